Background: an optimization exercise with open tools, aiming at small area. Do not read the settings as production practice. At most, simulation tests tie the RTL to the original design; equivalence was not proved. Order is by start time. A run may have started before the one above it ended, and the first run may already hold edits. Not every run is shown, and edits may drop behaviour that the tests do not exercise. No functional check of the RTL was part of runs 5 and 9.

--- flow/config.mk ---
export PLATFORM = sky130hd
export DESIGN_NAME = fifo
export DESIGN_NICKNAME = fifo
export VERILOG_FILES = /design/flow/design.v
export SDC_FILE = /design/flow/constraint.sdc
export NUM_CORES = 4
export LEC_CHECK = 0
export CAP_MARGIN = 20
export CORE_MARGIN = 2
export CORE_UTILIZATION = 40
export PLACE_DENSITY = 0.6
export SLEW_MARGIN = 20
--- flow/constraint.sdc ---
create_clock -name core_clock -period 5.0 [get_ports {clk}]
set_input_delay 1.0000 -clock core_clock [delete_from_list [all_inputs] [get_ports {clk}]]
set_output_delay 1.0000 -clock core_clock [all_outputs]
set_load 0.01 [all_outputs]
--- flow/design.v ---
module invert (input wire i, output wire o);
   assign o = !i;
endmodule
module and2 (input wire i0, i1, output wire o);
  assign o = i0 & i1;
endmodule
module or2 (input wire i0, i1, output wire o);
  assign o = i0 | i1;
endmodule
module xor2 (input wire i0, i1, output wire o);
  assign o = i0 ^ i1;
endmodule
module and3 (input wire i0, i1, i2, output wire o);
   wire t;
   and2 and2_0 (i0, i1, t);
   and2 and2_1 (i2, t, o);
endmodule
module or3 (input wire i0, i1, i2, output wire o);
   wire t;
   or2 or2_0 (i0, i1, t);
   or2 or2_1 (i2, t, o);
endmodule
module xor3 (input wire i0, i1, i2, output wire o);
   wire t;
   xor2 xor2_0 (i0, i1, t);
   xor2 xor2_1 (i2, t, o);
endmodule
module and5(input wire i0, i1, i2, i3, i4, output wire o);
  wire t1;
  and3 a1(i0,i1,i2,t1);
  and3 a2(i3,i4,t1,o);
endmodule
module or5(input wire i0, i1, i2, i3, i4, output wire o);
  wire t1;
  or3 o1(i0,i1,i2,t1);
  or3 o2(i3,i4,t1,o);
endmodule
module mux2 (input wire i0, i1, j, output wire o);
  assign o = (j==0)?i0:i1;
endmodule
module mux4 (input wire [0:3] i, input wire j1, j0, output wire o);
  wire  t0, t1;
  mux2 mux2_0 (i[0], i[1], j0, t0);
  mux2 mux2_1 (i[2], i[3], j0, t1);
  mux2 mux2_2 (t0, t1, j1, o);
endmodule
module mux8 (input wire [0:7] i, input wire j2, j1, j0, output wire o);
  wire  t0, t1;
  mux4 mux4_0 (i[0:3], j1, j0, t0);
  mux4 mux4_1 (i[4:7], j1, j0, t1);
  mux2 mux2_0 (t0, t1, j2, o);
endmodule
module mux16 (input wire [0:15] i, input wire j3, j2, j1, j0, output wire o);
  wire  t0, t1;
  mux8 mux8_0 (i[0:7], j2, j1, j0, t0);
  mux8 mux8_1 (i[8:15], j2, j1, j0, t1);
  mux2 mux2_0 (t0, t1, j3, o);
endmodule
module demux2 (input wire i, j, output wire o0, o1);
  assign o0 = (j==0)?i:1'b0;
  assign o1 = (j==1)?i:1'b0;
endmodule
module demux4 (input wire i, input wire j1, j0, output wire [0:3] o);
  wire  t0, t1;
  demux2 demux2_0 (i, j1, t0, t1);
  demux2 demux2_1 (t0, j0, o[0], o[1]);
  demux2 demux2_2 (t1, j0, o[2], o[3]);
endmodule
module demux8 (input wire i, j2, j1, j0, output wire [0:7] o);
  wire  t0, t1;
  demux2 demux2_0 (i, j2, t0, t1);
  demux4 demux4_0 (t0, j1, j0, o[0:3]);
  demux4 demux4_1 (t1, j1, j0, o[4:7]);
endmodule
module demux16 (input wire i, j3, j2, j1, j0, output wire [0:15] o);
  wire  t0, t1;
  demux2 demux2_0 (i, j3, t0, t1);
  demux8 demux4_0 (t0, j2, j1, j0, o[0:7]);
  demux8 demux4_1 (t1, j2, j1, j0, o[8:15]);
endmodule
module df (input wire clk, in, output wire out);
  reg df_out;
  always@(posedge clk) df_out <= in;
  assign out = df_out;
endmodule
module dfr (input wire clk, reset, in, output wire out);
  wire reset_, df_in;
  invert invert_0 (reset, reset_);
  and2 and2_0 (in, reset_, df_in);
  df df_0 (clk, df_in, out);
endmodule
module dfr16 (input wire clk,reset, input wire [15:0] in, output wire [15:0] out);
  dfr d0(clk,reset, in[0], out[0]);
  dfr d1(clk,reset, in[1], out[1]);
  dfr d2(clk,reset, in[2], out[2]);
  dfr d3(clk,reset, in[3], out[3]);
  dfr d4(clk,reset, in[4], out[4]);
  dfr d5(clk,reset, in[5], out[5]);
  dfr d6(clk,reset, in[6], out[6]);
  dfr d7(clk,reset, in[7], out[7]);
  dfr d8(clk,reset, in[8], out[8]);
  dfr d9(clk,reset, in[9], out[9]);
  dfr d10(clk,reset, in[10], out[10]);
  dfr d11(clk,reset, in[11], out[11]);
  dfr d12(clk,reset, in[12], out[12]);
  dfr d13(clk,reset, in[13], out[13]);
  dfr d14(clk,reset, in[14], out[14]);
  dfr d15(clk,reset, in[15], out[15]);
endmodule
module dfrl (input wire clk, reset, load, in, output wire out);
  wire _in;
  mux2 mux2_0(out, in, load, _in);
  dfr dfr_1(clk, reset, _in, out);
endmodule
module ha(input wire i0, i1, output wire sum, cout);
  xor2 _i0(i0, i1, sum);
  and2 _i1(i0, i1, cout);
endmodule
module fa (input wire i0, i1, cin, output wire sum, cout);
   wire t0, t1, t2;
   xor3 _i0 (i0, i1, cin, sum);
   and2 _i1 (i0, i1, t0);
   and2 _i2 (i1, cin, t1);
   and2 _i3 (cin, i0, t2);
   or3 _i4 (t0, t1, t2, cout);
endmodule
module addsub (input wire addsub, i0, i1, cin, output wire sumdiff, cout);
  wire t;
  fa _i0 (i0, t, cin, sumdiff, cout);
  xor2 _i1 (i1, addsub, t);
endmodule
module bin_counter(input wire clk, reset, in, output wire[3:0] out);
    wire[3:0] t0,t1;
    dfrl d0(clk,reset,in,t0[0],out[0]);
    dfrl d1(clk,reset,in,t0[1],out[1]);
    dfrl d2(clk,reset,in,t0[2],out[2]);
    dfrl d3(clk,reset,in,t0[3],out[3]);
    ha h0(out[0],in,t0[0],t1[0]);
    ha h1(out[1],t1[0],t0[1],t1[1]);
    ha h2(out[2],t1[1],t0[2],t1[2]);
    ha h3(out[3],t1[2],t0[3],t1[3]);
endmodule
module reg_file_slice (input wire clk, reset, wr, rd, input wire [3:0] rd_addr, wr_addr, input wire d_in, output wire d_out);
	wire [0:15] t1,t2;
	wire t3;
	demux16 dm1(wr, wr_addr[3], wr_addr[2], wr_addr[1], wr_addr[0], t1);
	dfrl d0 (clk,reset,t1[0] ,d_in,t2[0]);
	dfrl d1 (clk,reset,t1[1] ,d_in,t2[1]);
	dfrl d2 (clk,reset,t1[2] ,d_in,t2[2]);
	dfrl d3 (clk,reset,t1[3] ,d_in,t2[3]);
	dfrl d4 (clk,reset,t1[4] ,d_in,t2[4]);
	dfrl d5 (clk,reset,t1[5] ,d_in,t2[5]);
	dfrl d6 (clk,reset,t1[6] ,d_in,t2[6]);
	dfrl d7 (clk,reset,t1[7] ,d_in,t2[7]);
	dfrl d8 (clk,reset,t1[8] ,d_in,t2[8]);
	dfrl d9 (clk,reset,t1[9] ,d_in,t2[9]);
	dfrl d10(clk,reset,t1[10],d_in,t2[10]);
	dfrl d11(clk,reset,t1[11],d_in,t2[11]);
	dfrl d12(clk,reset,t1[12],d_in,t2[12]);
	dfrl d13(clk,reset,t1[13],d_in,t2[13]);
	dfrl d14(clk,reset,t1[14],d_in,t2[14]);
    dfrl d15(clk,reset,t1[15],d_in,t2[15]);
	mux16 m1(t2, rd_addr[3], rd_addr[2], rd_addr[1], rd_addr[0], t3);
	and2 a1(t3, rd, d_out);
endmodule
module full_empty(input wire[3:0] front,rear, output wire full, empty);
	wire [3:0] t,out;
	wire t1,t2;
	addsub as1(1, front[0], rear[0], 1, out[0], t[0]);
	addsub as2(1, front[1], rear[1], t[0], out[1], t[1]);
	addsub as3(1, front[2], rear[2], t[1], out[2], t[2]);
	addsub as4(1, front[3], rear[3], t[2], out[3], t[3]);
	invert i1(t[3],t1);
	and5 a1(out[0],out[1],out[2],out[3],1'b1,full);
	or5 o1(out[0],out[1],out[2],out[3],t1,t2);
	invert i2(t2,empty);
endmodule
module memory(input wire clk, reset, wr, rd, input wire[3:0] wr_addr, rd_addr, input wire[15:0] d_in, output wire[15:0] d_out);
	reg_file_slice r0 (clk,reset,wr,rd,rd_addr,wr_addr,d_in[0], d_out[0]);
	reg_file_slice r1 (clk,reset,wr,rd,rd_addr,wr_addr,d_in[1], d_out[1]);
	reg_file_slice r2 (clk,reset,wr,rd,rd_addr,wr_addr,d_in[2], d_out[2]);
	reg_file_slice r3 (clk,reset,wr,rd,rd_addr,wr_addr,d_in[3], d_out[3]);
	reg_file_slice r4 (clk,reset,wr,rd,rd_addr,wr_addr,d_in[4], d_out[4]);
	reg_file_slice r5 (clk,reset,wr,rd,rd_addr,wr_addr,d_in[5], d_out[5]);
	reg_file_slice r6 (clk,reset,wr,rd,rd_addr,wr_addr,d_in[6], d_out[6]);
	reg_file_slice r7 (clk,reset,wr,rd,rd_addr,wr_addr,d_in[7], d_out[7]);
	reg_file_slice r8 (clk,reset,wr,rd,rd_addr,wr_addr,d_in[8], d_out[8]);
	reg_file_slice r9 (clk,reset,wr,rd,rd_addr,wr_addr,d_in[9], d_out[9]);
	reg_file_slice r10(clk,reset,wr,rd,rd_addr,wr_addr,d_in[10],d_out[10]);
	reg_file_slice r11(clk,reset,wr,rd,rd_addr,wr_addr,d_in[11],d_out[11]);
	reg_file_slice r12(clk,reset,wr,rd,rd_addr,wr_addr,d_in[12],d_out[12]);
	reg_file_slice r13(clk,reset,wr,rd,rd_addr,wr_addr,d_in[13],d_out[13]);
	reg_file_slice r14(clk,reset,wr,rd,rd_addr,wr_addr,d_in[14],d_out[14]);
	reg_file_slice r15(clk,reset,wr,rd,rd_addr,wr_addr,d_in[15],d_out[15]);
endmodule
module fifo(input wire clk,reset,wr,rd, input wire[15:0] d_in, output wire full,empty, output wire[15:0] d_out);
	wire[3:0] front,rear;
	wire[15:0] t;
	wire front_inc,rear_inc,full_,empty_;
	full_empty f0(front,rear,full,empty);
	invert i0(full,full_);
	invert i1(empty,empty_);
	and2 a1(wr,full_,front_inc);
	bin_counter bc0(clk,reset,front_inc,front);
	and2 a2(rd,empty_,rear_inc);
	bin_counter bc1(clk,reset,rear_inc,rear);
	memory m0(clk, reset, front_inc, rear_inc, front, rear, d_in, t);
	dfr16 d0(clk, reset, t, d_out);
endmodule
--- flow/run.sh ---
#!/bin/bash
# synth_recipe.tcl (not shown) runs the flow's synth.tcl, then flattens the netlist and writes it again
# the make line also repeats each setting of config.mk as NAME=value (left out here)
make -C /OpenROAD-flow-scripts/flow DESIGN_CONFIG=/design/flow/config.mk WORK_HOME=/design/flow/orfs CLKGATE_MAP_FILE= SYNTH_SCRIPT=/design/flow/synth_recipe.tcl finish
==> impl_metrics.toml, run 1 <==
[run_status]
status = "no timing/DRC/antenna violations"

[floorplanning]
num_rows = 64
dieArea_um2 = 32000
die_h_um = 179
initial_core_util = 0.403
core-area_um2 = 30300
die_x_um = 179
io_pins = 38

[synthesis]
yosys_warnings = 6
synthesis.instances = 1399
async_reset_ff_frac = 0
synth-edff-count = 0
yosys_most_used_dff = "dfxtp_1"
syn_area_um2 = 12200
syn_avg_cell_area_um2 = 8.74
synth-seq-cells = 280
ys_types = 35
seq_area_frac_synth = 0.458

[critical_path]
worstSetupPathType = "flop to primary output"
crit_top_cell = "fa_1"
critPathLaunchType = "flop"
crit_slowest_cell = "dfxtp_4"
r2r_setup_slack_ns = 1.31
max_stage_delay_ns = 0.57
crit_required_ns = 4.00
crit_chain = "ha_1, inv_1, fa_1, fa_1, inv_1, fa_1, nand4bb_1, inv_2, clkdlybuf4s50_1"
reg2regPathDepth = 11
end_kind = "primary output"
critPathArrivalTime_ns = 3.47
timing.rr.start = "bc1.d0.dfr_1.df_0.df_out$_DFF_P_"
cp_max_fo = 16
r2r-end = "m0.r7.d2.dfr_1.df_0.df_out$_DFF_P_"

[routing]
drt_iter0_markers = 923
viasPerCell = 5.41
num_vias = 9475
drtPass1Iterations = 5
route.detailed.drc = 0
wl_mm = 33.4
wl_per_cell_um = 19.1
antenna_left = 0

[layout]
n_fill_cell = 2875
n_antenna_cell = 0
drive_gt1_frac = 0.106
area_growth_pct = 9.05
fin_util = 0.440
fin_nets = 1361

[sta]
slew_violations = 0
clock_skew_ns = 0.0227
period_minus_slack_ns = 4.47
tightestPinTransition_ns = 1.04
period_share = 0.893
setup_violations = 0
fin_setup_tns_ns = 0
slew_headroom = 0.305
rsz0062_at_grt = "no"
fmax_mhz = 224
finalHoldViolations = 0

[cts]
postCtsSetupRepairBufs = 0
clockRootBuffer = "clkbuf_16"
htree_levels = 1
clock_latency_ns = 0.56
cts_resized = 0
cts_buffer_depth = 3
cts_tree = "done"
clk_pin_slew_worst_paths_ns = 0.06
clkSinkCount = 280
numCtsBuffers = 30
ctsHoldBuffers = 0

[global_route]
grt_busiest_layer = "met2"
grt_max_degree = 139
grt_usage = 0.211
grtUsageMet3 = 0.0318
antenna_found_initial = 0
grt_pass1_vias = 9048
gr-total-overflow = 0
grt_pass1_wl_mm = 52.2
grt_use_met1 = 0.301
met2_usage = 0.336

[placed_design]
io_buffer_count = 37
post-dp-hpwl_mm = 18.9
gp_congestion = 0.763

[min_path]
hold_path_class = "flop to flop"
min_to = "m0.r9.d10.dfr_1.df_0.df_out$_DFF_P_"
holdPathStages = 2
hp-start = "m0.r9.d10.dfr_1.df_0.df_out$_DFF_P_"

[job]
cap_violations = 0
Yosys cell counts, drive strengths merged, types with 9 or more instances:
| master | number | share of area |
|---|---|---|
| a21oi | 260 | 0.11 |
| buf | 93 | 0.049 |
| clkbuf | 51 | 0.016 |
| dfxtp | 280 | 0.46 |
| inv | 9 | 0.0028 |
| mux2i | 32 | 0.026 |
| mux4 | 64 | 0.12 |
| nand2 | 520 | 0.16 |
| nand3 | 20 | 0.0082 |
| nor3 | 11 | 0.014 |
| o22ai | 16 | 0.0082 |
critical path: cells and delay by family (launching register included):
| family | cells | cell delay, ns |
|---|---|---|
| buffers and inverters | 4 | 0.73 |
| AND/OR/NAND/NOR | 1 | 0.24 |
| flip-flops | 1 | 0.57 |
| adder cells (fa/ha/maj) | 4 | 1.36 |
final cells by class:
class                      count  area, um^2  share of cell area
sequential                   280        5610               0.421
timing repair buffer          44         427              0.0320
multi-input combinational    966        5790               0.434
clock buffer                  45         887              0.0665
inverter                       9        33.8             0.00253
tap                          396         495              0.0371
clock inverter                11        93.8             0.00703
metrics by stage:
step                setup slack [ns]  hold WS (ns)  instances  area, um^2
finish                         0.534         0.452       1751       13300
global route                   0.407         0.467       1751       13300
floorplan                       1.11         0.433       1399       12200
global placement                1.10         0.439       1695       12400
detailed placement              1.10         0.444       1695       12400
CTS                            0.507         0.453       1751       13300
logic make-up (layout without fill, tap and decap cells):
kind of cell             count (synthesis)  after routing  share of synthesized area
adder cells (fa/ha/maj)                 10             10                     0.0121
AO/OA/AOI/OAI                          278            278                      0.118
flip-flops                             280            280                      0.458
XOR/XNOR                                 2              2                    0.00143
multiplexers                            96             96                      0.144
buffers and inverters                  153            109                     0.0685
AND/OR/NAND/NOR                        580            580                      0.198
placed cells by master, fill, tap and decap left out, types with 2 or more instances in the layout:
cell type        synthesis  layout
a21oi_1                253     253
a21oi_2                  7       7
and3_1                   7       7
and3b_1                  3       3
buf_4                   39       7
clkbuf_1                45       7
clkbuf_16                0      30
clkbuf_8                 0       9
clkdlybuf4s50_1          0      36
clkinv_2                 0       8
dfxtp_1                280     277
dfxtp_4                  0       2
fa_1                     3       3
ha_1                     7       7
inv_1                    7       7
inv_2                    2       2
mux2i_1                 32      32
mux4_2                  64      64
nand2_1                520     520
nand3_1                 20      20
nand3b_1                 3       3
nand4bb_1                2       2
nor2_1                   3       3
nor2b_1                  3       3
nor3_4                  10      10
nor3b_1                  3       3
o22ai_1                 16      16
or3_1                    2       2
how the worst max path moves through the flow:
| stage | from | cells after the start | slack [ns] | to |
|---|---|---|---|---|
| 4_1_cts | bc1.d0.dfr_1.df_0.df_out$_DFF_P_ | 9 | 0.51 | full |
| 3_3_place_gp | bc1.d0.dfr_1.df_0.df_out$_DFF_P_ | 9 | 1.10 | full |
| 2_1_floorplan | bc1.d1.dfr_1.df_0.df_out$_DFF_P_ | 12 | 1.11 | full |
| 3_5_place_dp | bc1.d0.dfr_1.df_0.df_out$_DFF_P_ | 9 | 1.10 | full |
| 6_report | bc1.d0.dfr_1.df_0.df_out$_DFF_P_ | 9 | 0.53 | full |
| 5_1_grt | bc1.d0.dfr_1.df_0.df_out$_DFF_P_ | 9 | 0.41 | full |
routing by layer:
layer	vias to the layer above	share of wire
met5	-	0
met4	0	0.018
met3	46	0.068
met2	305	0.46
met1	4576	0.45
li1	4548	-
Power of run 1 is not shown: the default activity estimate is doubtful for this run.
==> inputs of run 2 (changes only) <==
==> flow/design.v (replaced) <==
module fifo(input wire clk, reset, wr, rd, input wire [15:0] d_in,
            output wire full, empty, output wire [15:0] d_out);
	reg [3:0] cnt;       
	reg last_re;         
	reg [239:0] sr;      
	assign empty = (cnt == 4'd0);
	assign full  = (cnt == 4'd15);
	wire we = wr & ~full;
	wire re = rd & ~empty;
	always @(posedge clk) begin
		if (reset) begin
			cnt     <= 4'd0;
			last_re <= 1'b0;
		end else begin
			cnt     <= cnt + {3'b000, we} - {3'b000, re};
			last_re <= re;
		end
	end
	always @(posedge clk)
		if (we) sr <= {sr[223:0], d_in};
	assign d_out = last_re ? sr[16*cnt +: 16] : 16'd0;
endmodule
==> run 2 against run 1 <==
  * Register-to-register slack gained 0.76 ns
  * Utilization grew 3.3 points
  * Critical endpoint is now d_out[1]
  * Hold slack lost 0.0099 ns
  * Setup slack gained 0.46 ns
  * Non-clock buffer count grew 2
  * Routed wire length shrank 49%
  * Maximum frequency grew 11%
  * Via count shrank 51%
  * Still clean on timing, DRC and antenna
  * Synthesized area shrank 22%
==> impl_metrics.toml, run 2 <==
[cts]
cts_resized = 0
clkSinkCount = 245
cts_tree = "done"
htree_levels = 1
postCtsSetupRepairBufs = 0
ctsHoldBuffers = 0
clockRootBuffer = "clkbuf_16"
cts_buffer_depth = 3
numCtsBuffers = 25
clock_latency_ns = 0.51
clk_pin_slew_worst_paths_ns = 0.06

[sta]
fmax_mhz = 249
setup_violations = 0
clock_skew_ns = 0.00571
slew_headroom = 0.375
slew_violations = 0
period_share = 0.802
hold-worst-slack_ns = 0.442
period_minus_slack_ns = 4.01
tightestPinTransition_ns = 0.935
setup_slack_ns = 0.991
finalHoldViolations = 0
rsz0062_at_grt = "no"

[critical_path]
r2r_setup_slack_ns = 2.07
critPathLaunchType = "flop"
critPathArrivalTime_ns = 3.01
crit_slowest_cell = "dfxtp_4"
worstSetupPathType = "flop to primary output"
timing.rr.start = "cnt[1]$_SDFF_PP0_"
crit_chain = "buf_12, mux4_2, o211ai_1, o31ai_1, clkdlybuf4s50_1"
reg2regPathDepth = 5
cp_top_family = "buffers and inverters"
worst-path-buf-inv = 2
cp_max_fo = 50
r2r-end = "sr[72]$_DFFE_PP_"
max_stage_delay_ns = 0.59
end_kind = "primary output"
crit_required_ns = 4.00

[layout]
largest_register = "sr"
drive_gt1_frac = 0.223
multi_input_area_um2 = 2050
largestRegisters = "sr: 240 flops, cnt: 4 flops, last_re: 1 flops"
area_growth_pct = 15.9
largest_reg_flops = 240
n_antenna_cell = 0
final_cell_mix = "edfxtp_1, mux2_2, clkdlybuf4s50_1"
mostFrequentLayoutCell = "edfxtp_1"
fin_nets = 571
n_fill_cell = 1966
regArea_um2 = 7310

[floorplanning]
num_rows = 56
dieArea_um2 = 25200
initial_core_util = 0.408
die_x_um = 159
core-area_um2 = 23500
die_h_um = 159
io_pins = 38

[synthesis]
yosys-top-cells-area = "edfxtp_1, mux2_2, mux4_2, o22ai_1, mux2i_1"
synth-seq-cells = 245
synth-edff-count = 240
synth_most_common_cell = "edfxtp_1"
syn_area_um2 = 9580
seq_area_frac_synth = 0.762
synthesis.instances = 499
ys_types = 28
synth_largest_area_cell = "edfxtp_1"
synth_commonest_cells = "edfxtp_1, mux2_2, o22ai_1"
netlist.area_leader.share = 0.752
yosys_warnings = 1
syn_avg_cell_area_um2 = 19.2
async_reset_ff_frac = 0
yosys_most_used_dff = "edfxtp_1"

[routing]
drtPass1Iterations = 7
wl_per_cell_um = 19.2
antenna_left = 0
met2_length_mm = 7.94
wl_met3_um = 641
wl_met1_mm = 8.08
wl_mm = 16.9
num_vias = 4652
viasPerCell = 5.29
dr.max_layer_used = "met4"
drt_iter0_markers = 417
route.detailed.drc = 0

[global_route]
grt_max_degree = 99
grt_usage = 0.132
gr-total-overflow = 0
grt_pass1_vias = 4731
grt_pass1_wl_mm = 26.9
antenna_found_initial = 0

[run_status]
status = "no timing/DRC/antenna violations"

[min_path]
hold_path_class = "flop to flop"
min_to = "sr[137]$_DFFE_PP_"
holdPathStages = 0
hp-start = "sr[121]$_DFFE_PP_"

[placed_design]
io_buffer_count = 37
gp_congestion = 0.767
post-place-ws_ns = 1.44
post-dp-hpwl_mm = 10.2

[job]
cap_violations = 0
[run 2: worst max-delay path by stage]
| stage | from | cells past startpoint | endpoint |
|---|---|---|---|
| global placement | cnt[0]$_SDFF_PP0_ | 5 | d_out[1] |
| finish | cnt[0]$_SDFF_PP0_ | 5 | d_out[1] |
| floorplan | wr | 2 | sr[0]$_DFFE_PP_ |
| CTS | cnt[0]$_SDFF_PP0_ | 5 | d_out[1] |
| global route | cnt[0]$_SDFF_PP0_ | 5 | d_out[1] |
| detailed placement | cnt[0]$_SDFF_PP0_ | 5 | d_out[1] |
[run 2: logic make-up after synthesis]
logic type | after synthesis | share of synthesized area
fa+ha+maj | 7 | 0.00992
xor+xnor | 2 | 0.00183
mux | 96 | 0.130
simple gates | 16 | 0.00836
compound gates | 82 | 0.0619
flops | 245 | 0.762
buf+inv | 51 | 0.0261
[run 2: per-layer routing]
layer / global-route usage / vias up
met3: 0.0185 / 17
li1: - / 2119
met1: 0.197 / 2405
met4: 0.0346 / 0
met2: 0.203 / 111
met5: 0 / -
[run 2: final cells by class]
type	instances	share of cell area
flip-flops and latches	245	0.658
multi-input cells	203	0.184
clock buffers	32	0.0587
repair buffers	46	0.0428
well taps	319	0.0359
clock inverters	12	0.0116
inverters	23	0.00811
[run 2: through the flow]
stage	cell area (um^2)	cells	utilization	TNS, ns
after floorplan	9610	499	-	-3.17
after global placement	10300	836	0.440	0
after detailed placement	10300	836	0.440	0
after CTS	11100	880	0.473	0
after global routing	11100	880	0.473	0
final	11100	880	0.473	0
Power of run 2 is not shown: the default activity estimate is doubtful for this run.
==> inputs of run 3 (changes only) <==
--- a/flow/design.v
+++ b/flow/design.v
@@ -1 +1,28 @@
+module oai22 (input wire a, b, c, d, output wire y);
+	assign y = ~((a | b) & (c | d));
+endmodule
+module oai21 (input wire a, b, c, output wire y);
+	assign y = ~((a | b) & c);
+endmodule
+module nor2 (input wire a, b, output wire y);
+	assign y = ~(a | b);
+endmodule
+module nor4 (input wire a, b, c, d, output wire y);
+	assign y = ~(a | b | c | d);
+endmodule
+module rd_bit (input wire [14:0] nsel, input wire [14:0] w, input wire en, output wire y);
+	wire [7:0] t;
+	wire l, h;
+	genvar k;
+	generate for (k = 0; k < 7; k = k + 1) begin : g_pair
+		oai22 o (nsel[2*k], w[2*k], nsel[2*k+1], w[2*k+1], t[k]);
+	end endgenerate
+	oai21 o7 (nsel[14], w[14], en, t[7]);
+	wire [3:0] u;
+	nor2 n0 (t[0], t[1], u[0]);
+	nor2 n1 (t[2], t[3], u[1]);
+	nor2 n2 (t[4], t[5], u[2]);
+	nor2 n3 (t[6], t[7], u[3]);
+	assign y = &u;
+endmodule
 module fifo(input wire clk, reset, wr, rd, input wire [15:0] d_in,
@@ -20,3 +47,23 @@
 		if (we) sr <= {sr[223:0], d_in};
-	assign d_out = last_re ? sr[16*cnt +: 16] : 16'd0;
+	wire [3:0] lo, hi;
+	assign lo[0] = ~cnt[1] & ~cnt[0];
+	assign lo[1] = ~cnt[1] &  cnt[0];
+	assign lo[2] =  cnt[1] & ~cnt[0];
+	assign lo[3] =  cnt[1] &  cnt[0];
+	assign hi[0] = ~cnt[3] & ~cnt[2];
+	assign hi[1] = ~cnt[3] &  cnt[2];
+	assign hi[2] =  cnt[3] & ~cnt[2];
+	assign hi[3] =  cnt[3] &  cnt[2];
+	wire [14:0] nsel;
+	genvar k, b;
+	generate for (k = 0; k < 15; k = k + 1) begin : g_dec
+		assign nsel[k] = ~(lo[k % 4] & hi[k / 4]);
+	end endgenerate
+	generate for (b = 0; b < 16; b = b + 1) begin : g_rd
+		wire [14:0] col;
+		for (k = 0; k < 15; k = k + 1) begin : g_col
+			assign col[k] = sr[16*k + b];
+		end
+		rd_bit r (nsel, col, last_re, d_out[b]);
+	end endgenerate
 endmodule
--- a/flow/config.mk
+++ b/flow/config.mk
@@ -9,4 +9,9 @@
 export CORE_MARGIN = 2
-export CORE_UTILIZATION = 40
-export PLACE_DENSITY = 0.6
+export CORE_UTILIZATION = 60
+export CTS_BUF_LIST = sky130_fd_sc_hd__clkbuf_16
+export CTS_CLUSTER_DIAMETER = 80
+export CTS_CLUSTER_SIZE = 35
+export PLACE_DENSITY = 0.75
 export SLEW_MARGIN = 20
+export SYNTH_HIERARCHICAL = 1
+export SYNTH_MINIMUM_KEEP_SIZE = 0
==> run 3 against run 2 <==
  * Still clean on timing, DRC and antenna
  * Setup slack better by 0.016 ns
  * Via count grew 2.0%
  * Maximum frequency rose by 0.39%
  * Critical path depth grew 2
  * Utilization is 21 points higher
==> impl_metrics.toml, run 3 <==
[critical_path]
reg2regPathDepth = 10
cp_max_fo = 16
worstSetupPathType = "flop to primary output"
r2r-end = "cnt[2]$_SDFF_PP0_"
crit_slowest_cell = "clkdlybuf4s50_1"
r2r_setup_slack_ns = 2.40
crit_start = "cnt[1]$_SDFF_PP0_"
critPathArrivalTime_ns = 2.99
crit_chain = "inv_1, nor2_1, nand2_1, o22ai_1, nor2_1, and4_1, clkdlybuf4s50_1"
crit_required_ns = 4.00
critPathLaunchType = "flop"
timing.rr.start = "cnt[2]$_SDFF_PP0_"
worstSetupEndpoint = "d_out[15]"
max_stage_delay_ns = 0.50
end_kind = "primary output"
crit_top_cell = "nor2_1"

[global_route]
grt_max_degree = 79
antenna_found_initial = 1
grt_pass1_wl_mm = 24.4
gr-total-overflow = 0
grt_pass1_vias = 4496
grt_usage = 0.195

[sta]
hold-worst-slack_ns = 0.442
fmax_mhz = 250
period_minus_slack_ns = 3.99
slew_violations = 0
rsz0062_at_grt = "no"
slew_headroom = 0.395
tightestPinTransition_ns = 0.905
clock_skew_ns = 0.0211
setup_violations = 0
period_share = 0.799
finalHoldViolations = 0

[synthesis]
muxShareOfSynthArea = 0
syn_avg_cell_area_um2 = 17.5
yosys-top-cells-area = "edfxtp_1, o22ai_1, nor2_1, and4_1, dfxtp_1"
synth_commonest_cells = "edfxtp_1, o22ai_1, nor2_1"
seq_area_frac_synth = 0.831
netlist.area_leader.share = 0.820
async_reset_ff_frac = 0
ys_types = 20
synth_largest_area_cell = "edfxtp_1"
synth_top_family_by_area = "compound AO/OA/AOI/OAI gates"
synth-edff-count = 240
yosys_warnings = 7
synth_most_common_cell = "edfxtp_1"
synth_xor_area_frac = 0.000996
syn_area_um2 = 8790
yosys_most_used_dff = "edfxtp_1"
synth-seq-cells = 245
synthesis.instances = 502
synth_fa_ha_area_frac = 0.0137
synthSimpleGateAreaFrac = 0.0599
synth_compound_area_frac = 0.0909

[layout]
largest_reg_flops = 240
area_growth_pct = 11.6
final_cell_mix = "edfxtp_1, o22ai_1, nor2_1"
fin_nets = 585
largestRegisters = "sr: 240 flops, cnt: 4 flops, last_re: 1 flops"
mostFrequentLayoutCell = "edfxtp_1"
final_cells = 744
drive_gt1_frac = 0.0446
n_antenna_cell = 0
largest_register = "sr"

[routing]
drtPass1Iterations = 5
drt_iter0_markers = 444
route.detailed.drc = 0
wl_mm = 15.4
viasPerCell = 6.38
antenna_left = 0
num_vias = 4743
wl_per_cell_um = 20.7

[cts]
clkSinkCount = 245
postCtsSetupRepairBufs = 0
htree_levels = 1
cts_tree = "done"
clock_latency_ns = 0.47
clk_pin_slew_worst_paths_ns = 0.12
cts_resized = 0
cts_buffer_depth = 3
ctsHoldBuffers = 0
numCtsBuffers = 11
clockRootBuffer = "clkbuf_16"

[min_path]
hold_path_class = "flop to flop"

[placed_design]
post-dp-hpwl_mm = 10.4
dp.cells = 727
io_buffer_count = 37
gp_congestion = 0.750

[run_status]
status = "no timing/DRC/antenna violations"

[floorplanning]
io_pins = 38
core-area_um2 = 14400
die_h_um = 125
dieArea_um2 = 15600
die_x_um = 125
initial_core_util = 0.610
num_rows = 44

[job]
cap_violations = 0
-- run 3: cell count changes after synthesis, sizes merged, moves of 21 or more --
| cell | before | now |
|---|---|---|
| o22ai | 32 | 112 |
| nor2 | 2 | 68 |
| buf | 21 | 0 |
| mux2 | 64 | 0 |
-- run 3: worst min path at each step --
| stage | cells after the start | start | slack [ns] | endpoint |
|---|---|---|---|---|
| 2_1_floorplan | 0 | sr[96]$_DFFE_PP_ | 0.43 | sr[112]$_DFFE_PP_ |
| 6_report | 0 | sr[22]$_DFFE_PP_ | 0.44 | sr[38]$_DFFE_PP_ |
| 4_1_cts | 0 | sr[22]$_DFFE_PP_ | 0.45 | sr[38]$_DFFE_PP_ |
| 3_5_place_dp | 0 | sr[67]$_DFFE_PP_ | 0.43 | sr[83]$_DFFE_PP_ |
| 5_1_grt | 0 | sr[61]$_DFFE_PP_ | 0.46 | sr[77]$_DFFE_PP_ |
| 3_3_place_gp | 0 | sr[27]$_DFFE_PP_ | 0.43 | sr[43]$_DFFE_PP_ |
-- run 3: worst max-delay path: cells and delay by family (launching register included) --
kind | cells | cell delay [ns]
AND/OR/NAND/NOR | 4 | 1.01
buffers and inverters | 2 | 0.67
flip-flops | 1 | 0.49
AO/OA/AOI/OAI | 1 | 0.36
-- run 3: cells by family (layout without fill, tap and decap cells) --
family | count (synthesis) | after routing
flip-flops | 245 | 245
AO/OA/AOI/OAI | 131 | 131
AND/OR/NAND/NOR | 108 | 108
adder cells (fa/ha/maj) | 9 | 9
buffers and inverters | 8 | 66
XOR/XNOR | 1 | 1
-- run 3: cell type report --
class                      count  area (um^2)
sequential                   245         7310
fill                         957         4620
multi-input combinational    249         1470
timing repair buffer          41          438
clock buffer                  11          275
tap                          184          230
clock inverter                 6         52.6
inverter                       8         33.8
-- run 3: modules after synthesis, one instance, submodules excluded --
module | times used | flip-flops and latches
rd_bit | 16 | 0
fifo | 1 | 245
oai22 | 112 | 0
nor2 | 64 | 0
oai21 | 16 | 0
-- run 3: routing by layer --
| metal | global-route usage | part of all wire | vias up |
|---|---|---|---|
| met3 | 0.0329 | 0.070 | 23 |
| met5 | 0 | 0.00084 | - |
| met1 | 0.303 | 0.44 | 2384 |
| met2 | 0.299 | 0.47 | 177 |
| met4 | 0.0425 | 0.018 | 2 |
| li1 | - | - | 2157 |
-- run 3: through the flow --
step           setup TNS [ns]  instance area, um^2  utilization  setup slack, ns
6_report                    0                 9810        0.680             1.01
5_1_grt                     0                 9810        0.680            0.817
4_1_cts                     0                 9810        0.680            0.985
3_5_place_dp                0                 9480        0.657             1.51
3_3_place_gp                0                 9480        0.657             1.64
2_1_floorplan           -3.24                 8810            -          -0.0135
Power of run 3 is not shown: the default activity estimate is doubtful for this run.
==> inputs of run 4 (changes only) <==
--- a/flow/config.mk
+++ b/flow/config.mk
@@ -10,5 +10,5 @@
 export CORE_UTILIZATION = 60
-export CTS_BUF_LIST = sky130_fd_sc_hd__clkbuf_16
-export CTS_CLUSTER_DIAMETER = 80
-export CTS_CLUSTER_SIZE = 35
+export CTS_BUF_LIST = sky130_fd_sc_hd__clkbuf_8
+export CTS_CLUSTER_DIAMETER = 60
+export CTS_CLUSTER_SIZE = 20
 export PLACE_DENSITY = 0.75
==> run 4 against run 3 <==
  * Via count shrank 0.84%
  * Highest routed layer unchanged
  * Critical path type unchanged
  * Die area is the same
  * Global-route usage is essentially flat
  * Design area shrank 0.40%
  * Count of clock-buffer cells in the layout grew 6
  * Synthesized area is the same
  * Utilization shrank 0.27 points
  * First-iteration DRC count grew 7.7%
  * Maximum frequency shrank 1.5%
==> impl_metrics.toml, run 4 <==
[sta]
slew_headroom = 0.396
period_minus_slack_ns = 4.05
finalHoldViolations = 0
clock_skew_ns = 0.0144
setup_violations = 0
rsz0062_at_grt = "no"
slew_violations = 0
tightestPinTransition_ns = 0.905
setup_slack_ns = 0.947
fmax_mhz = 247
period_share = 0.811

[layout]
largestRegisters = "sr: 240 flops, cnt: 4 flops, last_re: 1 flops"
largest_reg_flops = 240
fin_nets = 590
n_fill_cell = 957
drive_gt1_frac = 0.0548
mostFrequentLayoutCell = "edfxtp_1"
largest_register = "sr"
final_cell_mix = "edfxtp_1, o22ai_1, nor2_1"
area_growth_pct = 11.1
n_antenna_cell = 0

[routing]
route.detailed.drc = 0
viasPerCell = 6.27
wl_mm = 15.5
num_vias = 4703
drt_iter0_markers = 478
drtPass1Iterations = 7
antenna_left = 0
wl_per_cell_um = 20.6

[cts]
htree_levels = 1
clock_latency_ns = 0.51
cts_resized = 0
clockRootBuffer = "clkbuf_8"
cts_buffer_depth = 3
clk_pin_slew_worst_paths_ns = 0.11
ctsHoldBuffers = 0
numCtsBuffers = 16
postCtsSetupRepairBufs = 0
cts_tree = "done"
clkSinkCount = 245

[floorplanning]
die_h_um = 125
initial_core_util = 0.610
dieArea_um2 = 15600
die_x_um = 125
io_pins = 38
num_rows = 44
core-area_um2 = 14400

[placed_design]
gp_congestion = 0.750
io_buffer_count = 37
post-place-ws_ns = 1.51
post-dp-hpwl_mm = 10.4

[synthesis]
yosys-top-cells-area = "edfxtp_1, o22ai_1, nor2_1, and4_1, dfxtp_1"
netlist.area_leader.share = 0.820
syn_area_um2 = 8790
synth_largest_area_cell = "edfxtp_1"
ys_types = 20
yosys_warnings = 7
yosys_most_used_dff = "edfxtp_1"
synth_commonest_cells = "edfxtp_1, o22ai_1, nor2_1"
synth-seq-cells = 245
syn_avg_cell_area_um2 = 17.5
synth-edff-count = 240
seq_area_frac_synth = 0.831
synthesis.instances = 502
async_reset_ff_frac = 0
synth_most_common_cell = "edfxtp_1"

[run_status]
status = "no timing/DRC/antenna violations"

[critical_path]
cp_max_fo = 16
critPathLaunchType = "flop"
worstSetupPathType = "flop to primary output"
critPathArrivalTime_ns = 3.05
crit_required_ns = 4.00
end_kind = "primary output"

[job]
cap_violations = 0

[global_route]
grt_max_degree = 79
grt_pass1_wl_mm = 24.5
gr-total-overflow = 0
grt_usage = 0.195
grt_pass1_vias = 4542
antenna_found_initial = 1

[min_path]
hold_path_class = "flop to flop"
-- run 4: cells by family after synthesis --
logic type      count (synthesis)  synth area share
buf+inv                         8           0.00342
xor+xnor                        1          0.000996
simple gates                  108            0.0599
fa+ha+maj                       9            0.0137
compound gates                131            0.0909
flops                         245             0.831
-- run 4: cell type report --
cell class	instances	area [um^2]	area share
Clock inverter	6	55.1	0.00564
Tap cell	184	230	0.0236
Sequential cell	245	7310	0.748
Multi-Input combinational cell	249	1470	0.151
Inverter	8	33.8	0.00346
Clock buffer	17	234	0.0239
Timing Repair Buffer	41	438	0.0448
-- run 4: Yosys stat by module (local to each module, per instance) --
module / copies in the design / cells
fifo: 1 / 294
nor2: 64 / 1
oai21: 16 / 1
oai22: 112 / 1
rd_bit: 16 / 1
-- run 4: worst paths after layout --
check	end	slack, ns	cells after the start	start
max	d_out[14]	0.95	7	cnt[1]$_SDFF_PP0_
min	sr[106]$_DFFE_PP_	0.45	0	sr[90]$_DFFE_PP_
max reg2reg	cnt[2]$_SDFF_PP0_	2.40	10	cnt[2]$_SDFF_PP0_
min reg2reg	sr[106]$_DFFE_PP_	0.45	0	sr[90]$_DFFE_PP_
-- run 4: layer usage --
metal	vias up	GRT usage	wire length, um
met5	-	0	15
met4	2	0.0523	304
met3	28	0.0334	1000
met2	163	0.293	7190
met1	2352	0.305	6950
li1	2158	-	-
-- run 4: critical path: stages (launching register included) --
cell             delay (ns)
dfxtp_1                0.50
inv_1                  0.16
nor2_1                 0.25
nand2_1                0.47
o22ai_1                0.38
nor2_1                 0.09
and4_1                 0.23
clkdlybuf4s50_1        0.48
-- run 4: metrics by stage --
step	setup TNS [ns]	hold WS, ns	std cells	utilization	cell area [um^2]
after floorplan	-3.24	0.427	502	-	8810
final	0	0.453	750	0.677	9770
after detailed placement	0	0.433	727	0.657	9480
after CTS	0	0.455	750	0.677	9770
after global placement	0	0.429	727	0.657	9480
after global routing	0	0.466	750	0.677	9770
Power of run 4 is not shown: the default activity estimate is doubtful for this run.
==> inputs of run 5 (changes only) <==
--- a/flow/design.v
+++ b/flow/design.v
@@ -27,22 +27,13 @@
 endmodule
-module fifo(input wire clk, reset, wr, rd, input wire [15:0] d_in,
-            output wire full, empty, output wire [15:0] d_out);
-	reg [3:0] cnt;       
-	reg last_re;         
-	reg [239:0] sr;      
+module ctrl (input wire [3:0] cnt, input wire wr, rd, reset,
+             output wire full, empty, we, output wire [3:0] cnt_d, output wire last_re_d);
+	wire re;
 	assign empty = (cnt == 4'd0);
 	assign full  = (cnt == 4'd15);
-	wire we = wr & ~full;
-	wire re = rd & ~empty;
-	always @(posedge clk) begin
-		if (reset) begin
-			cnt     <= 4'd0;
-			last_re <= 1'b0;
-		end else begin
-			cnt     <= cnt + {3'b000, we} - {3'b000, re};
-			last_re <= re;
-		end
-	end
-	always @(posedge clk)
-		if (we) sr <= {sr[223:0], d_in};
+	assign we = wr & ~full;
+	assign re = rd & ~empty;
+	assign cnt_d = reset ? 4'd0 : cnt + {3'b000, we} - {3'b000, re};
+	assign last_re_d = ~reset & re;
+endmodule
+module dec (input wire [3:0] cnt, output wire [14:0] nsel);
 	wire [3:0] lo, hi;
@@ -56,4 +47,3 @@
 	assign hi[3] =  cnt[3] &  cnt[2];
-	wire [14:0] nsel;
-	genvar k, b;
+	genvar k;
 	generate for (k = 0; k < 15; k = k + 1) begin : g_dec
@@ -61,2 +51,20 @@
 	end endgenerate
+endmodule
+module fifo(input wire clk, reset, wr, rd, input wire [15:0] d_in,
+            output wire full, empty, output wire [15:0] d_out);
+	reg [3:0] cnt;       
+	reg last_re;         
+	reg [239:0] sr;      
+	wire we, last_re_d;
+	wire [3:0] cnt_d;
+	ctrl c0 (cnt, wr, rd, reset, full, empty, we, cnt_d, last_re_d);
+	always @(posedge clk) begin
+		cnt     <= cnt_d;
+		last_re <= last_re_d;
+	end
+	always @(posedge clk)
+		if (we) sr <= {sr[223:0], d_in};
+	wire [14:0] nsel;
+	dec d0 (cnt, nsel);
+	genvar k, b;
 	generate for (b = 0; b < 16; b = b + 1) begin : g_rd
==> flow/flow/run.sh (new file) <==
#!/bin/bash
# The standard ORFS flow (standard.sh, which also runs the standard
# synthesis), with three changes to how the layout is made:
#  - ports are buffered with the smallest buffer (buf_1) instead of the
#    default clkdlybuf4s50_1;
#  - CTS clusters about 20 registers per clkbuf_8 and adds no dummy loads;
#  - after placement repair, gates with positive slack are sized down
#    (repair_timing -recover_power), see post_resize.tcl.
set -euo pipefail
here=$(pwd)
export BUFFER_PORTS_ARGS="-buffer_cell sky130_fd_sc_hd__buf_1"
export CTS_ARGS="-sink_clustering_enable -repair_clock_nets -dont_use_dummy_load -buf_list sky130_fd_sc_hd__clkbuf_8 -sink_clustering_size 20 -sink_clustering_max_diameter 60"
export POST_RESIZE_TCL="$here/flow/post_resize.tcl"
bash standard.sh finish > "$here/flow_make.log" 2>&1
==> flow/flow/post_resize.tcl (new file) <==
# Size down gates that have slack to spare, then legalise.
repair_timing -recover_power 100 -verbose
detailed_placement
==> flow/standard.sh (new file) <==
#!/bin/bash
# synth_recipe.tcl (not shown) runs the flow's synth.tcl, then flattens the netlist and writes it again
# the make line also repeats each setting of config.mk as NAME=value (left out here)
make -C /OpenROAD-flow-scripts/flow DESIGN_CONFIG=/design/flow/config.mk WORK_HOME=/design/flow/orfs CLKGATE_MAP_FILE= SYNTH_SCRIPT=/design/flow/synth_recipe.tcl "${@:-finish}"
--- a/flow/config.mk
+++ b/flow/config.mk
@@ -10,5 +10,2 @@
 export CORE_UTILIZATION = 60
-export CTS_BUF_LIST = sky130_fd_sc_hd__clkbuf_8
-export CTS_CLUSTER_DIAMETER = 60
-export CTS_CLUSTER_SIZE = 20
 export PLACE_DENSITY = 0.75
removed: flow/run.sh
==> run 5 against run 4 <==
  * Still clean on timing, DRC and antenna
  * Synthesized area grew 0.87%
  * Count of clock-buffer cells in the layout shrank 1
  * Setup slack gained 0.11 ns
  * Final cell count shrank 1.9%
  * Design area shrank 3.1%
  * Maximum frequency grew 2.8%
  * Critical path depth shrank 2
  * Register-to-register slack lost 0.32 ns
  * Utilization shrank 2.3 points
  * Hold slack lost 0.011 ns
  * First-iteration DRC count grew 9.0%
==> impl_metrics.toml, run 5 <==
[run_status]
status = "no timing/DRC/antenna violations"

[cts]
clk_pin_slew_worst_paths_ns = 0.11
htree_levels = 1
cts_resized = 0
postCtsSetupRepairBufs = 0
cts_buffer_depth = 3
numCtsBuffers = 16
clock_latency_ns = 0.51
ctsHoldBuffers = 0
cts_tree = "done"
clkSinkCount = 245
clockRootBuffer = "clkbuf_8"

[critical_path]
crit_slowest_cell = "nand4bb_1"
crit_chain = "nand4bb_1, o22ai_1, nor2_1, and4_1, buf_1"
end_kind = "primary output"
r2r_setup_slack_ns = 2.08
critPathLaunchType = "flop"
r2r-end = "sr[235]$_DFFE_PP_"
timing.rr.start = "cnt[2]$_DFF_P_"
critPathArrivalTime_ns = 2.94
reg2regPathDepth = 5
worstSetupPathType = "flop to primary output"
max_stage_delay_ns = 0.85
crit_required_ns = 4.00
cp_max_fo = 19

[sta]
period_minus_slack_ns = 3.94
clock_skew_ns = 0.0424
tightestPinTransition_ns = 1.01
slew_violations = 0
setup_violations = 0
period_share = 0.788
rsz0062_at_grt = "no"
fin_setup_tns_ns = 0
fmax_mhz = 254
finalHoldViolations = 0
slew_headroom = 0.323

[layout]
mostFrequentLayoutCell = "edfxtp_1"
largest_register = "sr"
n_antenna_cell = 0
largestRegisters = "sr: 240 flops, cnt: 4 flops, last_re: 1 flops"
n_fill_cell = 994
final_cell_mix = "edfxtp_1, o22ai_1, nor2_1"
area_growth_pct = 6.76
largest_reg_flops = 240
fin_nets = 581
drive_gt1_frac = 0.0362

[floorplanning]
core-area_um2 = 14500
die_x_um = 126
die_h_um = 126
num_rows = 44
initial_core_util = 0.613
io_pins = 38
dieArea_um2 = 15800

[min_path]
holdPathStages = 0
hold_path_class = "flop to flop"
hp-start = "sr[22]$_DFFE_PP_"
min_to = "sr[38]$_DFFE_PP_"

[synthesis]
synth-edff-count = 240
yosys_most_used_dff = "edfxtp_1"
netlist.area_leader.share = 0.813
syn_area_um2 = 8870
synthesis.instances = 501
yosys_warnings = 7
synth_largest_area_cell = "edfxtp_1"
async_reset_ff_frac = 0
syn_avg_cell_area_um2 = 17.7
ys_types = 24
seq_area_frac_synth = 0.824
yosys-top-cells-area = "edfxtp_1, o22ai_1, nor2_1, and4_1, dfxtp_1"
synth_commonest_cells = "edfxtp_1, o22ai_1, nor2_1"
synth-seq-cells = 245
synth_most_common_cell = "edfxtp_1"

[routing]
drt_iter0_markers = 521
num_vias = 4828
wl_mm = 16.5
antenna_left = 0
viasPerCell = 6.56
route.detailed.drc = 0
wl_per_cell_um = 22.4
drtPass1Iterations = 5

[placed_design]
gp_congestion = 0.781
post-dp-hpwl_mm = 9.81
io_buffer_count = 37

[global_route]
grt_max_degree = 187
grt_usage = 0.207
grt_pass1_wl_mm = 25.8
gr-total-overflow = 0
antenna_found_initial = 0
grt_pass1_vias = 4667

[job]
cap_violations = 0
run 5: cell types whose count changed in the layout (fill, tap and decap cells not counted), moves of 4 or more:
cell	before	now
nand2_1	11	0
nand4bb_1	0	6
or4b_1	0	4
buf_1	0	37
clkdlybuf4s50_1	37	0
nand4b_1	0	4
run 5: area by class of cell:
cell class / count / area (um^2) / area share
multi-input cells: 245 / 1500 / 0.159
clock buffers: 16 / 220 / 0.0233
inverters: 7 / 26.3 / 0.00278
well taps: 184 / 230 / 0.0243
repair buffers: 39 / 181 / 0.0192
flip-flops and latches: 245 / 7310 / 0.772
run 5: cell families after synthesis:
logic type,count (synthesis),share of synthesized area
AOI/OAI and AO/OA,131,0.0906
DFF,245,0.824
adders and majority gates,7,0.0107
buffers and inverters,11,0.00635
and+or+nand+nor,106,0.0674
xor gates and xnor gates,1,0.000988
run 5: through the flow:
step                hold slack, ns  instances   util  cell area, um^2  worst slack, ns
floorplan                    0.427        501      -             8870            0.942
global placement             0.428        719  0.637             9230             1.68
detailed placement           0.435        719  0.636             9210            0.836
CTS                          0.440        735  0.651             9430             1.06
global route                 0.442        736  0.654             9470            0.902
finish                       0.442        736  0.654             9470             1.06
run 5: modules after synthesis (local to each module, per instance):
module | cells inside | flip-flops and latches | cell area, um^2 | copies in the design
nor2 | 1 | 0 | 3.75 | 64
oai21 | 1 | 0 | 5.00 | 16
ctrl | 29 | 0 | 220 | 1
fifo | 245 | 245 | 7310 | 1
oai22 | 1 | 0 | 6.26 | 112
rd_bit | 1 | 0 | 8.76 | 16
dec | 19 | 0 | 180 | 1
run 5: worst max-delay path by stage:
stage / from / end / slack [ns]
floorplan: wr / cnt[2]$_DFF_P_ / 0.94
global route: cnt[1]$_DFF_P_ / d_out[1] / 0.90
detailed placement: wr / sr[187]$_DFFE_PP_ / 0.84
finish: cnt[1]$_DFF_P_ / d_out[14] / 1.06
global placement: cnt[0]$_DFF_P_ / d_out[15] / 1.68
CTS: cnt[1]$_DFF_P_ / d_out[14] / 1.06
run 5: metal layers:
metal  wire length, um  track usage  vias up
met5                 0            0        -
met4               321       0.0510        0
met3              1190       0.0223       27
met2              7810        0.329      234
met1              7170        0.316     2406
li1                  -            -     2161
run 5: critical path, delay by kind of cell, from the launching register on:
kind / cells / cell delay, ns
flops: 1 / 0.65
simple gates: 3 / 1.17
buf+inv: 1 / 0.13
compound gates: 1 / 0.52
Power of run 5 is not shown: the default activity estimate is doubtful for this run.
==> inputs of run 6 (changes only) <==
--- a/flow/design.v
+++ b/flow/design.v
@@ -29,9 +29,25 @@
              output wire full, empty, we, output wire [3:0] cnt_d, output wire last_re_d);
-	wire re;
-	assign empty = (cnt == 4'd0);
-	assign full  = (cnt == 4'd15);
+	wire re, up, dn;
+	wire [3:0] t;
+	assign empty = ~(cnt[0] | cnt[1] | cnt[2] | cnt[3]);
+	assign full  = cnt[0] & cnt[1] & cnt[2] & cnt[3];
 	assign we = wr & ~full;
 	assign re = rd & ~empty;
-	assign cnt_d = reset ? 4'd0 : cnt + {3'b000, we} - {3'b000, re};
+	assign up = we & ~re;
+	assign dn = re & ~we;
+	assign t[0] = up | dn;
+	assign t[1] = (up & cnt[0]) | (dn & ~cnt[0]);
+	assign t[2] = (up & cnt[0] & cnt[1]) | (dn & ~cnt[0] & ~cnt[1]);
+	assign t[3] = (up & cnt[0] & cnt[1] & cnt[2]) | (dn & ~cnt[0] & ~cnt[1] & ~cnt[2]);
+	assign cnt_d = {4{~reset}} & (cnt ^ t);
 	assign last_re_d = ~reset & re;
+endmodule
+module dec2 (input wire [1:0] a, output wire [3:0] y);
+	assign y[0] = ~a[1] & ~a[0];
+	assign y[1] = ~a[1] &  a[0];
+	assign y[2] =  a[1] & ~a[0];
+	assign y[3] =  a[1] &  a[0];
+endmodule
+module nand2 (input wire a, b, output wire y);
+	assign y = ~(a & b);
 endmodule
@@ -39,13 +55,7 @@
 	wire [3:0] lo, hi;
-	assign lo[0] = ~cnt[1] & ~cnt[0];
-	assign lo[1] = ~cnt[1] &  cnt[0];
-	assign lo[2] =  cnt[1] & ~cnt[0];
-	assign lo[3] =  cnt[1] &  cnt[0];
-	assign hi[0] = ~cnt[3] & ~cnt[2];
-	assign hi[1] = ~cnt[3] &  cnt[2];
-	assign hi[2] =  cnt[3] & ~cnt[2];
-	assign hi[3] =  cnt[3] &  cnt[2];
+	dec2 dl (cnt[1:0], lo);
+	dec2 dh (cnt[3:2], hi);
 	genvar k;
 	generate for (k = 0; k < 15; k = k + 1) begin : g_dec
-		assign nsel[k] = ~(lo[k % 4] & hi[k / 4]);
+		nand2 n (lo[k % 4], hi[k / 4], nsel[k]);
 	end endgenerate
==> run 6 against run 5 <==
  * Still clean
  * Final cell count increased by 0.41%
  * Sequential cell count unchanged
  * Synthesized area decreased by 1.1%
  * Non-clock buffer count decreased by 1
  * Setup slack improved by 0.31 ns
  * Hold slack improved by 0.0025 ns
  * Routed wire length decreased by 12%
==> impl_metrics.toml, run 6 <==
[run_status]
status = "no timing/DRC/antenna violations"

[critical_path]
r2r_setup_slack_ns = 2.05
max_stage_delay_ns = 0.52
reg2regPathDepth = 7
timing.rr.start = "cnt[0]$_DFF_P_"
critPathLaunchType = "flop"
critPathArrivalTime_ns = 2.63
worst-path-buf-inv = 1
cp_max_fo = 16
crit_chain = "nor2b_1, nand2_1, o22ai_1, nor2_1, and4_1, buf_1"
cp_top_family = "simple AND/OR/NAND/NOR gates"
end_kind = "primary output"
worstSetupPathType = "flop to primary output"
r2r-end = "cnt[3]$_DFF_P_"
crit_slowest_cell = "dfxtp_1"
crit_required_ns = 4.00

[cts]
cts_tree = "done"
clk_pin_slew_worst_paths_ns = 0.11
htree_levels = 1
ctsHoldBuffers = 0
clock_latency_ns = 0.49
postCtsSetupRepairBufs = 0
cts_resized = 0
clockRootBuffer = "clkbuf_8"
clkSinkCount = 245
numCtsBuffers = 16
cts_buffer_depth = 3

[min_path]
min_to = "sr[223]$_DFFE_PP_"
hp-start = "sr[207]$_DFFE_PP_"
holdPathStages = 0
hold_path_class = "flop to flop"

[routing]
route.detailed.drc = 0
antenna_left = 0
drtPass1Iterations = 5
viasPerCell = 6.23
num_vias = 4601
drt_iter0_markers = 518
wl_mm = 14.4
wl_per_cell_um = 19.5

[synthesis]
synthesis.instances = 502
yosys-top-cells-area = "edfxtp_1, o22ai_1, nor2_1, and4_1, dfxtp_1"
synth_commonest_cells = "edfxtp_1, o22ai_1, nor2_1"
yosys_warnings = 7
syn_avg_cell_area_um2 = 17.5
netlist.area_leader.share = 0.822
seq_area_frac_synth = 0.833
synth-seq-cells = 245
synth_most_common_cell = "edfxtp_1"
async_reset_ff_frac = 0
yosys_most_used_dff = "edfxtp_1"
ys_types = 25
synth_largest_area_cell = "edfxtp_1"
synth-edff-count = 240
syn_area_um2 = 8770

[sta]
tightestPinTransition_ns = 1.10
hold-worst-slack_ns = 0.445
setup_slack_ns = 1.37
slew_headroom = 0.267
clock_skew_ns = 0.0262
finalHoldViolations = 0
period_share = 0.725
rsz0062_at_grt = "no"
fmax_mhz = 276
slew_violations = 0
setup_violations = 0
period_minus_slack_ns = 3.63

[layout]
regArea_um2 = 7310
largest_reg_flops = 240
fin_nets = 579
area_growth_pct = 6.92
final_cells = 739
n_antenna_cell = 0
multi_input_area_um2 = 1450
n_fill_cell = 1018
largest_register = "sr"
final_cell_mix = "edfxtp_1, o22ai_1, nor2_1"
largestRegisters = "sr: 240 flops, cnt: 4 flops, last_re: 1 flops"
drive_gt1_frac = 0.0450
mostFrequentLayoutCell = "edfxtp_1"

[floorplanning]
core-area_um2 = 14400
num_rows = 44
initial_core_util = 0.608
die_x_um = 125
io_pins = 38
die_h_um = 125
dieArea_um2 = 15600

[placed_design]
io_buffer_count = 37
post-dp-hpwl_mm = 9.39
post-place-ws_ns = 0.989
gp_congestion = 0.837
dp.cells = 723

[global_route]
grt_max_degree = 208
gr-total-overflow = 0
grt_usage = 0.179
antenna_found_initial = 1
grt_pass1_vias = 4346
grt_pass1_wl_mm = 22.5

[job]
cap_violations = 0
[run 6: cell count changes in the layout (fill, tap and decap cells not counted), moves of 4 or more]
| cell | change |
|---|---|
| nor2_1 | +4 |
| nand4b_1 | -4 |
| nand4bb_1 | -6 |
| ha_1 | -4 |
| nand2_1 | +15 |
| or4b_1 | -4 |
| inv_1 | -5 |
[run 6: kinds of logic (layout without fill, tap and decap cells)]
| family | count (synthesis) | in the layout | share of synthesized area |
|---|---|---|---|
| flops | 245 | 245 | 0.833 |
| xor+xnor | 2 | 2 | 0.00200 |
| compound gates | 130 | 130 | 0.0913 |
| buf+inv | 4 | 57 | 0.00257 |
| mux | 2 | 2 | 0.00285 |
| simple gates | 117 | 117 | 0.0655 |
| fa+ha+maj | 2 | 2 | 0.00285 |
[run 6: per-layer routing]
| metal | share of wire | wire length [um] | global-route usage |
|---|---|---|---|
| met4 | 0.029 | 413 | 0.0627 |
| met2 | 0.45 | 6530 | 0.264 |
| met3 | 0.053 | 772 | 0.0288 |
| met5 | 0 | 0 | 0 |
| met1 | 0.47 | 6720 | 0.279 |
[run 6: through the flow]
stage	utilization	TNS (ns)	cell area [um^2]
2_1_floorplan	-	-8.33	8790
3_3_place_gp	0.636	0	9170
3_5_place_dp	0.635	0	9160
4_1_cts	0.650	0	9380
5_1_grt	0.650	0	9380
6_report	0.650	0	9380
[run 6: layout make-up]
class | instances | area share
flip-flops and latches | 245 | 0.779
multi-input cells | 253 | 0.154
well taps | 184 | 0.0245
clock buffers | 16 | 0.0235
repair buffers | 38 | 0.0169
inverters | 3 | 0.00160
[run 6: modules after synthesis, one instance, submodules excluded, a selection]
module,cell area [um^2],cells inside,copies in the design
dec2,26.3,4,2
oai22,6.26,1,112
oai21,5.00,1,16
nand2,3.75,1,15
rd_bit,8.76,1,16
nor2,3.75,1,64
ctrl,195,26,1
fifo,7310,245,1
[run 6: worst max path at each step]
stage	from	to	slack [ns]	cells past startpoint
floorplan	wr	cnt[3]$_DFF_P_	-0.75	6
global placement	wr	sr[1]$_DFFE_PP_	2.00	4
detailed placement	wr	cnt[3]$_DFF_P_	0.99	7
CTS	cnt[0]$_DFF_P_	cnt[3]$_DFF_P_	1.17	7
global route	cnt[1]$_DFF_P_	d_out[2]	1.17	6
finish	cnt[1]$_DFF_P_	d_out[6]	1.37	6
Power of run 6 is not shown: the default activity estimate is doubtful for this run.
==> inputs of run 7 (changes only) <==
--- a/flow/flow/run.sh
+++ b/flow/flow/run.sh
@@ -11,3 +11,3 @@
 export BUFFER_PORTS_ARGS="-buffer_cell sky130_fd_sc_hd__buf_1"
-export CTS_ARGS="-sink_clustering_enable -repair_clock_nets -dont_use_dummy_load -buf_list sky130_fd_sc_hd__clkbuf_8 -sink_clustering_size 20 -sink_clustering_max_diameter 60"
+export CTS_ARGS="-sink_clustering_enable -repair_clock_nets -dont_use_dummy_load -buf_list sky130_fd_sc_hd__clkbuf_8 -sink_clustering_size 22 -sink_clustering_max_diameter 45"
 export POST_RESIZE_TCL="$here/flow/post_resize.tcl"
==> run 7 against run 6 <==
  * Still clean on timing, DRC and antenna
  * Sequential cell count stayed put
  * Final cell count is 0.95% higher
  * First-iteration DRC count is 7.3% higher
  * Synthesized cell count stayed put
  * Via count is 0.37% higher
  * Critical path type unchanged
  * Largest cell class unchanged
  * Highest routed layer unchanged
==> impl_metrics.toml, run 7 <==
[run_status]
status = "no timing/DRC/antenna violations"

[layout]
final_cell_mix = "edfxtp_1, o22ai_1, nor2_1"
largestRegisters = "sr: 240 flops, cnt: 4 flops, last_re: 1 flops"
drive_gt1_frac = 0.0569
largest_reg_flops = 240
n_antenna_cell = 0
largest_register = "sr"
n_fill_cell = 1003
fin_nets = 586
mostFrequentLayoutCell = "edfxtp_1"
area_growth_pct = 8.02

[global_route]
gr-total-overflow = 0
antenna_found_initial = 1
grt_pass1_vias = 4410
grt_usage = 0.181
grt_pass1_wl_mm = 22.7
grt_max_degree = 208

[synthesis]
synth_largest_area_cell = "edfxtp_1"
async_reset_ff_frac = 0
yosys_most_used_dff = "edfxtp_1"
netlist.area_leader.share = 0.822
synthesis.instances = 502
ys_types = 25
syn_avg_cell_area_um2 = 17.5
syn_area_um2 = 8770
synth_most_common_cell = "edfxtp_1"
yosys-top-cells-area = "edfxtp_1, o22ai_1, nor2_1, and4_1, dfxtp_1"
synth-edff-count = 240
synth-seq-cells = 245
yosys_warnings = 7
seq_area_frac_synth = 0.833
synth_commonest_cells = "edfxtp_1, o22ai_1, nor2_1"

[placed_design]
gp_congestion = 0.837
io_buffer_count = 37
post-place-ws_ns = 0.989
post-dp-hpwl_mm = 9.39

[floorplanning]
num_rows = 44
dieArea_um2 = 15600
initial_core_util = 0.608
die_h_um = 125
die_x_um = 125
io_pins = 38
core-area_um2 = 14400

[critical_path]
cp_max_fo = 16
worstSetupPathType = "flop to primary output"
crit_required_ns = 4.00
end_kind = "primary output"
critPathArrivalTime_ns = 2.67
critPathLaunchType = "flop"

[sta]
rsz0062_at_grt = "no"
fin_setup_tns_ns = 0
period_share = 0.734
setup_slack_ns = 1.33
period_minus_slack_ns = 3.67
setup_violations = 0
slew_violations = 0
slew_headroom = 0.298
tightestPinTransition_ns = 1.05
fmax_mhz = 272
finalHoldViolations = 0
clock_skew_ns = 0.0442

[routing]
viasPerCell = 6.19
wl_mm = 14.5
drtPass1Iterations = 5
antenna_left = 0
num_vias = 4618
drt_iter0_markers = 556
wl_per_cell_um = 19.4
route.detailed.drc = 0

[cts]
cts_tree = "done"
cts_buffer_depth = 3
clock_latency_ns = 0.54
numCtsBuffers = 23
clkSinkCount = 245
clk_pin_slew_worst_paths_ns = 0.10
cts_resized = 0
ctsHoldBuffers = 0
clockRootBuffer = "clkbuf_8"
postCtsSetupRepairBufs = 0
htree_levels = 1

[job]
cap_violations = 0

[min_path]
hold_path_class = "flop to flop"
==> run 7: stage by stage <==
step,hold WS (ns),util,cell area [um^2],std cells
final,0.428,0.657,9480,746
after global routing,0.428,0.657,9480,746
after CTS,0.426,0.657,9470,746
after detailed placement,0.433,0.635,9160,723
after global placement,0.429,0.636,9170,723
after floorplan,0.427,-,8790,502
==> run 7: routing by layer <==
metal / share of wire / vias up / global-route usage
met3: 0.071 / 21 / 0.0382
met4: 0.021 / 0 / 0.0647
met2: 0.45 / 178 / 0.264
met1: 0.46 / 2258 / 0.279
met5: 0 / - / 0
li1: - / 2161 / -
==> run 7: layout make-up <==
type	count	area [um^2]	area share
Clock buffer	23	317	0.0334
Sequential cell	245	7310	0.771
Timing Repair Buffer	38	159	0.0168
Inverter	3	15.0	0.00158
Tap cell	184	230	0.0243
Multi-Input combinational cell	253	1450	0.153
==> run 7: path summary, 6_finish.rpt <==
check | startpoint | to | slack, ns | cells after the start
hold reg to reg | sr[93]$_DFFE_PP_ | sr[109]$_DFFE_PP_ | 0.43 | 0
setup reg to reg | cnt[0]$_DFF_P_ | cnt[3]$_DFF_P_ | 2.02 | 7
hold / removal | sr[93]$_DFFE_PP_ | sr[109]$_DFFE_PP_ | 0.43 | 0
setup / recovery | cnt[1]$_DFF_P_ | d_out[6] | 1.33 | 6
==> run 7: cells by family (layout without fill, tap and decap cells) <==
group,after synthesis,in the layout,synth area share
buffers and inverters,4,64,0.00257
adder cells (fa/ha/maj),2,2,0.00285
XOR/XNOR,2,2,0.00200
multiplexers,2,2,0.00285
AO/OA/AOI/OAI,130,130,0.0913
AND/OR/NAND/NOR,117,117,0.0655
flip-flops,245,245,0.833
==> run 7: critical path, cell delays in order, from the launching register on <==
cell	delay, ns
dfxtp_1	0.52
nor2b_1	0.38
nand2_1	0.43
o22ai_1	0.34
nor2_1	0.12
and4_1	0.21
buf_1	0.14
==> run 7: per-module statistics from Yosys (local to each module, per instance), a selection <==
module  flops+latches  copies in the design
nor2                0                    64
fifo              245                     1
oai22               0                   112
rd_bit              0                    16
nand2               0                    15
dec2                0                     2
ctrl                0                     1
oai21               0                    16
Power of run 7 is not shown: the default activity estimate is doubtful for this run.
==> inputs of run 8 (changes only) <==
--- a/flow/design.v
+++ b/flow/design.v
@@ -5,5 +5,2 @@
 	assign y = ~((a | b) & c);
-endmodule
-module nor2 (input wire a, b, output wire y);
-	assign y = ~(a | b);
 endmodule
@@ -20,7 +17,5 @@
 	oai21 o7 (nsel[14], w[14], en, t[7]);
-	wire [3:0] u;
-	nor2 n0 (t[0], t[1], u[0]);
-	nor2 n1 (t[2], t[3], u[1]);
-	nor2 n2 (t[4], t[5], u[2]);
-	nor2 n3 (t[6], t[7], u[3]);
+	wire [1:0] u;
+	nor4 n0 (t[0], t[1], t[2], t[3], u[0]);
+	nor4 n1 (t[4], t[5], t[6], t[7], u[1]);
 	assign y = &u;
==> flow/flow/run.sh (replaced) <==
#!/bin/bash
# The standard ORFS flow (standard.sh, which also runs the standard
# synthesis), with three changes to how the layout is made:
#  - ports are buffered with the smallest buffer (buf_1) instead of the
#    default clkdlybuf4s50_1;
#  - CTS clusters about 20 registers per clkbuf_8 and adds no dummy loads;
#  - after placement repair, gates are sized down where timing and the
#    slew/capacitance limits allow, see post_resize.tcl and downsize.tcl.
set -euo pipefail
here=$(pwd)
export BUFFER_PORTS_ARGS="-buffer_cell sky130_fd_sc_hd__buf_1"
export CTS_ARGS="-sink_clustering_enable -repair_clock_nets -dont_use_dummy_load -buf_list sky130_fd_sc_hd__clkbuf_8 -sink_clustering_size 20 -sink_clustering_max_diameter 60"
export POST_RESIZE_TCL="$here/flow/post_resize.tcl"
bash standard.sh finish > "$here/flow_make.log" 2>&1
==> flow/flow/downsize.tcl (new file) <==
# Greedy downsizing: try each combinational cell at a smaller drive
# strength of the same function; keep the change only if the worst setup
# slack stays above a margin and no max-slew, max-capacitance or
# max-fanout violation is added.
proc ds_counts {} {
  return [expr {[sta::max_slew_violation_count] + [sta::max_capacitance_violation_count] + [sta::max_fanout_violation_count]}]
}
proc ds_run { margin } {
  estimate_parasitics -placement
  set base_viol [ds_counts]
  set saved 0.0
  set n 0
  foreach inst [get_cells *] {
    set name [get_property $inst full_name]
    set m [get_property $inst ref_name]
    if {![regexp {^(sky130_fd_sc_hd__[a-z0-9]+)_([0-9]+)$} $m -> base sz]} { continue }
    if {[regexp {df|dl|tap|fill|decap|conb|clk|probe|lpflow} $base]} { continue }
    foreach c {0 1 2 4 6} {
      if {$c >= $sz} { break }
      set lc [get_lib_cells -quiet */${base}_$c]
      if {$lc eq ""} { continue }
      set a0 [get_property [get_lib_cells */$m] area]
      set a1 [get_property $lc area]
      if {$a1 >= $a0} { continue }
      replace_cell $name ${base}_$c
      estimate_parasitics -placement
      if {[sta::worst_slack_cmd max] >= $margin && [ds_counts] <= $base_viol} {
        set saved [expr {$saved + $a0 - $a1}]
        incr n
        break
      }
      replace_cell $name $m
      estimate_parasitics -placement
    }
  }
  puts "downsize: $n cells, [format %.2f $saved] um2 saved, worst slack [sta::worst_slack_cmd max]"
}
==> flow/flow/post_resize.tcl (replaced) <==
# After placement repair: size gates down where timing and the slew,
# capacitance and fanout limits allow (downsize.tcl).
source [file join [file dirname [info script]] downsize.tcl]
ds_run 0.5e-9
==> run 8 against run 7 <==
  * Design area decreased by 2.2%
  * Synthesized area increased by 1.4%
  * Maximum frequency decreased by 10%
  * Via count increased by 0.76%
  * First-iteration DRC count increased by 15%
  * Clock skew increased by 0.0060 ns
  * Global-route usage increased by 2.1 points
  * Critical path depth unchanged
  * Register-to-register slack improved by 0.13 ns
  * Synthesized cell count decreased by 6.4%
  * Critical endpoint is now d_out[13]
==> impl_metrics.toml, run 8 <==
[run_status]
status = "no timing/DRC/antenna violations"

[floorplanning]
num_rows = 44
core-area_um2 = 14500
dieArea_um2 = 15800
die_h_um = 126
initial_core_util = 0.612
io_pins = 38
die_x_um = 126

[cts]
cts_resized = 0
clock_latency_ns = 0.52
htree_levels = 1
clockRootBuffer = "clkbuf_8"
numCtsBuffers = 16
clkSinkCount = 245
ctsHoldBuffers = 0
postCtsSetupRepairBufs = 0
clk_pin_slew_worst_paths_ns = 0.11
cts_buffer_depth = 3
cts_tree = "done"

[sta]
period_share = 0.817
tightestPinTransition_ns = 1.09
finalHoldViolations = 0
period_minus_slack_ns = 4.08
slew_headroom = 0.273
fmax_mhz = 245
clock_skew_ns = 0.0502
slew_violations = 0
hold-worst-slack_ns = 0.432
setup_violations = 0
rsz0062_at_grt = "no"

[layout]
area_growth_pct = 4.25
n_antenna_cell = 0
largest_register = "sr"
drive_gt1_frac = 0.0363
n_fill_cell = 1039
largest_reg_flops = 240
largestRegisters = "sr: 240 flops, cnt: 4 flops, last_re: 1 flops"
mostFrequentLayoutCell = "edfxtp_1"
fin_nets = 548
final_cell_mix = "edfxtp_1, o22ai_1, buf_1"

[synthesis]
yosys-top-cells-area = "edfxtp_1, o22ai_1, nor4_2, and2_1, dfxtp_1"
syn_area_um2 = 8890
synth_largest_area_cell = "edfxtp_1"
syn_avg_cell_area_um2 = 18.9
seq_area_frac_synth = 0.822
synth_most_common_cell = "edfxtp_1"
netlist.area_leader.share = 0.810
async_reset_ff_frac = 0
synthesis.instances = 470
yosys_warnings = 7
synth-seq-cells = 245
ys_types = 26
synth-edff-count = 240
synth_commonest_cells = "edfxtp_1, o22ai_1, nor4_2"
yosys_most_used_dff = "edfxtp_1"

[routing]
viasPerCell = 6.57
route.detailed.drc = 0
wl_mm = 16.1
antenna_left = 0
drt_iter0_markers = 639
drtPass1Iterations = 5
num_vias = 4653
wl_per_cell_um = 22.7

[min_path]
min_to = "sr[166]$_DFFE_PP_"
hp-start = "sr[150]$_DFFE_PP_"
holdPathStages = 0
hold_path_class = "flop to flop"

[critical_path]
worst-path-buf-inv = 1
crit_required_ns = 4.00
r2r-end = "sr[210]$_DFFE_PP_"
r2r_setup_slack_ns = 2.15
critPathLaunchType = "flop"
end_kind = "primary output"
max_stage_delay_ns = 0.66
crit_slowest_cell = "nor4_1"
worstSetupPathType = "flop to primary output"
crit_chain = "and2b_1, nand2_1, o22ai_1, nor4_1, and2_1, buf_1"
timing.rr.start = "cnt[0]$_DFF_P_"
reg2regPathDepth = 4
cp_top_family = "simple AND/OR/NAND/NOR gates"
cp_max_fo = 16
critPathArrivalTime_ns = 3.08

[global_route]
grt_pass1_wl_mm = 25.3
antenna_found_initial = 0
grt_pass1_vias = 4542
grt_max_degree = 144
grt_usage = 0.202
gr-total-overflow = 0

[placed_design]
post-dp-hpwl_mm = 9.48
io_buffer_count = 37
gp_congestion = 0.808

[job]
cap_violations = 0
==> run 8: cell type report <==
cell class	instances	area (um^2)	share of cell area
clock buffers	16	220	0.0238
inverters	3	15.0	0.00162
multi-input cells	221	1340	0.144
flip-flops and latches	245	7310	0.788
well taps	184	230	0.0248
repair buffers	39	160	0.0173
==> run 8: kinds of logic (layout without fill, tap and decap cells) <==
kind of cell               count (synthesis)  in the layout  synth area share
DFF                                      245            245             0.822
AOI/OAI and AO/OA                        130            130            0.0901
and+or+nand+nor                           85             85            0.0781
buffers and inverters                      4             58           0.00253
adders and majority gates                  2              2           0.00281
xor gates and xnor gates                   2              2           0.00197
muxes                                      2              2           0.00281
==> run 8: per-module statistics from Yosys, one instance, submodules excluded, a selection <==
module | flip-flops and latches | cells inside | copies in the design
oai21 | 0 | 1 | 16
oai22 | 0 | 1 | 112
rd_bit | 0 | 1 | 16
nand2 | 0 | 1 | 15
fifo | 245 | 245 | 1
dec2 | 0 | 4 | 2
ctrl | 0 | 26 | 1
nor4 | 0 | 1 | 32
==> run 8: stage by stage <==
stage          TNS [ns]  cells  setup slack, ns   util  area, um^2
2_1_floorplan     -8.33    470           -0.747      -        8910
3_3_place_gp          0    692             1.78  0.640        9300
3_5_place_dp          0    692             1.62  0.622        9040
4_1_cts               0    708             1.03  0.637        9270
5_1_grt               0    708            0.837  0.638        9270
6_report              0    708            0.916  0.638        9270
==> run 8: how the worst max path moves through the flow <==
| stage | from | to | slack (ns) | depth (start not counted) |
|---|---|---|---|---|
| 4_1_cts | cnt[1]$_DFF_P_ | d_out[13] | 1.03 | 6 |
| 6_report | cnt[1]$_DFF_P_ | d_out[13] | 0.92 | 6 |
| 2_1_floorplan | wr | cnt[3]$_DFF_P_ | -0.75 | 6 |
| 3_3_place_gp | cnt[1]$_DFF_P_ | d_out[13] | 1.78 | 6 |
| 3_5_place_dp | cnt[1]$_DFF_P_ | d_out[13] | 1.62 | 6 |
| 5_1_grt | cnt[1]$_DFF_P_ | d_out[13] | 0.84 | 6 |
==> run 8: routing by layer <==
| layer | vias up | wire (um) | GRT usage | share of wire |
|---|---|---|---|---|
| li1 | 2083 | - | - | - |
| met1 | 2365 | 7130 | 0.313 | 0.44 |
| met2 | 188 | 7570 | 0.312 | 0.47 |
| met4 | 0 | 175 | 0.0459 | 0.011 |
| met3 | 17 | 1200 | 0.0323 | 0.075 |
| met5 | - | 0 | 0 | 0 |
Power of run 8 is not shown: the default activity estimate is doubtful for this run.
==> inputs of run 9 (changes only) <==
==> flow/design.v (replaced) <==
module aoi222 (input wire a0, a1, b0, b1, c0, c1, output wire y);
	assign y = ~((a0 & a1) | (b0 & b1) | (c0 & c1));
endmodule
module nand4 (input wire a, b, c, d, output wire y);
	assign y = ~(a & b & c & d);
endmodule
module nand2b (input wire an, b, output wire y);
	assign y = an | ~b;
endmodule
module rd_bit (input wire [14:0] sel, input wire [14:0] w, output wire y);
	wire [4:0] t;
	wire v;
	genvar k;
	generate for (k = 0; k < 5; k = k + 1) begin : g_tri
		aoi222 a (sel[3*k], w[3*k], sel[3*k+1], w[3*k+1], sel[3*k+2], w[3*k+2], t[k]);
	end endgenerate
	nand4 n0 (t[0], t[1], t[2], t[3], v);
	nand2b n1 (v, t[4], y);
endmodule
module ctrl (input wire [3:0] cnt, input wire wr, rd, reset,
             output wire full, empty, we, output wire [3:0] cnt_d, output wire last_re_d);
	wire re, up, dn;
	wire [3:0] t;
	assign empty = ~(cnt[0] | cnt[1] | cnt[2] | cnt[3]);
	assign full  = cnt[0] & cnt[1] & cnt[2] & cnt[3];
	assign we = wr & ~full;
	assign re = rd & ~empty;
	assign up = we & ~re;
	assign dn = re & ~we;
	assign t[0] = up | dn;
	assign t[1] = (up & cnt[0]) | (dn & ~cnt[0]);
	assign t[2] = (up & cnt[0] & cnt[1]) | (dn & ~cnt[0] & ~cnt[1]);
	assign t[3] = (up & cnt[0] & cnt[1] & cnt[2]) | (dn & ~cnt[0] & ~cnt[1] & ~cnt[2]);
	assign cnt_d = {4{~reset}} & (cnt ^ t);
	assign last_re_d = ~reset & re;
endmodule
module dec2n (input wire [1:0] a, input wire en, output wire [3:0] yn);
	assign yn[0] = ~(en & ~a[1] & ~a[0]);
	assign yn[1] = ~(en & ~a[1] &  a[0]);
	assign yn[2] = ~(en &  a[1] & ~a[0]);
	assign yn[3] = ~(en &  a[1] &  a[0]);
endmodule
module nor2 (input wire a, b, output wire y);
	assign y = ~(a | b);
endmodule
module dec (input wire [3:0] cnt, input wire en, output wire [14:0] sel);
	wire [3:0] lon, hin;
	dec2n dl (cnt[1:0], en, lon);
	dec2n dh (cnt[3:2], 1'b1, hin);
	genvar k;
	generate for (k = 0; k < 15; k = k + 1) begin : g_dec
		nor2 n (lon[k % 4], hin[k / 4], sel[k]);
	end endgenerate
endmodule
module fifo(input wire clk, reset, wr, rd, input wire [15:0] d_in,
            output wire full, empty, output wire [15:0] d_out);
	reg [3:0] cnt;       
	reg last_re;         
	reg [239:0] sr;      
	wire we, last_re_d;
	wire [3:0] cnt_d;
	ctrl c0 (cnt, wr, rd, reset, full, empty, we, cnt_d, last_re_d);
	always @(posedge clk) begin
		cnt     <= cnt_d;
		last_re <= last_re_d;
	end
	always @(posedge clk)
		if (we) sr <= {sr[223:0], d_in};
	wire [14:0] sel;
	dec d0 (cnt, last_re, sel);
	genvar k, b;
	generate for (b = 0; b < 16; b = b + 1) begin : g_rd
		wire [14:0] col;
		for (k = 0; k < 15; k = k + 1) begin : g_col
			assign col[k] = sr[16*k + b];
		end
		rd_bit r (sel, col, d_out[b]);
	end endgenerate
endmodule
==> run 9 against run 8 <==
  * Count of clock-buffer cells in the layout grew 1
  * Clock skew rose by 0.0034 ns
  * Die area down 3.0%
  * Critical path depth is 1 higher
  * First-iteration DRC count up 66%
==> impl_metrics.toml, run 9 <==
[cts]
clkSinkCount = 245
clockRootBuffer = "clkbuf_8"
cts_resized = 0
clock_latency_ns = 0.51
postCtsSetupRepairBufs = 0
numCtsBuffers = 17
htree_levels = 1
cts_tree = "done"
clk_pin_slew_worst_paths_ns = 0.11
ctsHoldBuffers = 0
cts_buffer_depth = 3

[routing]
antenna_left = 0
wl_per_cell_um = 24.4
route.detailed.drc = 0
viasPerCell = 6.85
wl_mm = 16.1
num_vias = 4510
drt_iter0_markers = 1058
drtPass1Iterations = 7

[global_route]
grt_busiest_layer = "met1"
grt_pass1_wl_mm = 24.6
grt_use_met1 = 0.339
antenna_found_initial = 0
gr-total-overflow = 0
grt_usage = 0.217
grt_pass1_vias = 4346
grtUsageMet3 = 0.0408
met2_usage = 0.326
grt_max_degree = 179

[placed_design]
io_buffer_count = 37
gp_congestion = 0.830
post_dp_cell_area_um2 = 9030
post-dp-hpwl_mm = 9.90
dp.cells = 640

[synthesis]
yosys-top-cells-area = "edfxtp_1, a222oi_1, nand4_1, dfxtp_1, nand2b_1"
ys_types = 26
yosys_most_used_dff = "edfxtp_1"
netlist.area_leader.share = 0.836
synth_largest_area_cell = "edfxtp_1"
synth_commonest_cells = "edfxtp_1, a222oi_1, nor2_1"
synth-seq-cells = 245
synth_most_common_cell = "edfxtp_1"
synthesis.instances = 407
async_reset_ff_frac = 0
synth-edff-count = 240
syn_area_um2 = 8620
seq_area_frac_synth = 0.848
yosys_warnings = 7
syn_avg_cell_area_um2 = 21.2

[min_path]
hp-start = "sr[86]$_DFFE_PP_"
holdPathStages = 0
hold_path_class = "flop to flop"
min_to = "sr[102]$_DFFE_PP_"

[sta]
fin_setup_tns_ns = 0
rsz0062_at_grt = "no"
slew_headroom = 0.288
setup_violations = 0
slew_violations = 0
period_minus_slack_ns = 4.09
tightestPinTransition_ns = 1.07
clock_skew_ns = 0.0536
period_share = 0.818
finalHoldViolations = 0
fmax_mhz = 245

[layout]
largest_reg_flops = 240
mostFrequentLayoutCell = "edfxtp_1"
fin_nets = 502
area_growth_pct = 7.94
largestRegisters = "sr: 240 flops, cnt: 4 flops, last_re: 1 flops"
final_cells = 658
final_cell_mix = "edfxtp_1, a222oi_1, buf_1"
n_antenna_cell = 0
fin_area_um2 = 9310
drive_gt1_frac = 0.0502
largest_register = "sr"

[floorplanning]
core-area_um2 = 13900
die_h_um = 124
initial_core_util = 0.619
num_rows = 43
die_x_um = 124
dieArea_um2 = 15300
io_pins = 38

[critical_path]
reg2regPathDepth = 5
end_kind = "primary output"
timing.rr.start = "cnt[0]$_DFF_P_"
cp_max_fo = 11
crit_slowest_cell = "dfxtp_1"
crit_chain = "nand3b_1, nor2_1, buf_1, a222oi_1, nand4_1, nand2b_1, buf_1"
max_stage_delay_ns = 0.55
critPathLaunchType = "flop"
r2r-end = "sr[160]$_DFFE_PP_"
critPathArrivalTime_ns = 3.09
r2r_setup_slack_ns = 2.82
crit_top_cell = "buf_1"
worstSetupPathType = "flop to primary output"
crit_required_ns = 4.00

[job]
cap_violations = 0

[run_status]
status = "no timing/DRC/antenna violations"
==> run 9: cell types whose count changed in the layout (fill, tap and decap cells not counted), sizes merged, moves of 4 or more <==
cell	delta
nand4	+16
o22ai	-112
nand2	-15
nor4	-32
nand2b	+16
conb	+4
and2	-18
a222oi	+80
nor2	+13
nand3b	+4
o21ai	-16
buf	+14
==> run 9: how the worst max path moves through the flow <==
stage                     slack, ns             end  cells past startpoint            from
after floorplan               -0.75  cnt[3]$_DFF_P_                      6              wr
after global placement         1.78        d_out[1]                      6  cnt[2]$_DFF_P_
after detailed placement       1.28       d_out[11]                      6  cnt[2]$_DFF_P_
after CTS                      0.75       d_out[11]                      6  cnt[3]$_DFF_P_
after global routing           0.70        d_out[6]                      7  cnt[0]$_DFF_P_
final                          0.91        d_out[6]                      7  cnt[0]$_DFF_P_
==> run 9: cell type report <==
class	instances	area [um^2]
multi-input cells	161	1290
fillers	871	4630
repair buffers	52	234
well taps	180	225
inverters	3	15.0
clock buffers	17	234
flip-flops and latches	245	7310
==> run 9: modules after synthesis, one instance, submodules excluded, a selection <==
module	times used	flops+latches
nand2b	16	0
fifo	1	245
dec2n	2	0
dec	1	0
nand4	16	0
ctrl	1	0
nor2	15	0
aoi222	80	0
==> run 9: metrics by stage <==
step / hold WS [ns] / utilization / worst slack (ns)
3_5_place_dp: 0.433 / 0.648 / 1.28
4_1_cts: 0.386 / 0.665 / 0.749
5_1_grt: 0.384 / 0.668 / 0.698
2_1_floorplan: 0.425 / - / -0.747
3_3_place_gp: 0.428 / 0.655 / 1.78
6_report: 0.383 / 0.668 / 0.911
==> run 9: cells by family (layout without fill, tap and decap cells) <==
kind of cell    Yosys count  after routing  synth area share
buf+inv                   4             72           0.00261
other cells               1              4          0.000435
xor+xnor                  2              2           0.00203
mux                       2              2           0.00290
compound gates           82             82            0.0952
fa+ha+maj                 2              2           0.00290
flops                   245            245             0.848
simple gates             69             69            0.0463
==> run 9: layer usage <==
layer  share of wire  routed length [um]
met2            0.47                7500
met1            0.41                6520
met4           0.013                 206
met5               0                   0
met3            0.11                1830
==> run 9: worst max-delay path, delay by kind of cell (launching register included) <==
kind                   cells  cell delay (ns)
flip-flops                 1             0.55
AO/OA/AOI/OAI              1             0.24
AND/OR/NAND/NOR            4             1.10
buffers and inverters      2             0.71
Power of run 9 is not shown: the default activity estimate is doubtful for this run.
==> inputs of run 10 (changes only) <==
==> flow/design.v: back to that of run 8 <==
--- a/flow/config.mk
+++ b/flow/config.mk
@@ -7,3 +7,3 @@
 export LEC_CHECK = 0
-export CAP_MARGIN = 20
+export CAP_MARGIN = 0
 export CORE_MARGIN = 2
@@ -11,3 +11,3 @@
 export PLACE_DENSITY = 0.75
-export SLEW_MARGIN = 20
+export SLEW_MARGIN = 0
 export SYNTH_HIERARCHICAL = 1
==> run 10 against run 9 <==
  * Design area fell by 0.40%
  * Sequential cell count did not move
  * Synthesized area rose by 3.1%
  * Largest cell class unchanged
  * Clock skew fell by 0.0070 ns
  * Sequential share of layout area rose by 0.32 points
  * Maximum frequency rose by 0.82%
  * Via count rose by 3.2%
  * Critical path type unchanged
  * Still clean
==> impl_metrics.toml, run 10 <==
[min_path]
hold_path_class = "flop to flop"

[global_route]
grt_pass1_vias = 4542
gr-total-overflow = 0
antenna_found_initial = 0
grt_pass1_wl_mm = 25.3
grt_usage = 0.202
grt_max_degree = 144

[placed_design]
post-place-ws_ns = 1.62
post_dp_cell_area_um2 = 9040
io_buffer_count = 37
gp_congestion = 0.808
post-dp-hpwl_mm = 9.48

[routing]
viasPerCell = 6.58
antenna_left = 0
num_vias = 4656
wl_met3_mm = 1.17
wl_met1_mm = 7.16
drtPass1Iterations = 5
met2_length_mm = 7.60
dr.max_layer_used = "met4"
wl_per_cell_um = 22.7
route.detailed.drc = 0
drt_iter0_markers = 639
wl_mm = 16.1

[floorplanning]
io_pins = 38
die_x_um = 126
core-area_um2 = 14500
num_rows = 44
initial_core_util = 0.612
dieArea_um2 = 15800
die_h_um = 126

[layout]
fin_area_um2 = 9270
fin_util = 0.638
fin_nets = 548
final_cell_mix = "edfxtp_1, o22ai_1, buf_1"
n_antenna_cell = 0
drive_gt1_frac = 0.0363
largest_register = "sr"
area_growth_pct = 4.22
largest_reg_flops = 240
largestRegisters = "sr: 240 flops, cnt: 4 flops, last_re: 1 flops"
mostFrequentLayoutCell = "edfxtp_1"
n_fill_cell = 1038

[critical_path]
critPathArrivalTime_ns = 3.06
critPathLaunchType = "flop"
cp_max_fo = 16
crit_required_ns = 4.00
worstSetupPathType = "flop to primary output"
end_kind = "primary output"

[synthesis]
synth_xor_area_frac = 0.00197
async_reset_ff_frac = 0
syn_avg_cell_area_um2 = 18.9
synth_fa_ha_area_frac = 0.00281
yosys-top-cells-area = "edfxtp_1, o22ai_1, nor4_2, and2_1, dfxtp_1"
synth-seq-cells = 245
syn_area_um2 = 8890
ys_types = 26
synth_top_family_by_area = "compound AO/OA/AOI/OAI gates"
yosys_most_used_dff = "edfxtp_1"
synthSimpleGateAreaFrac = 0.0781
synth_most_common_cell = "edfxtp_1"
seq_area_frac_synth = 0.822
synthesis.instances = 470
synth_largest_area_cell = "edfxtp_1"
synth_compound_area_frac = 0.0901
netlist.area_leader.share = 0.810
muxShareOfSynthArea = 0.00281
synth_commonest_cells = "edfxtp_1, o22ai_1, nor4_2"
yosys_warnings = 7
synth-edff-count = 240

[sta]
fmax_mhz = 247
finalHoldViolations = 0
setup_slack_ns = 0.944
rsz0062_at_grt = "no"
setup_violations = 0
fin_setup_tns_ns = 0
tightestPinTransition_ns = 1.26
slew_violations = 0
period_share = 0.811
clock_skew_ns = 0.0466
period_minus_slack_ns = 4.06
slew_headroom = 0.160

[cts]
htree_levels = 1
ctsHoldBuffers = 0
cts_tree = "done"
clkSinkCount = 245
postCtsSetupRepairBufs = 0
clockRootBuffer = "clkbuf_8"
cts_buffer_depth = 3
cts_resized = 0
clock_latency_ns = 0.52
numCtsBuffers = 16
clk_pin_slew_worst_paths_ns = 0.11

[run_status]
status = "no timing/DRC/antenna violations"

[job]
cap_violations = 0
==> run 10: cell count changes after synthesis, sizes merged, moves of 16 or more <==
cell / before / now
o21ai: 0 / 16
and2: 0 / 18
a222oi: 80 / 0
nand2b: 16 / 0
o22ai: 0 / 112
nand4: 17 / 1
nor4: 1 / 33
==> run 10: layout make-up <==
type	instances	area [um^2]	area share
clock buffers	16	220	0.0238
multi-input cells	221	1340	0.144
inverters	3	15.0	0.00162
well taps	184	230	0.0248
flip-flops and latches	245	7310	0.788
repair buffers	39	158	0.0170
==> run 10: worst max-delay path: stages (launching register included) <==
cell and delay (ns):
dfxtp_1 0.51, and2b_1 0.28, nand2_1 0.55, o22ai_1 0.19
nor4_1 0.64, and2_1 0.22, buf_1 0.15
==> run 10: metal layers <==
metal,vias to the layer above,GRT usage
li1,2081,-
met1,2364,0.313
met2,194,0.312
met3,17,0.0323
met4,0,0.0459
met5,-,0
==> run 10: metrics by stage <==
step	instances	hold WS, ns
floorplan	470	0.427
global placement	692	0.429
detailed placement	692	0.434
CTS	708	0.433
global route	708	0.436
finish	708	0.434
==> run 10: Yosys stat by module, one instance, submodules excluded, a selection <==
module	times used	flops+latches	cell area [um^2]
oai21	16	0	5.00
nor4	32	0	12.5
ctrl	1	0	195
rd_bit	16	0	6.26
dec2	2	0	26.3
fifo	1	245	7310
nand2	15	0	3.75
oai22	112	0	6.26
==> run 10: cells by family after synthesis <==
| logic type | count (synthesis) |
|---|---|
| simple gates | 85 |
| flops | 245 |
| fa+ha+maj | 2 |
| buf+inv | 4 |
| compound gates | 130 |
| mux | 2 |
| xor+xnor | 2 |
==> run 10: final timing paths <==
kind,start,end,slack [ns],depth (start not counted)
min,sr[150]$_DFFE_PP_,sr[166]$_DFFE_PP_,0.43,0
max,cnt[1]$_DFF_P_,d_out[13],0.94,6
max reg2reg,cnt[0]$_DFF_P_,cnt[3]$_DFF_P_,2.19,7
min reg2reg,sr[150]$_DFFE_PP_,sr[166]$_DFFE_PP_,0.43,0
Power of run 10 is not shown: the default activity estimate is doubtful for this run.
==> inputs of run 11 (changes only) <==
==> flow/design.v (replaced) <==
module aoi222 (input wire a0, a1, b0, b1, c0, c1, output wire y);
	assign y = ~((a0 & a1) | (b0 & b1) | (c0 & c1));
endmodule
module nand4 (input wire a, b, c, d, output wire y);
	assign y = ~(a & b & c & d);
endmodule
module nand2b (input wire an, b, output wire y);
	assign y = an | ~b;
endmodule
module rd_bit (input wire [14:0] sel, input wire [14:0] w, output wire y);
	wire [4:0] t;
	wire v;
	genvar k;
	generate for (k = 0; k < 5; k = k + 1) begin : g_tri
		aoi222 a (sel[3*k], w[3*k], sel[3*k+1], w[3*k+1], sel[3*k+2], w[3*k+2], t[k]);
	end endgenerate
	nand4 n0 (t[0], t[1], t[2], t[3], v);
	nand2b n1 (v, t[4], y);
endmodule
module ctrl (input wire [3:0] cnt, input wire wr, rd, reset,
             output wire full, empty, we, output wire [3:0] cnt_d, output wire last_re_d);
	wire re, up, dn;
	wire [3:0] t;
	assign empty = ~(cnt[0] | cnt[1] | cnt[2] | cnt[3]);
	assign full  = cnt[0] & cnt[1] & cnt[2] & cnt[3];
	assign we = wr & ~full;
	assign re = rd & ~empty;
	assign up = we & ~re;
	assign dn = re & ~we;
	assign t[0] = up | dn;
	assign t[1] = (up & cnt[0]) | (dn & ~cnt[0]);
	assign t[2] = (up & cnt[0] & cnt[1]) | (dn & ~cnt[0] & ~cnt[1]);
	assign t[3] = (up & cnt[0] & cnt[1] & cnt[2]) | (dn & ~cnt[0] & ~cnt[1] & ~cnt[2]);
	assign cnt_d = {4{~reset}} & (cnt ^ t);
	assign last_re_d = ~reset & re;
endmodule
module dec2n (input wire [1:0] a, input wire en, output wire [3:0] yn);
	assign yn[0] = ~(en & ~a[1] & ~a[0]);
	assign yn[1] = ~(en & ~a[1] &  a[0]);
	assign yn[2] = ~(en &  a[1] & ~a[0]);
	assign yn[3] = ~(en &  a[1] &  a[0]);
endmodule
module dec2nn (input wire [1:0] a, output wire [3:0] yn);
	assign yn[0] = ~(~a[1] & ~a[0]);
	assign yn[1] = ~(~a[1] &  a[0]);
	assign yn[2] = ~( a[1] & ~a[0]);
	assign yn[3] = ~( a[1] &  a[0]);
endmodule
module nor2 (input wire a, b, output wire y);
	assign y = ~(a | b);
endmodule
module dec (input wire [3:0] cnt, input wire en, output wire [14:0] sel);
	wire [3:0] lon, hin;
	dec2n dl (cnt[1:0], en, lon);
	dec2nn dh (cnt[3:2], hin);
	genvar k;
	generate for (k = 0; k < 15; k = k + 1) begin : g_dec
		nor2 n (lon[k % 4], hin[k / 4], sel[k]);
	end endgenerate
endmodule
module fifo(input wire clk, reset, wr, rd, input wire [15:0] d_in,
            output wire full, empty, output wire [15:0] d_out);
	reg [3:0] cnt;       
	reg last_re;         
	reg [239:0] sr;      
	wire we, last_re_d;
	wire [3:0] cnt_d;
	ctrl c0 (cnt, wr, rd, reset, full, empty, we, cnt_d, last_re_d);
	always @(posedge clk) begin
		cnt     <= cnt_d;
		last_re <= last_re_d;
	end
	always @(posedge clk)
		if (we) sr <= {sr[223:0], d_in};
	wire [14:0] sel;
	dec d0 (cnt, last_re, sel);
	genvar k, b;
	generate for (b = 0; b < 16; b = b + 1) begin : g_rd
		wire [14:0] col;
		for (k = 0; k < 15; k = k + 1) begin : g_col
			assign col[k] = sr[16*k + b];
		end
		rd_bit r (sel, col, d_out[b]);
	end endgenerate
endmodule
==> run 11 against run 10 <==
  * Design area is 0.39% lower
  * Maximum frequency is 3.8% lower
  * Clock skew is 0.0060 ns lower
  * Final cell count down 8.5%
  * Critical endpoint is now d_out[8]
  * First-iteration DRC count is 45% higher
  * Count of clock-buffer cells in the layout is the same
  * Hold slack improved by 0.0047 ns
  * Die area decreased by 3.1%
  * Setup slack got worse by 0.16 ns
==> impl_metrics.toml, run 11 <==
[min_path]
hp-start = "sr[160]$_DFFE_PP_"
hold_path_class = "flop to flop"
min_to = "sr[176]$_DFFE_PP_"
holdPathStages = 0

[routing]
viasPerCell = 6.99
drt_iter0_markers = 928
num_vias = 4528
route.detailed.drc = 0
wl_mm = 16.3
antenna_left = 0
drtPass1Iterations = 8
wl_per_cell_um = 25.2

[floorplanning]
initial_core_util = 0.618
io_pins = 38
die_x_um = 124
num_rows = 43
dieArea_um2 = 15300
die_h_um = 124
core-area_um2 = 13900

[placed_design]
post-dp-hpwl_mm = 9.79
post_dp_cell_area_um2 = 9000
io_buffer_count = 37
gp_congestion = 0.781

[sta]
period_share = 0.843
finalHoldViolations = 0
period_minus_slack_ns = 4.22
tightestPinTransition_ns = 1.36
rsz0062_at_grt = "no"
fmax_mhz = 237
slew_headroom = 0.0907
clock_skew_ns = 0.0406
slew_violations = 0
setup_violations = 0

[synthesis]
synthesis.instances = 406
netlist.area_leader.share = 0.837
ys_types = 26
synth_largest_area_cell = "edfxtp_1"
seq_area_frac_synth = 0.849
syn_avg_cell_area_um2 = 21.2
async_reset_ff_frac = 0
synth_most_common_cell = "edfxtp_1"
yosys_warnings = 7
synth-edff-count = 240
yosys_most_used_dff = "edfxtp_1"
synth-seq-cells = 245
synth_commonest_cells = "edfxtp_1, a222oi_1, nor2_1"
yosys-top-cells-area = "edfxtp_1, a222oi_1, nand2b_1, nand4_1, dfxtp_1"
syn_area_um2 = 8610

[critical_path]
crit_required_ns = 4.00
crit_chain = "or3b_1, nor2_1, a222oi_1, nand4_1, nand2b_1, buf_1"
timing.rr.start = "cnt[0]$_DFF_P_"
r2r_setup_slack_ns = 2.09
reg2regPathDepth = 7
crit_slowest_cell = "nor2_1"
max_stage_delay_ns = 1.04
end_kind = "primary output"
r2r-end = "cnt[3]$_DFF_P_"
critPathLaunchType = "flop"
critPathArrivalTime_ns = 3.22
cp_max_fo = 16
worstSetupPathType = "flop to primary output"

[layout]
final_cell_mix = "edfxtp_1, a222oi_1, buf_1"
largest_register = "sr"
mostFrequentLayoutCell = "edfxtp_1"
n_antenna_cell = 0
largest_reg_flops = 240
largestRegisters = "sr: 240 flops, cnt: 4 flops, last_re: 1 flops"
fin_area_um2 = 9230
area_growth_pct = 7.21
drive_gt1_frac = 0.0534
fin_nets = 492

[cts]
clkSinkCount = 245
cts_tree = "done"
numCtsBuffers = 16
cts_buffer_depth = 3
cts_resized = 0
clk_pin_slew_worst_paths_ns = 0.12
clockRootBuffer = "clkbuf_8"
htree_levels = 1
clock_latency_ns = 0.52
postCtsSetupRepairBufs = 0
ctsHoldBuffers = 0

[global_route]
gr-total-overflow = 0
grt_pass1_vias = 4356
grt_usage = 0.217
grt_pass1_wl_mm = 24.6
antenna_found_initial = 0
grt_max_degree = 141

[run_status]
status = "no timing/DRC/antenna violations"

[job]
cap_violations = 0
-- run 11: changes by cell type in the layout (fill, tap and decap cells not counted), sizes merged, moves of 18 or more --
cell	delta
o22ai	-112
a222oi	+80
nor4	-32
nand2b	+18
and2	-18
-- run 11: layout make-up --
class	instances	area, um^2
Timing Repair Buffer	47	188
Tap cell	180	225
Sequential cell	245	7310
Fill cell	902	4700
Clock buffer	16	220
Multi-Input combinational cell	157	1280
Inverter	3	15.0
-- run 11: worst max-delay path by stage --
stage,from,cells past startpoint,end
floorplan,wr,6,cnt[3]$_DFF_P_
global placement,cnt[0]$_DFF_P_,6,d_out[13]
detailed placement,cnt[1]$_DFF_P_,6,d_out[8]
CTS,cnt[1]$_DFF_P_,6,d_out[8]
global route,cnt[1]$_DFF_P_,6,d_out[12]
finish,cnt[1]$_DFF_P_,6,d_out[8]
-- run 11: metal layers --
| layer | track usage | part of all wire | wire, um |
|---|---|---|---|
| met1 | 0.331 | 0.42 | 6880 |
| met2 | 0.326 | 0.46 | 7530 |
| met3 | 0.0435 | 0.10 | 1630 |
| met4 | 0.0561 | 0.019 | 303 |
| met5 | 0 | 0 | 0 |
-- run 11: worst max-delay path: cells and delay by family (launching register included) --
family	cells	cell delay [ns]
buf+inv	1	0.16
flops	1	0.42
simple gates	4	1.89
compound gates	1	0.24
-- run 11: Yosys stat by module, one instance, submodules excluded, excerpt --
module	copies in the design	cell area, um^2	cells
fifo	1	7310	245
nand4	16	6.26	1
aoi222	80	10.0	1
nand2b	16	6.26	1
dec2nn	1	22.5	4
ctrl	1	195	26
dec2n	1	28.8	4
nor2	15	3.75	1
-- run 11: metrics by stage --
step / utilization / setup TNS [ns] / cells / setup WS [ns] / hold slack [ns]
3_5_place_dp: 0.646 / 0 / 632 / 1.26 / 0.432
4_1_cts: 0.662 / 0 / 648 / 0.692 / 0.437
3_3_place_gp: 0.652 / 0 / 632 / 1.77 / 0.430
5_1_grt: 0.662 / 0 / 648 / 0.599 / 0.453
2_1_floorplan: - / -8.33 / 406 / -0.747 / 0.425
6_report: 0.662 / 0 / 648 / 0.784 / 0.439
-- run 11: logic make-up after synthesis --
| family | count (synthesis) | share of synthesized area |
|---|---|---|
| buffers and inverters | 4 | 0.00262 |
| DFF | 245 | 0.849 |
| muxes | 2 | 0.00291 |
| and+or+nand+nor | 69 | 0.0456 |
| xor gates and xnor gates | 2 | 0.00203 |
| AOI/OAI and AO/OA | 82 | 0.0953 |
| adders and majority gates | 2 | 0.00291 |
Power of run 11 is not shown: the default activity estimate is doubtful for this run.
==> inputs of run 12 (changes only) <==
--- a/flow/flow/run.sh
+++ b/flow/flow/run.sh
@@ -11,3 +11,3 @@
 export BUFFER_PORTS_ARGS="-buffer_cell sky130_fd_sc_hd__buf_1"
-export CTS_ARGS="-sink_clustering_enable -repair_clock_nets -dont_use_dummy_load -buf_list sky130_fd_sc_hd__clkbuf_8 -sink_clustering_size 20 -sink_clustering_max_diameter 60"
+export CTS_ARGS="-sink_clustering_enable -repair_clock_nets -dont_use_dummy_load -buf_list sky130_fd_sc_hd__clkbuf_8 -sink_clustering_size 20 -sink_clustering_max_diameter 60 -root_buf sky130_fd_sc_hd__clkbuf_4"
 export POST_RESIZE_TCL="$here/flow/post_resize.tcl"
==> run 12 against run 11 <==
  * Synthesized cell count did not move
  * Routed wire length barely moved
  * Setup slack got worse by 0.11 ns
  * First-iteration DRC count rose by 5.7%
  * Sequential share of layout area rose by 0.16 points
  * Non-clock buffer count did not move
  * Register-to-register slack barely moved
  * Synthesized area did not move
  * Maximum frequency fell by 2.5%
  * Clock skew rose by 0.018 ns
  * Highest routed layer unchanged
==> impl_metrics.toml, run 12 <==
[critical_path]
crit_required_ns = 4.00
crit_start = "cnt[1]$_DFF_P_"
cp_max_fo = 16
end_kind = "primary output"
critPathArrivalTime_ns = 3.32
critPathLaunchType = "flop"
timing.rr.start = "cnt[0]$_DFF_P_"
worstSetupPathType = "flop to primary output"

[routing]
num_vias = 4561
drt_iter0_markers = 981
antenna_left = 0
drtPass1Iterations = 8
route.detailed.drc = 0
viasPerCell = 7.04
wl_per_cell_um = 25.2
wl_mm = 16.3

[cts]
cts_buffer_depth = 3
cts_tree = "done"
clock_latency_ns = 0.61
cts_resized = 0
ctsHoldBuffers = 0
postCtsSetupRepairBufs = 0
clkSinkCount = 245
clockRootBuffer = "clkbuf_4"
clk_pin_slew_worst_paths_ns = 0.12
htree_levels = 1
numCtsBuffers = 16

[sta]
rsz0062_at_grt = "no"
tightestPinTransition_ns = 1.41
finalHoldViolations = 0
hold-worst-slack_ns = 0.438
slew_violations = 0
fin_setup_tns_ns = 0
setup_violations = 0
fmax_mhz = 231
period_share = 0.865
slew_headroom = 0.0589
period_minus_slack_ns = 4.32
clock_skew_ns = 0.0583

[placed_design]
dp.cells = 632
gp_congestion = 0.781
io_buffer_count = 37
post-dp-hpwl_mm = 9.79

[layout]
multi_input_area_um2 = 1280
final_cells = 648
mostFrequentLayoutCell = "edfxtp_1"
largestRegisters = "sr: 240 flops, cnt: 4 flops, last_re: 1 flops"
n_antenna_cell = 0
largest_reg_flops = 240
regArea_um2 = 7310
n_fill_cell = 903
drive_gt1_frac = 0.0534
area_growth_pct = 6.99
fin_util = 0.661
final_cell_mix = "edfxtp_1, a222oi_1, buf_1"
largest_register = "sr"
fin_nets = 492

[synthesis]
synth_fa_ha_area_frac = 0.00291
yosys_most_used_dff = "edfxtp_1"
yosys-top-cells-area = "edfxtp_1, a222oi_1, nand2b_1, nand4_1, dfxtp_1"
synth-edff-count = 240
synth_compound_area_frac = 0.0953
async_reset_ff_frac = 0
synth_top_family_by_area = "compound AO/OA/AOI/OAI gates"
ys_types = 26
muxShareOfSynthArea = 0.00291
synthesis.instances = 406
synth_commonest_cells = "edfxtp_1, a222oi_1, nor2_1"
syn_avg_cell_area_um2 = 21.2
synth_largest_area_cell = "edfxtp_1"
netlist.area_leader.share = 0.837
seq_area_frac_synth = 0.849
synthSimpleGateAreaFrac = 0.0456
yosys_warnings = 7
syn_area_um2 = 8610
synth_most_common_cell = "edfxtp_1"
synth-seq-cells = 245
synth_xor_area_frac = 0.00203

[global_route]
grt_usage = 0.215
grt_pass1_vias = 4347
antenna_found_initial = 0
grt_pass1_wl_mm = 24.5
grt_max_degree = 141
gr-total-overflow = 0

[job]
cap_violations = 0

[floorplanning]
core-area_um2 = 13900
num_rows = 43
die_h_um = 124
io_pins = 38
initial_core_util = 0.618
dieArea_um2 = 15300
die_x_um = 124

[run_status]
status = "no timing/DRC/antenna violations"

[min_path]
hold_path_class = "flop to flop"
hp-start = "sr[160]$_DFFE_PP_"
==> run 12: changes by cell type in the layout (fill, tap and decap cells not counted) <==
cell      delta
clkbuf_4     +3
clkbuf_8     -3
==> run 12: routing by layer <==
metal,share of wire,vias up,track usage
met5,0,-,0
met4,0.017,0,0.0497
met3,0.092,22,0.0408
met2,0.47,266,0.328
met1,0.42,2314,0.330
li1,-,1959,-
==> run 12: cells by family after synthesis <==
logic type / after synthesis
AOI/OAI and AO/OA: 82
xor gates and xnor gates: 2
muxes: 2
buffers and inverters: 4
adders and majority gates: 2
DFF: 245
and+or+nand+nor: 69
==> run 12: path summary, 6_finish.rpt <==
| path | cells after the start | endpoint | slack (ns) |
|---|---|---|---|
| worst max-delay path | 6 | d_out[8] | 0.68 |
| worst min-delay path | 0 | sr[176]$_DFFE_PP_ | 0.44 |
| worst max register to register | 7 | cnt[3]$_DFF_P_ | 2.09 |
| worst min register to register | 0 | sr[176]$_DFFE_PP_ | 0.44 |
==> run 12: critical path, cell delays in order (launching register included) <==
cell and delay (ns):
dfxtp_1 0.42, or3b_1 0.48, nor2_1 1.07, a222oi_1 0.24, nand4_1 0.20, nand2b_1 0.16, buf_1 0.16
==> run 12: per-module statistics from Yosys (local to each module, per instance), a selection <==
module  flip-flops and latches  area (um^2)  times used
aoi222                       0         10.0          80
nand4                        0         6.26          16
ctrl                         0          195           1
nand2b                       0         6.26          16
dec2nn                       0         22.5           1
nor2                         0         3.75          15
fifo                       245         7310           1
dec2n                        0         28.8           1
==> run 12: area by class of cell <==
cell class	instances	area share
clock buffers	16	0.0219
inverters	3	0.00163
multi-input cells	157	0.139
repair buffers	47	0.0204
well taps	180	0.0244
flip-flops and latches	245	0.793
==> run 12: through the flow <==
step	setup slack, ns	area, um^2
final	0.677	9210
after floorplan	-0.747	8630
after detailed placement	1.26	9000
after CTS	0.613	9200
after global placement	1.77	9090
after global routing	0.520	9210
Power of run 12 is not shown: the default activity estimate is doubtful for this run.
==> inputs of run 13 (changes only) <==
--- a/flow/design.v
+++ b/flow/design.v
@@ -19,18 +19,40 @@
 endmodule
+module and4 (input wire a, b, c, d, output wire y);
+	assign y = a & b & c & d;
+endmodule
+module nor4 (input wire a, b, c, d, output wire y);
+	assign y = ~(a | b | c | d);
+endmodule
+module andn (input wire a, bn, output wire y);
+	assign y = a & ~bn;
+endmodule
+module and2 (input wire a, b, output wire y);
+	assign y = a & b;
+endmodule
+module xor2 (input wire a, b, output wire y);
+	assign y = a ^ b;
+endmodule
+module xnor2 (input wire a, b, output wire y);
+	assign y = ~(a ^ b);
+endmodule
 module ctrl (input wire [3:0] cnt, input wire wr, rd, reset,
              output wire full, empty, we, output wire [3:0] cnt_d, output wire last_re_d);
-	wire re, up, dn;
-	wire [3:0] t;
-	assign empty = ~(cnt[0] | cnt[1] | cnt[2] | cnt[3]);
-	assign full  = cnt[0] & cnt[1] & cnt[2] & cnt[3];
-	assign we = wr & ~full;
-	assign re = rd & ~empty;
-	assign up = we & ~re;
-	assign dn = re & ~we;
-	assign t[0] = up | dn;
-	assign t[1] = (up & cnt[0]) | (dn & ~cnt[0]);
-	assign t[2] = (up & cnt[0] & cnt[1]) | (dn & ~cnt[0] & ~cnt[1]);
-	assign t[3] = (up & cnt[0] & cnt[1] & cnt[2]) | (dn & ~cnt[0] & ~cnt[1] & ~cnt[2]);
-	assign cnt_d = {4{~reset}} & (cnt ^ t);
-	assign last_re_d = ~reset & re;
+	wire re;
+	wire [3:0] t, x;
+	wire [2:0] e;
+	and4  g_full  (cnt[0], cnt[1], cnt[2], cnt[3], full);
+	nor4  g_empty (cnt[0], cnt[1], cnt[2], cnt[3], empty);
+	andn  g_we    (wr, full, we);
+	andn  g_re    (rd, empty, re);
+	xor2  g_t0    (we, re, t[0]);
+	genvar i;
+	generate for (i = 0; i < 3; i = i + 1) begin : g_chain
+		xnor2 g_e (cnt[i], we, e[i]);
+		and2  g_t (t[i], e[i], t[i+1]);
+	end endgenerate
+	generate for (i = 0; i < 4; i = i + 1) begin : g_next
+		xnor2 g_x (cnt[i], t[i], x[i]);
+		nor2  g_n (reset, x[i], cnt_d[i]);
+	end endgenerate
+	andn  g_lr    (re, reset, last_re_d);
 endmodule
--- a/flow/flow/run.sh
+++ b/flow/flow/run.sh
@@ -5,3 +5,4 @@
 #    default clkdlybuf4s50_1;
-#  - CTS clusters about 20 registers per clkbuf_8 and adds no dummy loads;
+#  - CTS clusters about 20 registers per clkbuf_8 under a clkbuf_4 root
+#    and adds no dummy loads;
 #  - after placement repair, gates are sized down where timing and the
--- a/flow/flow/downsize.tcl
+++ b/flow/flow/downsize.tcl
@@ -2,10 +2,17 @@
 # strength of the same function; keep the change only if the worst setup
-# slack stays above a margin and no max-slew, max-capacitance or
-# max-fanout violation is added.
-proc ds_counts {} {
-  return [expr {[sta::max_slew_violation_count] + [sta::max_capacitance_violation_count] + [sta::max_fanout_violation_count]}]
+# slack stays above a margin, no max-fanout violation is added, and the
+# worst max-slew and max-capacitance slack (as a fraction of the limit)
+# stays at least min(lim_margin, what it was before).
+proc ds_ok { margin lim_margin base_s base_c base_f } {
+  if {[sta::worst_slack_cmd max] < $margin} { return 0 }
+  if {[sta::max_fanout_violation_count] > $base_f} { return 0 }
+  if {[sta::max_slew_check_slack_limit] < min($lim_margin, $base_s)} { return 0 }
+  if {[sta::max_capacitance_check_slack_limit] < min($lim_margin, $base_c)} { return 0 }
+  return 1
 }
-proc ds_run { margin } {
+proc ds_run { margin lim_margin } {
   estimate_parasitics -placement
-  set base_viol [ds_counts]
+  set base_s [sta::max_slew_check_slack_limit]
+  set base_c [sta::max_capacitance_check_slack_limit]
+  set base_f [sta::max_fanout_violation_count]
   set saved 0.0
@@ -26,3 +33,3 @@
       estimate_parasitics -placement
-      if {[sta::worst_slack_cmd max] >= $margin && [ds_counts] <= $base_viol} {
+      if {[ds_ok $margin $lim_margin $base_s $base_c $base_f]} {
         set saved [expr {$saved + $a0 - $a1}]
@@ -35,3 +42,4 @@
   }
-  puts "downsize: $n cells, [format %.2f $saved] um2 saved, worst slack [sta::worst_slack_cmd max]"
+  puts "downsize: $n cells, [format %.2f $saved] um2 saved, worst slack [sta::worst_slack_cmd max],\
+ slew/cap slack ratio [sta::max_slew_check_slack_limit] [sta::max_capacitance_check_slack_limit]"
 }
--- a/flow/flow/post_resize.tcl
+++ b/flow/flow/post_resize.tcl
@@ -3,2 +3,2 @@
 source [file join [file dirname [info script]] downsize.tcl]
-ds_run 0.5e-9
+ds_run 0.5e-9 0.1
--- a/flow/config.mk
+++ b/flow/config.mk
@@ -7,3 +7,3 @@
 export LEC_CHECK = 0
-export CAP_MARGIN = 0
+export CAP_MARGIN = 10
 export CORE_MARGIN = 2
@@ -11,3 +11,3 @@
 export PLACE_DENSITY = 0.75
-export SLEW_MARGIN = 0
+export SLEW_MARGIN = 10
 export SYNTH_HIERARCHICAL = 1
==> run 13 against run 12 <==
  * Final cell count is the same
  * Non-clock buffer count up 4
  * Critical path depth is 1 higher
  * Hold slack worse by 0.0024 ns
  * Utilization down 0.081 points
  * Die area fell by 0.32%
  * Routed wire length up 0.74%
  * Synthesized area shrank 0.33%
  * Sequential share of layout area is 0.097 points higher
  * Maximum frequency is 2.6% higher
==> impl_metrics.toml, run 13 <==
[synthesis]
async_reset_ff_frac = 0
synth-edff-count = 240
seq_area_frac_synth = 0.851
synth_most_common_cell = "edfxtp_1"
syn_avg_cell_area_um2 = 21.5
ys_types = 17
synth-seq-cells = 245
yosys-top-cells-area = "edfxtp_1, a222oi_1, nand2b_1, dfxtp_1, nand4_1"
netlist.area_leader.share = 0.840
synthesis.instances = 400
synth_largest_area_cell = "edfxtp_1"
synth_commonest_cells = "edfxtp_1, a222oi_1, nor2_1"
syn_area_um2 = 8580
yosys_warnings = 7
yosys_most_used_dff = "edfxtp_1"

[layout]
largest_register = "sr"
regArea_um2 = 7310
largestRegisters = "sr: 240 flops, cnt: 4 flops, last_re: 1 flops"
area_growth_pct = 7.22
fin_util = 0.660
drive_gt1_frac = 0.0450
largest_reg_flops = 240
n_fill_cell = 907
fin_area_um2 = 9200
final_cell_mix = "edfxtp_1, a222oi_1, buf_1"
final_cells = 648
multi_input_area_um2 = 1250
mostFrequentLayoutCell = "edfxtp_1"
fin_nets = 489

[floorplanning]
die_h_um = 124
die_x_um = 124
dieArea_um2 = 15300
initial_core_util = 0.616
io_pins = 38
core-area_um2 = 13900
num_rows = 43

[placed_design]
gp_congestion = 0.812
dp.cells = 631
io_buffer_count = 37
post-dp-hpwl_mm = 10.1
post_dp_cell_area_um2 = 8990

[global_route]
grt_pass1_vias = 4233
grt_usage = 0.219
gr-total-overflow = 0
grt_max_degree = 184
grt_pass1_wl_mm = 24.6
antenna_found_initial = 1

[critical_path]
worstSetupPathType = "flop to primary output"
crit_chain = "or3b_1, nor2_1, buf_1, a222oi_1, nand4_1, nand2b_1, buf_1"
crit_slowest_cell = "buf_1"
cp_max_fo = 10
end_kind = "primary output"
max_stage_delay_ns = 0.52
critPathLaunchType = "flop"
worst-path-buf-inv = 2
crit_top_cell = "buf_1"
crit_required_ns = 4.00
critPathArrivalTime_ns = 3.21
cp_top_family = "simple AND/OR/NAND/NOR gates"

[routing]
antenna_left = 0
dr.max_layer_used = "met4"
wl_met3_mm = 1.84
route.detailed.drc = 0
wl_per_cell_um = 25.4
drtPass1Iterations = 9
num_vias = 4533
wl_mm = 16.5
viasPerCell = 7.00
wl_met1_mm = 6.98
met2_length_mm = 7.39
drt_iter0_markers = 1016

[sta]
rsz0062_at_grt = "no"
hold-worst-slack_ns = 0.436
fmax_mhz = 237
clock_skew_ns = 0.0300
slew_violations = 0
period_minus_slack_ns = 4.21
setup_violations = 0
tightestPinTransition_ns = 0.995
period_share = 0.843
finalHoldViolations = 0
slew_headroom = 0.336

[run_status]
status = "no timing/DRC/antenna violations"

[cts]
clkSinkCount = 245
postCtsSetupRepairBufs = 0
ctsHoldBuffers = 0
numCtsBuffers = 16
cts_resized = 0
clock_latency_ns = 0.61
cts_tree = "done"
htree_levels = 1
cts_buffer_depth = 3
clockRootBuffer = "clkbuf_4"
clk_pin_slew_worst_paths_ns = 0.12

[job]
cap_violations = 0

[min_path]
hold_path_class = "flop to flop"
run 13: layout make-up:
type / count / share of cell area
Sequential cell: 245 / 0.794
Multi-Input combinational cell: 155 / 0.136
Tap cell: 180 / 0.0245
Timing Repair Buffer: 51 / 0.0230
Clock buffer: 16 / 0.0219
Antenna cell: 1 / 0.000272
run 13: path summary, 6_finish.rpt:
path                                       start                 to  slack, ns  cells after the start
worst min register to register  sr[88]$_DFFE_PP_  sr[104]$_DFFE_PP_       0.44                      0
worst max-delay path              cnt[1]$_DFF_P_           d_out[1]       0.79                      7
worst min-delay path            sr[88]$_DFFE_PP_  sr[104]$_DFFE_PP_       0.44                      0
worst max register to register    cnt[2]$_DFF_P_   sr[47]$_DFFE_PP_       2.54                      3
run 13: Yosys stat by module (local to each module, per instance), excerpt:
module,copies in the design,cells inside,flops+latches
and4,1,1,0
nor4,1,1,0
xnor2,7,1,0
andn,3,1,0
xor2,1,1,0
nand4,16,1,0
dec2n,1,4,0
and2,3,1,0
dec2nn,1,4,0
nor2,19,1,0
nand2b,16,1,0
fifo,1,245,245
aoi222,80,1,0
run 13: cell families (layout without fill, tap and decap cells):
kind of cell    count (synthesis)  in the layout  share of synthesized area
simple gates                   67             67                     0.0471
other cells                     0              1                          0
xor+xnor                        8              8                    0.00816
flops                         245            245                      0.851
compound gates                 80             80                     0.0933
buf+inv                         0             67                          0
run 13: metal layers:
layer  vias to the layer above  track usage
li1                       1943            -
met1                      2257        0.352
met2                       307        0.320
met3                        26       0.0385
met4                         0       0.0490
met5                         -            0
run 13: stage by stage:
| step | setup WS (ns) | setup TNS, ns |
|---|---|---|
| 6_report | 0.786 | 0 |
| 2_1_floorplan | -0.848 | -28.27 |
| 4_1_cts | 0.811 | 0 |
| 3_3_place_gp | 1.84 | 0 |
| 3_5_place_dp | 1.48 | 0 |
| 5_1_grt | 0.622 | 0 |
Power of run 13 is not shown: the default activity estimate is doubtful for this run.
==> inputs of run 14 (changes only) <==
--- a/flow/flow/post_resize.tcl
+++ b/flow/flow/post_resize.tcl
@@ -3,2 +3,2 @@
 source [file join [file dirname [info script]] downsize.tcl]
-ds_run 0.5e-9 0.1
+ds_run 0.5e-9 0.2
--- a/flow/config.mk
+++ b/flow/config.mk
@@ -7,3 +7,3 @@
 export LEC_CHECK = 0
-export CAP_MARGIN = 10
+export CAP_MARGIN = 20
 export CORE_MARGIN = 2
@@ -11,3 +11,3 @@
 export PLACE_DENSITY = 0.75
-export SLEW_MARGIN = 10
+export SLEW_MARGIN = 20
 export SYNTH_HIERARCHICAL = 1
==> run 14 against run 13 <==
  * Utilization unchanged
  * Maximum frequency did not move
  * Synthesized cell count did not move
  * Register-to-register slack is essentially flat
  * Sequential cell count did not move
  * Count of clock-buffer cells in the layout unchanged
  * Critical path type unchanged
  * Largest cell class unchanged
  * Highest routed layer unchanged
==> impl_metrics.toml, run 14 <==
[synthesis]
synth_top_family_by_area = "compound AO/OA/AOI/OAI gates"
netlist.area_leader.share = 0.840
synth-seq-cells = 245
yosys_warnings = 7
yosys-top-cells-area = "edfxtp_1, a222oi_1, nand2b_1, dfxtp_1, nand4_1"
muxShareOfSynthArea = 0
synth_most_common_cell = "edfxtp_1"
ys_types = 17
syn_area_um2 = 8580
synth_largest_area_cell = "edfxtp_1"
synth-edff-count = 240
yosys_most_used_dff = "edfxtp_1"
seq_area_frac_synth = 0.851
synth_xor_area_frac = 0.00816
synth_compound_area_frac = 0.0933
synth_fa_ha_area_frac = 0
syn_avg_cell_area_um2 = 21.5
synthSimpleGateAreaFrac = 0.0471
synth_commonest_cells = "edfxtp_1, a222oi_1, nor2_1"
synthesis.instances = 400
async_reset_ff_frac = 0

[layout]
final_cell_mix = "edfxtp_1, a222oi_1, buf_1"
largest_register = "sr"
fin_nets = 489
mostFrequentLayoutCell = "edfxtp_1"
drive_gt1_frac = 0.0450
largestRegisters = "sr: 240 flops, cnt: 4 flops, last_re: 1 flops"
area_growth_pct = 7.22
largest_reg_flops = 240

[floorplanning]
die_x_um = 124
core-area_um2 = 13900
initial_core_util = 0.616
io_pins = 38
num_rows = 43
dieArea_um2 = 15300
die_h_um = 124

[cts]
clockRootBuffer = "clkbuf_4"
cts_tree = "done"
clkSinkCount = 245
htree_levels = 1
cts_buffer_depth = 3
numCtsBuffers = 16
postCtsSetupRepairBufs = 0
clk_pin_slew_worst_paths_ns = 0.12
ctsHoldBuffers = 0
clock_latency_ns = 0.61
cts_resized = 0

[routing]
wl_mm = 16.5
drt_iter0_markers = 1016
num_vias = 4533
drtPass1Iterations = 9
wl_per_cell_um = 25.4
antenna_left = 0
viasPerCell = 7.00
route.detailed.drc = 0

[global_route]
grt_pass1_wl_mm = 24.6
grt_max_degree = 184
grt_usage = 0.219
grt_pass1_vias = 4233
gr-total-overflow = 0
antenna_found_initial = 1

[sta]
rsz0062_at_grt = "no"
tightestPinTransition_ns = 0.995
finalHoldViolations = 0
setup_violations = 0
fmax_mhz = 237
clock_skew_ns = 0.0300
slew_violations = 0
period_share = 0.843
slew_headroom = 0.336
period_minus_slack_ns = 4.21
setup_slack_ns = 0.786

[placed_design]
post-dp-hpwl_mm = 10.1
gp_congestion = 0.812
post-place-ws_ns = 1.48
io_buffer_count = 37

[critical_path]
end_kind = "primary output"
critPathArrivalTime_ns = 3.21
critPathLaunchType = "flop"
r2r_setup_slack_ns = 2.54
crit_chain = "or3b_1, nor2_1, buf_1, a222oi_1, nand4_1, nand2b_1, buf_1"
max_stage_delay_ns = 0.52
crit_required_ns = 4.00
worst-path-buf-inv = 2
worstSetupPathType = "flop to primary output"
path_depth = 7
cp_top_family = "simple AND/OR/NAND/NOR gates"
crit_slowest_cell = "buf_1"
reg2regPathDepth = 3
crit_top_cell = "buf_1"
cp_max_fo = 10

[run_status]
status = "no timing/DRC/antenna violations"

[min_path]
hold_path_class = "flop to flop"
holdPathStages = 0

[job]
cap_violations = 0
[run 14: cell counts after synthesis]
No cell type changed its count.
[run 14: Yosys stat by module (local to each module, per instance), a selection]
| module | flip-flops and latches | cell area [um^2] | copies in the design |
|---|---|---|---|
| and4 | 0 | 8.76 | 1 |
| nand2b | 0 | 6.26 | 16 |
| fifo | 245 | 7310 | 1 |
| xnor2 | 0 | 8.76 | 7 |
| andn | 0 | 13.8 | 3 |
| dec2n | 0 | 28.8 | 1 |
| dec2nn | 0 | 22.5 | 1 |
| aoi222 | 0 | 10.0 | 80 |
| xor2 | 0 | 8.76 | 1 |
| nor2 | 0 | 3.75 | 19 |
| nor4 | 0 | 12.5 | 1 |
| and2 | 0 | 6.26 | 3 |
| nand4 | 0 | 6.26 | 16 |
[run 14: path summary, 6_finish.rpt]
kind                                       start                 to
worst max-delay path              cnt[1]$_DFF_P_           d_out[1]
worst min-delay path            sr[88]$_DFFE_PP_  sr[104]$_DFFE_PP_
worst max register to register    cnt[2]$_DFF_P_   sr[47]$_DFFE_PP_
worst min register to register  sr[88]$_DFFE_PP_  sr[104]$_DFFE_PP_
[run 14: cell type report]
class	count	area, um^2
antenna	1	2.50
clock buffer	16	201
fill	907	4730
multi-input combinational	155	1250
sequential	245	7310
tap	180	225
timing repair buffer	51	211
[run 14: cells by family after synthesis]
family	count (synthesis)
AOI/OAI and AO/OA	80
DFF	245
xor gates and xnor gates	8
and+or+nand+nor	67
[run 14: per-layer routing]
layer	global-route usage	routed length (um)	vias to the layer above	share of wire
met3	0.0385	1840	26	0.11
met5	0	0	-	0
met2	0.320	7390	307	0.45
met1	0.352	6980	2257	0.42
li1	-	-	1943	-
met4	0.0490	254	0	0.015
[run 14: metrics by stage]
stage	hold slack [ns]	instance area (um^2)	std cells	util	setup TNS [ns]
4_1_cts	0.437	9200	647	0.660	0
6_report	0.436	9200	648	0.660	0
2_1_floorplan	0.425	8590	400	-	-28.27
3_5_place_dp	0.433	8990	631	0.646	0
3_3_place_gp	0.428	9080	631	0.651	0
5_1_grt	0.443	9200	648	0.660	0
Power of run 14 is not shown: the default activity estimate is doubtful for this run.
==> inputs of run 15 (changes only) <==
--- a/flow/design.v
+++ b/flow/design.v
@@ -31,2 +31,5 @@
 endmodule
+module nor2 (input wire a, b, output wire y);
+	assign y = ~(a | b);
+endmodule
 module xor2 (input wire a, b, output wire y);
@@ -58,24 +61,21 @@
 endmodule
-module dec2n (input wire [1:0] a, input wire en, output wire [3:0] yn);
-	assign yn[0] = ~(en & ~a[1] & ~a[0]);
-	assign yn[1] = ~(en & ~a[1] &  a[0]);
-	assign yn[2] = ~(en &  a[1] & ~a[0]);
-	assign yn[3] = ~(en &  a[1] &  a[0]);
+module dec2e (input wire [1:0] a, input wire en, output wire [3:0] y);
+	assign y[0] = en & ~a[1] & ~a[0];
+	assign y[1] = en & ~a[1] &  a[0];
+	assign y[2] = en &  a[1] & ~a[0];
+	assign y[3] = en &  a[1] &  a[0];
 endmodule
-module dec2nn (input wire [1:0] a, output wire [3:0] yn);
-	assign yn[0] = ~(~a[1] & ~a[0]);
-	assign yn[1] = ~(~a[1] &  a[0]);
-	assign yn[2] = ~( a[1] & ~a[0]);
-	assign yn[3] = ~( a[1] &  a[0]);
-endmodule
-module nor2 (input wire a, b, output wire y);
-	assign y = ~(a | b);
+module dec2 (input wire [1:0] a, output wire [3:0] y);
+	assign y[0] = ~a[1] & ~a[0];
+	assign y[1] = ~a[1] &  a[0];
+	assign y[2] =  a[1] & ~a[0];
+	assign y[3] =  a[1] &  a[0];
 endmodule
 module dec (input wire [3:0] cnt, input wire en, output wire [14:0] sel);
-	wire [3:0] lon, hin;
-	dec2n dl (cnt[1:0], en, lon);
-	dec2nn dh (cnt[3:2], hin);
+	wire [3:0] lo, hi;
+	dec2e dl (cnt[1:0], en, lo);
+	dec2  dh (cnt[3:2], hi);
 	genvar k;
 	generate for (k = 0; k < 15; k = k + 1) begin : g_dec
-		nor2 n (lon[k % 4], hin[k / 4], sel[k]);
+		and2 n (lo[k % 4], hi[k / 4], sel[k]);
 	end endgenerate
==> run 15 against run 14 <==
  * Final cell count fell by 1.9%
  * Utilization shrank 0.33 points
  * Clock skew rose by 0.0029 ns
  * Via count is 2.9% lower
  * Register-to-register slack got worse by 0.02 ns
  * Global-route usage shrank 1.7 points
  * Die area grew 0.57%
  * Hold slack better by 0.0070 ns
  * Critical path depth decreased by 1
  * Setup slack better by 0.30 ns
  * Critical endpoint is now d_out[7]
==> impl_metrics.toml, run 15 <==
[critical_path]
crit_chain = "nor3b_1, and2_1, a222oi_1, nand4_1, nand2b_1, buf_1"
cp_top_family = "simple AND/OR/NAND/NOR gates"
worst-path-buf-inv = 1
end_kind = "primary output"
crit_slowest_cell = "and2_1"
crit_required_ns = 4.00
cp_max_fo = 16
worstSetupPathType = "flop to primary output"
critPathLaunchType = "flop"
r2r_setup_slack_ns = 2.52
critPathArrivalTime_ns = 2.91
max_stage_delay_ns = 0.67

[routing]
antenna_left = 0
viasPerCell = 6.92
wl_mm = 15.3
num_vias = 4402
drt_iter0_markers = 961
wl_per_cell_um = 24.0
route.detailed.drc = 0
drtPass1Iterations = 9

[global_route]
grt_usage = 0.202
grt_max_degree = 184
grt_pass1_vias = 4022
grt_pass1_wl_mm = 23.1
antenna_found_initial = 1
gr-total-overflow = 0

[placed_design]
gp_congestion = 0.861
io_buffer_count = 37
post-dp-hpwl_mm = 9.80
dp.cells = 619

[sta]
period_share = 0.782
tightestPinTransition_ns = 0.933
rsz0062_at_grt = "no"
fmax_mhz = 256
setup_violations = 0
slew_violations = 0
hold-worst-slack_ns = 0.443
clock_skew_ns = 0.0329
slew_headroom = 0.378
finalHoldViolations = 0
period_minus_slack_ns = 3.91

[synthesis]
async_reset_ff_frac = 0
synth_commonest_cells = "edfxtp_1, a222oi_1, and2_1"
yosys-top-cells-area = "edfxtp_1, a222oi_1, and2_1, dfxtp_1, nand2b_1"
synth_most_common_cell = "edfxtp_1"
netlist.area_leader.share = 0.835
ys_types = 18
synthesis.instances = 400
syn_avg_cell_area_um2 = 21.6
syn_area_um2 = 8630
yosys_warnings = 7
synth_largest_area_cell = "edfxtp_1"
seq_area_frac_synth = 0.846
synth-seq-cells = 245
yosys_most_used_dff = "edfxtp_1"
synth-edff-count = 240

[floorplanning]
core-area_um2 = 14000
dieArea_um2 = 15400
die_h_um = 124
initial_core_util = 0.617
num_rows = 43
io_pins = 38
die_x_um = 124

[cts]
cts_tree = "done"
cts_buffer_depth = 3
ctsHoldBuffers = 0
clkSinkCount = 245
clk_pin_slew_worst_paths_ns = 0.12
cts_resized = 0
htree_levels = 1
clockRootBuffer = "clkbuf_4"
numCtsBuffers = 16
postCtsSetupRepairBufs = 0
clock_latency_ns = 0.59

[run_status]
status = "no timing/DRC/antenna violations"

[layout]
final_cells = 636
final_cell_mix = "edfxtp_1, a222oi_1, buf_1"
largest_reg_flops = 240
largest_register = "sr"
mostFrequentLayoutCell = "edfxtp_1"
n_fill_cell = 928
area_growth_pct = 6.46
largestRegisters = "sr: 240 flops, cnt: 4 flops, last_re: 1 flops"
fin_nets = 477
drive_gt1_frac = 0.0396

[min_path]
hold_path_class = "flop to flop"

[job]
cap_violations = 0
[run 15: cell count changes in the layout (fill, tap and decap cells not counted), sizes merged, moves of 2 or more]
cell,before,now
and2,3,19
and3b,0,2
buf,51,39
nand2b,18,16
nand3b,2,0
nor2,19,5
[run 15: final cells by class]
class                           count  area, um^2  area share
Sequential cell                   245        7310       0.795
Multi-Input combinational cell    155        1290       0.140
Tap cell                          180         225      0.0245
Clock buffer                       16         201      0.0219
Timing Repair Buffer               39         166      0.0181
Antenna cell                        1        2.50    0.000272
[run 15: final timing paths]
check                         start                 to  depth (start not counted)
setup / recovery     cnt[0]$_DFF_P_           d_out[7]                          6
setup reg to reg     cnt[2]$_DFF_P_   sr[15]$_DFFE_PP_                          3
hold reg to reg   sr[222]$_DFFE_PP_  sr[238]$_DFFE_PP_                          0
hold / removal    sr[222]$_DFFE_PP_  sr[238]$_DFFE_PP_                          0
[run 15: worst reg2reg max path: cells and delay by family (launching register included)]
kind                   cells  cell delay (ns)
buffers and inverters      1             0.71
flip-flops                 1             0.40
AND/OR/NAND/NOR            2             0.85
[run 15: cells by family after synthesis]
logic type and share of synthesized area:
flip-flops 0.846, XOR/XNOR 0.00812, AND/OR/NAND/NOR 0.0526, AO/OA/AOI/OAI 0.0928
[run 15: routing by layer]
| layer | routed length, um | up-vias | track usage | part of all wire |
|---|---|---|---|---|
| met2 | 6530 | 287 | 0.274 | 0.43 |
| met4 | 294 | 0 | 0.0478 | 0.019 |
| met1 | 6860 | 2174 | 0.341 | 0.45 |
| met3 | 1590 | 20 | 0.0394 | 0.10 |
| met5 | 0 | - | 0.0208 | 0 |
| li1 | - | 1921 | - | - |
[run 15: stage by stage]
stage / cell area [um^2] / setup TNS, ns / utilization / setup slack [ns]
2_1_floorplan: 8640 / -28.27 / - / -0.848
3_3_place_gp: 9030 / 0 / 0.645 / 1.83
3_5_place_dp: 8990 / 0 / 0.642 / 1.72
4_1_cts: 9190 / 0 / 0.657 / 1.05
5_1_grt: 9190 / 0 / 0.657 / 0.883
6_report: 9190 / 0 / 0.657 / 1.09
[run 15: Yosys stat by module, one instance, submodules excluded, excerpt]
module  times used  flip-flops and latches  cell area (um^2)
nor2             4                       0              3.75
and4             1                       0              8.76
xnor2            7                       0              8.76
and2            18                       0              6.26
aoi222          80                       0              10.0
andn             3                       0              13.8
fifo             1                     245              7310
xor2             1                       0              8.76
nor4             1                       0              12.5
nand2b          16                       0              6.26
dec2e            1                       0              37.5
dec2             1                       0              26.3
nand4           16                       0              6.26
Power of run 15 is not shown: the default activity estimate is doubtful for this run.
==> inputs of run 16 (changes only) <==
--- a/flow/config.mk
+++ b/flow/config.mk
@@ -9,4 +9,4 @@
 export CORE_MARGIN = 2
-export CORE_UTILIZATION = 60
-export PLACE_DENSITY = 0.75
+export CORE_UTILIZATION = 70
+export PLACE_DENSITY = 0.85
 export SLEW_MARGIN = 20
==> run 16 against run 15 <==
  * Highest routed layer unchanged
  * Register-to-register slack got worse by 0.27 ns
  * Largest cell class unchanged
  * Still clean on timing, DRC and antenna
  * Synthesized cell count unchanged
  * Non-clock buffer count is 1 higher
  * Sequential share of layout area is 0.39 points higher
  * Routed wire length is 3.6% higher
  * Via count rose by 1.0%
  * Hold slack got worse by 0.018 ns
==> impl_metrics.toml, run 16 <==
[run_status]
status = "no timing/DRC/antenna violations"

[min_path]
holdPathStages = 0
min_to = "sr[53]$_DFFE_PP_"
hp-start = "sr[37]$_DFFE_PP_"
hold_path_class = "flop to flop"

[synthesis]
ys_types = 18
synthesis.instances = 400
syn_area_um2 = 8630
seq_area_frac_synth = 0.846
synth_commonest_cells = "edfxtp_1, a222oi_1, and2_1"
synth-seq-cells = 245
async_reset_ff_frac = 0
syn_avg_cell_area_um2 = 21.6
synth-edff-count = 240
synth_most_common_cell = "edfxtp_1"
yosys_warnings = 7
yosys-top-cells-area = "edfxtp_1, a222oi_1, and2_1, dfxtp_1, nand2b_1"
synth_largest_area_cell = "edfxtp_1"
yosys_most_used_dff = "edfxtp_1"
netlist.area_leader.share = 0.835

[routing]
drtPass1Iterations = 8
route.detailed.drc = 0
antenna_left = 0
drt_iter0_markers = 1101
viasPerCell = 7.37
num_vias = 4446
wl_mm = 15.8
wl_per_cell_um = 26.2

[global_route]
grt_usage = 0.247
grt_max_degree = 113
gr-total-overflow = 0
grt_pass1_vias = 4403
antenna_found_initial = 0
grt_pass1_wl_mm = 24.4

[critical_path]
critPathArrivalTime_ns = 2.95
reg2regPathDepth = 4
critPathLaunchType = "flop"
crit_slowest_cell = "a222oi_1"
r2r_setup_slack_ns = 2.25
end_kind = "primary output"
max_stage_delay_ns = 0.69
worstSetupPathType = "flop to primary output"
cp_max_fo = 16
timing.rr.start = "cnt[2]$_DFF_P_"
crit_chain = "and3b_1, and2_1, a222oi_1, nand4_1, nand2b_1, buf_1"
crit_required_ns = 4.00
r2r-end = "sr[169]$_DFFE_PP_"

[sta]
fmax_mhz = 253
fin_setup_tns_ns = 0
period_share = 0.791
clock_skew_ns = 0.0361
slew_headroom = 0.347
period_minus_slack_ns = 3.95
rsz0062_at_grt = "no"
setup_violations = 0
tightestPinTransition_ns = 0.979
finalHoldViolations = 0
slew_violations = 0

[floorplanning]
die_h_um = 115
initial_core_util = 0.719
num_rows = 40
dieArea_um2 = 13200
io_pins = 38
die_x_um = 115
core-area_um2 = 12000

[placed_design]
io_buffer_count = 37
gp_congestion = 0.806
post-dp-hpwl_mm = 9.78

[layout]
mostFrequentLayoutCell = "edfxtp_1"
final_cell_mix = "edfxtp_1, a222oi_1, buf_1"
drive_gt1_frac = 0.0417
largest_register = "sr"
fin_nets = 478
area_growth_pct = 5.94
largestRegisters = "sr: 240 flops, cnt: 4 flops, last_re: 1 flops"
largest_reg_flops = 240
n_antenna_cell = 0

[cts]
cts_tree = "done"
postCtsSetupRepairBufs = 0
clock_latency_ns = 0.59
clockRootBuffer = "clkbuf_4"
htree_levels = 1
ctsHoldBuffers = 0
clk_pin_slew_worst_paths_ns = 0.11
numCtsBuffers = 16
clkSinkCount = 245
cts_resized = 0
cts_buffer_depth = 3

[job]
cap_violations = 0
## run 16: cell families (layout without fill, tap and decap cells)
family / count (synthesis) / in the layout / share of synthesized area
DFF: 245 / 245 / 0.846
xor gates and xnor gates: 8 / 8 / 0.00812
and+or+nand+nor: 67 / 67 / 0.0526
buffers and inverters: 0 / 56 / 0
AOI/OAI and AO/OA: 80 / 80 / 0.0928
## run 16: Yosys stat by module, one instance, submodules excluded, a selection
module  flops+latches  cells
dec2e               0      4
nor4                0      1
fifo              245    245
and2                0      1
dec2                0      4
andn                0      1
xnor2               0      1
## run 16: final cells by class
| class | instances | area [um^2] |
|---|---|---|
| fill | 676 | 2870 |
| clock buffer | 16 | 201 |
| tap | 147 | 184 |
| timing repair buffer | 40 | 165 |
| sequential | 245 | 7310 |
| multi-input combinational | 155 | 1290 |
## run 16: worst max path at each step
stage                   startpoint        endpoint  slack (ns)  cells after the start
floorplan                       wr  cnt[3]$_DFF_P_       -0.85                      7
global placement    cnt[0]$_DFF_P_        d_out[0]        1.80                      6
detailed placement  cnt[0]$_DFF_P_        d_out[0]        1.70                      6
CTS                 cnt[0]$_DFF_P_        d_out[0]        1.07                      6
global route        cnt[2]$_DFF_P_        d_out[0]        0.81                      6
finish              cnt[0]$_DFF_P_        d_out[0]        1.05                      6
## run 16: through the flow
step                      hold slack, ns  worst slack, ns  utilization  cell area [um^2]  std cells
final                              0.424             1.05        0.761              9150        603
after global routing               0.434            0.809        0.761              9150        603
after CTS                          0.428             1.07        0.761              9150        603
after detailed placement           0.434             1.70        0.745              8940        587
after global placement             0.427             1.80        0.749              8990        587
after floorplan                    0.425           -0.848            -              8640        400
## run 16: critical path: cells and delay by family, from the launching register on
kind	cells	cell delay, ns
buffers and inverters	1	0.13
flip-flops	1	0.47
AND/OR/NAND/NOR	4	1.09
AO/OA/AOI/OAI	1	0.69
## run 16: routing by layer
layer / routed length, um / up-vias / track usage
met2: 7580 / 274 / 0.384
met3: 1580 / 38 / 0.0596
met4: 374 / 0 / 0.0739
li1: - / 1918 / -
met1: 6270 / 2216 / 0.360
met5: 0 / - / 0
Power of run 16 is not shown: the default activity estimate is doubtful for this run.
==> inputs of run 17 (changes only) <==
--- a/flow/flow/run.sh
+++ b/flow/flow/run.sh
@@ -5,3 +5,3 @@
 #    default clkdlybuf4s50_1;
-#  - CTS clusters about 20 registers per clkbuf_8 under a clkbuf_4 root
+#  - CTS clusters about 21 registers per clkbuf_8 under a clkbuf_4 root
 #    and adds no dummy loads;
@@ -12,3 +12,3 @@
 export BUFFER_PORTS_ARGS="-buffer_cell sky130_fd_sc_hd__buf_1"
-export CTS_ARGS="-sink_clustering_enable -repair_clock_nets -dont_use_dummy_load -buf_list sky130_fd_sc_hd__clkbuf_8 -sink_clustering_size 20 -sink_clustering_max_diameter 60 -root_buf sky130_fd_sc_hd__clkbuf_4"
+export CTS_ARGS="-sink_clustering_enable -repair_clock_nets -dont_use_dummy_load -buf_list sky130_fd_sc_hd__clkbuf_8 -sink_clustering_size 21 -sink_clustering_max_diameter 70 -root_buf sky130_fd_sc_hd__clkbuf_4"
 export POST_RESIZE_TCL="$here/flow/post_resize.tcl"
==> run 17 against run 16 <==
  * Critical path depth is the same
  * Design area down 0.15%
  * Via count is 1.4% higher
  * Global-route usage about the same
  * Count of clock-buffer cells in the layout shrank 1
  * First-iteration DRC count decreased by 4.3%
  * Sequential cell count is the same
  * Routed wire length is 1.1% higher
  * Sequential share of layout area is 0.12 points higher
  * Die area unchanged
  * Non-clock buffer count unchanged
==> impl_metrics.toml, run 17 <==
[sta]
fmax_mhz = 251
finalHoldViolations = 0
clock_skew_ns = 0.0125
period_share = 0.797
slew_violations = 0
tightestPinTransition_ns = 0.978
setup_violations = 0
period_minus_slack_ns = 3.98
fin_setup_tns_ns = 0
slew_headroom = 0.348
rsz0062_at_grt = "no"

[synthesis]
synth_largest_area_cell = "edfxtp_1"
syn_area_um2 = 8630
netlist.area_leader.share = 0.835
ys_types = 18
async_reset_ff_frac = 0
yosys-top-cells-area = "edfxtp_1, a222oi_1, and2_1, dfxtp_1, nand2b_1"
synth_most_common_cell = "edfxtp_1"
yosys_most_used_dff = "edfxtp_1"
synth-edff-count = 240
synthesis.instances = 400
yosys_warnings = 7
synth-seq-cells = 245
syn_avg_cell_area_um2 = 21.6
seq_area_frac_synth = 0.846
synth_commonest_cells = "edfxtp_1, a222oi_1, and2_1"

[critical_path]
critPathArrivalTime_ns = 2.98
timing.rr.start = "cnt[2]$_DFF_P_"
end_kind = "primary output"
worstSetupPathType = "flop to primary output"
crit_start = "cnt[0]$_DFF_P_"
critPathLaunchType = "flop"
crit_required_ns = 4.00
cp_max_fo = 16

[cts]
numCtsBuffers = 15
clkSinkCount = 245
clk_pin_slew_worst_paths_ns = 0.12
clock_latency_ns = 0.57
cts_resized = 0
clockRootBuffer = "clkbuf_4"
cts_buffer_depth = 3
postCtsSetupRepairBufs = 0
cts_tree = "done"
htree_levels = 1
ctsHoldBuffers = 0

[routing]
num_vias = 4510
wl_per_cell_um = 26.6
wl_mm = 16.0
drt_iter0_markers = 1054
drtPass1Iterations = 8
viasPerCell = 7.49
antenna_left = 0
route.detailed.drc = 0

[floorplanning]
num_rows = 40
core-area_um2 = 12000
initial_core_util = 0.719
io_pins = 38
dieArea_um2 = 13200
die_x_um = 115
die_h_um = 115

[layout]
n_antenna_cell = 0
largestRegisters = "sr: 240 flops, cnt: 4 flops, last_re: 1 flops"
final_cell_mix = "edfxtp_1, a222oi_1, buf_1"
mostFrequentLayoutCell = "edfxtp_1"
regArea_um2 = 7310
fin_nets = 477
largest_register = "sr"
largest_reg_flops = 240
n_fill_cell = 678
multi_input_area_um2 = 1290
area_growth_pct = 5.78
drive_gt1_frac = 0.0396

[placed_design]
gp_congestion = 0.806
io_buffer_count = 37
post-dp-hpwl_mm = 9.78

[job]
cap_violations = 0

[global_route]
grt_pass1_wl_mm = 24.4
grt_pass1_vias = 4338
grt_max_degree = 113
gr-total-overflow = 0
grt_usage = 0.247
antenna_found_initial = 0

[min_path]
hold_path_class = "flop to flop"
hp-start = "sr[130]$_DFFE_PP_"

[run_status]
status = "no timing/DRC/antenna violations"
[run 17: layout make-up]
class	instances	area share
well taps	147	0.0201
clock buffers	15	0.0206
flip-flops and latches	245	0.800
multi-input cells	155	0.141
repair buffers	40	0.0181
[run 17: logic make-up after synthesis]
kind of cell     Yosys count  share of synthesized area
AND/OR/NAND/NOR           67                     0.0526
flip-flops               245                      0.846
AO/OA/AOI/OAI             80                     0.0928
XOR/XNOR                   8                    0.00812
[run 17: layer usage]
metal / GRT usage / part of all wire / up-vias / wire [um]
met3: 0.0548 / 0.11 / 24 / 1810
met2: 0.386 / 0.48 / 306 / 7610
met1: 0.367 / 0.39 / 2266 / 6300
li1: - / - / 1914 / -
met4: 0.0627 / 0.016 / 0 / 262
met5: 0 / 0 / - / 0
[run 17: path summary, 6_finish.rpt]
| path | endpoint | slack, ns | depth (start not counted) |
|---|---|---|---|
| setup reg to reg | sr[89]$_DFFE_PP_ | 2.20 | 4 |
| hold / removal | sr[146]$_DFFE_PP_ | 0.46 | 0 |
| setup / recovery | d_out[0] | 1.02 | 6 |
| hold reg to reg | sr[146]$_DFFE_PP_ | 0.46 | 0 |
[run 17: Yosys stat by module, one instance, submodules excluded, a selection]
module	area (um^2)	flops+latches
fifo	7310	245
dec2e	37.5	0
dec2	26.3	0
andn	13.8	0
nor4	12.5	0
aoi222	10.0	0
and4	8.76	0
xnor2	8.76	0
xor2	8.76	0
and2	6.26	0
nand2b	6.26	0
nand4	6.26	0
nor2	3.75	0
[run 17: metrics by stage]
stage,area [um^2],setup WS [ns],util,std cells,hold WS [ns]
CTS,9130,1.05,0.760,602,0.456
global placement,8990,1.80,0.749,587,0.427
finish,9130,1.02,0.760,602,0.457
global route,9130,0.785,0.760,602,0.474
detailed placement,8940,1.70,0.745,587,0.434
floorplan,8640,-0.848,-,400,0.425
[run 17: worst max-delay path, stage by stage, from the launching register on]
cell	delay (ns)
dfxtp_1	0.48
and3b_1	0.24
and2_1	0.42
a222oi_1	0.70
nand4_1	0.24
nand2b_1	0.20
buf_1	0.13
Power of run 17 is not shown: the default activity estimate is doubtful for this run.
==> inputs of run 18 (changes only) <==
--- a/flow/flow/run.sh
+++ b/flow/flow/run.sh
@@ -5,3 +5,3 @@
 #    default clkdlybuf4s50_1;
-#  - CTS clusters about 21 registers per clkbuf_8 under a clkbuf_4 root
+#  - CTS clusters about 21 registers per clkbuf_8 under a clkbuf_2 root
 #    and adds no dummy loads;
@@ -12,3 +12,3 @@
 export BUFFER_PORTS_ARGS="-buffer_cell sky130_fd_sc_hd__buf_1"
-export CTS_ARGS="-sink_clustering_enable -repair_clock_nets -dont_use_dummy_load -buf_list sky130_fd_sc_hd__clkbuf_8 -sink_clustering_size 21 -sink_clustering_max_diameter 70 -root_buf sky130_fd_sc_hd__clkbuf_4"
+export CTS_ARGS="-sink_clustering_enable -repair_clock_nets -dont_use_dummy_load -buf_list sky130_fd_sc_hd__clkbuf_8 -sink_clustering_size 21 -sink_clustering_max_diameter 70 -root_buf sky130_fd_sc_hd__clkbuf_2"
 export POST_RESIZE_TCL="$here/flow/post_resize.tcl"
==> run 18 against run 17 <==
  * Critical endpoint unchanged
  * Utilization is 0.062 points lower
  * Sequential cell count stayed put
  * Via count fell by 0.67%
  * Global-route usage hardly changed
  * Setup slack worse by 0.13 ns
==> impl_metrics.toml, run 18 <==
[critical_path]
crit_slowest_cell = "a222oi_1"
worstSetupPathType = "flop to primary output"
cp_max_fo = 16
max_stage_delay_ns = 0.74
timing.rr.start = "cnt[2]$_DFF_P_"
critPathLaunchType = "flop"
cp_top_family = "simple AND/OR/NAND/NOR gates"
crit_required_ns = 4.00
reg2regPathDepth = 4
r2r_setup_slack_ns = 2.22
critPathArrivalTime_ns = 3.11
r2r-end = "sr[169]$_DFFE_PP_"
crit_chain = "and3b_1, and2_1, a222oi_1, nand4_1, nand2b_1, buf_1"
worst-path-buf-inv = 1
end_kind = "primary output"

[sta]
rsz0062_at_grt = "no"
slew_headroom = 0.342
clock_skew_ns = 0.0217
hold-worst-slack_ns = 0.455
fmax_mhz = 243
tightestPinTransition_ns = 0.987
setup_violations = 0
period_minus_slack_ns = 4.11
period_share = 0.822
slew_violations = 0
finalHoldViolations = 0

[cts]
htree_levels = 1
ctsHoldBuffers = 0
clockRootBuffer = "clkbuf_2"
clock_latency_ns = 0.65
postCtsSetupRepairBufs = 0
cts_tree = "done"
clkSinkCount = 245
clk_pin_slew_worst_paths_ns = 0.12
cts_resized = 0
cts_buffer_depth = 3
numCtsBuffers = 15

[synthesis]
async_reset_ff_frac = 0
synth-seq-cells = 245
ys_types = 18
syn_area_um2 = 8630
synthSimpleGateAreaFrac = 0.0526
synth_largest_area_cell = "edfxtp_1"
synthesis.instances = 400
synth_fa_ha_area_frac = 0
synth_commonest_cells = "edfxtp_1, a222oi_1, and2_1"
yosys_most_used_dff = "edfxtp_1"
muxShareOfSynthArea = 0
yosys-top-cells-area = "edfxtp_1, a222oi_1, and2_1, dfxtp_1, nand2b_1"
synth-edff-count = 240
netlist.area_leader.share = 0.835
seq_area_frac_synth = 0.846
synth_compound_area_frac = 0.0928
syn_avg_cell_area_um2 = 21.6
synth_xor_area_frac = 0.00812
synth_most_common_cell = "edfxtp_1"
synth_top_family_by_area = "compound AO/OA/AOI/OAI gates"
yosys_warnings = 7

[global_route]
grt_busiest_layer = "met2"
grt_max_degree = 113
grtUsageMet3 = 0.0548
met2_usage = 0.386
grt_pass1_vias = 4348
gr-total-overflow = 0
grt_usage = 0.247
antenna_found_initial = 0
grt_use_met1 = 0.368
grt_pass1_wl_mm = 24.4

[layout]
fin_nets = 477
fin_area_um2 = 9120
largest_reg_flops = 240
drive_gt1_frac = 0.0396
fin_util = 0.760
n_antenna_cell = 0
area_growth_pct = 5.70
mostFrequentLayoutCell = "edfxtp_1"
largestRegisters = "sr: 240 flops, cnt: 4 flops, last_re: 1 flops"
final_cell_mix = "edfxtp_1, a222oi_1, buf_1"
largest_register = "sr"
n_fill_cell = 680

[routing]
viasPerCell = 7.44
route.detailed.drc = 0
wl_per_cell_um = 26.4
num_vias = 4480
antenna_left = 0
drt_iter0_markers = 1035
wl_mm = 15.9
drtPass1Iterations = 8

[floorplanning]
die_h_um = 115
die_x_um = 115
num_rows = 40
dieArea_um2 = 13200
core-area_um2 = 12000
initial_core_util = 0.719
io_pins = 38

[min_path]
min_to = "sr[146]$_DFFE_PP_"
hold_path_class = "flop to flop"
holdPathStages = 0
hp-start = "sr[130]$_DFFE_PP_"

[job]
cap_violations = 0

[placed_design]
post-dp-hpwl_mm = 9.78
io_buffer_count = 37
post_dp_cell_area_um2 = 8940
gp_congestion = 0.806

[run_status]
status = "no timing/DRC/antenna violations"
==> run 18: Yosys stat by module, one instance, submodules excluded, a selection <==
module / cells / flops+latches
xor2: 1 / 0
andn: 1 / 0
and2: 1 / 0
dec2e: 4 / 0
nor4: 1 / 0
fifo: 245 / 245
nor2: 1 / 0
nand4: 1 / 0
xnor2: 1 / 0
and4: 1 / 0
dec2: 4 / 0
nand2b: 1 / 0
aoi222: 1 / 0
==> run 18: stage by stage <==
| step | TNS, ns | instances | setup slack, ns |
|---|---|---|---|
| 6_report | 0 | 602 | 0.888 |
| 2_1_floorplan | -28.27 | 400 | -0.848 |
| 3_3_place_gp | 0 | 587 | 1.80 |
| 3_5_place_dp | 0 | 587 | 1.70 |
| 5_1_grt | 0 | 602 | 0.694 |
| 4_1_cts | 0 | 602 | 0.961 |
==> run 18: kinds of logic (layout without fill, tap and decap cells) <==
family | Yosys count | after routing
flops | 245 | 245
compound gates | 80 | 80
simple gates | 67 | 67
xor+xnor | 8 | 8
buf+inv | 0 | 55
==> run 18: worst max path at each step <==
stage	start	endpoint	slack, ns	depth (start not counted)
finish	cnt[0]$_DFF_P_	d_out[0]	0.89	6
global route	cnt[2]$_DFF_P_	d_out[0]	0.69	6
CTS	cnt[0]$_DFF_P_	d_out[0]	0.96	6
detailed placement	cnt[0]$_DFF_P_	d_out[0]	1.70	6
global placement	cnt[0]$_DFF_P_	d_out[0]	1.80	6
floorplan	wr	cnt[3]$_DFF_P_	-0.85	7
==> run 18: layout make-up <==
class,instances,area [um^2],share of cell area
Clock buffer,15,180,0.0197
Tap cell,147,184,0.0202
Timing Repair Buffer,40,165,0.0181
Sequential cell,245,7310,0.801
Multi-Input combinational cell,155,1290,0.141
==> run 18: per-layer routing <==
layer  up-vias  wire length, um
li1       1913                -
met1      2255             6230
met3        27             1700
met2       285             7650
met4         0              312
met5         -                0
Power of run 18 is not shown: the default activity estimate is doubtful for this run.

## re-timing with driven ports
The flow's constraints put no driver on any port. The routed layouts listed below were extracted and timed again, unchanged, in two steps. Step 1 (the two cells are an assumption about what drives the block):
set clk [get_ports {clk}]
set_driving_cell -lib_cell sky130_fd_sc_hd__clkbuf_16 $clk
set_driving_cell -lib_cell sky130_fd_sc_hd__buf_2 [delete_from_list [all_inputs] $clk]
Step 2 adds t to the input delays and takes it off the output delays; t is the mean of the earliest and latest rising clock arrival at the registers after step 1. Input paths then give back, and output paths get back, about the clock's delay inside the block. Three values: ideal ports, drivers, drivers and shift; two values: the first two.
run	t (ns)	setup WS [ns]	worst register clock-pin slew, ns
run 1	0.601	0.534 / 0.485 / 1.086	0.07 / 0.07
run 2	0.544	0.991 / 0.951 / 1.494	0.06 / 0.06
run 3	0.499	1.006 / 0.964 / 1.463	0.12 / 0.12
run 4	0.535	0.947 / 0.909 / 1.444	0.11 / 0.11
run 5	0.520	1.058 / 1.023 / 1.544	0.12 / 0.12
run 6	0.520	1.373 / 1.334 / 1.824	0.11 / 0.11
run 7	0.552	1.328 / 1.290 / 1.842	0.10 / 0.10
run 8	0.535	0.916 / 0.879 / 1.414	0.12 / 0.12
run 9	0.517	0.911 / 0.873 / 1.390	0.11 / 0.11
run 10	0.533	0.944 / 0.907 / 1.440	0.11 / 0.11
run 11	0.533	0.784 / 0.748 / 1.281	0.12 / 0.12
run 12	0.619	0.677 / 0.643 / 1.262	0.12 / 0.12
run 13	0.629	0.786 / 0.749 / 1.378	0.12 / 0.12
run 14	0.629	0.786 / 0.749 / 1.378	0.12 / 0.12
run 15	0.605	1.090 / 1.052 / 1.657	0.12 / 0.12
run 16	0.609	1.046 / 1.011 / 1.621	0.11 / 0.11
run 17	0.599	1.016 / 0.985 / 1.584	0.12 / 0.12
run 18	0.669	0.888 / 0.855 / 1.524	0.12 / 0.12
After both steps every run listed still meets setup and hold.
